This is an optimization exercise on Yosys and OpenROAD, whose aim is small area, not a production implementation.
Only simulation tests tie the RTL to the original design; equivalence was not proved.
Runs are listed by start time; runs that overlapped did not see each other's results, and the first one shown may already differ from the original design.
The series may have gaps, and a smaller design here may also do less where the tests do not look.
The clock port is modelled as an ideal driver; clocking choices that lean on that would not hold on a real chip.
Power is estimated from default activity; no workload was simulated.

## flow/config.mk

```make
export PLATFORM = sky130hd
export DESIGN_NAME = KitchenTimer
export DESIGN_NICKNAME = KitchenTimer
export VERILOG_FILES = /design/flow/design.v
export SDC_FILE = /design/flow/constraint.sdc
export NUM_CORES = 4
export LEC_CHECK = 0
export CAP_MARGIN = 20
export CORE_MARGIN = 2
export CORE_UTILIZATION = 40
export SLEW_MARGIN = 20
```

## flow/constraint.sdc

```tcl
create_clock -name core_clock -period 12.0 [get_ports {clk}]
set_input_delay 2.4000 -clock core_clock [delete_from_list [all_inputs] [get_ports {clk}]]
set_output_delay 2.4000 -clock core_clock [all_outputs]
set_load 0.01 [all_outputs]
```

## flow/design.v

```verilog
`timescale 1ns / 1ps
module ClockDivider(
input in_clk,
input reset,
input[4:0] clk_period,
output reg out_clk,
output out_rise
    );
	reg[4:0] count;
	wire next_out = (count >= (clk_period - 1'b1)/2) ? 1'b1 : 1'b0;
	assign out_rise = next_out & ~out_clk;
	always @ (posedge in_clk) begin
		if (reset) begin
			count <= 0;
			out_clk <= 0;
		end
		else begin
			if (count == clk_period - 1'b1)
				count <= 0;
			else
				count <= count + 1'b1;
			out_clk <= next_out;
		end
	end
endmodule
`timescale 1ns / 1ps
module Debounce(
    input clk,
    input PB,   
    output PB_down   
);
reg PB_state;
reg PB_sync_0;  always @(posedge clk) PB_sync_0 <= PB;  
reg PB_sync_1;  always @(posedge clk) PB_sync_1 <= PB_sync_0;
reg [5:0] PB_cnt;
wire PB_idle = (PB_state==PB_sync_1);
wire PB_cnt_max = &PB_cnt;	 
always @(posedge clk)
if(PB_idle)
    PB_cnt <= 0;   
else
begin
    PB_cnt <= PB_cnt + 6'd1;   
    if(PB_cnt_max) PB_state <= ~PB_state;   
end
assign PB_down = ~PB_idle & PB_cnt_max & ~PB_state;
endmodule
`timescale 1ns / 1ps
module binary_to_segment(
input[3:0] bin,
output reg[6:0] seven  
    );
	always @(bin) begin
		case (bin)
		4'b0000: seven = 7'b1000000;
		4'b0001: seven = 7'b1111001;
		4'b0010: seven = 7'b0100100;
		4'b0011: seven = 7'b0110000;
		4'b0100: seven = 7'b0011001;
		4'b0101: seven = 7'b0010010;
		4'b0110: seven = 7'b0000010;
		4'b0111: seven = 7'b1111000;
		4'b1000: seven = 7'b0000000;
		4'b1001: seven = 7'b0010000;
		4'b1010: seven = 7'b0001000;
		4'b1011: seven = 7'b0000000;
		4'b1100: seven = 7'b1000110;
		4'b1101: seven = 7'b1000000;
		4'b1110: seven = 7'b0000110;
		default: seven = 7'b0001110;
		endcase
	end
endmodule
`timescale 1ns / 1ps
module seven_alternate(
input clk,
input en,
input reset,
input[15:0] big_bin,
output reg[3:0] small_bin,
output reg[3:0] AN
    );
	reg[1:0] count;
	always @ (*) begin
		case (count)
			2'b00: begin
				AN = 4'b1110;
				small_bin = big_bin[3:0];
				end
			2'b01: begin
				AN = 4'b1101;
				small_bin = big_bin[7:4];
				end
			2'b10: begin
				AN = 4'b1011;
				small_bin = big_bin[11:8];
				end
			default: begin
				AN = 4'b0111;
				small_bin = big_bin[15:12];
				end
			endcase
	end
	always @ (posedge clk) begin
		if (reset) begin
			count <= 0;
		end
		else if (en)
			count <= count + 1'b1;
	end
endmodule
`timescale 1ns / 1ps
module KitchenTimer(
input clk, reset, minbtn, secbtn, pause, start, count_up, zippy,
input[5:0] timesetter,
output reg zled,
output [6:0] seven,
output [3:0] AN);
	parameter maxcount = 3600;
	reg[1:0] state;
	reg[11:0] totalseconds;
	reg[10:0] rawcount;
	parameter slow_period = 11'd2000;
	parameter fast_period = 11'd400;
	parameter khz_period =  5'd20;
	reg fast_flag, slow_flag;
	wire clean_reset, clean_minbtn, clean_secbtn, clean_pause, clean_start;
	wire khz_clk, khz_rise;
	ClockDivider CDK(clk, clean_reset, khz_period, khz_clk, khz_rise);
	Debounce DBRST(clk, reset, clean_reset);
	Debounce DBMIN(clk, minbtn, clean_minbtn);
	Debounce DBSEC(clk, secbtn, clean_secbtn);
	Debounce DBPAUSE(clk, pause, clean_pause);
	Debounce DBSTART(clk, start, clean_start);
	reg[15:0] allseconds_bin;
	wire[3:0] current_bin;
	seven_alternate SA(clk, khz_rise, clean_reset, allseconds_bin, current_bin, AN);
	binary_to_segment SEG(current_bin, seven);
	always @ (*) begin
		allseconds_bin[3:0] = (totalseconds % 60) % 10;
		allseconds_bin[7:4] = (totalseconds % 60) / 10;
		allseconds_bin[11:8] = (totalseconds / 60) % 10;
		allseconds_bin[15:12] = (totalseconds / 60) / 10;
		slow_flag = (rawcount % slow_period == slow_period - 1'b1) ? 1 : 0;
		fast_flag = (rawcount % fast_period == fast_period - 1'b1) ? 1 : 0;
	end
	always @ (posedge clk) begin
		if (clean_reset) begin
			zled <= 1'b0;
			totalseconds <= 12'b000000000000;
			rawcount <= 0;
			state <= 2'b00;
		end
		else begin
			case (state)
			2'b00:
				if (clean_start)
					state <= 2'b01;
				else begin
					if (clean_minbtn) begin
						totalseconds <= (totalseconds % 60) + 60 * timesetter;
					end
					if (clean_secbtn) begin
						totalseconds <= totalseconds - (totalseconds % 60) + timesetter;
					end
				end
			2'b01:
				if (clean_pause)
					state <= 2'b10;
				else begin
					if (rawcount == slow_period - 1'b1)
						rawcount <= 0;
					else
						rawcount <= rawcount + 1'b1;
					if (~count_up && totalseconds == 0) begin
						zled <= 1'b1;
						state <= 2'b11;
					end
					else begin
						if (count_up == 1'b1 && totalseconds >= maxcount) begin
							totalseconds <= 12'b000000000000;
						end
						else
							totalseconds <= totalseconds + (((zippy&&fast_flag) || ((~zippy)&&slow_flag))? 1 : 0)*(2 * count_up - 1'b1);
					end
				end
			2'b10:
				if (clean_pause)
					state <= 2'b01;
			default:
				if (count_up) begin
					totalseconds <= 12'b000000000001;
					zled <= 1'b0;
					state <= 2'b01;
				end
			endcase
		end
	end
endmodule
```

## flow/run.sh

```bash
#!/bin/bash
# synth_recipe.tcl (not shown) runs the flow's synth.tcl, then flattens the netlist and writes it again
# the make line also repeats each setting of config.mk as NAME=value (left out here)
make -C /OpenROAD-flow-scripts/flow DESIGN_CONFIG=/design/flow/config.mk WORK_HOME=/design/flow/orfs CLKGATE_MAP_FILE= SYNTH_SCRIPT=/design/flow/synth_recipe.tcl finish
```

==> results of run 1 <==
-- final cells by class --
class	count	area [um^2]	share of cell area [%]
Multi-Input combinational cell	980	6960	69.8
Sequential cell	79	1630	16.4
Timing Repair Buffer	48	423	4.24
Tap cell	285	357	3.57
Inverter	69	264	2.65
Clock buffer	9	225	2.26
Clock inverter	7	114	1.14
-- metal layers --
layer	vias to the layer above	global-route usage, %	share of wire (%)
li1	4342	-	-
met4	0	6.31	2.3
met3	43	2.61	5.7
met2	236	31.3	44
met5	-	0	0
met1	4030	28.5	48
-- sequential cells by signal, indices dropped and copies added (netlist names), 2 cells and up --
name / cells
DBSTART.PB_cnt: 6
DBSEC.PB_cnt: 6
state: 2
totalseconds: 12
DBRST.PB_cnt: 6
DBMIN.PB_cnt: 6
SA.count: 2
rawcount: 11
DBPAUSE.PB_cnt: 6
CDK.count: 5
-- through the flow --
| step | hold slack [ps] | utilization (%) |
|---|---|---|
| after floorplan | 310 | - |
| after global placement | 311 | 42.7 |
| after detailed placement | 313 | 42.7 |
| after CTS | 328 | 44.2 |
| after global routing | 336 | 44.5 |
| final | 326 | 44.5 |
-- synth_stat cells (15+ instances only) --
master / count
nor3_1: 41
a21oi_1: 84
a21o_1: 27
inv_1: 66
o21ai_0: 50
xnor2_1: 47
dfxtp_1: 74
xor2_1: 31
clkbuf_1: 31
nor4_1: 16
a211oi_1: 20
nand2_1: 78
nand3_1: 46
a31oi_1: 16
nor2b_1: 16
fa_1: 15
ha_1: 76
mux2i_1: 17
nor2_1: 129
-- where the power goes --
group / internal [W] / switching [W] / total (W) / leakage [nW]
logic: 0.00103 / 0.00136 / 0.00239 / 3.21
registers: 0.000310 / 0.0000613 / 0.000371 / 0.656
clock network: 0.000187 / 0.000120 / 0.000307 / 0.165
-- worst paths after layout --
check	slack, ps	from	cells after the start	to
worst min register to register	330	DBSTART.PB_sync_0	0	DBSTART.PB_sync_1
worst max register to register	4240	totalseconds[8]	35	totalseconds[11]
worst min-delay path	330	DBSTART.PB_sync_0	0	DBSTART.PB_sync_1
worst max-delay path	750	totalseconds[8]	35	seven[1]
-- kinds of logic after synthesis --
| logic type | count (synthesis) |
|---|---|
| muxes | 27 |
| AOI/OAI and AO/OA | 363 |
| adders and majority gates | 91 |
| and+or+nand+nor | 419 |
| DFF | 79 |
| xor gates and xnor gates | 78 |
| other | 2 |
| buffers and inverters | 121 |
-- repair_timing --
item | 4_1_cts | 5_1_grt
resized for setup | 0 | 5
setup buffers | 0 | 3
setup endpoints to repair | 0 | 7
-- critical path: cells and delay by family (launching register included) --
family	cells	cell delay (ps)
buffers and inverters	7	1470
and+or+nand+nor	5	1110
muxes	2	370
adders and majority gates	3	750
DFF	1	310
AOI/OAI and AO/OA	18	4440
==> results_dict.tcl, run 1 <==
set metrics [dict create \
    skew_ps 6.76 \
    worstHoldPathType "flop to flop" \
    finalPower_w 0.00307 \
    synth_adder_area_share_pct 13.8 \
    cts_tree "done" \
    cp.arrival_ps 8850 \
    track_usage_pct 20.0 \
    critPathSlowestCell "clkdlybuf4s50_1" \
    antenna_found_initial 0 \
    ys_ff_latch 79 \
    synth_top_family_by_area "compound AO/OA/AOI/OAI gates" \
    leakagePower_nw 4.03 \
    stdcell_count 1477 \
    dr.first_iter.drc_count 864 \
    routed-via-count 8651 \
    hold_buffers 0 \
    worstPathRequired_ps 9600 \
    criticalPathCategory "flop to output port" \
    drtPass1Iterations 7 \
    start_util_pct 40.4 \
    cp-end-kind "output port" \
    slew_headroom_pct 38.4 \
    fillCellCount 2301 \
    die_area_mm2 0.0239 \
    layout.nets 1292 \
    dp_hpwl_um 18400 \
    vias_per_cell 5.86 \
    yosysTopAreaCell "dfxtp_1" \
    diodes 0 \
    pre_cts_slack_ps 899 \
    dieHeight_um 154 \
    die_w_um 154 \
    h-tree-depth 3 \
    port_buffers 25 \
    drc 0 \
    placed_cells 1458 \
    hold_violations 0 \
    yosysTopAreaCellShare_pct 16.4 \
    seq_area_frac_synth_pct 18.0 \
    grt_pass1_vias 7902 \
    cap_viol_max_count 0 \
    fmax_ghz 0.0889 \
    synthCells 1180 \
    core_area_mm2 0.0224 \
    grt_max_degree 25 \
    num_rows 55 \
    final_area_mm2 0.00998 \
    ios 26 \
    crit_path_start_kind "flop" \
    grt-ovfl-total 0 \
    setup_slack_ps 752 \
    synth_compound_area_share_pct 29.1 \
    synth-xor-area-share_pct 7.55 \
    gp_congestion 0.931 \
    clk_path_buf_depth 2 \
    post_dp_cell_area_mm2 0.00958 \
    slowest_delay_ps 570 \
    clk_pin_slew_ps 60 \
    synth_area_mm2 0.00905 \
    cts_buffers 9 \
    final_common_cell "nor2_1" \
    async_flop_share_pct 0 \
    routedWlPerCell_um 16.2 \
    synthDistinctLibCells 105 \
    synth_area_leaders "dfxtp_1 16%, ha_1 11%, nor2_1 5.3%" \
    maxSlewViolCount 0 \
    fin_crit_ps 11250 \
    clock_latency_ps 350 \
    synth_simple_gate_area_share_pct 22.7 \
    fin_crit_sh_pct 93.7 \
    setup_violations 0 \
    powerDensity_mw_per_mm2 308 \
    final_cell_mix "129 x nor2_1, 84 x a21oi_1, 78 x nand2_1, 75 x ha_1, 74 x dfxtp_1" \
    cts.sink_count 79 \
    cp_max_fo 18 \
    synth_warnings 5 \
    rsz0062_at_grt "no" \
    drt_wl_total_um 23900 \
    ant_nets 0 \
    outcome "timing/DRC/antenna clean" \
    synthFlopType "dfxtp_1" \
    synth.avg_cell_area_um2 7.67 \
    synth_edf_count 5 \
    syn-num-nets 1285 \
    cts-root-buf "clkbuf_16" \
    setup_tns_ps 0 \
    grt_first_pass_wirelength_um 39600 \
    drive_above_1_share_pct 9.06 \
    muxShareOfSynthArea_pct 3.19 \
    ir_drop_mv 0.306 \
    area_growth_pct 10.2 \
    worstMarginPinSlew_ps 920 \
    cpMostUsedCell "buf_4" \
]
==> run 2, diff against run 1 <==
==> flow/design.v (replaced) <==
module ClockDivider(
input in_clk,
input reset,
output out_rise
    );
	reg[4:0] count;
	assign out_rise = count[4] & count[1] & count[0];
	always @ (posedge in_clk) begin
		if (reset)
			count <= 5'd10;
		else if (out_rise)
			count <= 0;
		else
			count <= count + 1'b1;
	end
endmodule
module Debounce(
    input clk,
    input PB,
    output PB_down
);
reg PB_sync_0;  always @(posedge clk) PB_sync_0 <= PB;
reg PB_sync_1;  always @(posedge clk) PB_sync_1 <= PB_sync_0;
reg PB_state;
reg [5:0] PB_cnt;
wire PB_idle = (PB_state==PB_sync_1);
wire PB_cnt_max = &PB_cnt;
always @(posedge clk)
if(PB_idle)
    PB_cnt <= 0;
else
begin
    PB_cnt <= PB_cnt + 6'd1;
    if(PB_cnt_max) PB_state <= ~PB_state;
end
assign PB_down = ~PB_idle & PB_cnt_max & ~PB_state;
endmodule
module binary_to_segment(
input[3:0] bin,
output reg[6:0] seven
    );
	always @(*) begin
		case (bin)
		4'd0: seven = 7'b1000000;
		4'd1: seven = 7'b1111001;
		4'd2: seven = 7'b0100100;
		4'd3: seven = 7'b0110000;
		4'd4: seven = 7'b0011001;
		4'd5: seven = 7'b0010010;
		4'd6: seven = 7'b0000010;
		4'd7: seven = 7'b1111000;
		4'd8: seven = 7'b0000000;
		4'd9: seven = 7'b0010000;
		default: seven = 7'bxxxxxxx;
		endcase
	end
endmodule
module seven_alternate(
input clk,
input en,
input reset,
input[3:0] s0,
input[2:0] s1,
input[3:0] m0,
input[2:0] m1,
output reg[3:0] small_bin,
output reg[3:0] AN
    );
	reg[1:0] count;
	always @ (*) begin
		case (count)
			2'b00: begin AN = 4'b1110; small_bin = s0; end
			2'b01: begin AN = 4'b1101; small_bin = {1'b0, s1}; end
			2'b10: begin AN = 4'b1011; small_bin = m0; end
			default: begin AN = 4'b0111; small_bin = {1'b0, m1}; end
		endcase
	end
	always @ (posedge clk) begin
		if (reset) count <= 0;
		else if (en) count <= count + 1'b1;
	end
endmodule
module KitchenTimer(
input clk, reset, minbtn, secbtn, pause, start, count_up, zippy,
input[5:0] timesetter,
output zled,
output [6:0] seven,
output [3:0] AN);
	reg[1:0] state;
	assign zled = state[1] & state[0];
	wire clean_reset, clean_minbtn, clean_secbtn, clean_pause, clean_start;
	Debounce DBRST(clk, reset, clean_reset);
	Debounce DBMIN(clk, minbtn, clean_minbtn);
	Debounce DBSEC(clk, secbtn, clean_secbtn);
	Debounce DBPAUSE(clk, pause, clean_pause);
	Debounce DBSTART(clk, start, clean_start);
	wire[2:0] m1; wire[3:0] m0; wire[2:0] s1; wire[3:0] s0;
	wire khz_rise;
	ClockDivider CDK(clk, clean_reset, khz_rise);
	wire[3:0] current_bin;
	seven_alternate SA(clk, khz_rise, clean_reset, s0, s1, m0, m1, current_bin, AN);
	binary_to_segment SEG(current_bin, seven);
	wire setting = state == 2'b00;
	wire running = state == 2'b01;
	wire advance = running & ~clean_pause;
	wire tick, tzero, m6x;
	RateCounter RC(clk, clean_reset, advance, zippy, tick);
	wire down_zero = advance & ~count_up & tzero;
	wire up_wrap = advance & count_up & m6x;
	wire zero_up = zled & count_up;
	wire set_ok = setting & ~clean_start;
	TimeCore TC(clk, clean_reset | up_wrap, zero_up,
		set_ok & clean_secbtn, set_ok & ~clean_secbtn & clean_minbtn,
		advance & ~down_zero & ~up_wrap & tick, count_up, timesetter,
		m1, m0, s1, s0, tzero, m6x);
	always @ (posedge clk) begin
		if (clean_reset)
			state <= 2'b00;
		else case (state)
			2'b00: if (clean_start) state <= 2'b01;
			2'b01: if (clean_pause) state <= 2'b10; else if (down_zero) state <= 2'b11;
			2'b10: if (clean_pause) state <= 2'b01;
			default: if (count_up) state <= 2'b01;
		endcase
	end
endmodule
module RateCounter(input clk, input reset, input en, input zippy, output tick);
	reg[8:0] r400; reg[2:0] r5;
	wire fast_flag = r400 == 9'd399;
	wire slow_flag = fast_flag && r5 == 3'd4;
	assign tick = zippy ? fast_flag : slow_flag;
	always @(posedge clk) begin
		if (reset) begin
			r400 <= 0; r5 <= 0;
		end else if (en) begin
			if (fast_flag) begin
				r400 <= 0;
				r5 <= (r5 == 3'd4) ? 3'd0 : r5 + 1'b1;
			end else
				r400 <= r400 + 1'b1;
		end
	end
endmodule
module TimeCore(input clk, input clear, input one, input set_sec, input set_min,
	input step, input up, input[5:0] ts,
	output reg[2:0] m1, output reg[3:0] m0, output reg[2:0] s1, output reg[3:0] s0,
	output tzero, output m6x);
	assign tzero = m1 == 0 && m0 == 0 && s1 == 0 && s0 == 0;
	assign m6x = m1 == 3'd6;
	wire m68 = m1 == 3'd6 && m0 == 4'd8;
	wire ts_hi = ts[5:2] == 4'b1111;          
	wire wrap = m68 & (ts[5:4] != 2'b00);     
	reg[5:0] cin;
	always @(*) begin
		if (!set_sec) cin = ts;
		else if (wrap) cin = {ts[5:4] - 1'b1, ts[3:0]};
		else if (ts_hi) cin = {4'b0000, ts[1:0]};
		else cin = ts;
	end
	wire[6:0] conv;
	bin2bcd CV(cin, conv);
	wire c0 = step & (up ? s0 == 4'd9 : s0 == 4'd0);
	wire c1 = c0 & (up ? s1 == 3'd5 : s1 == 3'd0);
	wire mstep = c1 | (set_sec & ts_hi & ~wrap);
	wire mup = up | set_sec;
	wire c2 = mstep & (mup ? m0 == 4'd9 : m0 == 4'd0);
	wire mclear = clear | one | (set_sec & wrap);
	always @(posedge clk) begin
		if (clear | one) begin
			s0 <= {3'b000, one & ~clear}; s1 <= 0;
		end else if (set_sec) begin
			{s1, s0} <= conv;
		end else if (step) begin
			s0 <= up ? (s0 == 4'd9 ? 4'd0 : s0 + 1'b1) : (s0 == 4'd0 ? 4'd9 : s0 - 1'b1);
			if (c0) s1 <= up ? (s1 == 3'd5 ? 3'd0 : s1 + 1'b1) : (s1 == 3'd0 ? 3'd5 : s1 - 1'b1);
		end
		if (mclear) begin
			m1 <= 0; m0 <= 0;
		end else if (set_min) begin
			{m1, m0} <= conv;
		end else if (mstep) begin
			m0 <= mup ? (m0 == 4'd9 ? 4'd0 : m0 + 1'b1) : (m0 == 4'd0 ? 4'd9 : m0 - 1'b1);
			if (c2) m1 <= mup ? m1 + 1'b1 : m1 - 1'b1;
		end
	end
endmodule
module bin2bcd(input[5:0] b, output[6:0] d);
	wire[3:0] a1 = {1'b0, b[5:3]};
	wire[3:0] c1 = a1 >= 5 ? a1 + 4'd3 : a1;
	wire[3:0] a2 = {c1[2:0], b[2]};
	wire[3:0] c2 = a2 >= 5 ? a2 + 4'd3 : a2;
	wire[3:0] a3 = {c2[2:0], b[1]};
	wire[3:0] c3 = a3 >= 5 ? a3 + 4'd3 : a3;
	assign d = {c1[3], c2[3], c3[3], c3[2:0], b[0]};
endmodule
==> results_dict.tcl, run 2 <==
set metrics [dict create \
    outcome "timing/DRC/antenna clean" \
    cts-root-buf "clkbuf_16" \
    ff_latch_area_mm2 0.00166 \
    start_util_pct 40.6 \
    area_growth_pct 14.2 \
    dr.first_iter.drc_count 258 \
    diodes 0 \
    ys_ff_latch 80 \
    crit_path_start_kind "input port" \
    drtPass1Iterations 4 \
    yosysTopAreaCellShare_pct 32.2 \
    grt_first_pass_wirelength_um 16900 \
    syn-num-nets 575 \
    utilization_pct 46.4 \
    hold_buffers 0 \
    antenna_found_initial 0 \
    synth_area_leaders "dfxtp_1 32%, ha_1 7.4%, nor2_1 6.3%" \
    cp.arrival_ps 6310 \
    fillCellCount 1108 \
    ant_nets 0 \
    cts_buffers 9 \
    hold_violations 0 \
    leakagePower_nw 1.98 \
    synth_area_mm2 0.00460 \
    grt_pass1_vias 3572 \
    vias_per_cell 5.44 \
    clk_path_buf_depth 2 \
    final_common_cell "nor2_1" \
    p_int_w 0.000570 \
    core_area_mm2 0.0113 \
    yosys-top-cells-count "77 x nor2_1, 74 x dfxtp_1, 30 x nand3_1, 28 x inv_1, 27 x ha_1" \
    async_flop_share_pct 0 \
    dieHeight_um 111 \
    clk_pin_slew_ps 60 \
    dp_hpwl_um 7250 \
    p_seq_share_pct 39.7 \
    ir_drop_mv 0.0874 \
    die_w_um 111 \
    ios 26 \
    cts.sink_count 80 \
    h-tree-depth 3 \
    setup_tns_ps 0 \
    dr_wl_met2_um 4700 \
    yosys.cell_count.top_type "nor2_1" \
    power.share.switching_pct 30.4 \
    clock_latency_ps 330 \
    routed-via-count 3783 \
    final_cell_mix "77 x nor2_1, 74 x dfxtp_1, 30 x nand3_1, 28 x inv_1, 27 x ha_1" \
    die_area_mm2 0.0124 \
    top_register "RC.r400" \
    worstMarginPinSlew_ps 975 \
    combPwrFrac_pct 27.1 \
    worstHoldPathType "flop to flop" \
    rsz0062_at_grt "no" \
    yosysTopAreaCell "dfxtp_1" \
    critPathBufInv 3 \
    grt-ovfl-total 0 \
    fin_crit_sh_pct 50.8 \
    cp_top_family "compound AO/OA/AOI/OAI gates" \
    synth.avg_cell_area_um2 8.62 \
    gp_congestion 0.910 \
    grt_max_degree 20 \
    critPathSlowestCell "clkdlybuf4s50_1" \
    cts_tree "done" \
    num_rows 39 \
    synth_top_family_by_area "simple AND/OR/NAND/NOR gates" \
    slowest_delay_ps 570 \
    synthDistinctLibCells 73 \
    p_switching_w 0.000249 \
    route.met3.wl_um 341 \
    cp-end-kind "flop" \
    synth_simple_gate_area_share_pct 24.1 \
    cp_max_fo 5 \
    largest_reg_flops 9 \
    synthCells 533 \
    muxShareOfSynthArea_pct 1.99 \
    dr.max_layer_used "met4" \
    worstPathRequired_ps 12210 \
    post-cts-setup-buffer-count 0 \
    synth_warnings 7 \
    maxSlewViolCount 0 \
    cap_viol_max_count 0 \
    routedWlPerCell_um 14.1 \
    multi_input_area_mm2 0.00272 \
    slew_headroom_pct 34.7 \
    layout.nets 590 \
    port_buffers 25 \
    setup_violations 0 \
    synth_edf_count 6 \
    criticalPathCategory "input port to flop" \
    seq_area_frac_synth_pct 36.2 \
    fin_crit_ps 6100 \
    synthFlopType "dfxtp_1" \
    cts_resized 0 \
    skew_ps 4.45 \
    power_frac_clock_pct 33.2 \
    synth_adder_area_share_pct 7.79 \
    drive_above_1_share_pct 6.87 \
    synth-xor-area-share_pct 8.41 \
    drc 0 \
    track_usage_pct 16.4 \
    synth_compound_area_share_pct 16.9 \
    path_cells "clkdlybuf4s50_1 -> inv_1 -> ha_1 -> or3b_4 -> o31ai_1 -> nand3_1 -> o2bb2ai_2 -> a21o_1 -> nand3_1 -> ha_1 -> inv_1 -> o22ai_1 -> a21oi_1 -> o22a_2 -> o21bai_4 -> and3_1 -> or3_1" \
    drt_wl_total_um 9810 \
    fmax_ghz 0.164 \
    wl_met1_um 4660 \
    powerDensity_mw_per_mm2 156 \
]
==> run 2: cell count changes in the layout (fill, tap and decap cells not counted), moves of 14 or more <==
| cell | delta |
|---|---|
| a21oi_1 | -58 |
| fa_1 | -14 |
| buf_4 | -20 |
| ha_1 | -48 |
| nand3_1 | -16 |
| nand2_1 | -59 |
| nor2_1 | -52 |
| o21ai_0 | -28 |
| inv_1 | -38 |
| xnor2_1 | -26 |
| nor3_1 | -29 |
| a21o_1 | -25 |
==> run 2: cell families after synthesis <==
family | Yosys count
flip-flops | 80
AO/OA/AOI/OAI | 108
buffers and inverters | 54
multiplexers | 9
AND/OR/NAND/NOR | 212
adder cells (fa/ha/maj) | 28
XOR/XNOR | 42
==> run 2: per-stage QoR <==
step	hold WS (ps)	setup WS [ps]	area [um^2]	cells	power (W)
floorplan	310	6520	4600	533	0.000469
global placement	312	5790	4950	680	0.000546
detailed placement	313	5640	4950	680	0.000553
CTS	327	5980	5250	696	0.000828
global route	331	5740	5250	696	0.000869
finish	325	5900	5250	696	0.000818
==> run 2: path summary, 6_finish.rpt <==
| path | start | endpoint | slack [ps] | cells after the start |
|---|---|---|---|---|
| setup reg to reg | TC.m0[3] | TC.s1[0] | 8270 | 14 |
| setup / recovery | timesetter[5] | TC.s1[0] | 5900 | 17 |
| hold / removal | DBSEC.PB_sync_0 | DBSEC.PB_sync_1 | 330 | 0 |
| hold reg to reg | DBSEC.PB_sync_0 | DBSEC.PB_sync_1 | 330 | 0 |
==> run 2: worst reg2reg max path, cell delays in order, from the launching register on <==
cell	delay (ps)
dfxtp_1	530
or3b_4	450
o31ai_1	280
nand3_1	190
o2bb2ai_2	230
a21o_1	180
nand3_1	110
ha_1	250
inv_1	70
o22ai_1	200
a21oi_1	130
o22a_2	280
o21bai_4	190
and3_1	180
or3_1	330
==> run 2: cell type report <==
cell class                 instances  share of cell area (%)
clock buffer                      11                    4.63
tap                              143                    3.41
multi-input combinational        399                    51.9
timing repair buffer              28                    5.20
sequential                        80                    31.7
clock inverter                     5                    1.07
inverter                          30                    2.15
==> run 2: routing by layer <==
layer	up-vias	global-route usage [%]
met5	-	0
met4	0	5.68
met3	12	3.01
met2	68	27.6
met1	1769	21.1
li1	1934	-
==> run 2: power by group through the flow <==
stage / Sequential [W] / Combinational [W] / Clock [W]
after detailed placement: 0.000331 / 0.000223 / 0
after global placement: 0.000329 / 0.000217 / 0
final: 0.000325 / 0.000222 / 0.000271
after global routing: 0.000330 / 0.000248 / 0.000290
after floorplan: 0.000323 / 0.000146 / 0
after CTS: 0.000325 / 0.000223 / 0.000280
==> run 3, diff against run 2 <==
==> flow/flow/run.sh (new file) <==
#!/bin/bash
# Own flow: the standard synthesis for reference, the same synthesis with area-oriented ABC
# scripts (best one kept), then the standard layout steps with small port buffers.
set -uo pipefail
W=$PWD
F=$W/flow
make_synth() {  # $1 work home, $2 synth script
  make -C $FLOW_HOME DESIGN_CONFIG=$W/config.mk WORK_HOME=$1 CLKGATE_MAP_FILE= \
    SYNTH_SCRIPT=$2 CAP_MARGIN=20 CORE_MARGIN=2 CORE_UTILIZATION=40 SLEW_MARGIN=20 \
    ADDER_MAP_FILE= synth
}
# reference: the standard synthesis
make -C $FLOW_HOME DESIGN_CONFIG=$W/config.mk WORK_HOME=$W/std CLKGATE_MAP_FILE= \
  SYNTH_SCRIPT=$W/synth_recipe.tcl CAP_MARGIN=20 CORE_MARGIN=2 CORE_UTILIZATION=40 SLEW_MARGIN=20 \
  synth > $W/synth_std.log 2>&1 || exit 1
STD=$W/std/results/$FLOW_PLATFORM/KitchenTimer/base/1_2_yosys.v
best=""; bestarea=""
for i in 1 2 3; do
  sed "s|@ABC@|$F/abc$i.script|" $F/my_synth.tcl.in > $W/my_synth_$i.tcl
  ( make_synth $W/syn$i $W/my_synth_$i.tcl > $W/synth_$i.log 2>&1 ) &
done
wait
for i in 1 2 3; do
  N=$W/syn$i/results/$FLOW_PLATFORM/KitchenTimer/base/1_2_yosys.v
  R=$W/syn$i/reports/$FLOW_PLATFORM/KitchenTimer/base/synth_stat.txt
  [ -f $N ] || continue
  python3 $F/regs.py $STD $N >> $W/regs_check.log 2>&1 || continue
  a=$(grep "Chip area for module" $R | tail -1 | awk '{print $NF}')
  echo "abc$i: $a" >> $W/synth_choice.log
  if [ -z "$best" ] || python3 -c "import sys; sys.exit(0 if $a < $bestarea else 1)"; then best=$N; bestarea=$a; fi
done
[ -n "$best" ] || best=$STD
echo "chosen: $best" >> $W/synth_choice.log
cp $best $W/chosen_netlist.v
bash $W/standard.sh SYNTH_NETLIST_FILES=$W/chosen_netlist.v \
  "BUFFER_PORTS_ARGS=-buffer_cell sky130_fd_sc_hd__buf_1" finish > $W/layout.log 2>&1
==> flow/flow/abc1.script (new file) <==
strash
balance -l; resub -K 6 -l; rewrite -l; resub -K 6 -N 2 -l; refactor -l; resub -K 8 -l; balance -l; resub -K 8 -N 2 -l; rewrite -l; resub -K 10 -l; rewrite -z -l; resub -K 10 -N 2 -l; balance -l; resub -K 12 -l; refactor -z -l; resub -K 12 -N 2 -l; rewrite -z -l; balance -l
dch -f
amap
topo
==> flow/flow/abc2.script (new file) <==
strash
balance -l; resub -K 6 -l; rewrite -l; resub -K 6 -N 2 -l; refactor -l; resub -K 8 -l; balance -l; resub -K 8 -N 2 -l; rewrite -l; resub -K 10 -l; rewrite -z -l; resub -K 10 -N 2 -l; balance -l; resub -K 12 -l; refactor -z -l; resub -K 12 -N 2 -l; rewrite -z -l; balance -l
dch -f
amap
strash
balance -l; resub -K 6 -l; rewrite -l; resub -K 6 -N 2 -l; refactor -l; resub -K 8 -l; balance -l; resub -K 8 -N 2 -l; rewrite -l; resub -K 10 -l; rewrite -z -l; resub -K 10 -N 2 -l; balance -l; resub -K 12 -l; refactor -z -l; resub -K 12 -N 2 -l; rewrite -z -l; balance -l
dch -f
amap
topo
==> flow/flow/abc3.script (new file) <==
strash
dch -f
amap
topo
==> flow/flow/my_synth.tcl.in (new file) <==
# The standard synthesis (synth_recipe.tcl), with the ABC step given its own script and
# no adder extraction; the registers are the standard synthesis's.
proc synth {args} { yosys synth -nofsm -noshare {*}$args }
set fd [open $::env(SCRIPTS_DIR)/synth.tcl]
set src [read $fd]
close $fd
set old {log_cmd abc {*}$abc_args}
if { [string first $old $src] < 0 } { error "abc call not found in synth.tcl" }
set src [string map [list $old {log_cmd abc {*}[lreplace $abc_args 1 1 @ABC@]}] $src]
eval $src
# left out here: clear keep_hierarchy, flatten, clean up, hide names made inside functions, write 1_2_yosys.v
==> flow/flow/regs.py (new file) <==
# Lists the registers (instance name and cell type) of a Yosys netlist, or compares two netlists' lists.
import re, sys
def regs(path):
    out = {}
    for m in re.finditer(r'^\s*(sky130_fd_sc_hd__\w*df\w*)\s+(\S+|\\\S+)\s*\(', open(path).read(), re.M):
        out[m.group(2)] = re.sub(r'_\d+$', '', m.group(1))
    return out
a, b = regs(sys.argv[1]), regs(sys.argv[2])
if a != b:
    print("register mismatch:", sorted(set(a.items()) ^ set(b.items()))[:20])
    sys.exit(1)
print("registers match:", len(a))
==> flow/standard.sh (new file) <==
#!/bin/bash
# synth_recipe.tcl (not shown) runs the flow's synth.tcl, then flattens the netlist and writes it again
# the make line also repeats each setting of config.mk as NAME=value (left out here)
make -C /OpenROAD-flow-scripts/flow DESIGN_CONFIG=/design/flow/config.mk WORK_HOME=/design/flow/orfs CLKGATE_MAP_FILE= SYNTH_SCRIPT=/design/flow/synth_recipe.tcl "${@:-finish}"
removed: flow/run.sh
==> results_dict.tcl, run 3 <==
set metrics [dict create \
    layout.nets 523 \
    cts_tree "done" \
    die_area_mm2 0.00972 \
    grt_first_pass_wirelength_um 12700 \
    fin_crit_sh_pct 43.1 \
    pre_cts_slack_ps 6650 \
    fmax_ghz 0.193 \
    ir_drop_mv 0.0712 \
    drive_above_1_share_pct 3.31 \
    hold_buffers 0 \
    final_area_mm2 0.00400 \
    h-tree-depth 3 \
    drt_wl_total_um 7570 \
    leakagePower_nw 1.46 \
    antenna_found_initial 0 \
    synthCells 468 \
    outcome "timing/DRC/antenna clean" \
    synth.avg_cell_area_um2 7.65 \
    post_dp_cell_area_mm2 0.00384 \
    cts_resized 0 \
    final_cell_mix "101 x nor2_1, 74 x dfxtp_1, 53 x clkinv_1, 41 x nor3_1, 40 x nand2_1" \
    grt_pass1_vias 2865 \
    crit_path_start_kind "flop" \
    top_register "RC.r400" \
    cts_buffers 9 \
    combPwrFrac_pct 30.3 \
    grt-ovfl-total 0 \
    num_rows 34 \
    core_area_mm2 0.00868 \
    cp_max_fo 11 \
    cp-end-kind "flop" \
    ios 26 \
    placed_cells 606 \
    skew_ps 4.50 \
    p_seq_share_pct 45.8 \
    start_util_pct 41.2 \
    drtPass1Iterations 5 \
    power_frac_clock_pct 23.9 \
    dr.first_iter.drc_count 119 \
    maxSlewViolCount 0 \
    die_w_um 98.6 \
    dieHeight_um 98.6 \
    track_usage_pct 15.8 \
    post-cts-setup-buffer-count 0 \
    clock_latency_ps 340 \
    gp_congestion 0.931 \
    syn-num-nets 482 \
    slew_headroom_pct 50.6 \
    synth_area_mm2 0.00358 \
    routedWlPerCell_um 12.2 \
    hold_violations 0 \
    clk_pin_slew_ps 80 \
    p_switching_w 0.000252 \
    vias_per_cell 5.25 \
    cp.arrival_ps 5410 \
    power.share.switching_pct 35.8 \
    cts.sink_count 80 \
    setup_tns_ps 0 \
    cts-root-buf "clkbuf_8" \
    area_growth_pct 11.9 \
    worstHoldPathType "flop to flop" \
    setup_slack_ps 6830 \
    routed-via-count 3264 \
    finalPower_w 0.000704 \
    grt_max_degree 15 \
    port_buffers 25 \
    criticalPathCategory "flop to flop" \
    final_common_cell "nor2_1" \
    p_int_w 0.000452 \
    drc 0 \
    rsz0062_at_grt "no" \
    setup_violations 0 \
    powerDensity_mw_per_mm2 176 \
    dp_hpwl_um 5700 \
    ant_nets 0 \
    worstPathRequired_ps 12240 \
    largest_reg_flops 9 \
    clk_path_buf_depth 2 \
    diodes 0 \
    synth_warnings 0 \
    worstMarginPinSlew_ps 731 \
    fin_crit_ps 5170 \
    cap_viol_max_count 0 \
    stdcell_count 622 \
]
## run 3: changes by cell type in the layout (fill, tap and decap cells not counted), moves of 21 or more
cell,change
buf_1,+25
clkdlybuf4s50_1,-25
clkinv_1,+52
ha_1,-27
inv_1,-28
nand2_1,+21
nand3_1,-26
nor2_1,+24
nor3_1,+30
xnor2_1,-21
## run 3: worst paths after layout
path,start,to,slack (ps),cells past startpoint
max reg2reg,DBSTART.PB_cnt[0],TC.m0[1],6830,23
min,DBSEC.PB_sync_0,DBSEC.PB_sync_1,330,0
min reg2reg,DBSEC.PB_sync_0,DBSEC.PB_sync_1,330,0
max,DBSTART.PB_cnt[0],TC.m0[1],6830,23
## run 3: layout make-up
cell class,count,area [um^2]
Clock buffer,13,139
Clock inverter,3,18.8
Sequential cell,80,1660
Multi-Input combinational cell,335,1720
Inverter,53,199
Fill cell,857,4680
Tap cell,108,135
Timing Repair Buffer,30,131
## run 3: layer usage
layer,routed length (um),GRT usage [%],vias to the layer above
li1,-,-,1740
met1,3640,20.6,1454
met2,3480,25.9,57
met3,342,4.26,13
met4,107,4.43,0
met5,0,0,-
## run 3: worst max-delay path: stages (launching register included)
cell	delay, ps
dfxtp_1	330
and3_1	200
and3_1	190
nand2_1	100
o311ai_0	230
nor4_1	250
buf_4	220
clkinv_1	250
nor4_1	410
o21ai_0	230
o21ai_0	350
a22oi_1	180
o21ai_0	140
clkinv_1	90
o21ai_0	300
clkinv_1	190
a21oi_1	200
nor2b_1	230
nor2_1	100
nor2_1	260
nor2_1	100
a21oi_1	210
a21oi_1	100
o221a_1	210
## run 3: power groups by stage
stage	combinational [W]	sequential [W]	clock, W
global placement	0.000210	0.000327	0
detailed placement	0.000214	0.000329	0
finish	0.000213	0.000322	0.000168
CTS	0.000215	0.000322	0.000176
floorplan	0.000155	0.000323	0
global route	0.000243	0.000326	0.000184
## run 3: through the flow
step / utilization [%] / hold WS (ps)
final: 46.1 / 330
after floorplan: - / 310
after global placement: 44.3 / 312
after detailed placement: 44.3 / 312
after CTS: 46.1 / 332
after global routing: 46.1 / 338
==> run 4, diff against run 3 <==
--- a/flow/config.mk
+++ b/flow/config.mk
@@ -9,3 +9,6 @@
 export CORE_MARGIN = 2
 export CORE_UTILIZATION = 40
+export CTS_BUF_LIST = sky130_fd_sc_hd__clkbuf_16
+export CTS_CLUSTER_DIAMETER = 500
+export CTS_CLUSTER_SIZE = 100
 export SLEW_MARGIN = 20
==> results_dict.tcl, run 4 <==
set metrics [dict create \
    die_area_mm2 0.00972 \
    crit_path_start_kind "flop" \
    setup_violations 0 \
    grt_util_met3_pct 4.68 \
    worstPathRequired_ps 12220 \
    grt_max_degree 15 \
    h-tree-depth 3 \
    fillCellCount 851 \
    worstHoldPathType "flop to flop" \
    fmax_ghz 0.193 \
    drc 0 \
    cts-root-buf "clkbuf_16" \
    grt-busiest-layer "met2" \
    powerDensity_mw_per_mm2 189 \
    start_util_pct 41.2 \
    hold_buffers 0 \
    grt_first_pass_wirelength_um 12700 \
    fin_crit_ps 5170 \
    stdcell_count 622 \
    die_w_um 98.6 \
    area_growth_pct 14.7 \
    cts_buffers 9 \
    slew_headroom_pct 50.7 \
    synthCells 468 \
    gp_congestion 0.931 \
    multi_input_area_mm2 0.00172 \
    synth_warnings 0 \
    critPathSlowestCell "nor4_1" \
    final_common_cell "nor2_1" \
    grt-ovfl-total 0 \
    port_buffers 25 \
    final_cell_mix "101 x nor2_1, 74 x dfxtp_1, 53 x clkinv_1, 41 x nor3_1, 40 x nand2_1" \
    synth.avg_cell_area_um2 7.65 \
    cts_tree "done" \
    grt_pass1_vias 2861 \
    use_met2_pct 25.9 \
    leakagePower_nw 1.52 \
    ios 26 \
    cp-end-kind "flop" \
    post-cts-setup-buffer-count 0 \
    clk_pin_slew_ps 60 \
    fin_crit_sh_pct 43.1 \
    routedWlPerCell_um 12.2 \
    worstMarginPinSlew_ps 730 \
    ir_drop_mv 0.0865 \
    setup_tns_ps 0 \
    path_cells "and3_1 -> and3_1 -> nand2_1 -> o311ai_0 -> nor4_1 -> buf_4 -> clkinv_1 -> nor4_1 -> o21ai_0 -> o21ai_0 -> a22oi_1 -> o21ai_0 -> clkinv_1 -> o21ai_0 -> clkinv_1 -> a21oi_1 -> nor2b_1 -> nor2_1 -> nor2_1 -> nor2_1 -> a21oi_1 -> a21oi_1 -> o221a_1" \
    cts_resized 0 \
    top_register "RC.r400" \
    dr.first_iter.drc_count 144 \
    dieHeight_um 98.6 \
    met1_usage_pct 20.6 \
    num_rows 34 \
    drive_above_1_share_pct 3.31 \
    maxSlewViolCount 0 \
    dp_hpwl_um 5700 \
    largest_reg_flops 9 \
    utilization_pct 47.3 \
    cap_viol_max_count 0 \
    core_area_mm2 0.00868 \
    skew_ps 4.30 \
    drtPass1Iterations 4 \
    diodes 0 \
    outcome "timing/DRC/antenna clean" \
    hold_violations 0 \
    cp.arrival_ps 5390 \
    ff_latch_area_mm2 0.00166 \
    syn-num-nets 482 \
    layout.nets 523 \
    antenna_found_initial 0 \
    drt_wl_total_um 7610 \
    slowest_delay_ps 410 \
    cpMostUsedCell "o21ai_0" \
    synth_area_mm2 0.00358 \
    cts.sink_count 80 \
    track_usage_pct 15.9 \
    routed-via-count 3257 \
    finalPower_w 0.000775 \
    clock_latency_ps 330 \
    cp_max_fo 11 \
    clk_path_buf_depth 2 \
    rsz0062_at_grt "no" \
    criticalPathCategory "flop to flop" \
    placed_cells 606 \
    vias_per_cell 5.24 \
    ant_nets 0 \
]
==> run 4: layout make-up <==
| type | instances | share of cell area, % |
|---|---|---|
| Tap cell | 108 | 3.29 |
| Sequential cell | 80 | 40.5 |
| Multi-Input combinational cell | 335 | 41.9 |
| Clock buffer | 9 | 5.49 |
| Inverter | 53 | 4.85 |
| Timing Repair Buffer | 30 | 3.20 |
| Clock inverter | 7 | 0.823 |
==> run 4: critical path, delay by kind of cell (launching register included) <==
kind            cells  cell delay (ps)
flops               1              330
compound gates     10             2150
buf+inv             4              750
simple gates        9             1850
==> run 4: metal layers <==
metal,part of all wire (%),up-vias
li1,-,1742
met1,48,1443
met2,46,63
met3,4.4,9
met4,1.5,0
met5,0,-
==> run 4: path summary, 6_finish.rpt <==
| check | to | slack (ps) | from | cells after the start |
|---|---|---|---|---|
| max reg2reg | TC.m0[1] | 6830 | DBSTART.PB_cnt[0] | 23 |
| max | TC.m0[1] | 6830 | DBSTART.PB_cnt[0] | 23 |
| min | DBSEC.PB_sync_1 | 330 | DBSEC.PB_sync_0 | 0 |
| min reg2reg | DBSEC.PB_sync_1 | 330 | DBSEC.PB_sync_0 | 0 |
==> run 4: through the flow <==
stage,worst slack (ps),hold WS [ps],cell area [um^2]
CTS,6820,326,4100
detailed placement,6650,312,3840
floorplan,7070,310,3580
global placement,6910,312,3840
finish,6830,326,4100
global route,6100,332,4100
==> run 4: power breakdown <==
| part | internal [W] | switching, W |
|---|---|---|
| combinational | 0.0000752 | 0.000138 |
| sequential | 0.000301 | 0.0000212 |
| clock | 0.000137 | 0.000103 |
| total | 0.000513 | 0.000262 |
==> run 5, diff against run 4 <==
--- a/flow/design.v
+++ b/flow/design.v
@@ -15,9 +15,5 @@
 	end
 endmodule
-module Debounce(
-    input clk,
-    input PB,
-    output PB_down
-);
+module Debounce(input clk, input PB, output PB_down);
 reg PB_sync_0;  always @(posedge clk) PB_sync_0 <= PB;
 reg PB_sync_1;  always @(posedge clk) PB_sync_1 <= PB_sync_0;
@@ -26,13 +22,10 @@
 wire PB_idle = (PB_state==PB_sync_1);
 wire PB_cnt_max = &PB_cnt;
-always @(posedge clk)
-if(PB_idle)
-    PB_cnt <= 0;
-else
-begin
-    PB_cnt <= PB_cnt + 6'd1;
-    if(PB_cnt_max) PB_state <= ~PB_state;
+wire fb = PB_cnt[5] ^ PB_cnt[4] ^ (PB_cnt[4:0] == 5'b10101);
+always @(posedge clk) begin
+    PB_cnt <= PB_idle ? 6'd0 : {~PB_cnt[4:0], fb};
+    if (PB_cnt_max) PB_state <= PB_sync_1;
 end
-assign PB_down = ~PB_idle & PB_cnt_max & ~PB_state;
+assign PB_down = PB_cnt_max & PB_sync_1 & ~PB_state;
 endmodule
 module binary_to_segment(
@@ -110,7 +103,7 @@
 	wire zero_up = zled & count_up;
 	wire set_ok = setting & ~clean_start;
-	TimeCore TC(clk, clean_reset | up_wrap, zero_up,
+	TimeCore TC(clk, clean_reset | up_wrap,
 		set_ok & clean_secbtn, set_ok & ~clean_secbtn & clean_minbtn,
-		advance & ~down_zero & ~up_wrap & tick, count_up, timesetter,
+		(advance & ~down_zero & tick) | zero_up, count_up, timesetter,
 		m1, m0, s1, s0, tzero, m6x);
 	always @ (posedge clk) begin
@@ -130,57 +123,55 @@
 	wire slow_flag = fast_flag && r5 == 3'd4;
 	assign tick = zippy ? fast_flag : slow_flag;
+	wire[8:0] t400;
+	assign t400[0] = en;
+	genvar i;
+	generate for (i = 1; i < 9; i = i + 1) begin : g
+		assign t400[i] = t400[i-1] & r400[i-1];
+	end endgenerate
 	always @(posedge clk) begin
-		if (reset) begin
-			r400 <= 0; r5 <= 0;
-		end else if (en) begin
-			if (fast_flag) begin
-				r400 <= 0;
-				r5 <= (r5 == 3'd4) ? 3'd0 : r5 + 1'b1;
-			end else
-				r400 <= r400 + 1'b1;
-		end
+		if (reset | (en & fast_flag)) r400 <= 0;
+		else r400 <= r400 ^ t400;
+		if (reset | (en & slow_flag)) r5 <= 0;
+		else r5 <= r5 ^ {en & fast_flag & r5[1] & r5[0], en & fast_flag & r5[0], en & fast_flag};
 	end
 endmodule
-module TimeCore(input clk, input clear, input one, input set_sec, input set_min,
+module TimeCore(input clk, input clear, input set_sec, input set_min,
 	input step, input up, input[5:0] ts,
 	output reg[2:0] m1, output reg[3:0] m0, output reg[2:0] s1, output reg[3:0] s0,
 	output tzero, output m6x);
 	assign tzero = m1 == 0 && m0 == 0 && s1 == 0 && s0 == 0;
-	assign m6x = m1 == 3'd6;
-	wire m68 = m1 == 3'd6 && m0 == 4'd8;
+	assign m6x = m1[2] & m1[1];
+	wire m68 = m6x && m0[3];
 	wire ts_hi = ts[5:2] == 4'b1111;          
-	wire wrap = m68 & (ts[5:4] != 2'b00);     
-	reg[5:0] cin;
-	always @(*) begin
-		if (!set_sec) cin = ts;
-		else if (wrap) cin = {ts[5:4] - 1'b1, ts[3:0]};
-		else if (ts_hi) cin = {4'b0000, ts[1:0]};
-		else cin = ts;
-	end
+	wire wrap = m68 & (ts[5] | ts[4]);        
+	wire[5:0] cin = {set_sec & wrap ? {ts[5] & ts[4], ~ts[4]} : set_sec & ts_hi ? 2'b00 : ts[5:4],
+	                 set_sec & ts_hi & ~wrap ? 2'b00 : ts[3:2], ts[1:0]};
 	wire[6:0] conv;
 	bin2bcd CV(cin, conv);
-	wire c0 = step & (up ? s0 == 4'd9 : s0 == 4'd0);
-	wire c1 = c0 & (up ? s1 == 3'd5 : s1 == 3'd0);
+	function [3:0] tog10(input [3:0] q, input u);
+		tog10 = u ? {q[0] & (q[3] | q[1] & q[2]), q[0] & q[1], q[0] & ~q[3], 1'b1}
+		          : {~q[0] & ~q[1] & ~q[2], ~q[0] & ~q[1] & (q[2] | q[3]), ~q[0] & (q[1] | q[2] | q[3]), 1'b1};
+	endfunction
+	function [2:0] tog6(input [2:0] q, input u);
+		tog6 = u ? {q[0] & (q[1] | q[2]), q[0] & ~q[2], 1'b1}
+		         : {~q[0] & ~q[1], ~q[0] & (q[1] | q[2]), 1'b1};
+	endfunction
+	function [2:0] tog7(input [2:0] q, input u);
+		tog7 = u ? {q[0] & q[1], q[0], 1'b1} : {~q[0] & ~q[1], ~q[0], 1'b1};
+	endfunction
+	wire s0t = up ? s0 == 4'd9 : s0 == 4'd0;
+	wire s1t = up ? s1 == 3'd5 : s1 == 3'd0;
+	wire c0 = step & s0t;
+	wire c1 = c0 & s1t;
 	wire mstep = c1 | (set_sec & ts_hi & ~wrap);
 	wire mup = up | set_sec;
-	wire c2 = mstep & (mup ? m0 == 4'd9 : m0 == 4'd0);
-	wire mclear = clear | one | (set_sec & wrap);
+	wire m0t = mup ? m0 == 4'd9 : m0 == 4'd0;
+	wire c2 = mstep & m0t;
+	wire mclear = clear | (set_sec & wrap);
 	always @(posedge clk) begin
-		if (clear | one) begin
-			s0 <= {3'b000, one & ~clear}; s1 <= 0;
-		end else if (set_sec) begin
-			{s1, s0} <= conv;
-		end else if (step) begin
-			s0 <= up ? (s0 == 4'd9 ? 4'd0 : s0 + 1'b1) : (s0 == 4'd0 ? 4'd9 : s0 - 1'b1);
-			if (c0) s1 <= up ? (s1 == 3'd5 ? 3'd0 : s1 + 1'b1) : (s1 == 3'd0 ? 3'd5 : s1 - 1'b1);
-		end
-		if (mclear) begin
-			m1 <= 0; m0 <= 0;
-		end else if (set_min) begin
-			{m1, m0} <= conv;
-		end else if (mstep) begin
-			m0 <= mup ? (m0 == 4'd9 ? 4'd0 : m0 + 1'b1) : (m0 == 4'd0 ? 4'd9 : m0 - 1'b1);
-			if (c2) m1 <= mup ? m1 + 1'b1 : m1 - 1'b1;
-		end
+		s0 <= clear ? 4'd0 : set_sec ? conv[3:0] : s0 ^ ({4{step}} & tog10(s0, up));
+		s1 <= clear ? 3'd0 : set_sec ? conv[6:4] : s1 ^ ({3{c0}} & tog6(s1, up));
+		m0 <= mclear ? 4'd0 : set_min ? conv[3:0] : m0 ^ ({4{mstep}} & tog10(m0, mup));
+		m1 <= mclear ? 3'd0 : set_min ? conv[6:4] : m1 ^ ({3{c2}} & tog7(m1, mup));
 	end
 endmodule
--- a/flow/config.mk
+++ b/flow/config.mk
@@ -9,6 +9,3 @@
 export CORE_MARGIN = 2
 export CORE_UTILIZATION = 40
-export CTS_BUF_LIST = sky130_fd_sc_hd__clkbuf_16
-export CTS_CLUSTER_DIAMETER = 500
-export CTS_CLUSTER_SIZE = 100
 export SLEW_MARGIN = 20
==> results_dict.tcl, run 5 <==
set metrics [dict create \
    num_rows 33 \
    cts.sink_count 80 \
    powerDensity_mw_per_mm2 225 \
    cts_buffers 9 \
    ir_drop_mv 0.100 \
    cts_tree "done" \
    power.share.switching_pct 39.3 \
    routed-via-count 2923 \
    vias_per_cell 5.08 \
    power_frac_clock_pct 21.1 \
    hold_violations 0 \
    gp_congestion 0.925 \
    dr.first_iter.drc_count 168 \
    synth_warnings 0 \
    outcome "timing/DRC/antenna clean" \
    worstHoldPathType "flop to flop" \
    ant_nets 0 \
    combPwrFrac_pct 34.6 \
    grt_pass1_vias 2559 \
    fmax_ghz 0.178 \
    placed_cells 559 \
    reg2reg_slack_ps 6950 \
    hold_buffers 0 \
    worstPathRequired_ps 12270 \
    diodes 0 \
    post-cts-setup-buffer-count 0 \
    drc 0 \
    grt-busiest-layer "met2" \
    stdcell_count 575 \
    cp_max_fo 6 \
    largest_reg_flops 9 \
    crit_path_start_kind "input port" \
    dieHeight_um 95.5 \
    grt-ovfl-total 0 \
    routedWlPerCell_um 11.6 \
    cp_top_family "simple AND/OR/NAND/NOR gates" \
    grt_first_pass_wirelength_um 11200 \
    p_seq_share_pct 44.3 \
    criticalPathCategory "input port to flop" \
    ios 26 \
    dp_hpwl_um 5170 \
    worstMarginPinSlew_ps 642 \
    port_buffers 25 \
    fillCellCount 811 \
    final_cell_mix "112 x nor2_1, 75 x dfxtp_1, 52 x clkinv_1, 35 x nand2_1, 29 x o21ai_0" \
    clk_path_buf_depth 2 \
    cts_resized 0 \
    met1_usage_pct 20.7 \
    synth.avg_cell_area_um2 7.80 \
    finalPower_w 0.000844 \
    drtPass1Iterations 4 \
    slowest_delay_ps 470 \
    multi_input_area_mm2 0.00150 \
    track_usage_pct 15.6 \
    cts-root-buf "clkbuf_8" \
    fin_crit_ps 5620 \
    critPathSlowestCell "o32ai_1" \
    maxSlewViolCount 0 \
    use_met2_pct 24.5 \
    drive_above_1_share_pct 3.40 \
    start_util_pct 40.9 \
    die_area_mm2 0.00911 \
    synth_area_mm2 0.00335 \
    syn-num-nets 443 \
    clk_pin_slew_ps 80 \
    p_int_w 0.000512 \
    ff_latch_area_mm2 0.00165 \
    p_switching_w 0.000332 \
    drt_wl_total_um 6660 \
    synthCells 429 \
    skew_ps 10.7 \
    setup_tns_ps 0 \
    grt_util_met3_pct 3.16 \
    pre_cts_slack_ps 6030 \
    final_common_cell "nor2_1" \
    rsz0062_at_grt "no" \
    path_cells "buf_1 -> clkinv_1 -> nand4_1 -> nor4_1 -> o32ai_1 -> clkinv_1 -> nor2_1 -> clkinv_1 -> nor2_1 -> o21a_1 -> o21ai_0 -> nor3_1 -> nor2_1 -> clkinv_1 -> o21ai_0 -> nor2_1 -> o221ai_1 -> or3_1 -> a31oi_1" \
    die_w_um 95.5 \
    grt_max_degree 16 \
    cp.arrival_ps 5900 \
    critPathBufInv 5 \
    top_register "RC.r400" \
    fin_crit_sh_pct 46.9 \
    cp-end-kind "flop" \
    setup_slack_ps 6380 \
    layout.nets 479 \
    setup_violations 0 \
    leakagePower_nw 1.38 \
    h-tree-depth 3 \
    core_area_mm2 0.00818 \
    cap_viol_max_count 0 \
    clock_latency_ps 340 \
    area_growth_pct 12.1 \
    antenna_found_initial 0 \
    slew_headroom_pct 56.6 \
]
## run 5: worst register-to-register path: cells and delay by family (launching register included)
| kind | cells | cell delay (ps) |
|---|---|---|
| buffers and inverters | 2 | 560 |
| AOI/OAI and AO/OA | 7 | 1830 |
| DFF | 1 | 380 |
| and+or+nand+nor | 14 | 2220 |
## run 5: per-layer routing
layer  vias to the layer above  part of all wire (%)
met1                      1306                    50
met2                        51                    44
li1                       1559                     -
met4                         0                   1.1
met3                         7                   4.6
met5                         -                     0
## run 5: worst paths after layout
check	depth (start not counted)	start	end
worst min register to register	0	DBMIN.PB_sync_0	DBMIN.PB_sync_1
worst min-delay path	0	DBMIN.PB_sync_0	DBMIN.PB_sync_1
worst max register to register	23	DBSEC.PB_cnt[4]	TC.s0[2]
worst max-delay path	19	count_up	TC.m1[2]
## run 5: final cells by class
cell class | instances | area share (%)
Clock buffer | 9 | 3.30
Tap cell | 105 | 3.50
Sequential cell | 80 | 44.0
Inverter | 52 | 5.21
Clock inverter | 7 | 1.47
Multi-Input combinational cell | 297 | 40.0
Timing Repair Buffer | 25 | 2.50
## run 5: per-stage QoR
step | util [%] | hold WS, ps | cell area, um^2
after floorplan | - | 310 | 3350
after global placement | 43.7 | 312 | 3570
after CTS | 45.9 | 332 | 3750
final | 45.9 | 331 | 3750
after global routing | 45.9 | 337 | 3750
after detailed placement | 43.7 | 312 | 3570
## run 5: power by group through the flow
stage,clock network [W],registers [W],logic (W)
4_1_cts,0.000184,0.000374,0.000293
6_report,0.000178,0.000374,0.000292
5_1_grt,0.000196,0.000384,0.000334
2_1_floorplan,0,0.000367,0.000221
3_3_place_gp,0,0.000379,0.000287
3_5_place_dp,0,0.000381,0.000291
==> run 6, diff against run 5 <==
--- a/flow/config.mk
+++ b/flow/config.mk
@@ -8,4 +8,5 @@
 export CAP_MARGIN = 20
 export CORE_MARGIN = 2
-export CORE_UTILIZATION = 40
+export CORE_UTILIZATION = 60
+export CTS_BUF_LIST = sky130_fd_sc_hd__clkbuf_4
 export SLEW_MARGIN = 20
==> results_dict.tcl, run 6 <==
set metrics [dict create \
    outcome "timing/DRC/antenna clean" \
    power_frac_clock_pct 20.9 \
    p_int_w 0.000525 \
    hold_buffers 0 \
    track_usage_pct 23.2 \
    routed-via-count 2992 \
    grt_max_degree 14 \
    post-cts-setup-buffer-count 0 \
    grt-ovfl-total 0 \
    crit_path_start_kind "input port" \
    fillCellCount 480 \
    syn-num-nets 443 \
    diodes 0 \
    clock_latency_ps 410 \
    clk_path_buf_depth 2 \
    grt_pass1_vias 2637 \
    drc 0 \
    hp-start "DBSTART.PB_sync_0" \
    p_switching_w 0.000322 \
    port_buffers 25 \
    cts.sink_count 80 \
    cp.arrival_ps 5990 \
    top_register "RC.r400" \
    setup_violations 0 \
    die_w_um 78.7 \
    hold_violations 0 \
    r2r-start "DBSEC.PB_cnt[4]" \
    powerDensity_mw_per_mm2 229 \
    vias_per_cell 5.52 \
    start_util_pct 61.5 \
    die_area_mm2 0.00619 \
    final_common_cell "nor2_1" \
    maxSlewViolCount 0 \
    worstHoldPathType "flop to flop" \
    p_seq_share_pct 44.5 \
    h-tree-depth 3 \
    largest_reg_flops 9 \
    met1_usage_pct 30.2 \
    leakagePower_nw 1.37 \
    setup_tns_ps 0 \
    final_cell_mix "112 x nor2_1, 75 x dfxtp_1, 53 x clkinv_1, 35 x nand2_1, 29 x o21ai_0" \
    finalPower_w 0.000847 \
    cts_resized 0 \
    core_area_mm2 0.00544 \
    synthCells 429 \
    criticalPathCategory "input port to flop" \
    fin_crit_ps 5660 \
    cap_viol_max_count 0 \
    combPwrFrac_pct 34.7 \
    reg2reg_slack_ps 6870 \
    use_met2_pct 36.9 \
    ant_nets 0 \
    cp_max_fo 6 \
    worstPathRequired_ps 12340 \
    drtPass1Iterations 4 \
    worstMarginPinSlew_ps 627 \
    crit_start "count_up" \
    fmax_ghz 0.177 \
    cts-root-buf "clkbuf_4" \
    dr.first_iter.drc_count 149 \
    drt_wl_total_um 6650 \
    gp_congestion 0.937 \
    area_growth_pct 10.4 \
    ios 26 \
    cts_buffers 9 \
    grt_util_met3_pct 7.36 \
    cts_tree "done" \
    drive_above_1_share_pct 3.19 \
    grt_first_pass_wirelength_um 11300 \
    synth.avg_cell_area_um2 7.80 \
    cp-end-kind "flop" \
    slew_headroom_pct 57.6 \
    antenna_found_initial 0 \
    rsz0062_at_grt "no" \
    synth_warnings 0 \
    ir_drop_mv 0.190 \
    synth_area_mm2 0.00335 \
    routedWlPerCell_um 12.3 \
    layout.nets 479 \
    dp_hpwl_um 5040 \
    num_rows 27 \
    power.share.switching_pct 38.0 \
    dieHeight_um 78.7 \
    fin_crit_sh_pct 47.1 \
    grt-busiest-layer "met2" \
    clk_pin_slew_ps 110 \
    skew_ps 14.6 \
]
## run 6: changes by cell type in the layout (fill, tap and decap cells not counted), sizes merged
cell,change
clkinv,-3
bufinv,+2
clkbuf,+2
inv,-1
## run 6: final cells by class
| class | count | area, um^2 | share of cell area, % |
|---|---|---|---|
| flip-flops and latches | 80 | 1650 | 44.7 |
| multi-input cells | 297 | 1500 | 40.6 |
| inverters | 52 | 195 | 5.29 |
| repair buffers | 25 | 93.8 | 2.54 |
| well taps | 72 | 90.1 | 2.44 |
| clock buffers | 11 | 82.6 | 2.24 |
| clock inverters | 5 | 80.1 | 2.17 |
## run 6: worst max-delay path, cell delays in order
cell and delay, ps:
buf_1 240, clkinv_1 260, nand4_1 170, nor4_1 90, o32ai_1 480, clkinv_1 170, nor2_1 170, clkinv_1 90
nor2_1 160, o21a_1 160, o21ai_0 130, nor3_1 190, nor2_1 100, clkinv_1 100, o21ai_0 110, nor2_1 210
o221ai_1 210, or3_1 390, a31oi_1 160
## run 6: final timing paths
path                       endpoint  depth (start not counted)
setup / recovery           TC.m1[2]                         19
hold / removal    DBSTART.PB_sync_1                          0
setup reg to reg           TC.s0[2]                         23
hold reg to reg   DBSTART.PB_sync_1                          0
## run 6: routing by layer
metal | up-vias | part of all wire [%]
met1 | 1357 | 50
met4 | 0 | 0.90
met3 | 7 | 3.8
met5 | - | 0
met2 | 59 | 45
li1 | 1569 | -
## run 6: power by group through the flow
stage                     clock, W  sequential [W]  combinational (W)
after global placement           0        0.000380           0.000284
after detailed placement         0        0.000382           0.000289
after CTS                 0.000182        0.000376           0.000291
after global routing      0.000195        0.000385           0.000333
after floorplan                  0        0.000367           0.000221
final                     0.000177        0.000376           0.000293
## run 6: metrics by stage
step                cells  cell area (um^2)  hold WS (ps)  setup slack, ps  util [%]
floorplan             429              3350           310             6740         -
global placement      526              3530           310             6080      64.9
detailed placement    526              3530           314             6060      64.9
CTS                   542              3690           341             6490      67.9
global route          542              3690           345             5990      67.9
finish                542              3690           338             6340      67.9
==> run 7, diff against run 6 <==
--- a/flow/design.v
+++ b/flow/design.v
@@ -120,6 +120,6 @@
 module RateCounter(input clk, input reset, input en, input zippy, output tick);
 	reg[8:0] r400; reg[2:0] r5;
-	wire fast_flag = r400 == 9'd399;
-	wire slow_flag = fast_flag && r5 == 3'd4;
+	wire fast_flag = &r400;
+	wire slow_flag = fast_flag & r5[2] & ~r5[0];
 	assign tick = zippy ? fast_flag : slow_flag;
 	wire[8:0] t400;
@@ -129,9 +129,10 @@
 		assign t400[i] = t400[i-1] & r400[i-1];
 	end endgenerate
+	wire wrap = en & fast_flag;
 	always @(posedge clk) begin
-		if (reset | (en & fast_flag)) r400 <= 0;
-		else r400 <= r400 ^ t400;
-		if (reset | (en & slow_flag)) r5 <= 0;
-		else r5 <= r5 ^ {en & fast_flag & r5[1] & r5[0], en & fast_flag & r5[0], en & fast_flag};
+		if (reset) r400 <= 9'd112;
+		else r400 <= (r400 ^ t400) | {2'b00, {3{wrap}}, 4'b0000};
+		if (reset) r5 <= 0;
+		else if (wrap) r5 <= {r5[1] & r5[0], r5[0], ~r5[2]};
 	end
 endmodule
--- a/flow/flow/run.sh
+++ b/flow/flow/run.sh
@@ -16,10 +16,10 @@
 STD=$W/std/results/$FLOW_PLATFORM/KitchenTimer/base/1_2_yosys.v
 best=""; bestarea=""
-for i in 1 2 3; do
+for i in 1 2 3 4 5 6; do
   sed "s|@ABC@|$F/abc$i.script|" $F/my_synth.tcl.in > $W/my_synth_$i.tcl
   ( make_synth $W/syn$i $W/my_synth_$i.tcl > $W/synth_$i.log 2>&1 ) &
 done
 wait
-for i in 1 2 3; do
+for i in 1 2 3 4 5 6; do
   N=$W/syn$i/results/$FLOW_PLATFORM/KitchenTimer/base/1_2_yosys.v
   R=$W/syn$i/reports/$FLOW_PLATFORM/KitchenTimer/base/synth_stat.txt
@@ -34,3 +34,4 @@
 cp $best $W/chosen_netlist.v
 bash $W/standard.sh SYNTH_NETLIST_FILES=$W/chosen_netlist.v \
-  "BUFFER_PORTS_ARGS=-buffer_cell sky130_fd_sc_hd__buf_1" finish > $W/layout.log 2>&1
+  "BUFFER_PORTS_ARGS=-buffer_cell sky130_fd_sc_hd__buf_1" \
+  "CTS_ARGS=-sink_clustering_enable -repair_clock_nets -dont_use_dummy_load" finish > $W/layout.log 2>&1
==> flow/flow/abc3.script (replaced) <==
strash
balance -l; resub -K 6 -l; rewrite -l; resub -K 6 -N 2 -l; refactor -l; resub -K 8 -l; balance -l; resub -K 8 -N 2 -l; rewrite -l; resub -K 10 -l; rewrite -z -l; resub -K 10 -N 2 -l; balance -l; resub -K 12 -l; refactor -z -l; resub -K 12 -N 2 -l; rewrite -z -l; balance -l
&get -n
&dch -f
&nf -a -R 1000
&put
topo
==> flow/flow/abc4.script (new file) <==
strash
balance -l; resub -K 6 -l; rewrite -l; resub -K 6 -N 2 -l; refactor -l; resub -K 8 -l; balance -l; resub -K 8 -N 2 -l; rewrite -l; resub -K 10 -l; rewrite -z -l; resub -K 10 -N 2 -l; balance -l; resub -K 12 -l; refactor -z -l; resub -K 12 -N 2 -l; rewrite -z -l; balance -l
&get -n
&dch -f
&nf -a -R 1000
&put
strash
balance -l; resub -K 6 -l; rewrite -l; resub -K 6 -N 2 -l; refactor -l; resub -K 8 -l; balance -l; resub -K 8 -N 2 -l; rewrite -l; resub -K 10 -l; rewrite -z -l; resub -K 10 -N 2 -l; balance -l; resub -K 12 -l; refactor -z -l; resub -K 12 -N 2 -l; rewrite -z -l; balance -l
&get -n
&dch -f
&nf -a -R 1000
&put
topo
==> flow/flow/abc5.script (new file) <==
strash
balance -l; resub -K 6 -l; rewrite -l; resub -K 6 -N 2 -l; refactor -l; resub -K 8 -l; balance -l; resub -K 8 -N 2 -l; rewrite -l; resub -K 10 -l; rewrite -z -l; resub -K 10 -N 2 -l; balance -l; resub -K 12 -l; refactor -z -l; resub -K 12 -N 2 -l; rewrite -z -l; balance -l
&get -n
&dch -f
&nf -a -R 1000 -F 10 -A 10
&put
topo
==> flow/flow/abc6.script (new file) <==
strash
balance -l; resub -K 6 -l; rewrite -l; resub -K 6 -N 2 -l; refactor -l; resub -K 8 -l; balance -l; resub -K 8 -N 2 -l; rewrite -l; resub -K 10 -l; rewrite -z -l; resub -K 10 -N 2 -l; balance -l; resub -K 12 -l; refactor -z -l; resub -K 12 -N 2 -l; rewrite -z -l; balance -l
dch -f
amap
strash
balance -l; resub -K 6 -l; rewrite -l; resub -K 6 -N 2 -l; refactor -l; resub -K 8 -l; balance -l; resub -K 8 -N 2 -l; rewrite -l; resub -K 10 -l; rewrite -z -l; resub -K 10 -N 2 -l; balance -l; resub -K 12 -l; refactor -z -l; resub -K 12 -N 2 -l; rewrite -z -l; balance -l
dch -f
amap
strash
balance -l; resub -K 6 -l; rewrite -l; resub -K 6 -N 2 -l; refactor -l; resub -K 8 -l; balance -l; resub -K 8 -N 2 -l; rewrite -l; resub -K 10 -l; rewrite -z -l; resub -K 10 -N 2 -l; balance -l; resub -K 12 -l; refactor -z -l; resub -K 12 -N 2 -l; rewrite -z -l; balance -l
dch -f
amap
topo
--- a/flow/config.mk
+++ b/flow/config.mk
@@ -8,5 +8,4 @@
 export CAP_MARGIN = 20
 export CORE_MARGIN = 2
-export CORE_UTILIZATION = 60
-export CTS_BUF_LIST = sky130_fd_sc_hd__clkbuf_4
+export CORE_UTILIZATION = 40
 export SLEW_MARGIN = 20
==> results_dict.tcl, run 7 <==
set metrics [dict create \
    cts_resized 0 \
    p_int_w 0.000515 \
    path_cells "buf_1 -> or2_0 -> nor3_1 -> and3_1 -> nor2_1 -> nand2_1 -> nand2_1 -> o311ai_0 -> nor3b_1 -> o21ai_0 -> nand2b_1 -> o31a_1 -> nor3_1 -> nand2_1 -> xor2_1 -> a21oi_1" \
    vias_per_cell 5.25 \
    setup_slack_ps 6770 \
    dieHeight_um 94.7 \
    fin_crit_sh_pct 43.6 \
    critPathSlowestCell "nor3b_1" \
    drc 0 \
    fin_crit_ps 5230 \
    layout.nets 428 \
    grt-ovfl-total 0 \
    die_w_um 94.7 \
    hold_ws_ps 327 \
    dr.first_iter.drc_count 128 \
    combPwrFrac_pct 33.0 \
    routedWlPerCell_um 12.3 \
    diodes 0 \
    die_area_mm2 0.00896 \
    drive_above_1_share_pct 2.67 \
    fillCellCount 835 \
    top_register "RC.r400" \
    cts.sink_count 80 \
    worstHoldPathType "flop to flop" \
    num_rows 33 \
    synth_warnings 0 \
    worstPathRequired_ps 12260 \
    slowest_delay_ps 380 \
    setup_violations 0 \
    powerDensity_mw_per_mm2 225 \
    crit_path_start_kind "input port" \
    ant_nets 0 \
    utilization_pct 45.1 \
    start_util_pct 40.6 \
    grt_pass1_vias 2424 \
    cp-end-kind "flop" \
    criticalPathCategory "input port to flop" \
    grt_max_degree 15 \
    port_buffers 25 \
    p_switching_w 0.000305 \
    hold_violations 0 \
    synth.avg_cell_area_um2 8.72 \
    grt_first_pass_wirelength_um 10800 \
    largest_reg_flops 9 \
    area_growth_pct 11.0 \
    core_area_mm2 0.00809 \
    ios 26 \
    cts_tree "done" \
    leakagePower_nw 1.35 \
    h-tree-depth 3 \
    cp.arrival_ps 5480 \
    clock_latency_ps 340 \
    hold_buffers 0 \
    gp_congestion 0.793 \
    cp_top_family "simple AND/OR/NAND/NOR gates" \
    power.share.switching_pct 37.2 \
    finalPower_w 0.000820 \
    drtPass1Iterations 4 \
    antenna_found_initial 0 \
    routed-via-count 2713 \
    maxSlewViolCount 0 \
    rsz0062_at_grt "no" \
    slew_headroom_pct 61.6 \
    cts_buffers 9 \
    synth_area_mm2 0.00329 \
    synthCells 377 \
    cap_viol_max_count 0 \
    syn-num-nets 391 \
    drt_wl_total_um 6330 \
    final_common_cell "dfxtp_1" \
    dp_hpwl_um 4680 \
    worstMarginPinSlew_ps 573 \
    ir_drop_mv 0.0699 \
    pre_cts_slack_ps 6480 \
    critPathBufInv 1 \
    skew_ps 28.6 \
    final_cell_mix "75 x dfxtp_1, 68 x nor2_1, 40 x a21oi_1, 29 x o21ai_0, 25 x buf_1" \
    setup_tns_ps 0 \
    p_seq_share_pct 49.1 \
    cts-root-buf "clkbuf_8" \
    fmax_ghz 0.191 \
    outcome "timing/DRC/antenna clean" \
    cpMostUsedCell "nand2_1" \
    clk_path_buf_depth 2 \
    cp_max_fo 9 \
    track_usage_pct 15.1 \
    post-cts-setup-buffer-count 0 \
    power_frac_clock_pct 17.9 \
    clk_pin_slew_ps 70 \
]
==> run 7: area by class of cell <==
type                    instances  area, um^2  area share (%)
clock buffers                   9         124            3.39
inverters                       8        30.0           0.823
multi-input cells             289        1610            44.2
flip-flops and latches         80        1650            45.3
well taps                     105         131            3.60
repair buffers                 26         101            2.78
==> run 7: final timing paths <==
kind	endpoint	from	slack, ps	depth (start not counted)
worst max-delay path	TC.m1[2]	count_up	6770	16
worst min-delay path	DBPAUSE.PB_sync_1	DBPAUSE.PB_sync_0	330	0
worst max register to register	TC.m1[2]	DBPAUSE.PB_cnt[5]	7630	19
worst min register to register	DBPAUSE.PB_sync_1	DBPAUSE.PB_sync_0	330	0
==> run 7: power by group through the flow <==
stage / clock, W / combinational (W) / sequential (W)
after global routing: 0.000164 / 0.000310 / 0.000415
after floorplan: 0 / 0.000211 / 0.000389
after detailed placement: 0 / 0.000271 / 0.000408
final: 0.000147 / 0.000271 / 0.000403
after CTS: 0.000153 / 0.000273 / 0.000402
after global placement: 0 / 0.000265 / 0.000407
==> run 7: worst reg2reg max path: stages (launching register included) <==
cell and delay, ps:
dfxtp_1 330, nand4_1 90, nor2_1 60, nand3b_1 110, and3b_1 350, and3_1 330
and4_1 310, and4_1 260, and2_0 270, nand2_1 90, nand2_1 140, o21ai_0 170
nor3b_1 360, o21ai_0 180, nand2b_1 210, o31a_1 340, nor3_1 310, nand2_1 110
xor2_1 150, a21oi_1 140
==> run 7: metrics by stage <==
| step | area (um^2) | std cells |
|---|---|---|
| floorplan | 3290 | 377 |
| global placement | 3530 | 508 |
| detailed placement | 3530 | 508 |
| CTS | 3650 | 517 |
| global route | 3650 | 517 |
| finish | 3650 | 517 |
==> run 7: layer usage <==
metal	track usage (%)	share of wire, %
met5	0	0
met4	7.49	1.9
met3	3.27	3.9
met2	23.9	44
met1	19.5	50
==> run 8, diff against run 7 <==
--- a/flow/flow/run.sh
+++ b/flow/flow/run.sh
@@ -7,10 +7,10 @@
 make_synth() {  # $1 work home, $2 synth script
   make -C $FLOW_HOME DESIGN_CONFIG=$W/config.mk WORK_HOME=$1 CLKGATE_MAP_FILE= \
-    SYNTH_SCRIPT=$2 CAP_MARGIN=20 CORE_MARGIN=2 CORE_UTILIZATION=40 SLEW_MARGIN=20 \
+    SYNTH_SCRIPT=$2 CAP_MARGIN=20 CORE_MARGIN=2 CORE_UTILIZATION=75 SLEW_MARGIN=20 \
     ADDER_MAP_FILE= synth
 }
 # reference: the standard synthesis
 make -C $FLOW_HOME DESIGN_CONFIG=$W/config.mk WORK_HOME=$W/std CLKGATE_MAP_FILE= \
-  SYNTH_SCRIPT=$W/synth_recipe.tcl CAP_MARGIN=20 CORE_MARGIN=2 CORE_UTILIZATION=40 SLEW_MARGIN=20 \
+  SYNTH_SCRIPT=$W/synth_recipe.tcl CAP_MARGIN=20 CORE_MARGIN=2 CORE_UTILIZATION=75 SLEW_MARGIN=20 \
   synth > $W/synth_std.log 2>&1 || exit 1
 STD=$W/std/results/$FLOW_PLATFORM/KitchenTimer/base/1_2_yosys.v
@@ -35,3 +35,3 @@
 bash $W/standard.sh SYNTH_NETLIST_FILES=$W/chosen_netlist.v \
   "BUFFER_PORTS_ARGS=-buffer_cell sky130_fd_sc_hd__buf_1" \
-  "CTS_ARGS=-sink_clustering_enable -repair_clock_nets -dont_use_dummy_load" finish > $W/layout.log 2>&1
+  "CTS_ARGS=-sink_clustering_enable -repair_clock_nets -dont_use_dummy_load -buf_list sky130_fd_sc_hd__clkbuf_4" finish > $W/layout.log 2>&1
--- a/flow/config.mk
+++ b/flow/config.mk
@@ -8,4 +8,4 @@
 export CAP_MARGIN = 20
 export CORE_MARGIN = 2
-export CORE_UTILIZATION = 40
+export CORE_UTILIZATION = 75
 export SLEW_MARGIN = 20
==> results_dict.tcl, run 8 <==
set metrics [dict create \
    dieHeight_um 70.2 \
    setup_tns_ps 0 \
    synth_area_mm2 0.00329 \
    critPathSlowestCell "nor3b_1" \
    leakagePower_nw 1.33 \
    maxSlewViolCount 0 \
    die_w_um 70.2 \
    worstPathRequired_ps 12320 \
    clk_pin_slew_ps 90 \
    cts_resized 0 \
    outcome "timing/DRC/antenna clean" \
    num_rows 24 \
    ir_drop_mv 0.125 \
    grt_max_degree 15 \
    skew_ps 22.7 \
    layout.nets 428 \
    core_area_mm2 0.00429 \
    antenna_found_initial 0 \
    path_cells "buf_1 -> or2_0 -> nor3_1 -> and3_1 -> nor2_1 -> nand2_1 -> nand2_1 -> o311ai_0 -> nor3b_1 -> o21ai_0 -> nand2b_1 -> o31a_1 -> nor3_1 -> nand2_1 -> xor2_1 -> a21oi_1" \
    grt-ovfl-total 0 \
    crit_start "count_up" \
    synthCells 377 \
    critPathBufInv 1 \
    dr.first_iter.drc_count 271 \
    worstHoldPathType "flop to flop" \
    cts_tree "done" \
    r2r-start "DBPAUSE.PB_cnt[3]" \
    vias_per_cell 6.16 \
    routed-via-count 2856 \
    port_buffers 25 \
    cpMostUsedCell "nand2_1" \
    final_cell_mix "75 x dfxtp_1, 68 x nor2_1, 40 x a21oi_1, 29 x o21ai_0, 25 x buf_1" \
    drive_above_1_share_pct 2.67 \
    powerDensity_mw_per_mm2 224 \
    area_growth_pct 7.31 \
    syn-num-nets 391 \
    hold_violations 0 \
    criticalPathCategory "input port to flop" \
    fmax_ghz 0.189 \
    track_usage_pct 28.5 \
    setup_violations 0 \
    slowest_delay_ps 390 \
    synth_warnings 0 \
    top_register "RC.r400" \
    gp_congestion 0.875 \
    rsz0062_at_grt "no" \
    cp-end-kind "flop" \
    drtPass1Iterations 7 \
    drc 0 \
    drt_wl_total_um 6550 \
    slew_headroom_pct 60.0 \
    cts_buffers 9 \
    start_util_pct 76.5 \
    diodes 0 \
    grt_pass1_vias 2662 \
    crit_path_start_kind "input port" \
    fin_crit_sh_pct 44.1 \
    h-tree-depth 3 \
    hp-start "DBSTART.PB_sync_0" \
    post-cts-setup-buffer-count 0 \
    cp_max_fo 9 \
    ios 26 \
    final_common_cell "dfxtp_1" \
    final_area_mm2 0.00353 \
    routedWlPerCell_um 14.1 \
    post_dp_cell_area_mm2 0.00346 \
    worstMarginPinSlew_ps 598 \
    cp.arrival_ps 5610 \
    cts-root-buf "clkbuf_4" \
    dp_hpwl_um 4710 \
    clk_path_buf_depth 2 \
    fin_crit_ps 5290 \
    die_area_mm2 0.00493 \
    hold_buffers 0 \
    grt_first_pass_wirelength_um 11300 \
    clock_latency_ps 410 \
    largest_reg_flops 9 \
    cap_viol_max_count 0 \
    cts.sink_count 80 \
    ant_nets 0 \
    cp_top_family "simple AND/OR/NAND/NOR gates" \
    synth.avg_cell_area_um2 8.72 \
]
==> run 8: through the flow <==
| stage | setup WS [ps] | total power, W | utilization [%] | hold WS, ps | instances |
|---|---|---|---|---|---|
| after floorplan | 7080 | 0.000600 | - | 310 | 377 |
| after global placement | 6680 | 0.000667 | 80.6 | 311 | 455 |
| after detailed placement | 6440 | 0.000682 | 80.6 | 315 | 455 |
| after CTS | 6750 | 0.000791 | 82.1 | 337 | 464 |
| after global routing | 6430 | 0.000848 | 82.1 | 343 | 464 |
| final | 6710 | 0.000791 | 82.1 | 335 | 464 |
==> run 8: final cells by class <==
| cell class | count | area, um^2 |
|---|---|---|
| tap | 52 | 65.1 |
| fill | 292 | 767 |
| sequential | 80 | 1650 |
| multi-input combinational | 289 | 1610 |
| timing repair buffer | 26 | 101 |
| clock buffer | 9 | 67.6 |
| inverter | 8 | 30.0 |
==> run 8: routing by layer <==
| layer | GRT usage [%] | share of wire (%) |
|---|---|---|
| met4 | 12.0 | 2.3 |
| met2 | 46.8 | 48 |
| met3 | 7.50 | 4.9 |
| met5 | 0 | 0 |
| met1 | 35.6 | 45 |
==> run 8: worst paths after layout <==
| kind | end | slack, ps | depth (start not counted) |
|---|---|---|---|
| setup / recovery | TC.m1[2] | 6710 | 16 |
| hold / removal | DBSTART.PB_sync_1 | 330 | 0 |
| setup reg to reg | TC.m1[2] | 7520 | 19 |
| hold reg to reg | DBSTART.PB_sync_1 | 330 | 0 |
==> run 8: power breakdown <==
group / internal (W) / switching (W) / total, W
Sequential: 0.000328 / 0.0000777 / 0.000406
Clock: 0.0000349 / 0.0000754 / 0.000110
Combinational: 0.000120 / 0.000155 / 0.000275
Total: 0.000483 / 0.000309 / 0.000791
==> run 9, diff against run 8 <==
--- a/flow/flow/run.sh
+++ b/flow/flow/run.sh
@@ -7,10 +7,10 @@
 make_synth() {  # $1 work home, $2 synth script
   make -C $FLOW_HOME DESIGN_CONFIG=$W/config.mk WORK_HOME=$1 CLKGATE_MAP_FILE= \
-    SYNTH_SCRIPT=$2 CAP_MARGIN=20 CORE_MARGIN=2 CORE_UTILIZATION=75 SLEW_MARGIN=20 \
+    SYNTH_SCRIPT=$2 CAP_MARGIN=20 CORE_MARGIN=2 CORE_UTILIZATION=85 SLEW_MARGIN=20 \
     ADDER_MAP_FILE= synth
 }
 # reference: the standard synthesis
 make -C $FLOW_HOME DESIGN_CONFIG=$W/config.mk WORK_HOME=$W/std CLKGATE_MAP_FILE= \
-  SYNTH_SCRIPT=$W/synth_recipe.tcl CAP_MARGIN=20 CORE_MARGIN=2 CORE_UTILIZATION=75 SLEW_MARGIN=20 \
+  SYNTH_SCRIPT=$W/synth_recipe.tcl CAP_MARGIN=20 CORE_MARGIN=2 CORE_UTILIZATION=85 SLEW_MARGIN=20 \
   synth > $W/synth_std.log 2>&1 || exit 1
 STD=$W/std/results/$FLOW_PLATFORM/KitchenTimer/base/1_2_yosys.v
--- a/flow/config.mk
+++ b/flow/config.mk
@@ -8,4 +8,4 @@
 export CAP_MARGIN = 20
 export CORE_MARGIN = 2
-export CORE_UTILIZATION = 75
+export CORE_UTILIZATION = 85
 export SLEW_MARGIN = 20
==> results_dict.tcl, run 9 <==
set metrics [dict create \
    tool.error "[ERROR GPL-0301] Utilization 101.092 % exceeds 100%." \
    dieHeight_um 66.2 \
    die_w_um 66.2 \
    num_rows 22 \
    start_util_pct 89.1 \
    syn-num-nets 391 \
    outcome "did not finish" \
    synth_warnings 0 \
    haltStage "3_1_place_gp_skip_io" \
    synth_area_mm2 0.00329 \
    synthCells 377 \
    synth.avg_cell_area_um2 8.72 \
]
==> run 10, diff against run 9 <==
==> flow/flow/run.sh (replaced) <==
#!/bin/bash
set -uo pipefail
W=$PWD
F=$W/flow
export W F
# reference: the standard synthesis
make -C $FLOW_HOME DESIGN_CONFIG=$W/config.mk WORK_HOME=$W/std CLKGATE_MAP_FILE= \
  SYNTH_SCRIPT=$W/synth_recipe.tcl synth > $W/synth_std.log 2>&1 || exit 1
STD=$W/std/results/$FLOW_PLATFORM/KitchenTimer/base/1_2_yosys.v
synth_one() {  # $1 ABC script name
  sed "s|@ABC@|$F/$1.script|" $F/my_synth.tcl.in > $W/my_synth_$1.tcl
  make -C $FLOW_HOME DESIGN_CONFIG=$W/config.mk WORK_HOME=$W/syn_$1 CLKGATE_MAP_FILE= \
    SYNTH_SCRIPT=$W/my_synth_$1.tcl ADDER_MAP_FILE= synth > $W/synth_$1.log 2>&1
}
export -f synth_one
SCRIPTS=$(cd $F && ls *.script | sed 's/\.script$//')
printf '%s\n' $SCRIPTS | xargs -P ${NUM_CORES:-4} -I{} bash -c 'synth_one {}'
best=""; bestarea=""
for s in $SCRIPTS; do
  N=$W/syn_$s/results/$FLOW_PLATFORM/KitchenTimer/base/1_2_yosys.v
  R=$W/syn_$s/reports/$FLOW_PLATFORM/KitchenTimer/base/synth_stat.txt
  [ -f $N ] || continue
  python3 $F/regs.py $STD $N >> $W/regs_check.log 2>&1 || continue
  a=$(grep "Chip area for module" $R | tail -1 | awk '{print $NF}')
  echo "$s: $a" >> $W/synth_choice.log
  if [ -z "$best" ] || python3 -c "import sys; sys.exit(0 if $a < $bestarea else 1)"; then best=$N; bestarea=$a; fi
done
[ -n "$best" ] || best=$STD
echo "chosen: $best" >> $W/synth_choice.log
cp $best $W/chosen_netlist.v
bash $W/standard.sh SYNTH_NETLIST_FILES=$W/chosen_netlist.v \
  "BUFFER_PORTS_ARGS=-buffer_cell sky130_fd_sc_hd__buf_1" \
  "CTS_ARGS=-sink_clustering_enable -repair_clock_nets -dont_use_dummy_load $(cat $F/cts_bufs.txt)" \
  finish > $W/layout.log 2>&1
==> flow/flow/a1.script (new file) <==
strash
balance -l; resub -K 6 -l; rewrite -l; resub -K 6 -N 2 -l; refactor -l; resub -K 8 -l; balance -l; resub -K 8 -N 2 -l; rewrite -l; resub -K 10 -l; rewrite -z -l; resub -K 10 -N 2 -l; balance -l; resub -K 12 -l; refactor -z -l; resub -K 12 -N 2 -l; rewrite -z -l; balance -l
dch -f
amap
topo
==> flow/flow/a2.script (new file) <==
strash
balance -l; resub -K 6 -l; rewrite -l; resub -K 6 -N 2 -l; refactor -l; resub -K 8 -l; balance -l; resub -K 8 -N 2 -l; rewrite -l; resub -K 10 -l; rewrite -z -l; resub -K 10 -N 2 -l; balance -l; resub -K 12 -l; refactor -z -l; resub -K 12 -N 2 -l; rewrite -z -l; balance -l
dch -f
amap
strash
balance -l; resub -K 6 -l; rewrite -l; resub -K 6 -N 2 -l; refactor -l; resub -K 8 -l; balance -l; resub -K 8 -N 2 -l; rewrite -l; resub -K 10 -l; rewrite -z -l; resub -K 10 -N 2 -l; balance -l; resub -K 12 -l; refactor -z -l; resub -K 12 -N 2 -l; rewrite -z -l; balance -l
dch -f
amap
topo
==> flow/flow/a3.script (new file) <==
strash
balance -l; resub -K 6 -l; rewrite -l; resub -K 6 -N 2 -l; refactor -l; resub -K 8 -l; balance -l; resub -K 8 -N 2 -l; rewrite -l; resub -K 10 -l; rewrite -z -l; resub -K 10 -N 2 -l; balance -l; resub -K 12 -l; refactor -z -l; resub -K 12 -N 2 -l; rewrite -z -l; balance -l
&get -n
&dch -f
&nf -a -R 1000
&put
topo
==> flow/flow/a4.script (new file) <==
strash
balance -l; resub -K 6 -l; rewrite -l; resub -K 6 -N 2 -l; refactor -l; resub -K 8 -l; balance -l; resub -K 8 -N 2 -l; rewrite -l; resub -K 10 -l; rewrite -z -l; resub -K 10 -N 2 -l; balance -l; resub -K 12 -l; refactor -z -l; resub -K 12 -N 2 -l; rewrite -z -l; balance -l
&get -n
&dch -f
&nf -a -R 1000
&put
strash
balance -l; resub -K 6 -l; rewrite -l; resub -K 6 -N 2 -l; refactor -l; resub -K 8 -l; balance -l; resub -K 8 -N 2 -l; rewrite -l; resub -K 10 -l; rewrite -z -l; resub -K 10 -N 2 -l; balance -l; resub -K 12 -l; refactor -z -l; resub -K 12 -N 2 -l; rewrite -z -l; balance -l
&get -n
&dch -f
&nf -a -R 1000
&put
topo
==> flow/flow/a5.script (new file) <==
strash
balance -l; resub -K 6 -l; rewrite -l; resub -K 6 -N 2 -l; refactor -l; resub -K 8 -l; balance -l; resub -K 8 -N 2 -l; rewrite -l; resub -K 10 -l; rewrite -z -l; resub -K 10 -N 2 -l; balance -l; resub -K 12 -l; refactor -z -l; resub -K 12 -N 2 -l; rewrite -z -l; balance -l
&get -n
&dch -f
&nf -a -R 1000 -F 10 -A 10
&put
topo
==> flow/flow/a6.script (new file) <==
strash
balance -l; resub -K 6 -l; rewrite -l; resub -K 6 -N 2 -l; refactor -l; resub -K 8 -l; balance -l; resub -K 8 -N 2 -l; rewrite -l; resub -K 10 -l; rewrite -z -l; resub -K 10 -N 2 -l; balance -l; resub -K 12 -l; refactor -z -l; resub -K 12 -N 2 -l; rewrite -z -l; balance -l
dch -f
amap
strash
balance -l; resub -K 6 -l; rewrite -l; resub -K 6 -N 2 -l; refactor -l; resub -K 8 -l; balance -l; resub -K 8 -N 2 -l; rewrite -l; resub -K 10 -l; rewrite -z -l; resub -K 10 -N 2 -l; balance -l; resub -K 12 -l; refactor -z -l; resub -K 12 -N 2 -l; rewrite -z -l; balance -l
dch -f
amap
strash
balance -l; resub -K 6 -l; rewrite -l; resub -K 6 -N 2 -l; refactor -l; resub -K 8 -l; balance -l; resub -K 8 -N 2 -l; rewrite -l; resub -K 10 -l; rewrite -z -l; resub -K 10 -N 2 -l; balance -l; resub -K 12 -l; refactor -z -l; resub -K 12 -N 2 -l; rewrite -z -l; balance -l
dch -f
amap
topo
==> flow/flow/cts_bufs.txt (new file) <==
-buf_list sky130_fd_sc_hd__clkbuf_4
==> flow/flow/d1.script (new file) <==
strash
&get -n
&deepsyn -J 500 -T 60 -S 1
&put
balance -l; resub -K 6 -l; rewrite -l; resub -K 6 -N 2 -l; refactor -l; resub -K 8 -l; balance -l; resub -K 8 -N 2 -l; rewrite -l; resub -K 10 -l; rewrite -z -l; resub -K 10 -N 2 -l; balance -l; resub -K 12 -l; refactor -z -l; resub -K 12 -N 2 -l; rewrite -z -l; balance -l
&get -n
&dch -f
&nf -a -R 1000
&put
topo
==> flow/flow/d2.script (new file) <==
strash
&get -n
&deepsyn -J 500 -T 60 -S 2
&put
balance -l; resub -K 6 -l; rewrite -l; resub -K 6 -N 2 -l; refactor -l; resub -K 8 -l; balance -l; resub -K 8 -N 2 -l; rewrite -l; resub -K 10 -l; rewrite -z -l; resub -K 10 -N 2 -l; balance -l; resub -K 12 -l; refactor -z -l; resub -K 12 -N 2 -l; rewrite -z -l; balance -l
&get -n
&dch -f
&nf -a -R 1000
&put
topo
==> flow/flow/d3.script (new file) <==
strash
&get -n
&deepsyn -J 500 -T 60 -S 3
&put
balance -l; resub -K 6 -l; rewrite -l; resub -K 6 -N 2 -l; refactor -l; resub -K 8 -l; balance -l; resub -K 8 -N 2 -l; rewrite -l; resub -K 10 -l; rewrite -z -l; resub -K 10 -N 2 -l; balance -l; resub -K 12 -l; refactor -z -l; resub -K 12 -N 2 -l; rewrite -z -l; balance -l
&get -n
&dch -f
&nf -a -R 1000
&put
topo
==> flow/flow/d4.script (new file) <==
strash
&get -n
&deepsyn -J 500 -T 60 -S 4
&put
balance -l; resub -K 6 -l; rewrite -l; resub -K 6 -N 2 -l; refactor -l; resub -K 8 -l; balance -l; resub -K 8 -N 2 -l; rewrite -l; resub -K 10 -l; rewrite -z -l; resub -K 10 -N 2 -l; balance -l; resub -K 12 -l; refactor -z -l; resub -K 12 -N 2 -l; rewrite -z -l; balance -l
&get -n
&dch -f
&nf -a -R 1000
&put
topo
==> flow/flow/d5.script (new file) <==
strash
&get -n
&deepsyn -J 500 -T 60 -S 5
&put
balance -l; resub -K 6 -l; rewrite -l; resub -K 6 -N 2 -l; refactor -l; resub -K 8 -l; balance -l; resub -K 8 -N 2 -l; rewrite -l; resub -K 10 -l; rewrite -z -l; resub -K 10 -N 2 -l; balance -l; resub -K 12 -l; refactor -z -l; resub -K 12 -N 2 -l; rewrite -z -l; balance -l
&get -n
&dch -f
&nf -a -R 1000
&put
topo
==> flow/flow/d6.script (new file) <==
strash
&get -n
&deepsyn -J 500 -T 60 -S 6
&put
balance -l; resub -K 6 -l; rewrite -l; resub -K 6 -N 2 -l; refactor -l; resub -K 8 -l; balance -l; resub -K 8 -N 2 -l; rewrite -l; resub -K 10 -l; rewrite -z -l; resub -K 10 -N 2 -l; balance -l; resub -K 12 -l; refactor -z -l; resub -K 12 -N 2 -l; rewrite -z -l; balance -l
&get -n
&dch -f
&nf -a -R 1000
&put
topo
--- a/flow/config.mk
+++ b/flow/config.mk
@@ -8,4 +8,4 @@
 export CAP_MARGIN = 20
 export CORE_MARGIN = 2
-export CORE_UTILIZATION = 85
+export CORE_UTILIZATION = 80
 export SLEW_MARGIN = 20
removed: flow/flow/abc1.script
removed: flow/flow/abc2.script
removed: flow/flow/abc3.script
removed: flow/flow/abc4.script
removed: flow/flow/abc5.script
removed: flow/flow/abc6.script
==> results_dict.tcl, run 10 <==
set metrics [dict create \
    die_w_um 67.5 \
    dieHeight_um 67.5 \
    ant_nets 0 \
    setup_tns_ps 0 \
    worstMarginPinSlew_ps 528 \
    cp.arrival_ps 5830 \
    crit_path_end "TC.m1[2]" \
    post_dp_cell_area_mm2 0.00339 \
    crit_start "count_up" \
    synth_area_mm2 0.00322 \
    path_cells "buf_1 -> or4_1 -> nor2_1 -> and4_1 -> nor2_1 -> a22oi_1 -> a211oi_1 -> nor4_1 -> o21ai_0 -> o31a_1 -> nand2b_1 -> a21oi_1 -> a21oi_1 -> o21ai_0 -> o21ai_0" \
    synth.avg_cell_area_um2 8.76 \
    ff_latch_area_mm2 0.00165 \
    top_register "RC.r400" \
    cap_viol_max_count 0 \
    dr.first_iter.drc_count 245 \
    fmax_ghz 0.180 \
    worstHoldPathType "flop to flop" \
    hold_buffers 0 \
    drive_above_1_share_pct 2.73 \
    crit_path_start_kind "input port" \
    fillCellCount 215 \
    slew_headroom_pct 64.5 \
    critPathSlowestCell "nor4_1" \
    final_common_cell "dfxtp_1" \
    setup_violations 0 \
    hp-start "DBRST.PB_sync_0" \
    largest_reg_flops 9 \
    final_cell_mix "75 x dfxtp_1, 60 x nor2_1, 31 x nand2_1, 29 x a21oi_1, 25 x buf_1" \
    drc 0 \
    grt_first_pass_wirelength_um 10500 \
    vias_per_cell 6.19 \
    fin_crit_ps 5550 \
    slowest_delay_ps 490 \
    clk_pin_slew_ps 110 \
    ios 26 \
    ir_drop_mv 0.134 \
    diodes 0 \
    criticalPathCategory "input port to flop" \
    stdcell_count 453 \
    clk_path_buf_depth 2 \
    cts-root-buf "clkbuf_4" \
    grt_pass1_vias 2525 \
    grt-ovfl-total 0 \
    maxSlewViolCount 0 \
    cpMostUsedCell "o21ai_0" \
    fin_crit_sh_pct 46.3 \
    final_area_mm2 0.00346 \
    syn-num-nets 382 \
    cts_buffers 9 \
    cts.sink_count 80 \
    worstPathRequired_ps 12280 \
    die_area_mm2 0.00455 \
    rr_worst_depth 19 \
    drtPass1Iterations 5 \
    reg2reg_slack_ps 7340 \
    utilization_pct 87.7 \
    hold_violations 0 \
    drt_wl_total_um 6610 \
    skew_ps 25.5 \
    layout.nets 419 \
    track_usage_pct 31.0 \
    routed-via-count 2805 \
    area_growth_pct 7.38 \
    port_buffers 25 \
    synthCells 368 \
    gp_congestion 0.859 \
    h-tree-depth 3 \
    cts_resized 0 \
    rsz0062_at_grt "no" \
    finalPower_w 0.000720 \
    num_rows 23 \
    antenna_found_initial 0 \
    r2r-start "DBPAUSE.PB_cnt[3]" \
    multi_input_area_mm2 0.00154 \
    start_util_pct 81.7 \
    core_area_mm2 0.00394 \
    cp-end-kind "flop" \
    placed_cells 444 \
    cts_tree "done" \
    cp_max_fo 11 \
    clock_latency_ps 410 \
    routedWlPerCell_um 14.6 \
    synth_warnings 0 \
    dp_hpwl_um 4950 \
    leakagePower_nw 1.31 \
    outcome "timing/DRC/antenna clean" \
    critPathBufInv 1 \
    timing.rr.end "TC.m1[2]" \
    worst-path-stages 15 \
    cp_top_family "compound AO/OA/AOI/OAI gates" \
    grt_max_degree 14 \
    post-cts-setup-buffer-count 0 \
    powerDensity_mw_per_mm2 208 \
]
-- run 10: worst register-to-register path, delay by kind of cell (launching register included) --
family,cells,cell delay (ps)
DFF,1,380
and+or+nand+nor,11,2570
AOI/OAI and AO/OA,8,1610
-- run 10: worst min-delay path by stage --
| stage | to | depth (start not counted) |
|---|---|---|
| 6_report | DBRST.PB_sync_1 | 0 |
| 5_1_grt | DBRST.PB_sync_1 | 0 |
| 4_1_cts | DBRST.PB_sync_1 | 0 |
| 3_5_place_dp | DBMIN.PB_sync_1 | 0 |
| 3_3_place_gp | DBSEC.PB_sync_1 | 0 |
| 2_1_floorplan | DBMIN.PB_sync_1 | 0 |
-- run 10: per-stage QoR --
stage / hold slack (ps) / worst slack, ps
3_5_place_dp: 317 / 6150
6_report: 332 / 6450
2_1_floorplan: 310 / 6780
5_1_grt: 328 / 6160
3_3_place_gp: 310 / 6350
4_1_cts: 328 / 6540
-- run 10: power breakdown --
part | internal, W | switching, W | leakage [nW]
clock network | 0.0000349 | 0.0000753 | 0.0414
logic | 0.0000946 | 0.000130 | 0.598
registers | 0.000325 | 0.0000607 | 0.671
-- run 10: area by class of cell --
| class | instances | share of cell area [%] |
|---|---|---|
| well taps | 50 | 1.81 |
| clock buffers | 9 | 1.95 |
| repair buffers | 26 | 2.93 |
| inverters | 10 | 1.08 |
| flip-flops and latches | 80 | 47.7 |
| multi-input cells | 278 | 44.5 |
-- run 10: layer usage --
| layer | GRT usage (%) | wire length [um] |
|---|---|---|
| met1 | 35.9 | 2880 |
| met2 | 52.5 | 3230 |
| met3 | 7.00 | 364 |
| met4 | 17.6 | 136 |
| met5 | 0 | 0 |
==> run 11, diff against run 10 <==
--- a/flow/flow/run.sh
+++ b/flow/flow/run.sh
@@ -31,4 +31,4 @@
 bash $W/standard.sh SYNTH_NETLIST_FILES=$W/chosen_netlist.v \
   "BUFFER_PORTS_ARGS=-buffer_cell sky130_fd_sc_hd__buf_1" \
-  "CTS_ARGS=-sink_clustering_enable -repair_clock_nets -dont_use_dummy_load $(cat $F/cts_bufs.txt)" \
+  "CTS_ARGS=-sink_clustering_enable -repair_clock_nets -dont_use_dummy_load" \
   finish > $W/layout.log 2>&1
--- a/flow/config.mk
+++ b/flow/config.mk
@@ -8,4 +8,4 @@
 export CAP_MARGIN = 20
 export CORE_MARGIN = 2
-export CORE_UTILIZATION = 80
+export CORE_UTILIZATION = 40
 export SLEW_MARGIN = 20
removed: flow/flow/cts_bufs.txt
==> results_dict.tcl, run 11 <==
set metrics [dict create \
    outcome "timing/DRC/antenna clean" \
    cts.sink_count 80 \
    routedWlPerCell_um 12.7 \
    worstMarginPinSlew_ps 511 \
    final_cell_mix "75 x dfxtp_1, 60 x nor2_1, 31 x nand2_1, 29 x a21oi_1, 25 x buf_1" \
    hold_violations 0 \
    track_usage_pct 15.8 \
    hold_ws_ps 321 \
    routed-via-count 2632 \
    worstPathRequired_ps 12210 \
    dp_hpwl_um 4750 \
    diodes 0 \
    pre_cts_slack_ps 6050 \
    drtPass1Iterations 4 \
    dieHeight_um 93.7 \
    grt_max_degree 15 \
    hp-start "DBMIN.PB_sync_0" \
    drive_above_1_share_pct 2.73 \
    core_area_mm2 0.00777 \
    post-cts-setup-buffer-count 0 \
    drt_wl_total_um 6420 \
    placed_cells 496 \
    num_rows 32 \
    maxSlewViolCount 0 \
    cap_viol_max_count 0 \
    h-tree-depth 3 \
    grt-ovfl-total 0 \
    dr.first_iter.drc_count 151 \
    top_register "RC.r400" \
    die_w_um 93.7 \
    ant_nets 0 \
    slew_headroom_pct 65.7 \
    drc 0 \
    cts_buffers 9 \
    ios 26 \
    skew_ps 20.3 \
    clk_path_buf_depth 2 \
    synth.avg_cell_area_um2 8.76 \
    synth_area_mm2 0.00322 \
    syn-num-nets 382 \
    clock_latency_ps 350 \
    setup_slack_ps 6330 \
    antenna_found_initial 0 \
    die_area_mm2 0.00879 \
    clk_pin_slew_ps 70 \
    powerDensity_mw_per_mm2 211 \
    setup_tns_ps 0 \
    vias_per_cell 5.21 \
    final_common_cell "dfxtp_1" \
    gp_congestion 0.816 \
    leakagePower_nw 1.33 \
    crit_start "count_up" \
    r2r-start "DBPAUSE.PB_cnt[1]" \
    layout.nets 419 \
    grt_pass1_vias 2414 \
    synth_warnings 0 \
    cts-root-buf "clkbuf_8" \
    crit_path_start_kind "input port" \
    setup_violations 0 \
    criticalPathCategory "input port to flop" \
    area_growth_pct 11.1 \
    rsz0062_at_grt "no" \
    hold_buffers 0 \
    cp.arrival_ps 5870 \
    ir_drop_mv 0.0924 \
    cp_max_fo 11 \
    stdcell_count 505 \
    grt_first_pass_wirelength_um 11000 \
    worstHoldPathType "flop to flop" \
    fin_crit_ps 5670 \
    fmax_ghz 0.177 \
    start_util_pct 41.5 \
    port_buffers 25 \
    synthCells 368 \
    cp-end-kind "flop" \
    fin_crit_sh_pct 47.2 \
    cts_resized 0 \
    cts_tree "done" \
    largest_reg_flops 9 \
]
[run 11: cell count changes in the layout (fill, tap and decap cells not counted)]
cell / before / now
clkbuf_4: 9 / 0
clkbuf_8: 0 / 9
[run 11: final cells by class]
class	count	area (um^2)
clock buffers	9	124
multi-input cells	278	1540
inverters	10	37.5
repair buffers	26	101
fillers	768	4190
well taps	102	128
flip-flops and latches	80	1650
[run 11: path summary, 6_finish.rpt]
check	endpoint	slack [ps]	cells after the start
worst max-delay path	TC.m1[2]	6330	15
worst min-delay path	DBMIN.PB_sync_1	320	0
worst max register to register	TC.m1[2]	7390	19
worst min register to register	DBMIN.PB_sync_1	320	0
[run 11: worst max-delay path, cell delays in order]
cell	delay, ps
buf_1	210
or4_1	480
nor2_1	150
and4_1	240
nor2_1	50
a22oi_1	380
a211oi_1	150
nor4_1	450
o21ai_0	240
o31a_1	390
nand2b_1	230
a21oi_1	220
a21oi_1	100
o21ai_0	80
o21ai_0	90
[run 11: stage by stage]
stage | area [um^2] | utilization [%] | total power [W]
floorplan | 3220 | - | 0.000543
global placement | 3460 | 44.5 | 0.000607
detailed placement | 3460 | 44.5 | 0.000613
CTS | 3580 | 46.1 | 0.000764
global route | 3580 | 46.1 | 0.000817
finish | 3580 | 46.1 | 0.000756
[run 11: power breakdown]
part / internal (W) / total (W) / switching, W
clock network: 0.0000670 / 0.000148 / 0.0000807
logic: 0.0000946 / 0.000225 / 0.000130
registers: 0.000325 / 0.000383 / 0.0000583
[run 11: per-layer routing]
layer,up-vias,share of wire [%],GRT usage (%)
li1,1373,-,-
met1,1175,46,19.8
met2,68,45,24.8
met3,16,6.1,4.65
met4,0,2.5,7.25
met5,-,0,0
==> run 12, diff against run 11 <==
--- a/flow/flow/run.sh
+++ b/flow/flow/run.sh
@@ -29,6 +29,14 @@
 echo "chosen: $best" >> $W/synth_choice.log
 cp $best $W/chosen_netlist.v
-bash $W/standard.sh SYNTH_NETLIST_FILES=$W/chosen_netlist.v \
-  "BUFFER_PORTS_ARGS=-buffer_cell sky130_fd_sc_hd__buf_1" \
-  "CTS_ARGS=-sink_clustering_enable -repair_clock_nets -dont_use_dummy_load" \
-  finish > $W/layout.log 2>&1
+ARGS=(SYNTH_NETLIST_FILES=$W/chosen_netlist.v "BUFFER_PORTS_ARGS=-buffer_cell sky130_fd_sc_hd__buf_1" \
+  "CTS_ARGS=-sink_clustering_enable -repair_clock_nets -dont_use_dummy_load")
+bash $W/standard.sh "${ARGS[@]}" place > $W/layout_place.log 2>&1
+# hand-made clock tree (leaf clkbuf_4 buffers) if its slew is safely under the limit
+RES=$W/orfs/results/$FLOW_PLATFORM/KitchenTimer/base
+for K in 12 14 16; do
+  sleep 1
+  RES_DIR=$RES LIB_FILE=$FLOW_HOME/platforms/$FLOW_PLATFORM/lib/sky130_fd_sc_hd__tt_025C_1v80.lib \
+    PLATFORM_DIR=$FLOW_HOME/platforms/$FLOW_PLATFORM CTS_K=$K CTS_LEAF=clkbuf_4 CTS_ROOT=clkbuf_4 \
+    CTS_MAX_SLEW_PS=100 openroad -no_init -exit $F/cts_manual.tcl > $W/cts_manual_$K.log 2>&1 && break
+done
+bash $W/standard.sh "${ARGS[@]}" finish > $W/layout.log 2>&1
==> flow/flow/cts_manual.tcl (new file) <==
# Clock tree by hand: the flip-flops are split into K groups by location (k-means), each
# group gets a leaf clock buffer at its centre, and one root buffer drives the leaves from
# the clock port. Writes 4_1_cts.odb, 4_cts.odb and 4_cts.sdc only if the flip-flop clock
# pins' slew stays under the limit given, so that the standard CTS step runs otherwise.
set res $::env(RES_DIR)
read_liberty $::env(LIB_FILE)
read_db $res/3_place.odb
read_sdc $res/3_place.sdc
source $::env(PLATFORM_DIR)/setRC.tcl
set K $::env(CTS_K)
set leaf sky130_fd_sc_hd__$::env(CTS_LEAF)
set root sky130_fd_sc_hd__$::env(CTS_ROOT)
set dbu [[ord::get_db_tech] getDbUnitsPerMicron]
set pts {}
foreach inst [[ord::get_db_block] getInsts] {
  if {[string match *df* [[$inst getMaster] getName]]} {
    set bb [$inst getBBox]
    lappend pts [list [$inst getName] [expr (([$bb xMin]+[$bb xMax])/2.0)/$dbu] [expr (([$bb yMin]+[$bb yMax])/2.0)/$dbu]]
  }
}
set pts [lsort -real -index 1 $pts]
set n [llength $pts]
set cs {}
for {set k 0} {$k < $K} {incr k} { set p [lindex $pts [expr int(($k + 0.5) * $n / $K)]]; lappend cs [list [lindex $p 1] [lindex $p 2]] }
for {set it 0} {$it < 50} {incr it} {
  set sum {}; for {set k 0} {$k < $K} {incr k} { lappend sum {0 0 0} }
  set asg {}
  foreach p $pts {
    set best -1; set bd 1e18
    for {set k 0} {$k < $K} {incr k} { set c [lindex $cs $k]; set d [expr abs([lindex $p 1]-[lindex $c 0]) + abs([lindex $p 2]-[lindex $c 1])]; if {$d < $bd} { set bd $d; set best $k } }
    lappend asg $best
    set s [lindex $sum $best]; lset sum $best [list [expr [lindex $s 0]+[lindex $p 1]] [expr [lindex $s 1]+[lindex $p 2]] [expr [lindex $s 2]+1]]
  }
  for {set k 0} {$k < $K} {incr k} { set s [lindex $sum $k]; if {[lindex $s 2] > 0} { lset cs $k [list [expr [lindex $s 0]/[lindex $s 2]] [expr [lindex $s 1]/[lindex $s 2]]] } }
}
set lx 0; set ly 0; set nl 0
for {set k 0} {$k < $K} {incr k} {
  set pins {}
  foreach p $pts a $asg { if {$a == $k} { lappend pins [get_pins "[lindex $p 0]/CLK"] } }
  if {[llength $pins] == 0} { continue }
  puts "leaf $k: [llength $pins] flops at [lindex $cs $k]"
  insert_buffer -buffer_cell $leaf -net clk -load_pins $pins -location [lindex $cs $k] -buffer_name clkbuf_leaf_$k -net_name clknet_leaf_$k
  set lx [expr $lx + [lindex $cs $k 0]]; set ly [expr $ly + [lindex $cs $k 1]]; incr nl
}
insert_buffer -buffer_cell $root -net clk -location [list [expr $lx / $nl] [expr $ly / $nl]] -buffer_name clkbuf_root -net_name clknet_root
set_propagated_clock [all_clocks]
detailed_placement
check_placement -verbose
estimate_parasitics -placement
set w 0
foreach p [get_pins */CLK] { set v [get_property $p slew_max]; if {$v > $w} { set w $v } }
set w [expr $w * 1e12]
puts "worst flip-flop clock slew (placement estimate): $w ps"
report_clock_skew
report_worst_slack -max
report_worst_slack -min
if {$w > $::env(CTS_MAX_SLEW_PS)} {
  puts "slew over $::env(CTS_MAX_SLEW_PS) ps: leaving CTS to the standard step"
  exit 1
}
write_db $res/4_1_cts.odb
exec cp $res/4_1_cts.odb $res/4_cts.odb
write_sdc $res/4_cts.sdc
puts "manual clock tree written"
==> flow/flow/d10.script (new file) <==
strash
&get -n
&deepsyn -J 500 -T 60 -S 10
&put
balance -l; resub -K 6 -l; rewrite -l; resub -K 6 -N 2 -l; refactor -l; resub -K 8 -l; balance -l; resub -K 8 -N 2 -l; rewrite -l; resub -K 10 -l; rewrite -z -l; resub -K 10 -N 2 -l; balance -l; resub -K 12 -l; refactor -z -l; resub -K 12 -N 2 -l; rewrite -z -l; balance -l
&get -n
&dch -f
&nf -a -R 1000
&put
topo
==> flow/flow/d11.script (new file) <==
strash
&get -n
&deepsyn -J 500 -T 60 -S 11
&put
balance -l; resub -K 6 -l; rewrite -l; resub -K 6 -N 2 -l; refactor -l; resub -K 8 -l; balance -l; resub -K 8 -N 2 -l; rewrite -l; resub -K 10 -l; rewrite -z -l; resub -K 10 -N 2 -l; balance -l; resub -K 12 -l; refactor -z -l; resub -K 12 -N 2 -l; rewrite -z -l; balance -l
&get -n
&dch -f
&nf -a -R 1000
&put
topo
==> flow/flow/d12.script (new file) <==
strash
&get -n
&deepsyn -J 500 -T 60 -S 12
&put
balance -l; resub -K 6 -l; rewrite -l; resub -K 6 -N 2 -l; refactor -l; resub -K 8 -l; balance -l; resub -K 8 -N 2 -l; rewrite -l; resub -K 10 -l; rewrite -z -l; resub -K 10 -N 2 -l; balance -l; resub -K 12 -l; refactor -z -l; resub -K 12 -N 2 -l; rewrite -z -l; balance -l
&get -n
&dch -f
&nf -a -R 1000
&put
topo
==> flow/flow/d7.script (new file) <==
strash
&get -n
&deepsyn -J 500 -T 60 -S 7
&put
balance -l; resub -K 6 -l; rewrite -l; resub -K 6 -N 2 -l; refactor -l; resub -K 8 -l; balance -l; resub -K 8 -N 2 -l; rewrite -l; resub -K 10 -l; rewrite -z -l; resub -K 10 -N 2 -l; balance -l; resub -K 12 -l; refactor -z -l; resub -K 12 -N 2 -l; rewrite -z -l; balance -l
&get -n
&dch -f
&nf -a -R 1000
&put
topo
==> flow/flow/d8.script (new file) <==
strash
&get -n
&deepsyn -J 500 -T 60 -S 8
&put
balance -l; resub -K 6 -l; rewrite -l; resub -K 6 -N 2 -l; refactor -l; resub -K 8 -l; balance -l; resub -K 8 -N 2 -l; rewrite -l; resub -K 10 -l; rewrite -z -l; resub -K 10 -N 2 -l; balance -l; resub -K 12 -l; refactor -z -l; resub -K 12 -N 2 -l; rewrite -z -l; balance -l
&get -n
&dch -f
&nf -a -R 1000
&put
topo
==> flow/flow/d9.script (new file) <==
strash
&get -n
&deepsyn -J 500 -T 60 -S 9
&put
balance -l; resub -K 6 -l; rewrite -l; resub -K 6 -N 2 -l; refactor -l; resub -K 8 -l; balance -l; resub -K 8 -N 2 -l; rewrite -l; resub -K 10 -l; rewrite -z -l; resub -K 10 -N 2 -l; balance -l; resub -K 12 -l; refactor -z -l; resub -K 12 -N 2 -l; rewrite -z -l; balance -l
&get -n
&dch -f
&nf -a -R 1000
&put
topo
removed: flow/flow/a1.script
removed: flow/flow/a2.script
removed: flow/flow/a3.script
removed: flow/flow/a5.script
==> results_dict.tcl, run 12 <==
set metrics [dict create \
    crit_path_start_kind "input port" \
    vias_per_cell 5.29 \
    post_dp_cell_area_mm2 0.00345 \
    synthCells 366 \
    drt_wl_total_um 6280 \
    slew_headroom_pct 53.4 \
    multi_input_area_mm2 0.00152 \
    num_rows 32 \
    clock_latency_ps 330 \
    ff_latch_area_mm2 0.00165 \
    hold_violations 0 \
    worstMarginPinSlew_ps 694 \
    top_register "RC.r400" \
    area_growth_pct 11.2 \
    dp_hpwl_um 4690 \
    syn-num-nets 380 \
    drc 0 \
    hold_ws_ps 318 \
    antenna_found_initial 0 \
    port_buffers 25 \
    fin_crit_sh_pct 48.1 \
    gp_congestion 0.862 \
    skew_ps 12.8 \
    h-tree-depth 3 \
    dieHeight_um 93.6 \
    die_area_mm2 0.00877 \
    setup_violations 0 \
    placed_cells 494 \
    cts_resized 0 \
    largest_reg_flops 9 \
    routed-via-count 2659 \
    layout.nets 417 \
    utilization_pct 46.0 \
    routedWlPerCell_um 12.5 \
    outcome "timing/DRC/antenna clean" \
    met1_usage_pct 20.3 \
    cts_tree "done" \
    synth_area_mm2 0.00321 \
    worstPathRequired_ps 12200 \
    powerDensity_mw_per_mm2 217 \
    cp_max_fo 14 \
    die_w_um 93.6 \
    cts-root-buf "clkbuf_8" \
    grt_max_degree 19 \
    start_util_pct 41.4 \
    maxSlewViolCount 0 \
    diodes 0 \
    ios 26 \
    fillCellCount 779 \
    worstHoldPathType "flop to flop" \
    cp-end-kind "flop" \
    leakagePower_nw 1.30 \
    drtPass1Iterations 4 \
    rsz0062_at_grt "no" \
    setup_tns_ps 0 \
    grt_pass1_vias 2509 \
    fmax_ghz 0.173 \
    grt_util_met3_pct 3.63 \
    drive_above_1_share_pct 2.74 \
    cts.sink_count 80 \
    final_common_cell "dfxtp_1" \
    final_cell_mix "75 x dfxtp_1, 55 x nor2_1, 31 x nand2_1, 27 x a21oi_1, 26 x o21ai_0" \
    ant_nets 0 \
    stdcell_count 503 \
    reg2reg_slack_ps 7020 \
    clk_pin_slew_ps 70 \
    track_usage_pct 15.6 \
    cp.arrival_ps 5970 \
    criticalPathCategory "input port to flop" \
    grt-ovfl-total 0 \
    clk_path_buf_depth 2 \
    cts_buffers 9 \
    grt_first_pass_wirelength_um 11000 \
    post-cts-setup-buffer-count 0 \
    synth.avg_cell_area_um2 8.78 \
    fin_crit_ps 5780 \
    hold_buffers 0 \
    cap_viol_max_count 0 \
    ir_drop_mv 0.0644 \
    dr.first_iter.drc_count 81 \
    final_area_mm2 0.00357 \
    grt-busiest-layer "met2" \
    synth_warnings 0 \
    use_met2_pct 25.1 \
    core_area_mm2 0.00777 \
]
[run 12: changes by cell type in the layout (fill, tap and decap cells not counted), moves of 3 or more]
cell / delta
or2_0: +4
xnor2_1: +3
nand2b_1: -4
nor2_1: -5
xor2_1: -4
nand3_1: +5
o22ai_1: -3
o21ai_0: +5
and3_1: -4
[run 12: critical path, stage by stage]
cell and delay (ps):
buf_1 250, or2_0 320, nor3_1 230, nand3_1 110, nor4_1 390, o31ai_1 260
nand4_1 170, nand2_1 90, nor3_1 410, nand2_1 120, nand2_1 110, and2_0 160
o21ai_0 200, nand2_1 160, o211ai_1 170, a21oi_1 200, xnor2_1 130, o22ai_1 80
[run 12: routing by layer]
layer	wire (um)	part of all wire, %
met5	0	0
met4	113	1.8
met3	248	3.9
met2	2790	44
met1	3130	50
[run 12: final cells by class]
| class | count | share of cell area (%) |
|---|---|---|
| multi-input cells | 274 | 42.6 |
| flip-flops and latches | 80 | 46.2 |
| repair buffers | 26 | 2.84 |
| well taps | 102 | 3.57 |
| inverters | 12 | 1.26 |
| clock buffers | 9 | 3.47 |
[run 12: worst paths after layout]
check | start | to | cells past startpoint
setup / recovery | count_up | TC.m1[1] | 18
hold / removal | DBRST.PB_sync_0 | DBRST.PB_sync_1 | 0
setup reg to reg | DBPAUSE.PB_cnt[1] | TC.m1[1] | 22
hold reg to reg | DBRST.PB_sync_0 | DBRST.PB_sync_1 | 0
[run 12: power breakdown]
part	total, W	internal, W	switching (W)
clock network	0.000147	0.0000670	0.0000801
registers	0.000386	0.000325	0.0000607
logic	0.000243	0.000101	0.000142
[run 12: stage by stage]
| stage | power, W | setup slack (ps) |
|---|---|---|
| floorplan | 0.000558 | 6930 |
| global placement | 0.000628 | 6210 |
| detailed placement | 0.000634 | 5950 |
| CTS | 0.000784 | 6290 |
| global route | 0.000840 | 5790 |
| finish | 0.000776 | 6220 |
==> run 13, diff against run 12 <==
--- a/flow/flow/run.sh
+++ b/flow/flow/run.sh
@@ -29,14 +29,6 @@
 echo "chosen: $best" >> $W/synth_choice.log
 cp $best $W/chosen_netlist.v
-ARGS=(SYNTH_NETLIST_FILES=$W/chosen_netlist.v "BUFFER_PORTS_ARGS=-buffer_cell sky130_fd_sc_hd__buf_1" \
-  "CTS_ARGS=-sink_clustering_enable -repair_clock_nets -dont_use_dummy_load")
-bash $W/standard.sh "${ARGS[@]}" place > $W/layout_place.log 2>&1
-# hand-made clock tree (leaf clkbuf_4 buffers) if its slew is safely under the limit
-RES=$W/orfs/results/$FLOW_PLATFORM/KitchenTimer/base
-for K in 12 14 16; do
-  sleep 1
-  RES_DIR=$RES LIB_FILE=$FLOW_HOME/platforms/$FLOW_PLATFORM/lib/sky130_fd_sc_hd__tt_025C_1v80.lib \
-    PLATFORM_DIR=$FLOW_HOME/platforms/$FLOW_PLATFORM CTS_K=$K CTS_LEAF=clkbuf_4 CTS_ROOT=clkbuf_4 \
-    CTS_MAX_SLEW_PS=100 openroad -no_init -exit $F/cts_manual.tcl > $W/cts_manual_$K.log 2>&1 && break
-done
-bash $W/standard.sh "${ARGS[@]}" finish > $W/layout.log 2>&1
+bash $W/standard.sh SYNTH_NETLIST_FILES=$W/chosen_netlist.v \
+  "BUFFER_PORTS_ARGS=-buffer_cell sky130_fd_sc_hd__buf_1" \
+  "CTS_ARGS=-sink_clustering_enable -repair_clock_nets -dont_use_dummy_load" \
+  finish > $W/layout.log 2>&1
removed: flow/flow/cts_manual.tcl
==> results_dict.tcl, run 13 <==
set metrics [dict create \
    path_cells "buf_1 -> or2_0 -> nor3_1 -> nand3_1 -> nor4_1 -> o31ai_1 -> nand4_1 -> nand2_1 -> nor3_1 -> nand2_1 -> nand2_1 -> and2_0 -> o21ai_0 -> nand2_1 -> o211ai_1 -> a21oi_1 -> xnor2_1 -> o22ai_1" \
    cts.sink_count 80 \
    ios 26 \
    top_register "RC.r400" \
    hold_ws_ps 318 \
    vias_per_cell 5.29 \
    fillCellCount 779 \
    synth_area_mm2 0.00321 \
    slew_headroom_pct 53.4 \
    leakagePower_nw 1.30 \
    layout.nets 417 \
    cts_buffers 9 \
    drtPass1Iterations 4 \
    ff_latch_area_mm2 0.00165 \
    worstPathRequired_ps 12200 \
    ant_nets 0 \
    criticalPathCategory "input port to flop" \
    outcome "timing/DRC/antenna clean" \
    antenna_found_initial 0 \
    num_rows 32 \
    cap_viol_max_count 0 \
    cts_tree "done" \
    clock_latency_ps 330 \
    cp-end-kind "flop" \
    hold_buffers 0 \
    dieHeight_um 93.6 \
    post-cts-setup-buffer-count 0 \
    cpMostUsedCell "nand2_1" \
    diodes 0 \
    worstHoldPathType "flop to flop" \
    final_area_mm2 0.00357 \
    synth_warnings 0 \
    grt_first_pass_wirelength_um 11000 \
    dr.first_iter.drc_count 81 \
    area_growth_pct 11.2 \
    die_area_mm2 0.00877 \
    core_area_mm2 0.00777 \
    drt_wl_total_um 6280 \
    drc 0 \
    routedWlPerCell_um 12.5 \
    dp_hpwl_um 4690 \
    hold_violations 0 \
    synth.avg_cell_area_um2 8.78 \
    synthCells 366 \
    clk_path_buf_depth 2 \
    crit_path_start_kind "input port" \
    clk_pin_slew_ps 70 \
    cp_max_fo 14 \
    gp_congestion 0.862 \
    multi_input_area_mm2 0.00152 \
    cts_resized 0 \
    setup_violations 0 \
    maxSlewViolCount 0 \
    port_buffers 25 \
    slowest_delay_ps 410 \
    fmax_ghz 0.173 \
    final_cell_mix "75 x dfxtp_1, 55 x nor2_1, 31 x nand2_1, 27 x a21oi_1, 26 x o21ai_0" \
    skew_ps 12.8 \
    grt_pass1_vias 2509 \
    start_util_pct 41.4 \
    grt-ovfl-total 0 \
    syn-num-nets 380 \
    worstMarginPinSlew_ps 694 \
    drive_above_1_share_pct 2.74 \
    grt_max_degree 19 \
    track_usage_pct 15.6 \
    powerDensity_mw_per_mm2 217 \
    fin_crit_ps 5780 \
    cts-root-buf "clkbuf_8" \
    routed-via-count 2659 \
    setup_tns_ps 0 \
    critPathSlowestCell "nor3_1" \
    ir_drop_mv 0.0644 \
    rsz0062_at_grt "no" \
    post_dp_cell_area_mm2 0.00345 \
    die_w_um 93.6 \
    largest_reg_flops 9 \
    fin_crit_sh_pct 48.1 \
    h-tree-depth 3 \
    cp.arrival_ps 5970 \
    final_common_cell "dfxtp_1" \
]
[run 13: final cells by class]
cell class / instances / area share [%]
flip-flops and latches: 80 / 46.2
multi-input cells: 274 / 42.6
well taps: 102 / 3.57
clock buffers: 9 / 3.47
repair buffers: 26 / 2.84
inverters: 12 / 1.26
[run 13: worst paths after layout]
path,cells past startpoint,to,start,slack [ps]
max,18,TC.m1[1],count_up,6220
min,0,DBRST.PB_sync_1,DBRST.PB_sync_0,320
max reg2reg,22,TC.m1[1],DBPAUSE.PB_cnt[1],7020
min reg2reg,0,DBRST.PB_sync_1,DBRST.PB_sync_0,320
[run 13: routing by layer]
metal  up-vias  share of wire (%)  wire length, um  global-route usage, %
li1       1380                  -                -                      -
met1      1226                 50             3130                   20.3
met2        42                 44             2790                   25.1
met3        11                3.9              248                   3.63
met4         0                1.8              113                   6.52
met5         -                  0                0                      0
[run 13: worst max-delay path, delay by kind of cell]
kind / cells / cell delay [ps]
AND/OR/NAND/NOR: 11 / 2270
XOR/XNOR: 1 / 130
AO/OA/AOI/OAI: 5 / 910
buffers and inverters: 1 / 250
[run 13: through the flow]
stage | setup WS, ps | std cells | util, % | total power, W
detailed placement | 5950 | 494 | 44.4 | 0.000634
CTS | 6290 | 503 | 46.0 | 0.000784
finish | 6220 | 503 | 46.0 | 0.000776
floorplan | 6930 | 366 | - | 0.000558
global route | 5790 | 503 | 46.0 | 0.000840
global placement | 6210 | 494 | 44.4 | 0.000628
[run 13: where the power goes]
group | switching (W) | internal, W | total [W]
Combinational | 0.000142 | 0.000101 | 0.000243
Clock | 0.0000801 | 0.0000670 | 0.000147
Sequential | 0.0000607 | 0.000325 | 0.000386
==> run 14, diff against run 13 <==
--- a/flow/design.v
+++ b/flow/design.v
@@ -30,8 +30,19 @@
 endmodule
 module binary_to_segment(
-input[3:0] bin,
+input tens,
+input[3:0] code,
 output reg[6:0] seven
     );
+	reg[3:0] bin;
 	always @(*) begin
+		if (tens)
+			bin = {1'b0, code[2], code[2] ^ code[1], code[0]};
+		else case (code[3:1])
+			3'b000: bin = {3'd0, code[0]};
+			3'b001: bin = {3'd1, code[0]};
+			3'b011: bin = {3'd2, code[0]};
+			3'b111: bin = {3'd3, code[0]};
+			default: bin = {3'd4, code[0]};
+		endcase
 		case (bin)
 		4'd0: seven = 7'b1000000;
@@ -44,6 +55,5 @@
 		4'd7: seven = 7'b1111000;
 		4'd8: seven = 7'b0000000;
-		4'd9: seven = 7'b0010000;
-		default: seven = 7'bxxxxxxx;
+		default: seven = 7'b0010000;
 		endcase
 	end
@@ -58,7 +68,9 @@
 input[2:0] m1,
 output reg[3:0] small_bin,
+output tens,
 output reg[3:0] AN
     );
 	reg[1:0] count;
+	assign tens = count[0];
 	always @ (*) begin
 		case (count)
@@ -92,6 +104,7 @@
 	ClockDivider CDK(clk, clean_reset, khz_rise);
 	wire[3:0] current_bin;
-	seven_alternate SA(clk, khz_rise, clean_reset, s0, s1, m0, m1, current_bin, AN);
-	binary_to_segment SEG(current_bin, seven);
+	wire tens;
+	seven_alternate SA(clk, khz_rise, clean_reset, s0, s1, m0, m1, current_bin, tens, AN);
+	binary_to_segment SEG(tens, current_bin, seven);
 	wire setting = state == 2'b00;
 	wire running = state == 2'b01;
@@ -137,44 +150,4 @@
 	end
 endmodule
-module TimeCore(input clk, input clear, input set_sec, input set_min,
-	input step, input up, input[5:0] ts,
-	output reg[2:0] m1, output reg[3:0] m0, output reg[2:0] s1, output reg[3:0] s0,
-	output tzero, output m6x);
-	assign tzero = m1 == 0 && m0 == 0 && s1 == 0 && s0 == 0;
-	assign m6x = m1[2] & m1[1];
-	wire m68 = m6x && m0[3];
-	wire ts_hi = ts[5:2] == 4'b1111;          
-	wire wrap = m68 & (ts[5] | ts[4]);        
-	wire[5:0] cin = {set_sec & wrap ? {ts[5] & ts[4], ~ts[4]} : set_sec & ts_hi ? 2'b00 : ts[5:4],
-	                 set_sec & ts_hi & ~wrap ? 2'b00 : ts[3:2], ts[1:0]};
-	wire[6:0] conv;
-	bin2bcd CV(cin, conv);
-	function [3:0] tog10(input [3:0] q, input u);
-		tog10 = u ? {q[0] & (q[3] | q[1] & q[2]), q[0] & q[1], q[0] & ~q[3], 1'b1}
-		          : {~q[0] & ~q[1] & ~q[2], ~q[0] & ~q[1] & (q[2] | q[3]), ~q[0] & (q[1] | q[2] | q[3]), 1'b1};
-	endfunction
-	function [2:0] tog6(input [2:0] q, input u);
-		tog6 = u ? {q[0] & (q[1] | q[2]), q[0] & ~q[2], 1'b1}
-		         : {~q[0] & ~q[1], ~q[0] & (q[1] | q[2]), 1'b1};
-	endfunction
-	function [2:0] tog7(input [2:0] q, input u);
-		tog7 = u ? {q[0] & q[1], q[0], 1'b1} : {~q[0] & ~q[1], ~q[0], 1'b1};
-	endfunction
-	wire s0t = up ? s0 == 4'd9 : s0 == 4'd0;
-	wire s1t = up ? s1 == 3'd5 : s1 == 3'd0;
-	wire c0 = step & s0t;
-	wire c1 = c0 & s1t;
-	wire mstep = c1 | (set_sec & ts_hi & ~wrap);
-	wire mup = up | set_sec;
-	wire m0t = mup ? m0 == 4'd9 : m0 == 4'd0;
-	wire c2 = mstep & m0t;
-	wire mclear = clear | (set_sec & wrap);
-	always @(posedge clk) begin
-		s0 <= clear ? 4'd0 : set_sec ? conv[3:0] : s0 ^ ({4{step}} & tog10(s0, up));
-		s1 <= clear ? 3'd0 : set_sec ? conv[6:4] : s1 ^ ({3{c0}} & tog6(s1, up));
-		m0 <= mclear ? 4'd0 : set_min ? conv[3:0] : m0 ^ ({4{mstep}} & tog10(m0, mup));
-		m1 <= mclear ? 3'd0 : set_min ? conv[6:4] : m1 ^ ({3{c2}} & tog7(m1, mup));
-	end
-endmodule
 module bin2bcd(input[5:0] b, output[6:0] d);
 	wire[3:0] a1 = {1'b0, b[5:3]};
@@ -186,2 +159,65 @@
 	assign d = {c1[3], c2[3], c3[3], c3[2:0], b[0]};
 endmodule
+module TimeCore(input clk, input clear, input set_sec, input set_min,
+	input step, input up, input[5:0] ts,
+	output reg[2:0] m1, output reg[3:0] m0, output reg[2:0] s1, output reg[3:0] s0,
+	output tzero, output m6x);
+	function [2:0] a_up(input [2:0] a); a_up = {a[1] & a[0], a[0], ~a[2]}; endfunction
+	function [2:0] a_dn(input [2:0] a); a_dn = {~a[0], a[2] | ~a[0], a[1]}; endfunction
+	function [1:0] c_up6(input [1:0] c); c_up6 = {~c[1] & c[0], ~c[1]}; endfunction
+	function [1:0] c_dn6(input [1:0] c); c_dn6 = {~c[0], c[1] | ~c[0]}; endfunction
+	function [1:0] c_up7(input [1:0] c); c_up7 = {c[0], ~c[1]}; endfunction
+	function [1:0] c_dn7(input [1:0] c); c_dn7 = {c[1] & ~c[0], c[1]}; endfunction
+	function o_zero(input [3:0] q); o_zero = ~q[2] & ~q[1] & ~q[0]; endfunction
+	function o_nine(input [3:0] q); o_nine = q[3] & ~q[1] & q[0]; endfunction
+	wire s1_zero = ~s1[1] & ~s1[0];
+	wire m1_zero = ~m1[2] & ~m1[1] & ~m1[0];
+	assign tzero = o_zero(s0) & s1_zero & o_zero(m0) & m1_zero;
+	assign m6x = m1[2] & ~m1[1];
+	wire m68 = m6x & m0[3] & ~m0[1];
+	wire ts_hi = ts[5:2] == 4'b1111;          
+	wire wrap = m68 & (ts[5] | ts[4]);        
+	wire[5:0] cin = {set_sec & wrap ? {ts[5] & ts[4], ~ts[4]} : set_sec & ts_hi ? 2'b00 : ts[5:4],
+	                 set_sec & ts_hi & ~wrap ? 2'b00 : ts[3:2], ts[1:0]};
+	wire[6:0] bcd;
+	bin2bcd CV(cin, bcd);
+	wire[2:0] oa = bcd[3:1];
+	wire[1:0] ta = bcd[6:5];
+	wire[6:0] conv = {ta[1], ta[1] ^ ta[0], bcd[4],
+	                  oa[2] | (oa[1] & oa[0]), oa[2] | oa[1], ~oa[2] & (oa[1] | oa[0]), bcd[0]};
+	wire s0t = up ? o_nine(s0) : o_zero(s0);
+	wire s1t = up ? s1[2] & s1[0] : s1_zero;
+	wire c0 = step & s0t;
+	wire c1 = c0 & s1t;
+	wire mstep = c1 | (set_sec & ts_hi & ~wrap);
+	wire mup = up | set_sec;
+	wire m0t = mup ? o_nine(m0) : o_zero(m0);
+	wire c2 = mstep & m0t;
+	wire mclear = clear | (set_sec & wrap);
+	always @(posedge clk) begin
+		if (clear) s0 <= 0;
+		else if (set_sec) s0 <= conv[3:0];
+		else if (step) begin
+			s0[0] <= ~s0[0];
+			if (up == s0[0]) s0[3:1] <= up ? a_up(s0[3:1]) : a_dn(s0[3:1]);
+		end
+		if (clear) s1 <= 0;
+		else if (set_sec) s1 <= conv[6:4];
+		else if (c0) begin
+			s1[0] <= ~s1[0];
+			if (up == s1[0]) s1[2:1] <= up ? c_up6(s1[2:1]) : c_dn6(s1[2:1]);
+		end
+		if (mclear) m0 <= 0;
+		else if (set_min) m0 <= conv[3:0];
+		else if (mstep) begin
+			m0[0] <= ~m0[0];
+			if (mup == m0[0]) m0[3:1] <= mup ? a_up(m0[3:1]) : a_dn(m0[3:1]);
+		end
+		if (mclear) m1 <= 0;
+		else if (set_min) m1 <= conv[6:4];
+		else if (c2) begin
+			m1[0] <= ~m1[0];
+			if (mup == m1[0]) m1[2:1] <= mup ? c_up7(m1[2:1]) : c_dn7(m1[2:1]);
+		end
+	end
+endmodule
==> results_dict.tcl, run 14 <==
set metrics [dict create \
    num_rows 32 \
    ios 26 \
    final_common_cell "dfxtp_1" \
    fillCellCount 797 \
    p_seq_share_pct 51.8 \
    utilization_pct 46.0 \
    routed-via-count 2689 \
    leakagePower_nw 1.31 \
    dieHeight_um 93.4 \
    vias_per_cell 5.35 \
    synth.avg_cell_area_um2 8.74 \
    crit_path_start_kind "input port" \
    ff_latch_area_mm2 0.00165 \
    p_int_w 0.000467 \
    powerDensity_mw_per_mm2 196 \
    setup_tns_ps 0 \
    synth_area_mm2 0.00320 \
    critPathBufInv 1 \
    port_buffers 25 \
    cp_top_family "simple AND/OR/NAND/NOR gates" \
    worstMarginPinSlew_ps 516 \
    hold_ws_ps 327 \
    drive_above_1_share_pct 2.74 \
    synth_warnings 0 \
    power_frac_clock_pct 21.3 \
    cp_max_fo 13 \
    start_util_pct 41.4 \
    gp_congestion 0.859 \
    multi_input_area_mm2 0.00151 \
    cts_tree "done" \
    grt_pass1_vias 2488 \
    dr.first_iter.drc_count 117 \
    syn-num-nets 380 \
    power.share.switching_pct 33.1 \
    fin_crit_sh_pct 45.3 \
    antenna_found_initial 0 \
    outcome "timing/DRC/antenna clean" \
    maxSlewViolCount 0 \
    die_w_um 93.4 \
    clock_latency_ps 350 \
    post-cts-setup-buffer-count 0 \
    p_switching_w 0.000231 \
    fmax_ghz 0.184 \
    routedWlPerCell_um 12.5 \
    critPathSlowestCell "nor3_1" \
    area_growth_pct 11.0 \
    setup_violations 0 \
    combPwrFrac_pct 26.9 \
    rsz0062_at_grt "no" \
    ir_drop_mv 0.0699 \
    grt-ovfl-total 0 \
    grt_first_pass_wirelength_um 10900 \
    drc 0 \
    largest_reg_flops 9 \
    criticalPathCategory "input port to flop" \
    h-tree-depth 3 \
    worstPathRequired_ps 12250 \
    slowest_delay_ps 460 \
    grt_max_degree 15 \
    worstHoldPathType "flop to flop" \
    cpMostUsedCell "nand2_1" \
    dp_hpwl_um 4690 \
    cp.arrival_ps 5690 \
    diodes 0 \
    synthCells 366 \
    hold_violations 0 \
    layout.nets 417 \
    core_area_mm2 0.00773 \
    skew_ps 16.0 \
    cts_resized 0 \
    track_usage_pct 15.7 \
    cap_viol_max_count 0 \
    ant_nets 0 \
    drt_wl_total_um 6280 \
    hold_buffers 0 \
    cp-end-kind "flop" \
    cts.sink_count 80 \
    die_area_mm2 0.00873 \
    drtPass1Iterations 4 \
    cts-root-buf "clkbuf_8" \
    clk_path_buf_depth 2 \
    top_register "RC.r400" \
    clk_pin_slew_ps 60 \
    slew_headroom_pct 65.3 \
    final_cell_mix "75 x dfxtp_1, 66 x nor2_1, 42 x nand2_1, 25 x o21ai_0, 25 x buf_1" \
    fin_crit_ps 5440 \
    path_cells "buf_1 -> nor4_1 -> nand3_1 -> o211ai_1 -> nand2_1 -> and2_0 -> nand2_1 -> o22a_1 -> nor3_1 -> a22oi_1 -> nor2_1 -> nand2_1 -> nor2_1 -> nand2_1 -> nor2_1 -> nor2_1 -> nand2_1 -> a21oi_1 -> a211oi_1" \
    cts_buffers 9 \
]
[run 14: cell types whose count changed in the layout (fill, tap and decap cells not counted), moves of 4 or more]
| cell | before | now |
|---|---|---|
| a21oi_1 | 27 | 20 |
| nand2_1 | 31 | 42 |
| nand3_1 | 12 | 8 |
| nor2_1 | 55 | 66 |
| nor3_1 | 14 | 7 |
| o211ai_1 | 1 | 9 |
| o21a_1 | 2 | 6 |
| or2_0 | 6 | 1 |
| xnor2_1 | 14 | 10 |
[run 14: final timing paths]
kind	start	end	slack, ps	depth (start not counted)
hold reg to reg	DBPAUSE.PB_sync_0	DBPAUSE.PB_sync_1	330	0
hold / removal	DBPAUSE.PB_sync_0	DBPAUSE.PB_sync_1	330	0
setup / recovery	count_up	TC.m1[1]	6560	19
setup reg to reg	DBPAUSE.PB_cnt[1]	TC.m1[1]	6800	25
[run 14: area by class of cell]
class                           count  share of cell area, %
Sequential cell                    80                   46.5
Multi-Input combinational cell    277                   42.6
Tap cell                          102                   3.59
Clock buffer                        9                   3.49
Timing Repair Buffer               26                   2.85
Inverter                            9                  0.951
[run 14: metal layers]
layer | vias up | GRT usage (%) | wire [um]
met5 | - | 0 | 0
met1 | 1230 | 19.7 | 2960
met2 | 65 | 25.8 | 2920
met3 | 12 | 3.22 | 285
li1 | 1382 | - | -
met4 | 0 | 7.60 | 112
[run 14: power by group through the flow]
stage / logic, W / clock network, W / registers (W)
floorplan: 0.000143 / 0 / 0.000355
finish: 0.000188 / 0.000149 / 0.000361
global route: 0.000217 / 0.000164 / 0.000370
global placement: 0.000185 / 0 / 0.000366
detailed placement: 0.000189 / 0 / 0.000367
CTS: 0.000189 / 0.000154 / 0.000361
[run 14: metrics by stage]
stage / cells / cell area [um^2] / worst slack [ps] / total power [W]
CTS: 503 / 3550 / 6600 / 0.000705
global placement: 494 / 3430 / 6460 / 0.000551
floorplan: 366 / 3200 / 7150 / 0.000498
global route: 503 / 3550 / 6110 / 0.000751
detailed placement: 494 / 3430 / 6260 / 0.000555
finish: 503 / 3550 / 6560 / 0.000698
[run 14: worst reg2reg max path, stage by stage (launching register included)]
cell	delay (ps)
dfxtp_1	320
nand4_1	90
nor2_1	60
nand3b_1	170
nor3b_1	460
and3_1	260
and2_0	240
and3_1	280
and4_1	260
and2_0	250
o211ai_1	140
nand2_1	90
and2_0	150
nand2_1	130
o22a_1	280
nor3_1	460
a22oi_1	190
nor2_1	270
nand2_1	110
nor2_1	170
nand2_1	90
nor2_1	180
nor2_1	90
nand2_1	70
a21oi_1	80
a211oi_1	210
==> run 15, diff against run 14 <==
--- a/flow/flow/run.sh
+++ b/flow/flow/run.sh
@@ -29,6 +29,12 @@
 echo "chosen: $best" >> $W/synth_choice.log
 cp $best $W/chosen_netlist.v
-bash $W/standard.sh SYNTH_NETLIST_FILES=$W/chosen_netlist.v \
-  "BUFFER_PORTS_ARGS=-buffer_cell sky130_fd_sc_hd__buf_1" \
-  "CTS_ARGS=-sink_clustering_enable -repair_clock_nets -dont_use_dummy_load" \
-  finish > $W/layout.log 2>&1
+ARGS=(SYNTH_NETLIST_FILES=$W/chosen_netlist.v "BUFFER_PORTS_ARGS=-buffer_cell sky130_fd_sc_hd__buf_1" \
+  "CTS_ARGS=-sink_clustering_enable -repair_clock_nets -dont_use_dummy_load")
+bash $W/standard.sh "${ARGS[@]}" cts > $W/layout_cts.log 2>&1
+# smaller clock buffers where the flip-flop clock slew stays well under the limit
+sleep 1
+RES_DIR=$W/orfs/results/$FLOW_PLATFORM/KitchenTimer/base \
+  LIB_FILE=$FLOW_HOME/platforms/$FLOW_PLATFORM/lib/sky130_fd_sc_hd__tt_025C_1v80.lib \
+  PLATFORM_DIR=$FLOW_HOME/platforms/$FLOW_PLATFORM CTS_SIZES="clkbuf_2 clkbuf_4" \
+  CTS_MAX_SLEW_PS=105 openroad -no_init -exit $F/cts_resize.tcl > $W/cts_resize.log 2>&1
+bash $W/standard.sh "${ARGS[@]}" finish > $W/layout.log 2>&1
==> flow/flow/cts_resize.tcl (new file) <==
# After the standard CTS step: gives each clock buffer the smallest size (from CTS_SIZES, in
# order) whose flip-flop clock-pin slew, estimated from placement, stays under CTS_MAX_SLEW_PS.
# Rewrites 4_1_cts.odb, 4_cts.odb and 4_cts.sdc only when some buffer got smaller.
set res $::env(RES_DIR)
read_liberty $::env(LIB_FILE)
read_db $res/4_cts.odb
read_sdc $res/4_cts.sdc
source $::env(PLATFORM_DIR)/setRC.tcl
set_propagated_clock [all_clocks]
set limit [expr $::env(CTS_MAX_SLEW_PS) * 1e-12]
proc worst_slew {} {
  estimate_parasitics -placement
  set w 0
  foreach p [get_pins */CLK] { set v [get_property $p slew_max]; if {$v > $w} { set w $v } }
  # slew_max is in the user time unit (ns)
  return [expr $w * 1e-9]
}
set w0 [worst_slew]
puts "worst flip-flop clock slew before: [expr $w0 * 1e12] ps"
if {$w0 > $limit} { puts "already over the limit; nothing changed"; exit 0 }
set changed 0
set bufs {}
foreach inst [get_cells clkbuf_*] { lappend bufs [get_property $inst name] }
# leaves first, the root last
set bufs [lsort -decreasing $bufs]
foreach name $bufs {
  set inst [get_cells $name]
  set orig [get_property $inst ref_name]
  foreach size $::env(CTS_SIZES) {
    set cell sky130_fd_sc_hd__$size
    if {$cell == $orig} { break }
    replace_cell $inst $cell
    set w [worst_slew]
    if {$w <= $limit} {
      puts "$name: $orig -> $cell (worst slew [expr $w * 1e12] ps)"
      incr changed
      break
    }
    replace_cell $inst $orig
  }
}
set w [worst_slew]
puts "worst flip-flop clock slew after: [expr $w * 1e12] ps, buffers resized: $changed"
if {$changed == 0 || $w > $limit} { exit 0 }
detailed_placement
check_placement -verbose
write_db $res/4_1_cts.odb
exec cp $res/4_1_cts.odb $res/4_cts.odb
write_sdc $res/4_cts.sdc
puts "resized clock tree written"
==> results_dict.tcl, run 15 <==
set metrics [dict create \
    outcome "timing/DRC/antenna clean" \
    dieHeight_um 93.4 \
    synthCells 366 \
    synth.avg_cell_area_um2 8.74 \
    hold_buffers 0 \
    setup_violations 0 \
    cp_max_fo 13 \
    p_int_w 0.000467 \
    drive_above_1_share_pct 2.74 \
    clock_latency_ps 350 \
    drt_wl_total_um 6280 \
    slew_headroom_pct 65.3 \
    hold_ws_ps 327 \
    die_w_um 93.4 \
    routedWlPerCell_um 12.5 \
    fillCellCount 797 \
    post-cts-setup-buffer-count 0 \
    p_seq_share_pct 51.8 \
    slowest_delay_ps 460 \
    gp_congestion 0.859 \
    clk_pin_slew_ps 60 \
    cts_tree "done" \
    criticalPathCategory "input port to flop" \
    grt_pass1_vias 2488 \
    power.share.switching_pct 33.1 \
    largest_reg_flops 9 \
    syn-num-nets 380 \
    combPwrFrac_pct 26.9 \
    fmax_ghz 0.184 \
    ios 26 \
    start_util_pct 41.4 \
    maxSlewViolCount 0 \
    final_common_cell "dfxtp_1" \
    clk_path_buf_depth 2 \
    num_rows 32 \
    top_register "RC.r400" \
    drc 0 \
    cpMostUsedCell "nand2_1" \
    fin_crit_ps 5440 \
    cts-root-buf "clkbuf_8" \
    worstPathRequired_ps 12250 \
    cp-end-kind "flop" \
    hold_violations 0 \
    grt_max_degree 15 \
    grt-ovfl-total 0 \
    cap_viol_max_count 0 \
    p_switching_w 0.000231 \
    power_frac_clock_pct 21.3 \
    die_area_mm2 0.00873 \
    ir_drop_mv 0.0699 \
    antenna_found_initial 0 \
    crit_path_start_kind "input port" \
    routed-via-count 2689 \
    area_growth_pct 11.0 \
    cp.arrival_ps 5690 \
    cts_buffers 9 \
    dr.first_iter.drc_count 117 \
    final_cell_mix "75 x dfxtp_1, 66 x nor2_1, 42 x nand2_1, 25 x o21ai_0, 25 x buf_1" \
    cts.sink_count 80 \
    path_cells "buf_1 -> nor4_1 -> nand3_1 -> o211ai_1 -> nand2_1 -> and2_0 -> nand2_1 -> o22a_1 -> nor3_1 -> a22oi_1 -> nor2_1 -> nand2_1 -> nor2_1 -> nand2_1 -> nor2_1 -> nor2_1 -> nand2_1 -> a21oi_1 -> a211oi_1" \
    drtPass1Iterations 4 \
    grt_first_pass_wirelength_um 10900 \
    rsz0062_at_grt "no" \
    worstMarginPinSlew_ps 516 \
    synth_warnings 0 \
    cts_resized 0 \
    diodes 0 \
    powerDensity_mw_per_mm2 196 \
    synth_area_mm2 0.00320 \
    port_buffers 25 \
    setup_tns_ps 0 \
    core_area_mm2 0.00773 \
    ant_nets 0 \
    track_usage_pct 15.7 \
    fin_crit_sh_pct 45.3 \
    dp_hpwl_um 4690 \
    h-tree-depth 3 \
    critPathSlowestCell "nor3_1" \
    leakagePower_nw 1.31 \
    layout.nets 417 \
    skew_ps 16.0 \
    vias_per_cell 5.35 \
    worstHoldPathType "flop to flop" \
]
[run 15: cell counts in the layout (fill, tap and decap cells not counted)]
Identical to the previous run, type by type.
[run 15: per-layer routing]
| metal | vias to the layer above | track usage (%) | wire length, um |
|---|---|---|---|
| met2 | 65 | 25.8 | 2920 |
| met3 | 12 | 3.22 | 285 |
| met1 | 1230 | 19.7 | 2960 |
| met5 | - | 0 | 0 |
| met4 | 0 | 7.60 | 112 |
| li1 | 1382 | - | - |
[run 15: stage by stage]
step                      std cells  area [um^2]  total power, W  worst slack (ps)  utilization, %
final                           503         3550        0.000698              6560            46.0
after detailed placement        494         3430        0.000555              6260            44.4
after global placement          494         3430        0.000551              6460            44.4
after floorplan                 366         3200        0.000498              7150               -
after global routing            503         3550        0.000751              6110            46.0
after CTS                       503         3550        0.000705              6600            46.0
[run 15: power groups by stage]
stage | Clock, W | Sequential, W | Combinational [W]
after global routing | 0.000164 | 0.000370 | 0.000217
final | 0.000149 | 0.000361 | 0.000188
after CTS | 0.000154 | 0.000361 | 0.000189
after detailed placement | 0 | 0.000367 | 0.000189
after floorplan | 0 | 0.000355 | 0.000143
after global placement | 0 | 0.000366 | 0.000185
[run 15: critical path: cells and delay by family]
| kind | cells | cell delay (ps) |
|---|---|---|
| buffers and inverters | 1 | 390 |
| AO/OA/AOI/OAI | 5 | 870 |
| AND/OR/NAND/NOR | 13 | 2030 |
[run 15: cell type report]
cell class / count / area (um^2) / share of cell area [%]
Tap cell: 102 / 128 / 3.59
Inverter: 9 / 33.8 / 0.951
Clock buffer: 9 / 124 / 3.49
Sequential cell: 80 / 1650 / 46.5
Timing Repair Buffer: 26 / 101 / 2.85
Multi-Input combinational cell: 277 / 1510 / 42.6
[run 15: path summary, 6_finish.rpt]
| path | startpoint | endpoint | slack, ps | cells after the start |
|---|---|---|---|---|
| min reg2reg | DBPAUSE.PB_sync_0 | DBPAUSE.PB_sync_1 | 330 | 0 |
| max reg2reg | DBPAUSE.PB_cnt[1] | TC.m1[1] | 6800 | 25 |
| min | DBPAUSE.PB_sync_0 | DBPAUSE.PB_sync_1 | 330 | 0 |
| max | count_up | TC.m1[1] | 6560 | 19 |
==> run 16, diff against run 15 <==
--- a/flow/flow/run.sh
+++ b/flow/flow/run.sh
@@ -29,12 +29,6 @@
 echo "chosen: $best" >> $W/synth_choice.log
 cp $best $W/chosen_netlist.v
-ARGS=(SYNTH_NETLIST_FILES=$W/chosen_netlist.v "BUFFER_PORTS_ARGS=-buffer_cell sky130_fd_sc_hd__buf_1" \
-  "CTS_ARGS=-sink_clustering_enable -repair_clock_nets -dont_use_dummy_load")
-bash $W/standard.sh "${ARGS[@]}" cts > $W/layout_cts.log 2>&1
-# smaller clock buffers where the flip-flop clock slew stays well under the limit
-sleep 1
-RES_DIR=$W/orfs/results/$FLOW_PLATFORM/KitchenTimer/base \
-  LIB_FILE=$FLOW_HOME/platforms/$FLOW_PLATFORM/lib/sky130_fd_sc_hd__tt_025C_1v80.lib \
-  PLATFORM_DIR=$FLOW_HOME/platforms/$FLOW_PLATFORM CTS_SIZES="clkbuf_2 clkbuf_4" \
-  CTS_MAX_SLEW_PS=105 openroad -no_init -exit $F/cts_resize.tcl > $W/cts_resize.log 2>&1
-bash $W/standard.sh "${ARGS[@]}" finish > $W/layout.log 2>&1
+bash $W/standard.sh SYNTH_NETLIST_FILES=$W/chosen_netlist.v \
+  "BUFFER_PORTS_ARGS=-buffer_cell sky130_fd_sc_hd__buf_1" \
+  "CTS_ARGS=-sink_clustering_enable -repair_clock_nets -dont_use_dummy_load" \
+  POST_CTS_TCL=$F/cts_hook.tcl finish > $W/layout.log 2>&1
==> flow/flow/cts_hook.tcl (new file) <==
set kt_limit 105e-12
proc kt_worst_slew {} {
  estimate_parasitics -placement
  set w 0
  foreach p [get_pins */CLK] { set v [get_property $p slew_max]; if {$v > $w} { set w $v } }
  # slew_max is in the user time unit (ns)
  return [expr $w * 1e-9]
}
set kt_w0 [kt_worst_slew]
puts "clock buffer sizing: worst flip-flop clock slew before [expr $kt_w0 * 1e12] ps"
set kt_changed 0
if {$kt_w0 <= $kt_limit} {
  set kt_bufs {}
  foreach inst [get_cells clkbuf_*] { lappend kt_bufs [get_property $inst name] }
  foreach name [lsort -decreasing $kt_bufs] {
    set inst [get_cells $name]
    set orig [get_property $inst ref_name]
    foreach size {clkbuf_2 clkbuf_4} {
      set cell sky130_fd_sc_hd__$size
      if {$cell == $orig} { break }
      replace_cell $inst $cell
      set w [kt_worst_slew]
      if {$w <= $kt_limit} {
        puts "clock buffer sizing: $name $orig -> $cell (worst slew [expr $w * 1e12] ps)"
        incr kt_changed
        break
      }
      replace_cell $inst $orig
    }
  }
}
if {$kt_changed > 0} {
  detailed_placement
  check_placement -verbose
  estimate_parasitics -placement
}
puts "clock buffer sizing: $kt_changed buffers resized, worst slew [expr [kt_worst_slew] * 1e12] ps"
removed: flow/flow/cts_resize.tcl
==> results_dict.tcl, run 16 <==
set metrics [dict create \
    outcome "timing/DRC/antenna clean" \
    crit_start "count_up" \
    ir_drop_mv 0.0720 \
    setup_tns_ps 0 \
    reg2reg_slack_ps 6780 \
    synth_area_mm2 0.00320 \
    start_util_pct 41.4 \
    post_dp_cell_area_mm2 0.00343 \
    fmax_ghz 0.189 \
    clock_latency_ps 520 \
    dr.first_iter.drc_count 125 \
    maxSlewViolCount 0 \
    grt_first_pass_wirelength_um 10900 \
    drt_wl_total_um 6270 \
    skew_ps 36.6 \
    critPathBufInv 1 \
    power_frac_clock_pct 18.6 \
    p_int_w 0.000446 \
    rsz0062_at_grt "no" \
    cp-end-kind "flop" \
    synth_warnings 0 \
    combPwrFrac_pct 27.8 \
    gp_congestion 0.859 \
    die_area_mm2 0.00873 \
    dp_hpwl_um 4690 \
    grt_pass1_vias 2488 \
    cap_viol_max_count 0 \
    cp_top_family "simple AND/OR/NAND/NOR gates" \
    worst-path-stages 19 \
    synth.avg_cell_area_um2 8.74 \
    final_common_cell "dfxtp_1" \
    track_usage_pct 15.7 \
    crit_path_end "TC.m1[1]" \
    area_growth_pct 9.97 \
    critPathSlowestCell "nor3_1" \
    cpMostUsedCell "nand2_1" \
    antenna_found_initial 0 \
    fin_crit_sh_pct 44.1 \
    syn-num-nets 380 \
    grt-ovfl-total 0 \
    rr_worst_depth 25 \
    num_rows 32 \
    ant_nets 0 \
    worstHoldPathType "flop to flop" \
    die_w_um 93.4 \
    cts.sink_count 80 \
    top_register "RC.r400" \
    cp_max_fo 13 \
    diodes 0 \
    timing.rr.end "TC.m1[1]" \
    p_seq_share_pct 53.5 \
    layout.nets 417 \
    worstMarginPinSlew_ps 543 \
    crit_path_start_kind "input port" \
    cts_tree "done" \
    clk_pin_slew_ps 90 \
    power.share.switching_pct 33.8 \
    hold_violations 0 \
    final_cell_mix "75 x dfxtp_1, 66 x nor2_1, 42 x nand2_1, 25 x o21ai_0, 25 x buf_1" \
    p_switching_w 0.000228 \
    grt_max_degree 15 \
    routed-via-count 2675 \
    setup_violations 0 \
    r2r-start "DBPAUSE.PB_cnt[5]" \
    port_buffers 25 \
    slew_headroom_pct 63.4 \
    core_area_mm2 0.00773 \
    drc 0 \
    routedWlPerCell_um 12.5 \
    dieHeight_um 93.4 \
    path_cells "buf_1 -> nor4_1 -> nand3_1 -> o211ai_1 -> nand2_1 -> and2_0 -> nand2_1 -> o22a_1 -> nor3_1 -> a22oi_1 -> nor2_1 -> nand2_1 -> nor2_1 -> nand2_1 -> nor2_1 -> nor2_1 -> nand2_1 -> a21oi_1 -> a211oi_1" \
    drive_above_1_share_pct 2.74 \
    worstPathRequired_ps 12430 \
    powerDensity_mw_per_mm2 192 \
    fillCellCount 801 \
    cp.arrival_ps 5710 \
    final_area_mm2 0.00352 \
    hp-start "DBMIN.PB_sync_0" \
    leakagePower_nw 1.30 \
    setup_slack_ps 6710 \
    fin_crit_ps 5290 \
    criticalPathCategory "input port to flop" \
    ios 26 \
    synthCells 366 \
    largest_reg_flops 9 \
    vias_per_cell 5.32 \
    drtPass1Iterations 4 \
    slowest_delay_ps 460 \
    pre_cts_slack_ps 6260 \
]
-- run 16: cell types whose count changed in the layout (fill, tap and decap cells not counted) --
| cell | before | now |
|---|---|---|
| clkbuf_8 | 9 | 4 |
| clkbuf_4 | 0 | 4 |
| clkbuf_2 | 0 | 1 |
-- run 16: through the flow --
| stage | power [W] | cells | utilization [%] | hold slack (ps) |
|---|---|---|---|---|
| global route | 0.000728 | 503 | 45.5 | 347 |
| detailed placement | 0.000555 | 494 | 44.4 | 315 |
| global placement | 0.000551 | 494 | 44.4 | 311 |
| floorplan | 0.000498 | 366 | - | 310 |
| finish | 0.000674 | 503 | 45.5 | 332 |
-- run 16: power groups by stage --
stage               Combinational, W  Clock [W]  Sequential, W
finish                      0.000188   0.000126       0.000361
global route                0.000217   0.000141       0.000370
detailed placement          0.000189          0       0.000367
global placement            0.000185          0       0.000366
floorplan                   0.000143          0       0.000355
-- run 16: worst min-delay path by stage --
stage	to	slack, ps	depth (start not counted)
floorplan	DBMIN.PB_sync_1	310	0
global placement	DBPAUSE.PB_sync_1	310	0
detailed placement	DBPAUSE.PB_sync_1	310	0
global route	DBRST.PB_sync_1	350	0
finish	DBMIN.PB_sync_1	330	0
-- run 16: final cells by class --
| type | instances | area (um^2) | area share [%] |
|---|---|---|---|
| Sequential cell | 80 | 1650 | 46.9 |
| Inverter | 9 | 33.8 | 0.960 |
| Timing Repair Buffer | 26 | 101 | 2.88 |
| Clock buffer | 9 | 90.1 | 2.56 |
| Tap cell | 102 | 128 | 3.63 |
| Multi-Input combinational cell | 277 | 1510 | 43.0 |
-- run 16: metal layers --
metal  global-route usage, %  share of wire (%)  vias up  wire length, um
met5                       0                  0        -                0
met4                    7.60                2.3        0              144
met3                    3.22                4.1       12              255
met2                    25.8                 46       56             2890
met1                    19.7                 48     1226             2990
li1                        -                  -     1381                -

-- afterwards: timing with drivers on the ports --
How much do the figures lean on ideal ports? The routed layouts below were timed once more, with nothing changed but the port constraints. Step 1 (the two cells are an assumption about what drives the block):
set clk [get_ports {clk}]
set_driving_cell -lib_cell sky130_fd_sc_hd__clkbuf_16 $clk
set_driving_cell -lib_cell sky130_fd_sc_hd__buf_2 [delete_from_list [all_inputs] $clk]
Step 2 moves the port delays by t, midway between the first and last clock arrival at a register: inputs arrive t later, outputs are due t later. That takes back most of the time a late clock gives input paths. Three values: ideal, step 1, step 2; two values: the first two.
| run | t, ns | setup slack, ns | pins driven straight from the clock port |
|---|---|---|---|
| run 1 | 0.383 | 0.752 / 0.716 / 1.098 | 1 |
| run 2 | 0.367 | 5.901 / 5.916 / 5.549 | 1 |
| run 3 | 0.368 | 6.829 / 6.829 / 6.541 | 1 |
| run 4 | 0.361 | 6.829 / 6.829 / 6.533 | 1 |
| run 5 | 0.369 | 6.375 / 6.369 / 6.000 | 1 |
| run 6 | 0.433 | 6.343 / 6.349 / 5.915 | 1 |
| run 7 | 0.356 | 6.773 / 6.776 / 6.420 | 1 |
| run 8 | 0.427 | 6.710 / 6.715 / 6.288 | 1 |
| run 10 | 0.423 | 6.449 / 6.451 / 6.027 | 1 |
| run 11 | 0.366 | 6.335 / 6.346 / 5.980 | 1 |
| run 12 | 0.354 | 6.222 / 6.227 / 5.873 | 1 |
| run 13 | 0.354 | 6.222 / 6.227 / 5.873 | 1 |
| run 14 | 0.367 | 6.559 / 6.545 / 6.178 | 1 |
| run 15 | 0.367 | 6.559 / 6.545 / 6.178 | 1 |
| run 16 | 0.524 | 6.714 / 6.698 / 6.175 | 1 |
After both steps setup and hold are still met in every run listed. The setup slack of run 16, which loses most, moves by -0.016 ns with the drivers and by -0.539 ns with both steps.
